Context: an optimization exercise on an open-source flow, tuned for small area. The choices shown serve that exercise and are no tape-out recipe.
RTL that was checked went through simulation tests only; none was proved equivalent to the original.
Runs are listed by start time; runs that overlapped did not see each other's results, and the first one shown may already differ from the original design.
Not every run is shown, and edits may drop behaviour that the tests do not exercise.
The RTL of runs 4, 5, 8 and 9 was laid out without a check of its function.
The clock cells of runs 12 to 25 come from the design's own scripts or RTL, not from TritonCTS.
The flow treats the clock pin as an ideal source. Dropping or thinning the clock tree relies on that and would not hold on a real chip.
Power is estimated from default activity; no workload was simulated.

`config.mk`:
```
export PLATFORM = sky130hd
export DESIGN_NAME = controller
export DESIGN_NICKNAME = controller
export VERILOG_FILES = /design/flow/design.v
export SDC_FILE = /design/flow/constraint.sdc
export NUM_CORES = 4
export LEC_CHECK = 0
export CAP_MARGIN = 20
export CORE_MARGIN = 2
export CORE_UTILIZATION = 40
export SLEW_MARGIN = 20
```
`constraint.sdc`:
```
create_clock -name core_clock -period 10.0 [get_ports {clk}]
set_input_delay 2.0000 -clock core_clock [delete_from_list [all_inputs] [get_ports {clk}]]
set_output_delay 2.0000 -clock core_clock [all_outputs]
set_load 0.01 [all_outputs]
```
`design.v`:
```
`timescale 1ns / 1ps
module recieve(
input rxd,
input clk,
input ce,
input rst,
output [7:0] word,
output reg word_on_line);
reg [7:0] recieved_data_1;
reg [7:0] recieved_data;
reg [3:0] counter;
reg recieve_ready;
reg [7:0] recieved_data_1_n;
reg [7:0] recieved_data_n;
reg [3:0] counter_n;
reg word_on_line_n;
reg recieve_ready_n;
always @*
begin
    recieved_data_1_n = recieved_data_1;
    recieved_data_n = recieved_data;
    counter_n = counter;
    word_on_line_n = word_on_line;
    recieve_ready_n = recieve_ready;
    if (rst)
        begin
            recieved_data_n = 0;
            counter_n = 0;
            recieve_ready_n = 1;
            recieved_data_1_n = 0;
            word_on_line_n = 0;
        end
    else if (counter_n == 8 && rxd == 1 && recieve_ready_n == 0)  
        begin
            recieved_data_n = recieved_data_1_n;
            counter_n = 0;
            recieve_ready_n = 1;
            word_on_line_n = 1;
        end
    else if (rxd == 0 && counter_n == 0 && recieve_ready_n == 1)  
        begin
            recieve_ready_n = 0;
            word_on_line_n = 0;
        end
    else if (recieve_ready_n == 0 && counter_n < 8)  
        begin
            recieved_data_1_n = recieved_data_1_n >> 1;
            recieved_data_1_n[7] = rxd;
            counter_n = counter_n + 1;
            word_on_line_n = 0;
        end
    else
        word_on_line_n = 0;
end
always @(posedge clk)
    if (ce)
        begin
            recieved_data_1 <= recieved_data_1_n;
            recieved_data <= recieved_data_n;
            counter <= counter_n;
            word_on_line <= word_on_line_n;
            recieve_ready <= recieve_ready_n;
        end
assign word = recieved_data;
endmodule
`timescale 1ns / 1ps
module transmit(
input [7:0] word,
input clk,
input ce,
input rst,
input connection_status,
output reg transmit_ready,
output reg txd);
reg [7:0] transmissive_data;
reg [9:0] counter;
reg [7:0] transmissive_data_n;
reg [9:0] counter_n;
reg transmit_ready_n;
reg txd_n;
always @*
begin
    transmissive_data_n = transmissive_data;
    counter_n = counter;
    transmit_ready_n = transmit_ready;
    txd_n = txd;
    if (rst)
        begin
            txd_n = 1;
            counter_n = 0;
            transmissive_data_n = 0;
            transmit_ready_n = 1;
        end
    else if (connection_status)
        begin
            if (transmit_ready_n)
                begin
                    transmissive_data_n = word;
                    transmit_ready_n = 0;
                end
            else if (counter_n >= 10 && counter_n < 23)
                begin
                    txd_n = 1;
                    counter_n = counter_n + 1;
                end
            else if (counter_n == 23)
                begin
                    counter_n = 0;
                    transmit_ready_n = 1;
                    transmissive_data_n = 0;
                end
            else
                begin
                    if (counter_n == 0)
                        txd_n = 1;
                    else if (counter_n == 1)
                        txd_n = 0;
                    else
                        begin
                            txd_n = transmissive_data_n[0];
                            transmissive_data_n = transmissive_data_n >> 1;
                        end
                    counter_n = counter_n + 1;
                end
        end
    else
        begin
            txd_n = 1;
            counter_n = 0;
            transmit_ready_n = 1;
        end
end
always @(posedge clk)
    if (ce)
        begin
            transmissive_data <= transmissive_data_n;
            counter <= counter_n;
            transmit_ready <= transmit_ready_n;
            txd <= txd_n;
        end
endmodule
`timescale 1ns / 1ps
module echo_mode(
input clk,
input ce,
input rst,
input SW,
input rxd,
output txd,
output [7:0] word
);
reg connection_status;
reg [9:0] counter;
reg connection_status_n;
reg [9:0] counter_n;
wire word_on_line;
wire transmit_ready;
recieve uut3 (
    .rxd(rxd),
    .clk(clk),
    .ce(ce),
    .rst(rst),
    .word(word),
    .word_on_line(word_on_line)
);
transmit uut2 (
    .word(word),
    .clk(clk),
    .ce(ce),
    .rst(rst),
    .connection_status(connection_status),
    .txd(txd),
    .transmit_ready(transmit_ready)
);
always @*
begin
    connection_status_n = connection_status;
    counter_n = counter;
    if (rst)
        begin
            connection_status_n = 0;
            counter_n = 0;
        end
    else if (!SW)
        begin
            if (word_on_line)              
                begin
                    connection_status_n = 1;
                    counter_n = 0;
                end
            else if (transmit_ready && counter_n > 1)
                connection_status_n = 0;
            counter_n = counter_n + 1;
        end
end
always @(posedge clk)
    if (ce)
        begin
            connection_status <= connection_status_n;
            counter <= counter_n;
        end
endmodule
`timescale 1ns / 1ps
module message_mode(
input clk,
input ce,
input rst,
input SW,
output txd,
output [7:0] word
);
reg [95:0] str;
reg [32:0] counter;
reg connection_status;
reg [7:0] char;
reg [95:0] str_n;
reg [32:0] counter_n;
reg connection_status_n;
reg [7:0] char_n;
wire transmit_ready;
transmit uut1 (
    .word(word),
    .clk(clk),
    .ce(ce),
    .rst(rst),
    .connection_status(connection_status),
    .txd(txd),
    .transmit_ready(transmit_ready)
);
always @*
begin
    str_n = str;
    counter_n = counter;
    connection_status_n = connection_status;
    char_n = char;
    if (rst)
        begin
            str_n = "hello world!";
            connection_status_n = 0;
            counter_n = 0;
            char_n = 0;
        end
    if (SW)
        begin
            if (counter_n > 12 && transmit_ready && counter_n < 15000)
                begin
                    connection_status_n = 0;
                    counter_n = counter_n + 1;
                end
            else if (counter_n >= 15000)
                begin
                    counter_n = 0;
                    connection_status_n = 0;
                    str_n = "hello world!";
                end
            else if (transmit_ready && counter_n < 13)
                begin
                    connection_status_n = 1;
                    char_n = str_n[95:88];
                    str_n = str_n << 8;
                    counter_n = counter_n + 1;
                end
        end
end
always @(posedge clk)
    if (ce)
        begin
            str <= str_n;
            counter <= counter_n;
            connection_status <= connection_status_n;
            char <= char_n;
        end
assign word = char;
endmodule
`timescale 1ns / 1ps
module controller(
input clk,
input SW,
input rst,
input rxd,
output reg txd,
output [7:0] LD
);
reg [31:0] counter;
wire freq_tick = (counter == 99);
wire txd_1;
wire txd_2;
echo_mode echo(
    .clk(clk),
    .ce(freq_tick),
    .rst(rst),
    .SW(SW),
    .rxd(rxd),
    .word(LD),
    .txd(txd_1)
);
message_mode uut (
    .clk(clk),
    .ce(freq_tick),
    .rst(rst),
    .SW(SW),
    .txd(txd_2),
    .word()
);
always @(posedge clk)
begin
    if (rst)
        counter <= 99;
    else if (counter == 0)
        counter <= 99;
    else
        counter <= counter - 1;
end
always @(posedge clk)
begin
    if (rst)
        txd <= 1'b1;
    else if (SW)
        txd <= txd_2;
    else
        txd <= txd_1;
end
endmodule
```
`run.sh`:
```
#!/bin/bash
# synth_recipe.tcl (not shown) runs the flow's synth.tcl, then flattens the netlist and writes it again
# the make line also repeats each setting of config.mk as NAME=value (left out here)
make -C /OpenROAD-flow-scripts/flow DESIGN_CONFIG=/design/flow/config.mk WORK_HOME=/design/flow/orfs CLKGATE_MAP_FILE= SYNTH_SCRIPT=/design/flow/synth_recipe.tcl finish
```
==> results.py, run 1 <==
metrics = {
    "logic_synthesis": {
        "ys_top_cells_by_count": "211 x edfxtp_1, 157 x nor2_1, 81 x nand2_1",
        "syn_inst": 1015,
        "synth_top_area_share_pct": 55.6,
        "synth_edf_count": 211,
        "ys_seq_area_share_pct": 61.4,
        "ys_top_cells_by_area": "edfxtp_1 56%, dfxtp_1 5.8%, nor2_1 5.2%",
        "synthesis.nets": 1035,
        "yosysMostFrequentCell": "edfxtp_1",
        "synth_area_sq_um": 11400,
        "ys_ff_latch": 244,
        "synth_top_area_cell": "edfxtp_1",
        "ys_warn_count": 5,
        "postSynth.asyncResetShare_pct": 0,
        "synthDistinctLibCells": 64,
        "syn-mean-instance-area_sq_um": 11.2,
        "ys.flop_type": "edfxtp_1",
    },
    "setup_path": {
        "timing.rr.end": "uut.str[22]",
        "crit_type": "primary input to flip-flop",
        "crit_top_cell": "a21oi_1",
        "timing.rr.start": "counter[17]",
        "worstRegToRegCells": 6,
        "regToRegSetupSlack_ns": 5.48,
        "worst-endpoint-required_ns": 10.24,
        "cp-start-kind": "primary input",
        "path_cells": "buf_4 -> nor2b_1 -> inv_1 -> ha_1 -> nor2_1 -> nor4b_1 -> nand3_2 -> a21oi_1 -> a21oi_1",
        "crit_arrival_ns": 4.78,
        "critical_path_buf_inv_count": 2,
        "crit_family": "simple AND/OR/NAND/NOR gates",
        "worstSetupEndpoint": "uut.str[25]",
        "cp_slowest_stage_delay_ns": 0.80,
        "startpoint": "rst",
        "cp.depth": 9,
        "cp-end-kind": "flip-flop",
        "crit_slowest_cell": "nand3_2",
        "path_max_fanout": 56,
    },
    "routing": {
        "vias_per_cell": 5.40,
        "drt-initial-drc-count": 622,
        "route.met3.wl_microns": 838,
        "drt_pass1_iterations": 6,
        "ant_nets": 0,
        "routedWlPerCell_microns": 15.6,
        "totalWireLength_mm": 21.9,
        "top_layer": "met4",
        "route.met2.wl_mm": 9.71,
        "drc": 0,
        "vias": 7596,
        "wl_met1_mm": 10.9,
    },
    "sta": {
        "setup_viol": 0,
        "rsz0062_at_grt": "no",
        "fmax_mhz": 220,
        "slew_violations": 0,
        "period_minus_slack_ns": 4.54,
        "hold_viol_final": 0,
        "finClkSkew_ns": 0.0196,
        "whs_ns": 0.431,
        "tns_ns": 0,
        "tightest_slew_ns": 1.06,
        "period_share_pct": 45.4,
        "slew_headroom_pct": 29.5,
    },
    "pwr": {
        "p_leak_nw": 4.31,
        "internal_power_mw": 1.92,
        "power_frac_clock_pct": 36.3,
        "sw_frac_of_total_pct": 25.5,
        "ir_worst_vdd_mv": 0.145,
        "power.density_nw_per_um2": 203,
        "p_comb_share_pct": 11.1,
        "p_seq_share_pct": 52.6,
        "p_switching_mw": 0.657,
    },
    "clocking": {
        "htreeDepth": 1,
        "cts_tree": "built",
        "post_cts_buffers": 0,
        "clk_latency_ns": 0.54,
        "clkTransAtPathRegs_ns": 0.06,
        "clock_path_buffers": 3,
        "cts.sinks": 244,
        "cts_made_buffers": 27,
        "cts.repair.resized": 0,
        "root_buffer": "clkbuf_16",
        "hold_buffers": 0,
    },
    "floorplan": {
        "die_h_microns": 173,
        "coreArea_sq_um": 27900,
        "ioPinCount": 13,
        "dieWidth_microns": 173,
        "dieArea_sq_um": 29900,
        "initial_utilization_pct": 40.8,
        "rows": 61,
    },
    "worst_hold_path": {
        "hp-class": "flip-flop to flip-flop",
        "hp-start": "counter[0]",
    },
    "placed_design": {
        "port_buffers": 12,
        "hpwl_mm": 12.7,
        "gp_congestion": 0.775,
        "place_area_sq_um": 11800,
    },
    "global_route": {
        "grt_max_degree": 73,
        "grt_pass1_vias": 7390,
        "grt_pass1_wl_mm": 37.1,
        "grt_overflow": 0,
        "grt_antenna_before_repair": 0,
        "grt_use_total_pct": 14.5,
    },
    "finish": {
        "n_antenna_cell": 0,
        "drive_gt1_share_pct": 5.84,
        "postLayoutCellArea_sq_um": 12700,
        "syn_to_final_growth_pct": 11.1,
        "nets": 1028,
    },
    "outcome": {
        "status": "finished clean",
    },
    "job": {
        "max_cap_violations": 0,
    },
}
through the flow:
step           util (%)  worst slack (ns)  instances  power (mW)
2_1_floorplan         -              4.68       1015        1.58
3_3_place_gp       42.4              5.00       1357        1.66
3_5_place_dp       42.4              4.92       1357        1.66
4_1_cts            45.4              5.39       1406        2.61
5_1_grt            45.4              5.12       1406        2.70
6_report           45.4              5.46       1406        2.58
routing by layer:
| metal | up-vias | track usage, % |
|---|---|---|
| li1 | 3739 | - |
| met1 | 3708 | 21.2 |
| met2 | 116 | 22.3 |
| met3 | 33 | 2.33 |
| met4 | 0 | 3.99 |
| met5 | - | 0 |
cell families after synthesis:
logic type | synth area share (%)
flip-flops | 61.4
buffers and inverters | 2.52
multiplexers | 0.0878
AO/OA/AOI/OAI | 11.0
AND/OR/NAND/NOR | 19.5
adder cells (fa/ha/maj) | 1.76
XOR/XNOR | 3.84
sequential cells by signal, indices dropped and copies added, names as in the netlist:
name	cells
echo.uut3.recieved_data	8
uut.uut1.transmissive_data	8
txd	1
echo.uut2.counter	10
echo.uut3.recieved_data_1	8
echo.counter	10
uut.connection_status	1
counter	32
uut.counter	33
echo.uut3.recieve_ready	1
uut.uut1.txd	1
uut.uut1.counter	10
echo.uut2.transmissive_data	8
uut.uut1.transmit_ready	1
echo.uut2.txd	1
echo.connection_status	1
echo.uut2.transmit_ready	1
uut.char	8
echo.uut3.counter	4
uut.str	96
echo.uut3.word_on_line	1
final cells by class:
cell class / count / area [sq um]
clock buffer: 34 / 702
fill: 2603 / 15300
sequential: 244 / 7000
tap: 378 / 473
inverter: 21 / 83.8
timing repair buffer: 18 / 163
multi-input combinational: 696 / 4130
clock inverter: 15 / 120
layout by cell type, fill, tap and decap left out, types with 7 or more instances in the layout:
cell,count
edfxtp_1,211
nor2_1,157
nand2_1,81
a22oi_1,55
a21oi_1,37
dfxtp_1,33
nor2b_1,32
xnor2_1,30
o22ai_1,30
and2_1,27
clkbuf_16,27
nand3_1,26
and3_1,25
nor3_1,24
inv_1,20
xor2_1,20
ha_1,16
o21ai_0,15
or4_1,11
nor4_1,11
clkdlybuf4s50_1,11
nand4_1,10
a22o_1,8
nand3b_1,8
or3_1,7
clkinv_1,7
clkbuf_1,7
buf_4,7
worst reg2reg max path, delay by kind of cell (launching register included):
family / cells / cell delay, ns
flip-flops: 1 / 0.34
AND/OR/NAND/NOR: 4 / 2.20
buffers and inverters: 2 / 1.52
how the worst min path moves through the flow:
stage | cells after the start | to
2_1_floorplan | 1 | counter[0]
3_3_place_gp | 1 | counter[0]
3_5_place_dp | 1 | counter[0]
4_1_cts | 1 | counter[0]
5_1_grt | 1 | counter[0]
6_report | 1 | counter[0]
power by group through the flow:
stage	logic, mW	registers [mW]	clock network, mW
finish	0.285	1.36	0.936
global route	0.324	1.37	1.00
CTS	0.290	1.36	0.965
detailed placement	0.289	1.37	0
global placement	0.283	1.37	0
floorplan	0.222	1.36	0
==> inputs of run 2 (changes only) <==
==> design.v (replaced) <==
`timescale 1ns / 1ps
module recieve(
input rxd,
input clk,
input ce,
input rst,
output reg [7:0] word,
output word_on_line);
reg [7:0] shift;
reg [3:0] state;
assign word_on_line = (state == 4'd9);
always @(posedge clk)
    if (ce)
        begin
            if (rst)
                state <= 4'd15;
            else if (state[3] == 1'b0)
                state <= state + 4'd1;
            else if (state == 4'd8)
                state <= rxd ? 4'd9 : 4'd8;
            else
                state <= rxd ? 4'd15 : 4'd0;
        end
always @(posedge clk)
    if (ce && state[3] == 1'b0)
        shift <= {rxd, shift[7:1]};
always @(posedge clk)
    if (ce)
        begin
            if (rst)
                word <= 8'd0;
            else if (state == 4'd8 && rxd)
                word <= shift;
        end
endmodule
`timescale 1ns / 1ps
module transmit(
input clk,
input ce,
input rst,
input connection_status,
output transmit_ready,
output start_bit,
output data_bit,
output [2:0] bit_index
);
reg [4:0] state;
assign transmit_ready = (state == 5'd4);
assign start_bit = (state == 5'd7);
assign data_bit = (state[4:3] == 2'b01);
assign bit_index = state[2:0];
always @(posedge clk)
    if (ce)
        begin
            if (rst || !connection_status || state == 5'd28)
                state <= 5'd4;
            else
                state <= state + 5'd1;
        end
endmodule
`timescale 1ns / 1ps
module echo_mode(
input clk,
input ce,
input rst,
input SW,
input rxd,
output txd,
output [7:0] word
);
reg connection_status;
reg [9:0] counter;       
reg [7:0] data;
wire word_on_line;
wire transmit_ready;
wire start_bit;
wire data_bit;
wire [2:0] bit_index;
recieve rx (
    .rxd(rxd),
    .clk(clk),
    .ce(ce),
    .rst(rst),
    .word(word),
    .word_on_line(word_on_line)
);
transmit tx (
    .clk(clk),
    .ce(ce),
    .rst(rst),
    .connection_status(connection_status),
    .transmit_ready(transmit_ready),
    .start_bit(start_bit),
    .data_bit(data_bit),
    .bit_index(bit_index)
);
assign txd = !(start_bit || (data_bit && !data[bit_index]));
always @(posedge clk)
    if (ce && transmit_ready && connection_status)
        data <= word;
always @(posedge clk)
    if (ce)
        begin
            if (rst)
                connection_status <= 1'b0;
            else if (!SW)
                begin
                    if (word_on_line)
                        connection_status <= 1'b1;
                    else if (transmit_ready && counter[9:1] != 9'd0)
                        connection_status <= 1'b0;
                end
        end
always @(posedge clk)
    if (ce && !rst && !SW)
        counter <= word_on_line ? 10'd1 : counter + 10'd1;
endmodule
`timescale 1ns / 1ps
module message_mode(
input clk,
input ce,
input rst,
input SW,
output txd
);
reg [13:0] counter;
reg adv;
wire transmit_ready;
wire start_bit;
wire data_bit;
wire [2:0] bit_index;
wire connection_status = (counter != 14'd0) && (counter <= 14'd13);
transmit tx (
    .clk(clk),
    .ce(ce),
    .rst(rst),
    .connection_status(connection_status),
    .transmit_ready(transmit_ready),
    .start_bit(start_bit),
    .data_bit(data_bit),
    .bit_index(bit_index)
);
reg [7:0] ch;
always @*
    case (counter[3:0] - {3'd0, adv})
        4'd1:  ch = "h";
        4'd2:  ch = "e";
        4'd3:  ch = "l";
        4'd4:  ch = "l";
        4'd5:  ch = "o";
        4'd6:  ch = " ";
        4'd7:  ch = "w";
        4'd8:  ch = "o";
        4'd9:  ch = "r";
        4'd10: ch = "l";
        4'd11: ch = "d";
        4'd12: ch = "!";
        default: ch = 8'd0;
    endcase
assign txd = !(start_bit || (data_bit && !ch[bit_index]));
always @(posedge clk)
    if (ce && transmit_ready && connection_status)
        adv <= SW;
always @(posedge clk)
    if (ce)
        begin
            if (rst)
                counter <= (SW && transmit_ready) ? 14'd1 : 14'd0;
            else if (SW)
                begin
                    if (counter == 14'd15000)
                        counter <= 14'd0;
                    else if (transmit_ready)
                        counter <= counter + 14'd1;
                end
        end
endmodule
`timescale 1ns / 1ps
module controller(
input clk,
input SW,
input rst,
input rxd,
output reg txd,
output [7:0] LD
);
reg [6:0] div;
wire tick = div[6] & div[5] & div[1] & div[0];    
wire txd_1;
wire txd_2;
always @(posedge clk)
    if (rst || tick)
        div <= rst ? 7'd99 : 7'd0;
    else
        div <= div + 7'd1;
echo_mode echo(
    .clk(clk),
    .ce(tick),
    .rst(rst),
    .SW(SW),
    .rxd(rxd),
    .word(LD),
    .txd(txd_1)
);
message_mode msg(
    .clk(clk),
    .ce(tick),
    .rst(rst),
    .SW(SW),
    .txd(txd_2)
);
always @(posedge clk)
    if (rst)
        txd <= 1'b1;
    else
        txd <= SW ? txd_2 : txd_1;
endmodule
==> run 2 against run 1 <==
Clock-buffer cell count decreased by 25. Die area shrank 64%. First-iteration DRC count decreased by 74%. Largest power group unchanged. Synthesized cell count fell by 63%. Routed wire length is 67% lower. Utilization shrank 0.11 points. Highest routed layer unchanged. Non-clock buffer count decreased by 5.
==> results.py, run 2 <==
metrics = {
    "floorplan": {
        "ioPinCount": 13,
        "dieArea_sq_um": 10700,
        "dieWidth_microns": 103,
        "rows": 36,
        "initial_utilization_pct": 40.9,
        "die_h_microns": 103,
        "coreArea_sq_um": 9680,
    },
    "sta": {
        "fmax_mhz": 231,
        "worst_slack_ns": 5.67,
        "slew_headroom_pct": 45.4,
        "period_share_pct": 43.3,
        "tightest_slew_ns": 0.816,
        "rsz0062_at_grt": "no",
        "slew_violations": 0,
        "hold_viol_final": 0,
        "finClkSkew_ns": 0.0142,
        "whs_ns": 0.415,
        "tns_ns": 0,
        "setup_viol": 0,
        "period_minus_slack_ns": 4.33,
    },
    "logic_synthesis": {
        "ys.flop_type": "edfxtp_1",
        "syn-mean-instance-area_sq_um": 10.5,
        "ys_seq_area_share_pct": 52.6,
        "postSynth.asyncResetShare_pct": 0,
        "synth_edf_count": 64,
        "synth_area_sq_um": 3960,
        "ys_top_cells_by_area": "edfxtp_1 49%, ha_1 4.4%, xor2_1 4.2%",
        "ys_top_cells_by_count": "64 x edfxtp_1, 44 x nor2_1, 29 x nand2_1",
        "syn_inst": 378,
        "yosysMostFrequentCell": "edfxtp_1",
        "ys_ff_latch": 72,
        "ys_warn_count": 5,
        "synth_top_area_cell": "edfxtp_1",
        "synth_top_area_share_pct": 48.6,
        "synthDistinctLibCells": 48,
        "synthesis.nets": 396,
    },
    "setup_path": {
        "path_max_fanout": 19,
        "crit_family": "buffers and inverters",
        "cp_slowest_stage_delay_ns": 0.91,
        "crit_arrival_ns": 4.30,
        "crit_slowest_cell": "clkdlybuf4s50_1",
        "cp-end-kind": "flip-flop",
        "worst-endpoint-required_ns": 9.97,
        "path_cells": "clkdlybuf4s50_1 -> inv_1 -> o41ai_4 -> nor2b_1 -> nor2_2",
        "critical_path_buf_inv_count": 2,
        "crit_type": "primary input to flip-flop",
        "cp-start-kind": "primary input",
    },
    "job": {
        "max_cap_violations": 0,
    },
    "pwr": {
        "power.density_nw_per_um2": 166,
        "p_leak_nw": 1.50,
        "internal_power_mw": 0.519,
        "power_frac_clock_pct": 33.7,
        "sw_frac_of_total_pct": 28.4,
        "p_comb_share_pct": 13.5,
        "p_seq_share_pct": 52.8,
        "p_switching_mw": 0.206,
        "ir_worst_vdd_mv": 0.109,
    },
    "clocking": {
        "cts_tree": "built",
        "clkTransAtPathRegs_ns": 0.08,
        "clk_latency_ns": 0.35,
        "cts.sinks": 72,
        "hold_buffers": 0,
        "cts_made_buffers": 9,
        "post_cts_buffers": 0,
        "cts.repair.resized": 0,
        "clock_path_buffers": 2,
        "root_buffer": "clkbuf_8",
        "htreeDepth": 3,
    },
    "routing": {
        "routedWlPerCell_microns": 13.8,
        "drt-initial-drc-count": 162,
        "drc": 0,
        "vias_per_cell": 5.27,
        "totalWireLength_mm": 7.22,
        "ant_nets": 0,
        "vias": 2749,
        "drt_pass1_iterations": 4,
    },
    "global_route": {
        "grt_use_total_pct": 14.3,
        "grt_antenna_before_repair": 0,
        "grt_pass1_wl_mm": 11.9,
        "grt_pass1_vias": 2507,
        "grt_max_degree": 24,
        "grt_overflow": 0,
    },
    "placed_design": {
        "gp_congestion": 0.797,
        "port_buffers": 12,
        "hpwl_mm": 4.93,
        "post-place-ws_ns": 5.02,
    },
    "finish": {
        "final_util_pct": 45.2,
        "multi_input_area_sq_um": 1740,
        "nets": 402,
        "fillers": 908,
        "regMostFlops": "msg.counter",
        "n_antenna_cell": 0,
        "regArea_sq_um": 2080,
        "drive_gt1_share_pct": 6.94,
        "largest_reg_flops": 14,
        "reg.largest.list": "msg.counter (14), echo.counter (10)",
        "syn_to_final_growth_pct": 10.7,
        "most-common-layout-cells": "64 x edfxtp_1, 43 x nor2_1, 29 x nand2_1",
        "final_common_cell": "edfxtp_1",
    },
    "worst_hold_path": {
        "hp-class": "flip-flop to flip-flop",
    },
    "outcome": {
        "status": "finished clean",
    },
}
==> run 2: per-layer routing <==
layer / vias to the layer above / wire length (microns) / track usage [%]
met5: - / 0 / 0
met4: 0 / 73 / 3.64
met3: 6 / 226 / 3.36
met2: 35 / 3400 / 22.7
met1: 1313 / 3520 / 19.9
li1: 1395 / - / -
==> run 2: stage by stage <==
step / cells / cell area [sq um] / power, mW
global placement: 506 / 4170 / 0.485
detailed placement: 506 / 4170 / 0.488
floorplan: 378 / 3960 / 0.458
CTS: 522 / 4380 / 0.733
finish: 522 / 4380 / 0.725
global route: 522 / 4380 / 0.760
==> run 2: path summary, 6_finish.rpt <==
| check | slack (ns) | cells after the start | from | end |
|---|---|---|---|---|
| hold / removal | 0.42 | 1 | div[0] | div[0] |
| hold reg to reg | 0.42 | 1 | div[0] | div[0] |
| setup / recovery | 5.67 | 5 | rst | msg.counter[5] |
| setup reg to reg | 6.74 | 5 | msg.counter[3] | msg.counter[5] |
==> run 2: cell type report <==
| cell class | instances | share of cell area (%) |
|---|---|---|
| sequential | 72 | 47.5 |
| clock buffer | 9 | 2.83 |
| multi-input combinational | 272 | 39.6 |
| inverter | 16 | 1.37 |
| tap | 133 | 3.80 |
| timing repair buffer | 13 | 2.91 |
| clock inverter | 7 | 1.97 |
==> run 2: logic make-up after synthesis <==
| family | share of synthesized area (%) |
|---|---|
| and+or+nand+nor | 20.2 |
| muxes | 1.14 |
| adders and majority gates | 4.43 |
| AOI/OAI and AO/OA | 11.8 |
| buffers and inverters | 3.60 |
| DFF | 52.6 |
| xor gates and xnor gates | 6.20 |
==> run 2: power groups by stage <==
stage	logic, mW	clock network [mW]	registers, mW
finish	0.0979	0.244	0.383
global route	0.111	0.261	0.387
CTS	0.0984	0.251	0.383
detailed placement	0.0980	0	0.390
global placement	0.0957	0	0.389
floorplan	0.0772	0	0.381
==> inputs of run 3 (changes only) <==
--- a/config.mk
+++ b/config.mk
@@ -5,6 +5,7 @@
 export SDC_FILE = /design/flow/constraint.sdc
 export NUM_CORES = 4
 export LEC_CHECK = 0
+export ABC_AREA = 1
 export CAP_MARGIN = 20
 export CORE_MARGIN = 2
 export CORE_UTILIZATION = 40
==> run 3 against run 2 <==
Clock skew rose by 0.0025 ns. Register-to-register slack improved by 0.68 ns. Power rose by 3.6%. Hold slack improved by 0.019 ns. Design area fell by 0.91%. Sequential cell count did not move. Maximum frequency rose by 8.3%. Clock power rose by 14%. Combinational power fell by 2%. Global-route usage rose by 0.34 points. Critical path depth fell by 1. Critical path type unchanged.
==> results.py, run 3 <==
metrics = {
    "placed_design": {
        "place_area_sq_um": 4100,
        "gp_congestion": 0.847,
        "hpwl_mm": 5.10,
        "port_buffers": 12,
    },
    "global_route": {
        "grt_pass1_wl_mm": 12.0,
        "grt_use_total_pct": 14.7,
        "grt_pass1_vias": 2586,
        "grt_max_degree": 18,
        "grt_overflow": 0,
        "grt_antenna_before_repair": 0,
    },
    "pwr": {
        "ir_worst_vdd_mv": 0.0882,
        "p_leak_nw": 1.79,
        "power.density_nw_per_um2": 173,
        "total_power_mw": 0.751,
    },
    "floorplan": {
        "dieWidth_microns": 102,
        "ioPinCount": 13,
        "rows": 35,
        "initial_utilization_pct": 41.4,
        "die_h_microns": 102,
        "dieArea_sq_um": 10400,
        "coreArea_sq_um": 9280,
    },
    "finish": {
        "fillers": 922,
        "nets": 456,
        "multi_input_area_sq_um": 1500,
        "syn_to_final_growth_pct": 12.9,
        "drive_gt1_share_pct": 7.67,
        "reg.largest.list": "msg.counter (14), echo.counter (10)",
        "n_antenna_cell": 0,
        "postLayoutCellArea_sq_um": 4340,
        "largest_reg_flops": 14,
        "most-common-layout-cells": "85 x nand2_1, 64 x edfxtp_1, 61 x inv_1",
        "final_common_cell": "nand2_1",
        "regMostFlops": "msg.counter",
        "regArea_sq_um": 2080,
        "final_util_pct": 46.8,
    },
    "sta": {
        "slew_violations": 0,
        "setup_viol": 0,
        "hold_viol_final": 0,
        "period_minus_slack_ns": 3.99,
        "rsz0062_at_grt": "no",
        "period_share_pct": 39.9,
        "tns_ns": 0,
        "tightest_slew_ns": 0.860,
        "slew_headroom_pct": 42.5,
        "fmax_mhz": 250,
        "finClkSkew_ns": 0.0167,
    },
    "clocking": {
        "cts_made_buffers": 9,
        "post_cts_buffers": 0,
        "hold_buffers": 0,
        "htreeDepth": 3,
        "clk_latency_ns": 0.34,
        "clock_path_buffers": 2,
        "cts.sinks": 72,
        "cts_tree": "built",
        "root_buffer": "clkbuf_8",
        "cts.repair.resized": 0,
        "clkTransAtPathRegs_ns": 0.09,
    },
    "logic_synthesis": {
        "synth_area_sq_um": 3850,
        "ys_top_cells_by_count": "85 x nand2_1, 64 x edfxtp_1, 61 x inv_1",
        "ys_ff_latch": 72,
        "synth_top_area_share_pct": 50.0,
        "syn_inst": 422,
        "yosysMostFrequentCell": "nand2_1",
        "ys_warn_count": 5,
        "synthDistinctLibCells": 35,
        "ys.flop_type": "edfxtp_1",
        "ys_top_cells_by_area": "edfxtp_1 50%, nand2_1 8.3%, inv_1 6.0%",
        "ys_seq_area_share_pct": 54.1,
        "synth_top_area_cell": "edfxtp_1",
        "syn-mean-instance-area_sq_um": 9.11,
        "postSynth.asyncResetShare_pct": 0,
        "synth_edf_count": 64,
        "synthesis.nets": 440,
    },
    "routing": {
        "ant_nets": 0,
        "vias": 2773,
        "drt_pass1_iterations": 5,
        "routedWlPerCell_microns": 12.0,
        "drt-initial-drc-count": 140,
        "totalWireLength_mm": 6.87,
        "drc": 0,
        "vias_per_cell": 4.85,
    },
    "setup_path": {
        "crit_family": "buffers and inverters",
        "path_cells": "clkdlybuf4s50_1 -> inv_1 -> nand2_1 -> nor2_1",
        "regToRegSetupSlack_ns": 7.42,
        "path_max_fanout": 16,
        "crit_arrival_ns": 3.96,
        "worst-endpoint-required_ns": 9.96,
        "crit_slowest_cell": "clkdlybuf4s50_1",
        "cp-end-kind": "flip-flop",
        "cp-start-kind": "primary input",
        "critical_path_buf_inv_count": 2,
        "worstRegToRegCells": 8,
        "crit_type": "primary input to flip-flop",
        "cp.depth": 4,
        "cp_slowest_stage_delay_ns": 0.72,
    },
    "job": {
        "max_cap_violations": 0,
    },
    "worst_hold_path": {
        "holdPathStages": 0,
        "hp-class": "flip-flop to flip-flop",
    },
    "outcome": {
        "status": "finished clean",
    },
}
## run 3: cell types whose count changed after synthesis, sizes merged, moves of 6 or more
cell,before,now
xor2,19,5
nand2,29,90
xnor2,9,3
and3,7,1
nand3,20,32
nor2b,18,0
buf,8,2
nor2,44,63
inv,15,62
## run 3: logic make-up (layout without fill, tap and decap cells)
logic type,Yosys count,in the layout,synth area share [%]
adders and majority gates,14,14,4.55
xor gates and xnor gates,8,8,1.82
AOI/OAI and AO/OA,43,43,6.51
and+or+nand+nor,216,216,26.2
DFF,72,72,54.1
buffers and inverters,69,90,6.80
## run 3: power breakdown
part           leakage [nW]  internal, mW  total, mW  switching (mW)
logic                  1.02        0.0331     0.0964          0.0632
clock network         0.116         0.166      0.278           0.112
registers             0.654         0.357      0.377          0.0198
## run 3: worst paths after layout
check / from / end
worst max-delay path: rst / echo.counter[2]
worst min-delay path: echo.rx.word[1] / echo.data[1]
worst max register to register: msg.counter[1] / msg.counter[7]
worst min register to register: echo.rx.word[1] / echo.data[1]
## run 3: area by class of cell
class | instances | share of cell area [%]
Timing Repair Buffer | 12 | 2.77
Clock buffer | 9 | 2.85
Multi-Input combinational cell | 281 | 34.6
Clock inverter | 7 | 2.74
Sequential cell | 72 | 48.0
Tap cell | 129 | 3.72
Inverter | 62 | 5.36
## run 3: routing by layer
metal	GRT usage [%]	routed length [microns]
met5	0	0
met4	4.00	60
met3	3.49	221
met2	22.2	3050
met1	21.2	3540
## run 3: through the flow
step / instances / worst slack [ns] / hold slack [ns]
6_report: 572 / 6.01 / 0.434
5_1_grt: 572 / 5.78 / 0.451
4_1_cts: 572 / 5.97 / 0.437
3_5_place_dp: 556 / 5.60 / 0.418
3_3_place_gp: 556 / 5.66 / 0.414
2_1_floorplan: 422 / 6.59 / 0.397
==> inputs of run 4 (changes only) <==
--- a/design.v
+++ b/design.v
@@ -69,7 +69,7 @@
 output [7:0] word
 );
 reg connection_status;
-reg [9:0] counter;       
+reg [9:0] counter;
 reg [7:0] data;
 wire word_on_line;
 wire transmit_ready;
@@ -113,7 +113,7 @@
         end
 always @(posedge clk)
     if (ce && !rst && !SW)
-        counter <= word_on_line ? 10'd1 : counter + 10'd1;
+        counter <= word_on_line ? 10'd1 : {counter[8:0], counter[9] ^ counter[6] ^ (counter[8:0] == 9'd0)};
 endmodule
 `timescale 1ns / 1ps
 module message_mode(
@@ -123,13 +123,16 @@
 input SW,
 output txd
 );
-reg [13:0] counter;
+reg [9:0] hi;
+reg [3:0] lo;
 reg adv;
 wire transmit_ready;
 wire start_bit;
 wire data_bit;
 wire [2:0] bit_index;
-wire connection_status = (counter != 14'd0) && (counter <= 14'd13);
+wire at_end = (hi == 10'b1111010000) && (lo == 4'd8);      
+wire connection_status = (hi == 10'd0) && (lo != 4'd0) && (lo <= 4'd13);
+wire step = SW && (transmit_ready || at_end);
 transmit tx (
     .clk(clk),
     .ce(ce),
@@ -142,7 +145,7 @@
 );
 reg [7:0] ch;
 always @*
-    case (counter[3:0] - {3'd0, adv})
+    case (lo - {3'd0, adv})
         4'd1:  ch = "h";
         4'd2:  ch = "e";
         4'd3:  ch = "l";
@@ -165,14 +168,17 @@
     if (ce)
         begin
             if (rst)
-                counter <= (SW && transmit_ready) ? 14'd1 : 14'd0;
-            else if (SW)
-                begin
-                    if (counter == 14'd15000)
-                        counter <= 14'd0;
-                    else if (transmit_ready)
-                        counter <= counter + 14'd1;
-                end
+                lo <= (SW && transmit_ready) ? 4'd1 : 4'd0;
+            else if (step)
+                lo <= at_end ? 4'd0 : lo + 4'd1;
+        end
+always @(posedge clk)
+    if (ce)
+        begin
+            if (rst)
+                hi <= 10'd0;
+            else if (step && (lo == 4'd15 || at_end))
+                hi <= at_end ? 10'd0 : {hi[8:0], ~(hi[9] ^ hi[6])};
         end
 endmodule
 `timescale 1ns / 1ps
@@ -185,14 +191,14 @@
 output [7:0] LD
 );
 reg [6:0] div;
-wire tick = div[6] & div[5] & div[1] & div[0];    
+wire tick = (div == 7'b1110001);
 wire txd_1;
 wire txd_2;
 always @(posedge clk)
-    if (rst || tick)
-        div <= rst ? 7'd99 : 7'd0;
+    if (rst)
+        div <= 7'b1110001;
     else
-        div <= div + 7'd1;
+        div <= {div[5:0], div[6] ^ div[5] ^ tick};
 echo_mode echo(
     .clk(clk),
     .ce(tick),
==> run 4 against run 3 <==
Design area fell by 8.2%. Sequential cell count did not move. Setup slack got worse by 0.35 ns. Maximum frequency fell by 8.0%. Clock-buffer cell count rose by 1. Routed wire length fell by 11%. Clock skew fell by 0.0087 ns. Combinational power fell by about 60%. Global-route usage fell by 1.3 points. Critical endpoint is now msg.hi[8]. Sequential share of layout area rose by 4.3 points. Die area fell by 7.0%. First-iteration DRC count fell by 34%. Largest power group unchanged.
==> results.py, run 4 <==
metrics = {
    "routing": {
        "drt_pass1_iterations": 4,
        "vias": 2436,
        "vias_per_cell": 4.86,
        "routedWlPerCell_microns": 12.3,
        "ant_nets": 0,
        "drt-initial-drc-count": 92,
        "totalWireLength_mm": 6.14,
        "drc": 0,
    },
    "setup_path": {
        "worst-endpoint-required_ns": 9.98,
        "cp-end-kind": "flip-flop",
        "worstRegToRegCells": 6,
        "crit_arrival_ns": 4.32,
        "timing.rr.end": "msg.hi[8]",
        "timing.rr.start": "msg.lo[1]",
        "regToRegSetupSlack_ns": 7.17,
        "cp-start-kind": "primary input",
        "path_max_fanout": 21,
        "crit_type": "primary input to flip-flop",
    },
    "finish": {
        "final_common_cell": "inv_1",
        "most-common-layout-cells": "70 x inv_1, 64 x edfxtp_1, 60 x nand2_1",
        "n_antenna_cell": 0,
        "drive_gt1_share_pct": 8.14,
        "syn_to_final_growth_pct": 11.8,
        "reg.largest.list": "echo.counter (10), msg.hi (10)",
        "nets": 405,
        "final_util_pct": 45.9,
    },
    "logic_synthesis": {
        "synth_top_area_share_pct": 53.9,
        "synth_area_sq_um": 3570,
        "postSynth.asyncResetShare_pct": 0,
        "syn-mean-instance-area_sq_um": 9.61,
        "synth_edf_count": 64,
        "ys_top_cells_by_count": "70 x inv_1, 64 x edfxtp_1, 60 x nand2_1",
        "yosysMostFrequentCell": "inv_1",
        "synthesis.nets": 388,
        "syn_inst": 371,
        "synthDistinctLibCells": 36,
        "ys_top_cells_by_area": "edfxtp_1 54%, inv_1 7.4%, nand2_1 6.3%",
        "ys.flop_type": "edfxtp_1",
        "synth_top_area_cell": "edfxtp_1",
        "ys_warn_count": 5,
        "ys_seq_area_share_pct": 58.4,
        "ys_ff_latch": 72,
    },
    "sta": {
        "period_share_pct": 43.4,
        "tightest_slew_ns": 0.759,
        "hold_viol_final": 0,
        "slew_violations": 0,
        "setup_viol": 0,
        "finClkSkew_ns": 0.00798,
        "period_minus_slack_ns": 4.34,
        "fmax_mhz": 230,
        "rsz0062_at_grt": "no",
        "tns_ns": 0,
        "slew_headroom_pct": 49.2,
    },
    "pwr": {
        "power.density_nw_per_um2": 151,
        "p_leak_nw": 1.70,
        "ir_worst_vdd_mv": 0.0888,
    },
    "global_route": {
        "grt_pass1_vias": 2298,
        "grt_overflow": 0,
        "grt_use_total_pct": 13.4,
        "grt_max_degree": 22,
        "grt_antenna_before_repair": 0,
        "grt_pass1_wl_mm": 10.2,
    },
    "floorplan": {
        "dieArea_sq_um": 9690,
        "rows": 34,
        "initial_utilization_pct": 41.1,
        "coreArea_sq_um": 8680,
        "die_h_microns": 98.4,
        "ioPinCount": 13,
        "dieWidth_microns": 98.4,
    },
    "clocking": {
        "cts_made_buffers": 9,
        "cts.sinks": 72,
        "clkTransAtPathRegs_ns": 0.07,
        "cts.repair.resized": 0,
        "clock_path_buffers": 2,
        "htreeDepth": 3,
        "post_cts_buffers": 0,
        "cts_tree": "built",
        "root_buffer": "clkbuf_8",
        "clk_latency_ns": 0.34,
        "hold_buffers": 0,
    },
    "worst_hold_path": {
        "hp-class": "flip-flop to flip-flop",
        "holdPathStages": 2,
        "hold_path_end": "div[3]",
        "hp-start": "div[2]",
    },
    "placed_design": {
        "hpwl_mm": 4.45,
        "gp_congestion": 0.829,
        "port_buffers": 12,
    },
    "outcome": {
        "status": "finished clean",
    },
    "job": {
        "max_cap_violations": 0,
    },
}
-- run 4: cell types whose count changed after synthesis, sizes merged, moves of 2 or more --
cell   before  now
a21oi      17   11
inv        62   72
nand2      90   65
nand3      32   25
nand4      11    5
nor2       63   52
nor3       10    4
nor3b       5    1
o21a        2    0
or2         0    4
-- run 4: logic make-up (layout without fill, tap and decap cells) --
logic type | Yosys count | in the layout | share of synthesized area [%]
XOR/XNOR | 8 | 8 | 1.96
AND/OR/NAND/NOR | 163 | 163 | 20.4
buffers and inverters | 80 | 102 | 8.81
AO/OA/AOI/OAI | 35 | 35 | 5.93
flip-flops | 72 | 72 | 58.4
adder cells (fa/ha/maj) | 13 | 13 | 4.56
-- run 4: final cells by class --
| class | instances | area (sq um) |
|---|---|---|
| Sequential cell | 72 | 2080 |
| Inverter | 72 | 270 |
| Timing Repair Buffer | 14 | 135 |
| Clock inverter | 6 | 60.1 |
| Tap cell | 108 | 135 |
| Fill cell | 823 | 4690 |
| Clock buffer | 10 | 128 |
| Multi-Input combinational cell | 219 | 1170 |
-- run 4: layer usage --
metal,track usage (%),share of wire [%],vias up
met4,7.17,2.0,0
met3,3.62,2.4,10
met1,16.4,45,1146
li1,-,-,1244
met5,0,0,-
met2,21.7,50,36
-- run 4: how the worst max path moves through the flow --
stage	startpoint	to	slack, ns	cells after the start
global placement	rst	msg.hi[5]	5.31	5
finish	rst	msg.hi[8]	5.66	5
detailed placement	rst	msg.hi[0]	5.25	5
global route	rst	msg.hi[8]	5.33	5
floorplan	rst	echo.counter[0]	6.64	2
CTS	rst	msg.hi[8]	5.62	5
-- run 4: power by group --
part           internal (mW)  leakage (nW)  switching (mW)  total (mW)
clock network          0.114        0.0920           0.106       0.220
logic                 0.0144         0.964          0.0247      0.0390
registers              0.336         0.648         0.00633       0.342
-- run 4: metrics by stage --
step | hold slack, ns | std cells | power [mW] | area, sq um | setup slack (ns)
3_3_place_gp | 0.414 | 485 | 0.387 | 3790 | 5.31
2_1_floorplan | 0.400 | 371 | 0.375 | 3570 | 6.64
5_1_grt | 0.447 | 501 | 0.629 | 3990 | 5.33
6_report | 0.429 | 501 | 0.601 | 3990 | 5.66
4_1_cts | 0.433 | 501 | 0.609 | 3990 | 5.62
3_5_place_dp | 0.422 | 485 | 0.388 | 3800 | 5.25
-- run 4: critical path, cell delays in order --
cell             delay [ns]
clkdlybuf4s50_1        0.96
inv_1                  0.35
o41ai_4                0.23
o21ai_1                0.14
nor2_1                 0.62
==> inputs of run 5 (changes only) <==
==> flow/run.sh (new file) <==
#!/bin/bash
# Standard ORFS layout (standard.sh, standard synthesis unchanged) with
# clock tree synthesis told not to add dummy loads and small port buffers.
set -euo pipefail
export CTS_ARGS="-sink_clustering_enable -repair_clock_nets -dont_use_dummy_load"
export BUFFER_PORTS_ARGS="-buffer_cell sky130_fd_sc_hd__buf_1"
bash standard.sh > standard.log 2>&1
==> standard.sh (new file) <==
#!/bin/bash
# synth_recipe.tcl (not shown) runs the flow's synth.tcl, then flattens the netlist and writes it again
# the make line also repeats each setting of config.mk as NAME=value (left out here)
make -C /OpenROAD-flow-scripts/flow DESIGN_CONFIG=/design/flow/config.mk WORK_HOME=/design/flow/orfs CLKGATE_MAP_FILE= SYNTH_SCRIPT=/design/flow/synth_recipe.tcl "${@:-finish}"
removed: run.sh
==> run 5 against run 4 <==
Still clean on timing, DRC and antenna. Combinational power is 4% lower. Global-route usage increased by 0.43 points. Routed wire length rose by 1.2%. Via count down 1.9%. Setup slack gained 0.76 ns. Sequential share of layout area rose by 1.8 points. Sequential power about the same. Die area unchanged. Utilization decreased by 1.5 points. Design area down 3.3%. Critical path type unchanged.
==> results.py, run 5 <==
metrics = {
    "global_route": {
        "grt_overflow": 0,
        "grt.busiest_layer": "met2",
        "grtUsageMet1_pct": 17.3,
        "use_met2_pct": 23.7,
        "grt_pass1_vias": 2370,
        "grt_pass1_wl_mm": 10.8,
        "grt_use_total_pct": 13.8,
        "grt_antenna_before_repair": 0,
        "grt_max_degree": 22,
        "grtUsageMet3_pct": 3.05,
    },
    "clocking": {
        "clk_latency_ns": 0.34,
        "cts.repair.resized": 0,
        "root_buffer": "clkbuf_8",
        "clkTransAtPathRegs_ns": 0.06,
        "htreeDepth": 3,
        "cts_tree": "built",
        "clock_path_buffers": 2,
        "cts.sinks": 72,
        "cts_made_buffers": 9,
        "hold_buffers": 0,
        "post_cts_buffers": 0,
    },
    "floorplan": {
        "initial_utilization_pct": 41.1,
        "die_h_microns": 98.4,
        "dieArea_sq_um": 9690,
        "ioPinCount": 13,
        "coreArea_sq_um": 8680,
        "dieWidth_microns": 98.4,
        "rows": 34,
    },
    "setup_path": {
        "cp-end-kind": "flip-flop",
        "timing.rr.end": "msg.hi[7]",
        "regToRegSetupSlack_ns": 7.09,
        "cp-start-kind": "primary input",
        "crit_type": "primary input to flip-flop",
        "timing.rr.start": "msg.lo[1]",
        "crit_arrival_ns": 3.54,
        "worst-endpoint-required_ns": 9.96,
        "worstRegToRegCells": 6,
        "path_max_fanout": 21,
    },
    "sta": {
        "period_share_pct": 35.9,
        "period_minus_slack_ns": 3.59,
        "rsz0062_at_grt": "no",
        "setup_viol": 0,
        "whs_ns": 0.414,
        "tightest_slew_ns": 0.799,
        "hold_viol_final": 0,
        "tns_ns": 0,
        "slew_headroom_pct": 46.5,
        "worst_slack_ns": 6.41,
        "slew_violations": 0,
        "finClkSkew_ns": 0.0140,
        "fmax_mhz": 279,
    },
    "finish": {
        "drive_gt1_share_pct": 6.98,
        "nets": 406,
        "reg.largest.list": "echo.counter (10), msg.hi (10)",
        "final_common_cell": "inv_1",
        "multi_input_area_sq_um": 1170,
        "regArea_sq_um": 2080,
        "syn_to_final_growth_pct": 8.07,
        "most-common-layout-cells": "70 x inv_1, 64 x edfxtp_1, 60 x nand2_1",
        "fillers": 849,
        "n_antenna_cell": 0,
    },
    "worst_hold_path": {
        "holdPathStages": 2,
        "hp-class": "flip-flop to flip-flop",
        "hold_path_end": "div[1]",
        "hp-start": "div[0]",
    },
    "pwr": {
        "ir_worst_vdd_mv": 0.0633,
        "power.density_nw_per_um2": 143,
        "p_leak_nw": 1.65,
        "total_power_mw": 0.552,
    },
    "job": {
        "max_cap_violations": 0,
    },
    "routing": {
        "ant_nets": 0,
        "drc": 0,
        "vias_per_cell": 4.83,
        "drt_pass1_iterations": 6,
        "drt-initial-drc-count": 114,
        "routedWlPerCell_microns": 12.5,
        "vias": 2390,
        "totalWireLength_mm": 6.21,
    },
    "logic_synthesis": {
        "ys_top_cells_by_count": "70 x inv_1, 64 x edfxtp_1, 60 x nand2_1",
        "synth_area_sq_um": 3570,
        "synthesis.nets": 388,
        "synth_top_area_cell": "edfxtp_1",
        "synthDistinctLibCells": 36,
        "ys_warn_count": 5,
        "ys_ff_latch": 72,
        "ys_top_cells_by_area": "edfxtp_1 54%, inv_1 7.4%, nand2_1 6.3%",
        "ys_seq_area_share_pct": 58.4,
        "syn-mean-instance-area_sq_um": 9.61,
        "synth_top_area_share_pct": 53.9,
        "postSynth.asyncResetShare_pct": 0,
        "syn_inst": 371,
        "ys.flop_type": "edfxtp_1",
        "yosysMostFrequentCell": "inv_1",
        "synth_edf_count": 64,
    },
    "outcome": {
        "status": "finished clean",
    },
    "placed_design": {
        "port_buffers": 12,
        "hpwl_mm": 4.59,
        "gp_congestion": 0.892,
        "post-place-ws_ns": 6.03,
    },
}
[run 5: layout make-up]
class	count	share of cell area [%]
Inverter	72	7.01
Tap cell	108	3.51
Sequential cell	72	54.0
Multi-Input combinational cell	219	30.5
Clock buffer	9	3.21
Timing Repair Buffer	15	1.75
[run 5: worst max-delay path, stage by stage]
cell and delay (ns):
buf_1 0.08, buf_4 0.24, inv_1 0.20, o41ai_4 0.19
o21ai_1 0.17, nor2_1 0.66
[run 5: cell families after synthesis]
family	after synthesis	synth area share [%]
adder cells (fa/ha/maj)	13	4.56
flip-flops	72	58.4
XOR/XNOR	8	1.96
AND/OR/NAND/NOR	163	20.4
buffers and inverters	80	8.81
AO/OA/AOI/OAI	35	5.93
[run 5: stage by stage]
stage / instances / instance area, sq um / util [%]
2_1_floorplan: 371 / 3570 / -
3_3_place_gp: 486 / 3720 / 42.9
3_5_place_dp: 486 / 3720 / 42.9
4_1_cts: 495 / 3850 / 44.3
5_1_grt: 495 / 3850 / 44.4
6_report: 495 / 3850 / 44.4
[run 5: power breakdown]
part / total [mW] / internal [mW] / switching (mW)
sequential: 0.342 / 0.336 / 0.00618
clock: 0.173 / 0.0803 / 0.0925
combinational: 0.0373 / 0.0124 / 0.0249
total: 0.552 / 0.429 / 0.124
[run 5: worst max path at each step]
stage | from | to | slack (ns) | depth (start not counted)
3_5_place_dp | rst | msg.hi[0] | 6.03 | 6
4_1_cts | rst | msg.hi[4] | 6.37 | 6
3_3_place_gp | rst | msg.hi[0] | 6.13 | 6
5_1_grt | rst | msg.hi[7] | 6.21 | 6
6_report | rst | msg.hi[7] | 6.41 | 6
2_1_floorplan | rst | echo.counter[0] | 6.64 | 2
[run 5: layer usage]
layer / share of wire, % / vias up
li1: - / 1239
met1: 45 / 1106
met2: 51 / 38
met3: 2.9 / 7
met4: 1.2 / 0
met5: 0 / -
==> inputs of run 6 (changes only) <==
--- a/design.v
+++ b/design.v
@@ -40,19 +40,21 @@
 input rst,
 input connection_status,
 output transmit_ready,
+output last_step,
 output start_bit,
 output data_bit,
 output [2:0] bit_index
 );
 reg [4:0] state;
 assign transmit_ready = (state == 5'd4);
+assign last_step = (state == 5'd28);
 assign start_bit = (state == 5'd7);
 assign data_bit = (state[4:3] == 2'b01);
 assign bit_index = state[2:0];
 always @(posedge clk)
     if (ce)
         begin
-            if (rst || !connection_status || state == 5'd28)
+            if (rst || !connection_status || last_step)
                 state <= 5'd4;
             else
                 state <= state + 5'd1;
@@ -90,6 +92,7 @@
     .rst(rst),
     .connection_status(connection_status),
     .transmit_ready(transmit_ready),
+    .last_step(),
     .start_bit(start_bit),
     .data_bit(data_bit),
     .bit_index(bit_index)
@@ -129,6 +132,7 @@
 wire transmit_ready;
 wire start_bit;
 wire data_bit;
+wire last_step;
 wire [2:0] bit_index;
 wire at_end = (hi == 10'b1111010000) && (lo == 4'd8);      
 wire connection_status = (hi == 10'd0) && (lo != 4'd0) && (lo <= 4'd13);
@@ -139,38 +143,77 @@
     .rst(rst),
     .connection_status(connection_status),
     .transmit_ready(transmit_ready),
+    .last_step(last_step),
     .start_bit(start_bit),
     .data_bit(data_bit),
     .bit_index(bit_index)
 );
-reg [7:0] ch;
+reg rom;
 always @*
-    case (lo - {3'd0, adv})
-        4'd1:  ch = "h";
-        4'd2:  ch = "e";
-        4'd3:  ch = "l";
-        4'd4:  ch = "l";
-        4'd5:  ch = "o";
-        4'd6:  ch = " ";
-        4'd7:  ch = "w";
-        4'd8:  ch = "o";
-        4'd9:  ch = "r";
-        4'd10: ch = "l";
-        4'd11: ch = "d";
-        4'd12: ch = "!";
-        default: ch = 8'd0;
+    case ({lo, bit_index})
+        7'b0001011: rom = 1'b1;
+        7'b0001101: rom = 1'b1;
+        7'b0001110: rom = 1'b1;
+        7'b0010000: rom = 1'b1;
+        7'b0010010: rom = 1'b1;
+        7'b0010101: rom = 1'b1;
+        7'b0010110: rom = 1'b1;
+        7'b0011010: rom = 1'b1;
+        7'b0011011: rom = 1'b1;
+        7'b0011101: rom = 1'b1;
+        7'b0011110: rom = 1'b1;
+        7'b0100010: rom = 1'b1;
+        7'b0100011: rom = 1'b1;
+        7'b0100101: rom = 1'b1;
+        7'b0100110: rom = 1'b1;
+        7'b0101000: rom = 1'b1;
+        7'b0101001: rom = 1'b1;
+        7'b0101010: rom = 1'b1;
+        7'b0101011: rom = 1'b1;
+        7'b0101101: rom = 1'b1;
+        7'b0101110: rom = 1'b1;
+        7'b0110101: rom = 1'b1;
+        7'b0111000: rom = 1'b1;
+        7'b0111001: rom = 1'b1;
+        7'b0111010: rom = 1'b1;
+        7'b0111100: rom = 1'b1;
+        7'b0111101: rom = 1'b1;
+        7'b0111110: rom = 1'b1;
+        7'b1000000: rom = 1'b1;
+        7'b1000001: rom = 1'b1;
+        7'b1000010: rom = 1'b1;
+        7'b1000011: rom = 1'b1;
+        7'b1000101: rom = 1'b1;
+        7'b1000110: rom = 1'b1;
+        7'b1001001: rom = 1'b1;
+        7'b1001100: rom = 1'b1;
+        7'b1001101: rom = 1'b1;
+        7'b1001110: rom = 1'b1;
+        7'b1010010: rom = 1'b1;
+        7'b1010011: rom = 1'b1;
+        7'b1010101: rom = 1'b1;
+        7'b1010110: rom = 1'b1;
+        7'b1011010: rom = 1'b1;
+        7'b1011101: rom = 1'b1;
+        7'b1011110: rom = 1'b1;
+        7'b1100000: rom = 1'b1;
+        7'b1100101: rom = 1'b1;
+        default: rom = 1'b0;
     endcase
-assign txd = !(start_bit || (data_bit && !ch[bit_index]));
+assign txd = !(start_bit || (data_bit && !rom));
 always @(posedge clk)
     if (ce && transmit_ready && connection_status)
         adv <= SW;
+wire load_defer = transmit_ready && connection_status && (lo != 4'd13);
 always @(posedge clk)
     if (ce)
         begin
             if (rst)
                 lo <= (SW && transmit_ready) ? 4'd1 : 4'd0;
-            else if (step)
-                lo <= at_end ? 4'd0 : lo + 4'd1;
+            else if (SW && at_end)
+                lo <= 4'd0;
+            else if ((SW && transmit_ready && !load_defer) || (last_step && adv))
+                lo <= lo + 4'd1;
         end
 always @(posedge clk)
     if (ce)
==> run.sh (new file) <==
#!/bin/bash
# synth_recipe.tcl (not shown) runs the flow's synth.tcl, then flattens the netlist and writes it again
# the make line also repeats each setting of config.mk as NAME=value (left out here)
make -C /OpenROAD-flow-scripts/flow DESIGN_CONFIG=/design/flow/config.mk WORK_HOME=/design/flow/orfs CLKGATE_MAP_FILE= SYNTH_SCRIPT=/design/flow/synth_recipe.tcl finish
removed: flow/run.sh
removed: standard.sh
==> run 6 against run 5 <==
Still clean on timing, DRC and antenna. Design area increased by 1.8%. Global-route usage decreased by 0.32 points. Synthesized cell count decreased by 3.0%. Clock-buffer cell count increased by 2. Sequential power about the same. Cell count decreased by 0.81%. Routed wire length decreased by 4.7%. Power increased by 11%. Clock skew decreased by 0.0070 ns. Largest power group unchanged. Highest routed layer unchanged.
==> results.py, run 6 <==
metrics = {
    "logic_synthesis": {
        "synthesis.nets": 376,
        "syn-mean-instance-area_sq_um": 9.70,
        "synth_edf_count": 64,
        "synth_area_sq_um": 3490,
        "ys_top_cells_by_area": "edfxtp_1 55%, nand2_1 6.6%, inv_1 5.9%",
        "synth_top_area_share_pct": 55.0,
        "ys.flop_type": "edfxtp_1",
        "synthDistinctLibCells": 35,
        "ys_top_cells_by_count": "64 x edfxtp_1, 61 x nand2_1, 55 x inv_1",
        "yosysMostFrequentCell": "edfxtp_1",
        "postSynth.asyncResetShare_pct": 0,
        "syn_inst": 360,
        "synth_top_area_cell": "edfxtp_1",
        "ys_warn_count": 5,
        "ys_seq_area_share_pct": 59.6,
        "ys_ff_latch": 72,
    },
    "clocking": {
        "htreeDepth": 3,
        "hold_buffers": 0,
        "cts.repair.resized": 0,
        "root_buffer": "clkbuf_8",
        "cts_tree": "built",
        "cts.sinks": 72,
        "clk_latency_ns": 0.34,
        "clkTransAtPathRegs_ns": 0.08,
        "post_cts_buffers": 0,
        "cts_made_buffers": 9,
        "clock_path_buffers": 2,
    },
    "setup_path": {
        "crit_type": "primary input to flip-flop",
        "path_max_fanout": 20,
        "cp-start-kind": "primary input",
        "cp-end-kind": "flip-flop",
        "worst-endpoint-required_ns": 9.97,
        "regToRegSetupSlack_ns": 7.38,
        "timing.rr.start": "msg.lo[0]",
        "worstRegToRegCells": 8,
        "crit_arrival_ns": 4.30,
        "worstSetupEndpoint": "msg.hi[1]",
        "startpoint": "rst",
        "timing.rr.end": "msg.hi[1]",
    },
    "placed_design": {
        "post-place-ws_ns": 5.22,
        "hpwl_mm": 4.31,
        "gp_congestion": 0.782,
        "place_area_sq_um": 3720,
        "port_buffers": 12,
    },
    "pwr": {
        "ir_worst_vdd_mv": 0.0689,
        "p_leak_nw": 1.65,
        "power.density_nw_per_um2": 156,
    },
    "finish": {
        "n_antenna_cell": 0,
        "syn_to_final_growth_pct": 12.2,
        "fillers": 839,
        "postLayoutCellArea_sq_um": 3920,
        "reg.largest.list": "echo.counter (10), msg.hi (10)",
        "final_common_cell": "edfxtp_1",
        "most-common-layout-cells": "64 x edfxtp_1, 61 x nand2_1, 55 x inv_1",
        "drive_gt1_share_pct": 11.0,
        "nets": 394,
    },
    "global_route": {
        "grt_pass1_wl_mm": 10.3,
        "grt_max_degree": 21,
        "grt_antenna_before_repair": 0,
        "grt_use_total_pct": 13.5,
        "grt_pass1_vias": 2194,
        "grt_overflow": 0,
    },
    "floorplan": {
        "initial_utilization_pct": 40.7,
        "dieWidth_microns": 97.5,
        "die_h_microns": 97.5,
        "rows": 34,
        "ioPinCount": 13,
        "dieArea_sq_um": 9500,
        "coreArea_sq_um": 8590,
    },
    "sta": {
        "slew_headroom_pct": 40.4,
        "tightest_slew_ns": 0.893,
        "period_share_pct": 43.3,
        "setup_viol": 0,
        "finClkSkew_ns": 0.00699,
        "slew_violations": 0,
        "period_minus_slack_ns": 4.33,
        "tns_ns": 0,
        "worst_slack_ns": 5.67,
        "hold_viol_final": 0,
        "fmax_mhz": 231,
        "rsz0062_at_grt": "no",
    },
    "worst_hold_path": {
        "hp-class": "flip-flop to flip-flop",
    },
    "routing": {
        "vias": 2325,
        "drc": 0,
        "totalWireLength_mm": 5.92,
        "drt_pass1_iterations": 4,
        "routedWlPerCell_microns": 12.1,
        "vias_per_cell": 4.74,
        "ant_nets": 0,
        "drt-initial-drc-count": 92,
    },
    "job": {
        "max_cap_violations": 0,
    },
    "outcome": {
        "status": "finished clean",
    },
}
==> run 6: how the worst min path moves through the flow <==
| stage | from | to | slack [ns] | cells after the start |
|---|---|---|---|---|
| 3_5_place_dp | div[0] | div[1] | 0.42 | 2 |
| 4_1_cts | div[0] | div[1] | 0.43 | 2 |
| 6_report | div[0] | div[1] | 0.43 | 2 |
| 3_3_place_gp | div[0] | div[1] | 0.41 | 2 |
| 2_1_floorplan | div[3] | div[4] | 0.40 | 2 |
| 5_1_grt | div[0] | div[1] | 0.44 | 2 |
==> run 6: kinds of logic after synthesis <==
kind of cell / share of synthesized area (%)
simple gates: 20.7
buf+inv: 8.38
flops: 59.6
compound gates: 5.27
fa+ha+maj: 4.30
xor+xnor: 1.76
==> run 6: metal layers <==
layer | vias up | global-route usage [%] | wire [microns]
li1 | 1204 | - | -
met1 | 1069 | 18.9 | 3070
met2 | 43 | 20.0 | 2560
met3 | 9 | 2.37 | 175
met4 | 0 | 7.37 | 111
met5 | - | 0 | 0
==> run 6: power by group <==
group / switching, mW / internal, mW
registers: 0.00678 / 0.336
logic: 0.0251 / 0.0143
clock network: 0.107 / 0.122
total: 0.139 / 0.473
==> run 6: area by class of cell <==
class	count	area (sq um)	area share, %
Clock buffer	11	141	3.61
Sequential cell	72	2080	53.1
Clock inverter	5	56.3	1.44
Tap cell	108	135	3.45
Multi-Input combinational cell	214	1120	28.5
Timing Repair Buffer	14	135	3.45
Inverter	67	253	6.45
==> run 6: critical path, stage by stage <==
cell	delay, ns
clkdlybuf4s50_1	0.94
inv_2	0.22
nand2_2	0.30
nand2_1	0.12
a21oi_1	0.71
==> run 6: metrics by stage <==
step,utilization (%),power [mW],std cells,hold slack [ns]
6_report,45.6,0.611,491,0.427
5_1_grt,45.6,0.637,491,0.443
4_1_cts,45.6,0.617,491,0.426
3_5_place_dp,43.3,0.390,475,0.418
3_3_place_gp,43.3,0.389,475,0.408
2_1_floorplan,-,0.377,360,0.400
==> inputs of run 7 (changes only) <==
==> flow/run.sh (new file) <==
#!/bin/bash
# Standard ORFS layout (standard.sh, standard synthesis unchanged) with
# clock tree synthesis told not to add dummy loads and small port buffers.
set -euo pipefail
export CTS_ARGS="-sink_clustering_enable -repair_clock_nets -dont_use_dummy_load"
export BUFFER_PORTS_ARGS="-buffer_cell sky130_fd_sc_hd__buf_1"
bash standard.sh > standard.log 2>&1
==> standard.sh (new file) <==
#!/bin/bash
# synth_recipe.tcl (not shown) runs the flow's synth.tcl, then flattens the netlist and writes it again
# the make line also repeats each setting of config.mk as NAME=value (left out here)
make -C /OpenROAD-flow-scripts/flow DESIGN_CONFIG=/design/flow/config.mk WORK_HOME=/design/flow/orfs CLKGATE_MAP_FILE= SYNTH_SCRIPT=/design/flow/synth_recipe.tcl "${@:-finish}"
removed: run.sh
==> run 7 against run 6 <==
Maximum frequency rose by 3.6%. First-iteration DRC count rose by 13%. Highest routed layer unchanged. Design area fell by 3.8%. Area after synthesis did not move. Critical endpoint is now msg.hi[3]. Critical path type unchanged. Utilization fell by 1.7 points. Sequential share of layout area rose by 2.1 points. Largest cell class unchanged. Combinational power fell by 6.3%.
==> results.py, run 7 <==
metrics = {
    "setup_path": {
        "critical_path_buf_inv_count": 2,
        "regToRegSetupSlack_ns": 7.32,
        "path_max_fanout": 20,
        "worstSetupEndpoint": "msg.hi[3]",
        "cp_slowest_stage_delay_ns": 0.75,
        "cp.depth": 5,
        "timing.rr.end": "msg.hi[3]",
        "cp-start-kind": "primary input",
        "cp-end-kind": "flip-flop",
        "path_cells": "buf_1 -> inv_2 -> nand2_2 -> nand2_1 -> a21oi_1",
        "crit_family": "buffers and inverters",
        "timing.rr.start": "msg.lo[0]",
        "crit_slowest_cell": "a21oi_1",
        "worst-endpoint-required_ns": 9.94,
        "crit_arrival_ns": 4.12,
        "crit_type": "primary input to flip-flop",
        "worstRegToRegCells": 8,
        "startpoint": "rst",
    },
    "placed_design": {
        "hpwl_mm": 4.26,
        "dp.cells": 475,
        "port_buffers": 12,
        "gp_congestion": 0.811,
    },
    "routing": {
        "routedWlPerCell_microns": 12.2,
        "drt_pass1_iterations": 4,
        "totalWireLength_mm": 5.90,
        "vias": 2267,
        "drt-initial-drc-count": 104,
        "vias_per_cell": 4.68,
        "drc": 0,
        "ant_nets": 0,
    },
    "clocking": {
        "clock_path_buffers": 2,
        "cts_tree": "built",
        "post_cts_buffers": 0,
        "cts.repair.resized": 0,
        "hold_buffers": 0,
        "root_buffer": "clkbuf_8",
        "clk_latency_ns": 0.34,
        "cts.sinks": 72,
        "cts_made_buffers": 9,
        "htreeDepth": 3,
        "clkTransAtPathRegs_ns": 0.07,
    },
    "global_route": {
        "grt_antenna_before_repair": 0,
        "grt_use_total_pct": 13.4,
        "grt_pass1_vias": 2115,
        "grt_overflow": 0,
        "grt_max_degree": 21,
        "grt_pass1_wl_mm": 10.1,
    },
    "logic_synthesis": {
        "synthesis.nets": 376,
        "syn_inst": 360,
        "synth_top_area_share_pct": 55.0,
        "syn-mean-instance-area_sq_um": 9.70,
        "synth_top_area_cell": "edfxtp_1",
        "synth_area_sq_um": 3490,
        "ys_top_cells_by_area": "edfxtp_1 55%, nand2_1 6.6%, inv_1 5.9%",
        "ys.flop_type": "edfxtp_1",
        "yosysMostFrequentCell": "edfxtp_1",
        "postSynth.asyncResetShare_pct": 0,
        "synthDistinctLibCells": 35,
        "ys_ff_latch": 72,
        "synth_edf_count": 64,
        "ys_top_cells_by_count": "64 x edfxtp_1, 61 x nand2_1, 55 x inv_1",
        "ys_seq_area_share_pct": 59.6,
        "ys_warn_count": 5,
    },
    "sta": {
        "finClkSkew_ns": 0.0309,
        "fmax_mhz": 239,
        "setup_viol": 0,
        "tightest_slew_ns": 0.953,
        "period_minus_slack_ns": 4.18,
        "hold_viol_final": 0,
        "rsz0062_at_grt": "no",
        "slew_headroom_pct": 36.5,
        "period_share_pct": 41.8,
        "tns_ns": 0,
        "slew_violations": 0,
    },
    "finish": {
        "n_antenna_cell": 0,
        "reg.largest.list": "echo.counter (10), msg.hi (10)",
        "nets": 394,
        "drive_gt1_share_pct": 9.57,
        "fillers": 826,
        "fin_cells": 484,
        "regArea_sq_um": 2080,
        "most-common-layout-cells": "64 x edfxtp_1, 61 x nand2_1, 55 x inv_1",
        "multi_input_area_sq_um": 1120,
        "final_common_cell": "edfxtp_1",
        "syn_to_final_growth_pct": 7.99,
    },
    "job": {
        "max_cap_violations": 0,
    },
    "floorplan": {
        "dieWidth_microns": 97.5,
        "dieArea_sq_um": 9500,
        "die_h_microns": 97.5,
        "coreArea_sq_um": 8590,
        "ioPinCount": 13,
        "rows": 34,
        "initial_utilization_pct": 40.7,
    },
    "pwr": {
        "ir_worst_vdd_mv": 0.0573,
        "power.density_nw_per_um2": 146,
        "p_leak_nw": 1.58,
        "total_power_mw": 0.551,
    },
    "worst_hold_path": {
        "holdPathStages": 2,
        "hp-class": "flip-flop to flip-flop",
        "hp-start": "div[0]",
    },
    "outcome": {
        "status": "finished clean",
    },
}
[run 7: cell counts after synthesis]
Identical to the previous run, type by type.
[run 7: power breakdown]
part | switching, mW | internal, mW | leakage (nW)
clock | 0.0905 | 0.0801 | 0.0647
sequential | 0.00672 | 0.337 | 0.648
combinational | 0.0249 | 0.0120 | 0.865
[run 7: worst register-to-register path, cell delays in order (launching register included)]
cell	delay, ns
edfxtp_1	0.51
inv_2	0.22
ha_1	0.20
nand3_1	0.08
nor2_1	0.10
nand2_1	0.09
nand2_2	0.24
nand2_1	0.11
a21oi_1	0.75
[run 7: how the worst min path moves through the flow]
stage,end
2_1_floorplan,div[4]
3_3_place_gp,div[1]
3_5_place_dp,div[1]
4_1_cts,div[1]
5_1_grt,div[1]
6_report,div[1]
[run 7: per-stage QoR]
step	area, sq um	utilization, %	setup slack (ns)	hold slack (ns)
final	3770	43.9	5.82	0.423
after global routing	3770	43.9	5.57	0.447
after CTS	3770	43.9	5.81	0.422
after detailed placement	3650	42.5	5.47	0.412
after global placement	3650	42.5	5.58	0.408
after floorplan	3490	-	6.76	0.400
[run 7: layout make-up]
type,count,share of cell area (%)
repair buffers,14,1.59
clock buffers,9,3.28
inverters,67,6.70
multi-input cells,214,29.7
flip-flops and latches,72,55.2
well taps,108,3.58
[run 7: logic make-up (layout without fill, tap and decap cells)]
kind of cell,Yosys count,in the layout,share of synthesized area (%)
DFF,72,72,59.6
AOI/OAI and AO/OA,31,31,5.27
and+or+nand+nor,164,164,20.7
adders and majority gates,12,12,4.30
xor gates and xnor gates,7,7,1.76
buffers and inverters,74,90,8.38
[run 7: metal layers]
metal  part of all wire [%]  vias up  global-route usage [%]
met3                    3.0        6                    3.96
met2                     43       27                    19.2
met5                      0        -                       0
met1                     52     1041                    19.5
li1                       -     1193                       -
met4                    1.5        0                    4.91
==> inputs of run 8 (changes only) <==
--- a/design.v
+++ b/design.v
@@ -135,7 +135,7 @@
 wire last_step;
 wire [2:0] bit_index;
 wire at_end = (hi == 10'b1111010000) && (lo == 4'd8);      
-wire connection_status = (hi == 10'd0) && (lo != 4'd0) && (lo <= 4'd13);
+wire connection_status = (hi == 10'd0) && (lo != 4'd0) && !(lo[3] && lo[2] && lo[1]);    
 wire step = SW && (transmit_ready || at_end);
 transmit tx (
     .clk(clk),
==> flow/run.sh (replaced) <==
#!/bin/bash
# The standard layout (standard.sh) with three changes:
#  - synthesis is the standard flow's script unchanged except that ABC maps the logic with
#    flow/abc_area.script (area-oriented mapping, no buffering or upsizing);
#  - clock tree synthesis adds no dummy loads;
#  - port buffers are buf_1 cells.
# Each tool's output is in the ORFS logs under orfs/logs; make's is in standard.log.
set -euo pipefail
here=$(pwd)
{
  echo 'proc abc {args} {'
  echo '  set i [lsearch -exact $args -script]'
  echo '  if { $i >= 0 } { lset args [expr {$i + 1}] '"$here"'/flow/abc_area.script }'
  echo '  set j [lsearch -exact $args -D]'
  echo '  if { $j >= 0 } { set args [lreplace $args $j [expr {$j + 1}]] }'
  echo '  yosys abc {*}$args'
  echo '}'
  cat synth_recipe.tcl
} > my_synth.tcl
sed "s#SYNTH_SCRIPT=[^ ]*#SYNTH_SCRIPT=$here/my_synth.tcl#" standard.sh > my_standard.sh
grep -q "SYNTH_SCRIPT=$here/my_synth.tcl" my_standard.sh
export CTS_ARGS="-sink_clustering_enable -repair_clock_nets -dont_use_dummy_load"
export BUFFER_PORTS_ARGS="-buffer_cell sky130_fd_sc_hd__buf_1"
bash my_standard.sh > standard.log 2>&1
==> flow/abc_area.script (new file) <==
strash; &get -n; &fraig -x; &dch -f; &nf -R 1000; &put; strash; &get -n; &dch -f; &nf -R 1000; &put; topo
==> run 8 against run 7 <==
Still clean on timing, DRC and antenna. Design area decreased by 6.5%. Via count decreased by 16%. Cell count decreased by 22%. Global-route usage increased by 0.061 points. Maximum frequency increased by 14%. Routed wire length decreased by 9.3%. Clock skew decreased by 0.0033 ns. Critical endpoint is now msg.hi[8]. Largest power group unchanged.
==> results.py, run 8 <==
metrics = {
    "logic_synthesis": {
        "synth_area_sq_um": 3220,
        "syn-mean-instance-area_sq_um": 12.7,
        "ys_seq_area_share_pct": 64.7,
        "synth_top_area_share_pct": 59.7,
        "ys_top_cells_by_area": "edfxtp_1 60%, dfxtp_1 5.0%, ha_1 4.7%",
        "synth_top_area_cell": "edfxtp_1",
        "synthesis.nets": 269,
        "postSynth.asyncResetShare_pct": 0,
        "syn_inst": 253,
        "ys.flop_type": "edfxtp_1",
        "synth_edf_count": 64,
        "synthDistinctLibCells": 34,
        "ys_top_cells_by_count": "64 x edfxtp_1, 29 x nor2_1, 17 x and2_0",
        "ys_ff_latch": 72,
        "ys_warn_count": 5,
        "yosysMostFrequentCell": "edfxtp_1",
    },
    "global_route": {
        "grt_overflow": 0,
        "grtUsageMet3_pct": 4.57,
        "use_met2_pct": 20.1,
        "grt_use_total_pct": 13.5,
        "grt_pass1_wl_mm": 8.91,
        "grt_max_degree": 30,
        "grtUsageMet1_pct": 17.9,
        "grt_antenna_before_repair": 0,
        "grt.busiest_layer": "met2",
        "grt_pass1_vias": 1882,
    },
    "worst_hold_path": {
        "hold_path_end": "echo.rx.shift[6]",
        "hp-start": "echo.rx.shift[7]",
        "holdPathStages": 0,
        "hp-class": "flip-flop to flip-flop",
    },
    "clocking": {
        "clock_path_buffers": 2,
        "htreeDepth": 3,
        "clk_latency_ns": 0.35,
        "clkTransAtPathRegs_ns": 0.08,
        "cts.sinks": 72,
        "cts.repair.resized": 0,
        "root_buffer": "clkbuf_8",
        "post_cts_buffers": 0,
        "hold_buffers": 0,
        "cts_made_buffers": 9,
        "cts_tree": "built",
    },
    "routing": {
        "totalWireLength_mm": 5.35,
        "ant_nets": 0,
        "drt-initial-drc-count": 70,
        "drt_pass1_iterations": 6,
        "vias_per_cell": 5.06,
        "drc": 0,
        "routedWlPerCell_microns": 14.2,
        "vias": 1912,
    },
    "sta": {
        "period_minus_slack_ns": 3.66,
        "tightest_slew_ns": 0.807,
        "hold_viol_final": 0,
        "setup_viol": 0,
        "rsz0062_at_grt": "no",
        "fmax_mhz": 273,
        "slew_violations": 0,
        "period_share_pct": 36.6,
        "finClkSkew_ns": 0.0276,
        "slew_headroom_pct": 46.0,
        "tns_ns": 0,
    },
    "finish": {
        "fin_cells": 378,
        "nets": 294,
        "syn_to_final_growth_pct": 9.68,
        "final_common_cell": "edfxtp_1",
        "n_antenna_cell": 0,
        "reg.largest.list": "echo.counter (10), msg.hi (10)",
        "final_util_pct": 45.4,
        "most-common-layout-cells": "64 x edfxtp_1, 29 x nor2_1, 17 x and2_0",
        "drive_gt1_share_pct": 4.71,
        "postLayoutCellArea_sq_um": 3530,
    },
    "placed_design": {
        "dp.cells": 369,
        "gp_congestion": 0.734,
        "place_area_sq_um": 3400,
        "port_buffers": 12,
        "hpwl_mm": 3.62,
    },
    "floorplan": {
        "dieArea_sq_um": 8780,
        "rows": 32,
        "coreArea_sq_um": 7770,
        "ioPinCount": 13,
        "dieWidth_microns": 93.7,
        "die_h_microns": 93.7,
        "initial_utilization_pct": 41.4,
    },
    "pwr": {
        "total_power_mw": 0.548,
        "power.density_nw_per_um2": 155,
        "ir_worst_vdd_mv": 0.102,
        "p_leak_nw": 1.14,
    },
    "setup_path": {
        "crit_arrival_ns": 3.61,
        "worst-endpoint-required_ns": 9.95,
        "timing.rr.end": "msg.hi[8]",
        "timing.rr.start": "msg.hi[1]",
        "regToRegSetupSlack_ns": 6.97,
        "crit_type": "primary input to flip-flop",
        "cp-start-kind": "primary input",
        "path_max_fanout": 29,
        "cp-end-kind": "flip-flop",
        "worstRegToRegCells": 6,
    },
    "outcome": {
        "status": "finished clean",
    },
    "job": {
        "max_cap_violations": 0,
    },
}
-- run 8: cell types whose count changed after synthesis, moves of 9 or more --
cell,before,now
and2_0,0,17
nand2_1,61,10
inv_2,9,0
nor2_1,54,29
nor2b_1,0,14
clkinv_1,2,13
nand3_1,21,9
inv_1,55,0
-- run 8: final cells by class --
cell class / count / area [sq um]
Inverter: 13 / 48.8
Tap cell: 102 / 128
Multi-Input combinational cell: 168 / 1090
Timing Repair Buffer: 14 / 60.1
Fill cell: 728 / 4240
Sequential cell: 72 / 2080
Clock buffer: 9 / 124
-- run 8: critical path: stages --
cell and delay [ns]:
buf_1 0.07, buf_4 0.29, nor2_1 0.19, nor2_1 0.34
a41oi_1 0.08, nor2_1 0.64
-- run 8: how the worst max path moves through the flow --
stage	start	to	slack (ns)	cells after the start
6_report	rst	msg.hi[8]	6.34	6
5_1_grt	rst	msg.hi[8]	6.17	6
4_1_cts	rst	msg.hi[8]	6.34	6
3_5_place_dp	rst	msg.hi[1]	6.00	6
3_3_place_gp	rst	msg.hi[1]	6.08	6
2_1_floorplan	rst	msg.hi[0]	6.76	4
-- run 8: metrics by stage --
| stage | setup WS [ns] | hold WS, ns |
|---|---|---|
| 3_5_place_dp | 6.00 | 0.429 |
| 3_3_place_gp | 6.08 | 0.424 |
| 5_1_grt | 6.17 | 0.445 |
| 6_report | 6.34 | 0.431 |
| 2_1_floorplan | 6.76 | 0.415 |
| 4_1_cts | 6.34 | 0.440 |
-- run 8: cell families (layout without fill, tap and decap cells) --
family	count (synthesis)	after routing	synth area share, %
AOI/OAI and AO/OA	30	30	5.72
xor gates and xnor gates	12	12	3.27
adders and majority gates	12	12	4.67
buffers and inverters	13	36	1.52
DFF	72	72	64.7
muxes	4	4	2.06
and+or+nand+nor	110	110	18.0
-- run 8: report_power, final --
group	switching, mW	internal, mW
logic	0.0192	0.0121
clock network	0.0927	0.0802
registers	0.00753	0.337
total	0.120	0.429
-- run 8: routing by layer --
layer / wire length, microns / share of wire, %
met5: 0 / 0
met4: 113 / 2.1
met3: 214 / 4.0
met2: 2410 / 45
met1: 2610 / 49
==> inputs of run 9 (changes only) <==
--- a/flow/run.sh
+++ b/flow/run.sh
@@ -19,6 +19,6 @@
 } > my_synth.tcl
 sed "s#SYNTH_SCRIPT=[^ ]*#SYNTH_SCRIPT=$here/my_synth.tcl#" standard.sh > my_standard.sh
 grep -q "SYNTH_SCRIPT=$here/my_synth.tcl" my_standard.sh
-export CTS_ARGS="-sink_clustering_enable -repair_clock_nets -dont_use_dummy_load"
+export CTS_ARGS="-sink_clustering_enable -repair_clock_nets -dont_use_dummy_load -sink_clustering_size 25 -sink_clustering_max_diameter 80 -buf_list sky130_fd_sc_hd__clkbuf_8"
 export BUFFER_PORTS_ARGS="-buffer_cell sky130_fd_sc_hd__buf_1"
 bash my_standard.sh > standard.log 2>&1
==> run 9 against run 8 <==
Hold slack stayed put. Design area did not move. Clock skew stayed put. Cell count did not move.
==> results.py, run 9 <==
metrics = {
    "global_route": {
        "grt_overflow": 0,
        "grt_pass1_wl_mm": 8.91,
        "grt_use_total_pct": 13.5,
        "grt_max_degree": 30,
        "grt_antenna_before_repair": 0,
        "grt_pass1_vias": 1882,
    },
    "logic_synthesis": {
        "synthMuxAreaShare_pct": 2.06,
        "synth-simple-area-share_pct": 18.0,
        "synth_edf_count": 64,
        "ys_top_cells_by_area": "edfxtp_1 60%, dfxtp_1 5.0%, ha_1 4.7%",
        "synth_top_area_share_pct": 59.7,
        "synthAdderAreaFrac_pct": 4.67,
        "ys.flop_type": "edfxtp_1",
        "synth_compound_area_share_pct": 5.72,
        "synth_area_sq_um": 3220,
        "postSynth.asyncResetShare_pct": 0,
        "yosysMostFrequentCell": "edfxtp_1",
        "ys_warn_count": 5,
        "synthesis.nets": 269,
        "synth_top_area_cell": "edfxtp_1",
        "ys_top_cells_by_count": "64 x edfxtp_1, 29 x nor2_1, 17 x and2_0",
        "syn_inst": 253,
        "synth_top_family_by_area": "simple AND/OR/NAND/NOR gates",
        "ys_seq_area_share_pct": 64.7,
        "synthXorXnorAreaFrac_pct": 3.27,
        "syn-mean-instance-area_sq_um": 12.7,
        "ys_ff_latch": 72,
        "synthDistinctLibCells": 34,
    },
    "routing": {
        "drt_pass1_iterations": 6,
        "vias": 1912,
        "totalWireLength_mm": 5.35,
        "routedWlPerCell_microns": 14.2,
        "vias_per_cell": 5.06,
        "drt-initial-drc-count": 70,
        "ant_nets": 0,
        "drc": 0,
    },
    "clocking": {
        "root_buffer": "clkbuf_8",
        "clock_path_buffers": 2,
        "post_cts_buffers": 0,
        "hold_buffers": 0,
        "htreeDepth": 3,
        "cts.repair.resized": 0,
        "cts.sinks": 72,
        "clkTransAtPathRegs_ns": 0.08,
        "cts_made_buffers": 9,
        "cts_tree": "built",
        "clk_latency_ns": 0.35,
    },
    "sta": {
        "finClkSkew_ns": 0.0276,
        "rsz0062_at_grt": "no",
        "whs_ns": 0.431,
        "period_minus_slack_ns": 3.66,
        "hold_viol_final": 0,
        "tns_ns": 0,
        "worst_slack_ns": 6.34,
        "slew_headroom_pct": 46.0,
        "fmax_mhz": 273,
        "slew_violations": 0,
        "setup_viol": 0,
        "tightest_slew_ns": 0.807,
        "period_share_pct": 36.6,
    },
    "finish": {
        "fillers": 728,
        "drive_gt1_share_pct": 4.71,
        "reg.largest.list": "echo.counter (10), msg.hi (10)",
        "final_util_pct": 45.4,
        "fin_cells": 378,
        "final_common_cell": "edfxtp_1",
        "postLayoutCellArea_sq_um": 3530,
        "most-common-layout-cells": "64 x edfxtp_1, 29 x nor2_1, 17 x and2_0",
        "nets": 294,
        "syn_to_final_growth_pct": 9.68,
        "n_antenna_cell": 0,
    },
    "pwr": {
        "sw_frac_of_total_pct": 21.8,
        "power_frac_clock_pct": 31.5,
        "total_power_mw": 0.548,
        "ir_worst_vdd_mv": 0.102,
        "p_comb_share_pct": 5.7,
        "power.density_nw_per_um2": 155,
        "internal_power_mw": 0.429,
        "p_seq_share_pct": 62.8,
        "p_leak_nw": 1.14,
        "p_switching_mw": 0.120,
    },
    "floorplan": {
        "ioPinCount": 13,
        "coreArea_sq_um": 7770,
        "rows": 32,
        "dieWidth_microns": 93.7,
        "initial_utilization_pct": 41.4,
        "dieArea_sq_um": 8780,
        "die_h_microns": 93.7,
    },
    "setup_path": {
        "crit_type": "primary input to flip-flop",
        "cp-end-kind": "flip-flop",
        "cp-start-kind": "primary input",
        "worst-endpoint-required_ns": 9.95,
        "crit_arrival_ns": 3.61,
        "path_max_fanout": 29,
        "worstRegToRegCells": 6,
    },
    "worst_hold_path": {
        "holdPathStages": 0,
        "hp-class": "flip-flop to flip-flop",
    },
    "placed_design": {
        "place_area_sq_um": 3400,
        "dp.cells": 369,
        "hpwl_mm": 3.62,
        "port_buffers": 12,
        "gp_congestion": 0.734,
        "post-place-ws_ns": 6.00,
    },
    "job": {
        "max_cap_violations": 0,
    },
    "outcome": {
        "status": "finished clean",
    },
}
## run 9: cell counts after synthesis
No cell type changed its count.
## run 9: cell type report
class                           instances  area [sq um]  share of cell area (%)
Timing Repair Buffer                   14          60.1                    1.70
Clock buffer                            9           124                    3.51
Sequential cell                        72          2080                    59.0
Multi-Input combinational cell        168          1090                    30.8
Tap cell                              102           128                    3.62
Inverter                               13          48.8                    1.38
## run 9: power by group through the flow
stage	clock network, mW	registers [mW]	logic (mW)
2_1_floorplan	0	0.349	0.0218
3_3_place_gp	0	0.351	0.0312
3_5_place_dp	0	0.351	0.0316
4_1_cts	0.180	0.344	0.0319
5_1_grt	0.192	0.346	0.0357
6_report	0.173	0.344	0.0313
## run 9: final timing paths
kind / from / end / slack, ns
max: rst / msg.hi[8] / 6.34
min: echo.rx.shift[7] / echo.rx.shift[6] / 0.43
max reg2reg: msg.hi[1] / msg.hi[8] / 6.97
min reg2reg: echo.rx.shift[7] / echo.rx.shift[6] / 0.43
## run 9: cells by family (layout without fill, tap and decap cells)
| logic type | Yosys count | in the layout |
|---|---|---|
| AO/OA/AOI/OAI | 30 | 30 |
| XOR/XNOR | 12 | 12 |
| adder cells (fa/ha/maj) | 12 | 12 |
| buffers and inverters | 13 | 36 |
| flip-flops | 72 | 72 |
| multiplexers | 4 | 4 |
| AND/OR/NAND/NOR | 110 | 110 |
## run 9: worst max-delay path: stages
cell and delay (ns):
buf_1 0.07, buf_4 0.29, nor2_1 0.19, nor2_1 0.34
a41oi_1 0.08, nor2_1 0.64
## run 9: layer usage
metal,vias up,wire [microns],GRT usage [%]
met5,-,0,0
met4,0,113,6.16
met3,10,214,4.57
met2,29,2410,20.1
met1,907,2610,17.9
li1,966,-,-
==> inputs of run 10 (changes only) <==
--- a/design.v
+++ b/design.v
@@ -126,81 +126,99 @@
 input SW,
 output txd
 );
+reg p;
 reg [9:0] hi;
 reg [3:0] lo;
 reg adv;
-wire transmit_ready;
-wire start_bit;
-wire data_bit;
-wire last_step;
-wire [2:0] bit_index;
-wire at_end = (hi == 10'b1111010000) && (lo == 4'd8);      
-wire connection_status = (hi == 10'd0) && (lo != 4'd0) && !(lo[3] && lo[2] && lo[1]);    
+wire at_end = !p && (hi == 10'b0011001001) && (lo == 4'd8);    
+wire connection_status = p && (lo != 4'd0) && !(lo[3] && lo[2] && lo[1]);    
+wire transmit_ready = !p || ready_st;
 wire step = SW && (transmit_ready || at_end);
-transmit tx (
-    .clk(clk),
-    .ce(ce),
-    .rst(rst),
-    .connection_status(connection_status),
-    .transmit_ready(transmit_ready),
-    .last_step(last_step),
-    .start_bit(start_bit),
-    .data_bit(data_bit),
-    .bit_index(bit_index)
-);
+wire carry = step && (lo == 4'd15);        
+reg ready_st;
+always @*
+    case ({hi[8], hi[6], hi[2:0]})
+        5'b00101: ready_st = 1'b1;
+        default: ready_st = 1'b0;
+    endcase
+reg start_bit;
+always @*
+    case ({hi[8], hi[6], hi[2:0]})
+        5'b11100: start_bit = 1'b1;
+        default: start_bit = 1'b0;
+    endcase
+reg data_bit;
+always @*
+    case ({hi[8], hi[6], hi[2:0]})
+        5'b11000: data_bit = 1'b1;
+        5'b10001: data_bit = 1'b1;
+        5'b11010: data_bit = 1'b1;
+        5'b01101: data_bit = 1'b1;
+        5'b10011: data_bit = 1'b1;
+        5'b10111: data_bit = 1'b1;
+        5'b00110: data_bit = 1'b1;
+        5'b01100: data_bit = 1'b1;
+        default: data_bit = 1'b0;
+    endcase
+reg last_step;
+always @*
+    case ({hi[8], hi[6], hi[2:0]})
+        5'b00001: last_step = 1'b1;
+        default: last_step = 1'b0;
+    endcase
 reg rom;
 always @*
-    case ({lo, bit_index})
-        7'b0001011: rom = 1'b1;
+    case ({lo, hi[2:0]})
         7'b0001101: rom = 1'b1;
         7'b0001110: rom = 1'b1;
+        7'b0001111: rom = 1'b1;
         7'b0010000: rom = 1'b1;
         7'b0010010: rom = 1'b1;
-        7'b0010101: rom = 1'b1;
         7'b0010110: rom = 1'b1;
+        7'b0010111: rom = 1'b1;
         7'b0011010: rom = 1'b1;
-        7'b0011011: rom = 1'b1;
         7'b0011101: rom = 1'b1;
         7'b0011110: rom = 1'b1;
+        7'b0011111: rom = 1'b1;
         7'b0100010: rom = 1'b1;
-        7'b0100011: rom = 1'b1;
         7'b0100101: rom = 1'b1;
         7'b0100110: rom = 1'b1;
+        7'b0100111: rom = 1'b1;
         7'b0101000: rom = 1'b1;
         7'b0101001: rom = 1'b1;
         7'b0101010: rom = 1'b1;
-        7'b0101011: rom = 1'b1;
         7'b0101101: rom = 1'b1;
         7'b0101110: rom = 1'b1;
-        7'b0110101: rom = 1'b1;
+        7'b0101111: rom = 1'b1;
+        7'b0110111: rom = 1'b1;
         7'b0111000: rom = 1'b1;
         7'b0111001: rom = 1'b1;
         7'b0111010: rom = 1'b1;
-        7'b0111100: rom = 1'b1;
-        7'b0111101: rom = 1'b1;
+        7'b0111011: rom = 1'b1;
         7'b0111110: rom = 1'b1;
+        7'b0111111: rom = 1'b1;
         7'b1000000: rom = 1'b1;
         7'b1000001: rom = 1'b1;
         7'b1000010: rom = 1'b1;
-        7'b1000011: rom = 1'b1;
         7'b1000101: rom = 1'b1;
         7'b1000110: rom = 1'b1;
+        7'b1000111: rom = 1'b1;
         7'b1001001: rom = 1'b1;
-        7'b1001100: rom = 1'b1;
-        7'b1001101: rom = 1'b1;
+        7'b1001011: rom = 1'b1;
         7'b1001110: rom = 1'b1;
+        7'b1001111: rom = 1'b1;
         7'b1010010: rom = 1'b1;
-        7'b1010011: rom = 1'b1;
         7'b1010101: rom = 1'b1;
         7'b1010110: rom = 1'b1;
+        7'b1010111: rom = 1'b1;
         7'b1011010: rom = 1'b1;
-        7'b1011101: rom = 1'b1;
         7'b1011110: rom = 1'b1;
+        7'b1011111: rom = 1'b1;
         7'b1100000: rom = 1'b1;
-        7'b1100101: rom = 1'b1;
+        7'b1100111: rom = 1'b1;
         default: rom = 1'b0;
     endcase
-assign txd = !(start_bit || (data_bit && !rom));
+assign txd = !(p && (start_bit || (data_bit && !rom)));
 always @(posedge clk)
     if (ce && transmit_ready && connection_status)
         adv <= SW;
@@ -212,16 +230,24 @@
                 lo <= (SW && transmit_ready) ? 4'd1 : 4'd0;
             else if (SW && at_end)
                 lo <= 4'd0;
-            else if ((SW && transmit_ready && !load_defer) || (last_step && adv))
+            else if ((SW && transmit_ready && !load_defer) || (connection_status && last_step && adv))
                 lo <= lo + 4'd1;
         end
 always @(posedge clk)
     if (ce)
         begin
-            if (rst)
-                hi <= 10'd0;
-            else if (step && (lo == 4'd15 || at_end))
-                hi <= at_end ? 10'd0 : {hi[8:0], ~(hi[9] ^ hi[6])};
+            if (rst || (SW && at_end))
+                begin
+                    p <= 1'b1;
+                    hi <= 10'b0000111101;
+                end
+            else if (carry)
+                begin
+                    p <= 1'b0;
+                    hi <= {hi[8:0], ~(hi[9] ^ hi[6])};
+                end
+            else if (p)
+                hi <= (!connection_status || last_step) ? 10'b0000111101 : {hi[8:0], ~(hi[9] ^ hi[6])};
         end
 endmodule
 `timescale 1ns / 1ps
--- a/flow/run.sh
+++ b/flow/run.sh
@@ -19,6 +19,6 @@
 } > my_synth.tcl
 sed "s#SYNTH_SCRIPT=[^ ]*#SYNTH_SCRIPT=$here/my_synth.tcl#" standard.sh > my_standard.sh
 grep -q "SYNTH_SCRIPT=$here/my_synth.tcl" my_standard.sh
-export CTS_ARGS="-sink_clustering_enable -repair_clock_nets -dont_use_dummy_load -sink_clustering_size 25 -sink_clustering_max_diameter 80 -buf_list sky130_fd_sc_hd__clkbuf_8"
+export CTS_ARGS="-sink_clustering_enable -repair_clock_nets -dont_use_dummy_load"
 export BUFFER_PORTS_ARGS="-buffer_cell sky130_fd_sc_hd__buf_1"
 bash my_standard.sh > standard.log 2>&1
==> run 10 against run 9 <==
Power fell by 3.1%. Sequential power fell by 3%. Clock-buffer cell count did not move. Routed wire length rose by 4.4%. Clock power fell by 3%. Still clean on timing, DRC and antenna.
==> results.py, run 10 <==
metrics = {
    "logic_synthesis": {
        "ys.flop_type": "edfxtp_1",
        "yosysMostFrequentCell": "edfxtp_1",
        "synth_compound_area_share_pct": 9.34,
        "synthDistinctLibCells": 38,
        "synth_area_sq_um": 3100,
        "ys_warn_count": 5,
        "synth_top_area_cell": "edfxtp_1",
        "synthesis.nets": 262,
        "postSynth.asyncResetShare_pct": 0,
        "ys_top_cells_by_count": "60 x edfxtp_1, 18 x nor2_1, 17 x nand2_1",
        "ys_seq_area_share_pct": 64.0,
        "synth_top_family_by_area": "simple AND/OR/NAND/NOR gates",
        "synth_top_area_share_pct": 58.2,
        "synthAdderAreaFrac_pct": 3.23,
        "ys_ff_latch": 69,
        "ys_top_cells_by_area": "edfxtp_1 58%, dfxtp_1 5.8%, ha_1 3.2%",
        "synthXorXnorAreaFrac_pct": 2.55,
        "synth_edf_count": 60,
        "syn-mean-instance-area_sq_um": 12.4,
        "syn_inst": 250,
        "synth-simple-area-share_pct": 17.3,
        "synthMuxAreaShare_pct": 2.10,
    },
    "clocking": {
        "htreeDepth": 3,
        "cts.sinks": 69,
        "cts.repair.resized": 0,
        "clkTransAtPathRegs_ns": 0.07,
        "post_cts_buffers": 0,
        "cts_tree": "built",
        "cts_made_buffers": 9,
        "clock_path_buffers": 2,
        "root_buffer": "clkbuf_8",
        "hold_buffers": 0,
        "clk_latency_ns": 0.33,
    },
    "global_route": {
        "grt_pass1_vias": 1953,
        "grt_overflow": 0,
        "grt_pass1_wl_mm": 9.48,
        "grt_max_degree": 28,
        "grt_use_total_pct": 14.4,
        "grt_antenna_before_repair": 0,
    },
    "setup_path": {
        "path_cells": "buf_1 -> and4b_1 -> a31oi_1 -> clkinv_1 -> nor2_1 -> nand2_1 -> nand2_1 -> o21ai_0 -> a22oi_1 -> mux2i_1",
        "crit_arrival_ns": 4.13,
        "path_max_fanout": 9,
        "crit_top_cell": "nand2_1",
        "cp-start-kind": "primary input",
        "crit_family": "simple AND/OR/NAND/NOR gates",
        "worst-endpoint-required_ns": 10.18,
        "crit_type": "primary input to flip-flop",
        "cp_slowest_stage_delay_ns": 0.43,
        "critical_path_buf_inv_count": 2,
        "crit_slowest_cell": "a31oi_1",
        "cp-end-kind": "flip-flop",
    },
    "finish": {
        "most-common-layout-cells": "60 x edfxtp_1, 18 x nor2_1, 17 x nand2_1",
        "nets": 287,
        "final_common_cell": "edfxtp_1",
        "multi_input_area_sq_um": 1070,
        "syn_to_final_growth_pct": 10.3,
        "reg.largest.list": "echo.counter (10), msg.hi (10)",
        "n_antenna_cell": 0,
        "drive_gt1_share_pct": 5.13,
        "regArea_sq_um": 1980,
        "fillers": 709,
    },
    "sta": {
        "setup_viol": 0,
        "hold_viol_final": 0,
        "finClkSkew_ns": 0.0294,
        "slew_headroom_pct": 53.4,
        "tightest_slew_ns": 0.696,
        "slew_violations": 0,
        "rsz0062_at_grt": "no",
        "tns_ns": 0,
        "period_share_pct": 39.5,
        "period_minus_slack_ns": 3.95,
        "fmax_mhz": 253,
    },
    "floorplan": {
        "coreArea_sq_um": 7610,
        "rows": 32,
        "initial_utilization_pct": 40.7,
        "ioPinCount": 13,
        "dieWidth_microns": 92.0,
        "die_h_microns": 92.0,
        "dieArea_sq_um": 8460,
    },
    "routing": {
        "drt-initial-drc-count": 143,
        "vias": 1991,
        "totalWireLength_mm": 5.59,
        "vias_per_cell": 5.31,
        "drc": 0,
        "drt_pass1_iterations": 4,
        "routedWlPerCell_microns": 14.9,
        "ant_nets": 0,
    },
    "worst_hold_path": {
        "hp-class": "flip-flop to flip-flop",
    },
    "placed_design": {
        "port_buffers": 12,
        "hpwl_mm": 3.85,
        "gp_congestion": 0.777,
    },
    "pwr": {
        "total_power_mw": 0.531,
        "power.density_nw_per_um2": 156,
        "p_leak_nw": 1.09,
        "ir_worst_vdd_mv": 0.0902,
    },
    "job": {
        "max_cap_violations": 0,
    },
    "outcome": {
        "status": "finished clean",
    },
}
[run 10: changes by cell type in the layout (fill, tap and decap cells not counted), sizes merged, moves of 3 or more]
cell    before  now
and2        17   14
o21ai       10   13
a21oi        6   16
edfxtp      64   60
nor2        29   18
ha          12    8
nand2       10   17
[run 10: metrics by stage]
| stage | cell area, sq um | hold slack, ns | setup slack (ns) | utilization (%) | instances |
|---|---|---|---|---|---|
| 6_report | 3410 | 0.443 | 6.05 | 44.9 | 375 |
| 2_1_floorplan | 3100 | 0.415 | 6.38 | - | 250 |
| 3_3_place_gp | 3280 | 0.426 | 5.95 | 43.2 | 366 |
| 5_1_grt | 3410 | 0.463 | 5.73 | 44.9 | 375 |
| 4_1_cts | 3410 | 0.446 | 6.15 | 44.8 | 375 |
| 3_5_place_dp | 3280 | 0.429 | 5.82 | 43.2 | 366 |
[run 10: routing by layer]
| metal | vias up | track usage, % | routed length [microns] |
|---|---|---|---|
| met1 | 956 | 21.4 | 2880 |
| met4 | 0 | 4.10 | 76 |
| met3 | 6 | 4.03 | 224 |
| met2 | 49 | 20.7 | 2410 |
| met5 | - | 0 | 0 |
| li1 | 980 | - | - |
[run 10: final timing paths]
check	start	end	slack, ns	cells past startpoint
setup / recovery	SW	msg.data_bit	6.05	10
setup reg to reg	msg.lo[0]	msg.data_bit	6.98	11
hold reg to reg	div[1]	div[2]	0.44	1
hold / removal	div[1]	div[2]	0.44	1
[run 10: cells by family after synthesis]
| group | Yosys count |
|---|---|
| adders and majority gates | 8 |
| and+or+nand+nor | 100 |
| AOI/OAI and AO/OA | 48 |
| xor gates and xnor gates | 9 |
| muxes | 4 |
| DFF | 69 |
| buffers and inverters | 12 |
[run 10: final cells by class]
cell class              instances  share of cell area [%]
well taps                     102                    3.74
repair buffers                 14                    1.76
inverters                      12                    1.32
clock buffers                   9                    3.63
multi-input cells             169                    31.5
flip-flops and latches         69                    58.1
[run 10: where the power goes]
group	leakage, nW	total, mW	internal (mW)	switching [mW]
clock network	0.0647	0.167	0.0801	0.0864
logic	0.404	0.0329	0.0124	0.0205
registers	0.617	0.332	0.323	0.00881
==> inputs of run 11 (changes only) <==
--- a/design.v
+++ b/design.v
@@ -130,92 +130,64 @@
 reg [9:0] hi;
 reg [3:0] lo;
 reg adv;
-wire at_end = !p && (hi == 10'b0011001001) && (lo == 4'd8);    
+wire at_end = !p && (hi == 10'b1000010111) && (lo == 4'd8);    
 wire connection_status = p && (lo != 4'd0) && !(lo[3] && lo[2] && lo[1]);    
-wire transmit_ready = !p || ready_st;
+wire transmit_ready = !p || (hi[4:0] == 5'd4);
+wire last_step = (hi[4:0] == 5'd28);        
+wire start_bit = (hi[4:0] == 5'd7);
+wire data_bit = (hi[4:3] == 2'b01);
 wire step = SW && (transmit_ready || at_end);
 wire carry = step && (lo == 4'd15);        
-reg ready_st;
-always @*
-    case ({hi[8], hi[6], hi[2:0]})
-        5'b00101: ready_st = 1'b1;
-        default: ready_st = 1'b0;
-    endcase
-reg start_bit;
-always @*
-    case ({hi[8], hi[6], hi[2:0]})
-        5'b11100: start_bit = 1'b1;
-        default: start_bit = 1'b0;
-    endcase
-reg data_bit;
-always @*
-    case ({hi[8], hi[6], hi[2:0]})
-        5'b11000: data_bit = 1'b1;
-        5'b10001: data_bit = 1'b1;
-        5'b11010: data_bit = 1'b1;
-        5'b01101: data_bit = 1'b1;
-        5'b10011: data_bit = 1'b1;
-        5'b10111: data_bit = 1'b1;
-        5'b00110: data_bit = 1'b1;
-        5'b01100: data_bit = 1'b1;
-        default: data_bit = 1'b0;
-    endcase
-reg last_step;
-always @*
-    case ({hi[8], hi[6], hi[2:0]})
-        5'b00001: last_step = 1'b1;
-        default: last_step = 1'b0;
-    endcase
 reg rom;
 always @*
     case ({lo, hi[2:0]})
+        7'b0001011: rom = 1'b1;
         7'b0001101: rom = 1'b1;
         7'b0001110: rom = 1'b1;
-        7'b0001111: rom = 1'b1;
         7'b0010000: rom = 1'b1;
         7'b0010010: rom = 1'b1;
+        7'b0010101: rom = 1'b1;
         7'b0010110: rom = 1'b1;
-        7'b0010111: rom = 1'b1;
         7'b0011010: rom = 1'b1;
+        7'b0011011: rom = 1'b1;
         7'b0011101: rom = 1'b1;
         7'b0011110: rom = 1'b1;
-        7'b0011111: rom = 1'b1;
         7'b0100010: rom = 1'b1;
+        7'b0100011: rom = 1'b1;
         7'b0100101: rom = 1'b1;
         7'b0100110: rom = 1'b1;
-        7'b0100111: rom = 1'b1;
         7'b0101000: rom = 1'b1;
         7'b0101001: rom = 1'b1;
         7'b0101010: rom = 1'b1;
+        7'b0101011: rom = 1'b1;
         7'b0101101: rom = 1'b1;
         7'b0101110: rom = 1'b1;
-        7'b0101111: rom = 1'b1;
-        7'b0110111: rom = 1'b1;
+        7'b0110101: rom = 1'b1;
         7'b0111000: rom = 1'b1;
         7'b0111001: rom = 1'b1;
         7'b0111010: rom = 1'b1;
-        7'b0111011: rom = 1'b1;
+        7'b0111100: rom = 1'b1;
+        7'b0111101: rom = 1'b1;
         7'b0111110: rom = 1'b1;
-        7'b0111111: rom = 1'b1;
         7'b1000000: rom = 1'b1;
         7'b1000001: rom = 1'b1;
         7'b1000010: rom = 1'b1;
+        7'b1000011: rom = 1'b1;
         7'b1000101: rom = 1'b1;
         7'b1000110: rom = 1'b1;
-        7'b1000111: rom = 1'b1;
         7'b1001001: rom = 1'b1;
-        7'b1001011: rom = 1'b1;
+        7'b1001100: rom = 1'b1;
+        7'b1001101: rom = 1'b1;
         7'b1001110: rom = 1'b1;
-        7'b1001111: rom = 1'b1;
         7'b1010010: rom = 1'b1;
+        7'b1010011: rom = 1'b1;
         7'b1010101: rom = 1'b1;
         7'b1010110: rom = 1'b1;
-        7'b1010111: rom = 1'b1;
         7'b1011010: rom = 1'b1;
+        7'b1011101: rom = 1'b1;
         7'b1011110: rom = 1'b1;
-        7'b1011111: rom = 1'b1;
         7'b1100000: rom = 1'b1;
-        7'b1100111: rom = 1'b1;
+        7'b1100101: rom = 1'b1;
         default: rom = 1'b0;
     endcase
 assign txd = !(p && (start_bit || (data_bit && !rom)));
@@ -239,7 +211,7 @@
             if (rst || (SW && at_end))
                 begin
                     p <= 1'b1;
-                    hi <= 10'b0000111101;
+                    hi <= 10'd4;
                 end
             else if (carry)
                 begin
@@ -247,7 +219,12 @@
                     hi <= {hi[8:0], ~(hi[9] ^ hi[6])};
                 end
             else if (p)
-                hi <= (!connection_status || last_step) ? 10'b0000111101 : {hi[8:0], ~(hi[9] ^ hi[6])};
+                begin
+                    if (!connection_status || last_step)
+                        hi[4:0] <= 5'd4;
+                    else
+                        hi[4:0] <= hi[4:0] + 5'd1;
+                end
         end
 endmodule
 `timescale 1ns / 1ps
--- a/flow/run.sh
+++ b/flow/run.sh
@@ -1,7 +1,8 @@
 #!/bin/bash
 # The standard layout (standard.sh) with three changes:
 #  - synthesis is the standard flow's script unchanged except that ABC maps the logic with
-#    flow/abc_area.script (area-oriented mapping, no buffering or upsizing);
+#    flow/abc_area.script (area-oriented mapping, no buffering or upsizing)
+#    and no half/full adder cells are extracted before it (ABC maps them);
 #  - clock tree synthesis adds no dummy loads;
 #  - port buffers are buf_1 cells.
 # Each tool's output is in the ORFS logs under orfs/logs; make's is in standard.log.
@@ -15,6 +16,7 @@
   echo '  if { $j >= 0 } { set args [lreplace $args $j [expr {$j + 1}]] }'
   echo '  yosys abc {*}$args'
   echo '}'
+  echo 'proc extract_fa {args} {}'
   cat synth_recipe.tcl
 } > my_synth.tcl
 sed "s#SYNTH_SCRIPT=[^ ]*#SYNTH_SCRIPT=$here/my_synth.tcl#" standard.sh > my_standard.sh
==> run 11 against run 10 <==
Still clean on timing, DRC and antenna. Non-clock buffer count up 1. Power down 0.61%. Sequential cell count down 1. Combinational power about the same. Critical path depth down 4. Clock power about the same. Die area down 4.1%. Utilization up 0.62 points. Setup slack better by 0.17 ns. Critical path type unchanged.
==> results.py, run 11 <==
metrics = {
    "clocking": {
        "cts.sinks": 68,
        "htreeDepth": 3,
        "cts.repair.resized": 0,
        "cts_tree": "built",
        "clk_latency_ns": 0.33,
        "root_buffer": "clkbuf_8",
        "hold_buffers": 0,
        "cts_made_buffers": 9,
        "post_cts_buffers": 0,
        "clock_path_buffers": 2,
        "clkTransAtPathRegs_ns": 0.07,
    },
    "setup_path": {
        "crit_type": "primary input to flip-flop",
        "path_max_fanout": 7,
        "cp_slowest_stage_delay_ns": 0.62,
        "crit_slowest_cell": "nor3_1",
        "path_cells": "buf_1 -> nand2_1 -> nor3_1 -> nor2_1 -> nor2_1 -> a21o_1",
        "crit_family": "simple AND/OR/NAND/NOR gates",
        "crit_arrival_ns": 3.79,
        "crit_top_cell": "nor2_1",
        "critical_path_buf_inv_count": 1,
        "cp-end-kind": "flip-flop",
        "worst-endpoint-required_ns": 10.01,
        "cp-start-kind": "primary input",
    },
    "sta": {
        "slew_headroom_pct": 52.2,
        "period_share_pct": 37.8,
        "hold_viol_final": 0,
        "whs_ns": 0.434,
        "tightest_slew_ns": 0.712,
        "tns_ns": 0,
        "period_minus_slack_ns": 3.78,
        "slew_violations": 0,
        "setup_viol": 0,
        "rsz0062_at_grt": "no",
        "finClkSkew_ns": 0.0282,
        "fmax_mhz": 265,
        "worst_slack_ns": 6.22,
    },
    "logic_synthesis": {
        "ys_seq_area_share_pct": 66.2,
        "ys.flop_type": "edfxtp_1",
        "postSynth.asyncResetShare_pct": 0,
        "ys_top_cells_by_count": "60 x edfxtp_1, 28 x nor2b_1, 21 x nor2_1",
        "syn-mean-instance-area_sq_um": 12.5,
        "synth_edf_count": 60,
        "yosysMostFrequentCell": "edfxtp_1",
        "synthDistinctLibCells": 38,
        "ys_top_cells_by_area": "edfxtp_1 61%, nor2b_1 5.9%, dfxtp_1 5.4%",
        "syn_inst": 237,
        "ys_ff_latch": 68,
        "synth_area_sq_um": 2960,
        "ys_warn_count": 5,
        "synthesis.nets": 241,
        "synth_top_area_cell": "edfxtp_1",
        "synth_top_area_share_pct": 60.8,
    },
    "routing": {
        "totalWireLength_mm": 5.30,
        "ant_nets": 0,
        "drt-initial-drc-count": 92,
        "routedWlPerCell_microns": 14.7,
        "vias_per_cell": 5.20,
        "vias": 1873,
        "drc": 0,
        "drt_pass1_iterations": 4,
    },
    "finish": {
        "reg.largest.list": "echo.counter (10), msg.hi (10)",
        "final_common_cell": "edfxtp_1",
        "fin_cells": 360,
        "most-common-layout-cells": "60 x edfxtp_1, 28 x nor2b_1, 21 x nor2_1",
        "syn_to_final_growth_pct": 10.8,
        "n_antenna_cell": 0,
        "drive_gt1_share_pct": 5.75,
        "nets": 267,
    },
    "global_route": {
        "grt_use_total_pct": 14.2,
        "grt_max_degree": 28,
        "grt_pass1_vias": 1908,
        "grt_pass1_wl_mm": 9.14,
        "grt_antenna_before_repair": 0,
        "grt_overflow": 0,
    },
    "placed_design": {
        "post-place-ws_ns": 5.86,
        "hpwl_mm": 3.60,
        "gp_congestion": 0.877,
        "dp.cells": 351,
        "port_buffers": 12,
    },
    "worst_hold_path": {
        "hp-class": "flip-flop to flip-flop",
    },
    "floorplan": {
        "rows": 31,
        "dieWidth_microns": 90.0,
        "ioPinCount": 13,
        "die_h_microns": 90.0,
        "dieArea_sq_um": 8110,
        "initial_utilization_pct": 41.1,
        "coreArea_sq_um": 7210,
    },
    "pwr": {
        "p_leak_nw": 1.05,
        "p_seq_share_pct": 62.2,
        "p_switching_mw": 0.116,
        "p_comb_share_pct": 6.2,
        "total_power_mw": 0.528,
        "sw_frac_of_total_pct": 22.0,
        "internal_power_mw": 0.412,
        "ir_worst_vdd_mv": 0.0574,
        "power.density_nw_per_um2": 161,
        "power_frac_clock_pct": 31.7,
    },
    "job": {
        "max_cap_violations": 0,
    },
    "outcome": {
        "status": "finished clean",
    },
}
==> run 11: cell types whose count changed after synthesis, moves of 3 or more <==
cell	previous run	this run
nand2_1	17	14
clkinv_1	12	5
ha_1	8	0
or3_1	5	2
nand3b_1	0	3
and2_0	14	1
nor2b_1	14	28
xnor2_1	3	6
and3_1	2	5
nor2_1	18	21
xor2_1	6	2
==> run 11: final timing paths <==
kind	start	end	slack (ns)	depth (start not counted)
max	SW	msg.hi[2]	6.22	6
min	echo.rx.shift[2]	echo.rx.shift[1]	0.43	0
max reg2reg	msg.hi[0]	msg.hi[2]	7.08	8
min reg2reg	echo.rx.shift[2]	echo.rx.shift[1]	0.43	0
==> run 11: kinds of logic (layout without fill, tap and decap cells) <==
| group | after synthesis | in the layout | share of synthesized area [%] |
|---|---|---|---|
| AND/OR/NAND/NOR | 106 | 106 | 19.2 |
| flip-flops | 68 | 68 | 66.2 |
| AO/OA/AOI/OAI | 47 | 47 | 9.67 |
| XOR/XNOR | 8 | 8 | 2.37 |
| buffers and inverters | 5 | 29 | 0.634 |
| multiplexers | 3 | 3 | 1.86 |
==> run 11: area by class of cell <==
| cell class | instances | area, sq um |
|---|---|---|
| fillers | 673 | 3930 |
| flip-flops and latches | 68 | 1960 |
| multi-input cells | 164 | 986 |
| clock buffers | 9 | 124 |
| well taps | 99 | 124 |
| repair buffers | 15 | 67.6 |
| inverters | 5 | 18.8 |
==> run 11: stage by stage <==
step	utilization [%]	area, sq um
2_1_floorplan	-	2960
3_3_place_gp	43.7	3150
5_1_grt	45.5	3280
6_report	45.5	3280
3_5_place_dp	43.7	3150
4_1_cts	45.4	3280
==> run 11: routing by layer <==
metal / vias up / share of wire (%) / GRT usage (%)
li1: 947 / - / -
met1: 882 / 51 / 20.2
met2: 32 / 44 / 20.0
met3: 12 / 2.7 / 3.94
met4: 0 / 2.3 / 6.92
met5: - / 0 / 0
==> run 11: power by group through the flow <==
| stage | logic [mW] | registers [mW] | clock network (mW) |
|---|---|---|---|
| after floorplan | 0.0227 | 0.332 | 0 |
| after global placement | 0.0322 | 0.334 | 0 |
| after detailed placement | 0.0327 | 0.334 | 0 |
| after CTS | 0.0330 | 0.328 | 0.172 |
| after global routing | 0.0376 | 0.330 | 0.185 |
| final | 0.0326 | 0.328 | 0.167 |
==> inputs of run 12 (changes only) <==
--- a/flow/run.sh
+++ b/flow/run.sh
@@ -3,7 +3,9 @@
 #  - synthesis is the standard flow's script unchanged except that ABC maps the logic with
 #    flow/abc_area.script (area-oriented mapping, no buffering or upsizing)
 #    and no half/full adder cells are extracted before it (ABC maps them);
-#  - clock tree synthesis adds no dummy loads;
+#  - the clock tree is built by flow/pre_cts.tcl (a root buffer and five
+#    leaf buffers at the centres of k-means clusters of the flip-flops) in
+#    place of clock_tree_synthesis;
 #  - port buffers are buf_1 cells.
 # Each tool's output is in the ORFS logs under orfs/logs; make's is in standard.log.
 set -euo pipefail
@@ -22,5 +24,6 @@
 sed "s#SYNTH_SCRIPT=[^ ]*#SYNTH_SCRIPT=$here/my_synth.tcl#" standard.sh > my_standard.sh
 grep -q "SYNTH_SCRIPT=$here/my_synth.tcl" my_standard.sh
 export CTS_ARGS="-sink_clustering_enable -repair_clock_nets -dont_use_dummy_load"
+export PRE_CTS_TCL="$here/flow/pre_cts.tcl"
 export BUFFER_PORTS_ARGS="-buffer_cell sky130_fd_sc_hd__buf_1"
 bash my_standard.sh > standard.log 2>&1
==> flow/pre_cts.tcl (new file) <==
# Clock tree built by hand in place of clock_tree_synthesis: the clock port
# drives one root buffer, which drives NLEAF leaf buffers, each placed at the
# centroid of a k-means cluster of the clock's sinks (flip-flop clock pins).
proc my_clock_tree { nleaf bufname rootname } {
  set block [ord::get_db_block]
  set clknet [$block findNet clk]
  set sinks {}
  foreach it [$clknet getITerms] {
    set inst [$it getInst]
    set bb [$inst getBBox]
    lappend sinks [list $it [expr {([$bb xMin] + [$bb xMax]) / 2}] [expr {([$bb yMin] + [$bb yMax]) / 2}]]
  }
  set n [llength $sinks]
  # k-means, seeded by sorting on x then taking evenly spaced sinks
  set sorted [lsort -integer -index 1 $sinks]
  set cents {}
  for {set k 0} {$k < $nleaf} {incr k} {
    set s [lindex $sorted [expr {int(($k + 0.5) * $n / $nleaf)}]]
    lappend cents [list [lindex $s 1] [lindex $s 2]]
  }
  for {set iter 0} {$iter < 30} {incr iter} {
    set assign {}
    foreach s $sinks {
      set best 0; set bd 1e30
      for {set k 0} {$k < $nleaf} {incr k} {
        lassign [lindex $cents $k] cx cy
        set d [expr {abs([lindex $s 1] - $cx) + abs([lindex $s 2] - $cy)}]
        if {$d < $bd} { set bd $d; set best $k }
      }
      lappend assign $best
    }
    set newc {}
    for {set k 0} {$k < $nleaf} {incr k} {
      set sx 0; set sy 0; set c 0
      foreach s $sinks a $assign { if {$a == $k} { set sx [expr {$sx + [lindex $s 1]}]; set sy [expr {$sy + [lindex $s 2]}]; incr c } }
      if {$c > 0} { lappend newc [list [expr {$sx / $c}] [expr {$sy / $c}]] } else { lappend newc [lindex $cents $k] }
    }
    set cents $newc
  }
  set master [[ord::get_db] findMaster $bufname]
  for {set k 0} {$k < $nleaf} {incr k} {
    set buf [odb::dbInst_create $block $master clkleaf_$k]
    lassign [lindex $cents $k] cx cy
    $buf setLocation [expr {int($cx)}] [expr {int($cy)}]
    $buf setPlacementStatus PLACED
    set net [odb::dbNet_create $block clk_leaf_$k]
    $net setSigType CLOCK
    [$buf findITerm A] connect $clknet
    [$buf findITerm X] connect $net
    foreach s $sinks a $assign {
      if {$a == $k} { set it [lindex $s 0]; $it disconnect; $it connect $net }
    }
  }
  # root buffer between the port and the leaves
  set rmaster [[ord::get_db] findMaster $rootname]
  set root [odb::dbInst_create $block $rmaster clkroot]
  set sx 0; set sy 0
  foreach c $cents { set sx [expr {$sx + [lindex $c 0]}]; set sy [expr {$sy + [lindex $c 1]}] }
  $root setLocation [expr {int($sx / $nleaf)}] [expr {int($sy / $nleaf)}]
  $root setPlacementStatus PLACED
  set rnet [odb::dbNet_create $block clk_root]
  $rnet setSigType CLOCK
  for {set k 0} {$k < $nleaf} {incr k} {
    set it [[$block findInst clkleaf_$k] findITerm A]
    $it disconnect
    $it connect $rnet
  }
  [$root findITerm A] connect $clknet
  [$root findITerm X] connect $rnet
  $clknet setSigType CLOCK
}

proc clock_tree_synthesis { args } {
  my_clock_tree 5 sky130_fd_sc_hd__clkbuf_8 sky130_fd_sc_hd__clkbuf_4
  set_propagated_clock [all_clocks]
}
==> run 12 against run 11 <==
Power fell by 7.2%. Sequential share of layout area increased by 0.88 points. Setup slack better by 0.038 ns. Design area decreased by 1.4%. Critical endpoint unchanged. Critical path depth is the same. Largest power group unchanged. Clock skew grew 0.0093 ns. Hold slack better by 0.013 ns. Register-to-register slack hardly changed. Clock power fell by 23%. Sequential cell count did not move. Combinational power about the same. Largest cell class unchanged.
==> results.py, run 12 <==
metrics = {
    "clocking": {
        "cts.repair.resized": 0,
        "clk_latency_ns": 0.40,
        "hold_buffers": 0,
        "clkTransAtPathRegs_ns": 0.12,
        "post_cts_buffers": 0,
    },
    "logic_synthesis": {
        "ys.flop_type": "edfxtp_1",
        "synthesis.nets": 241,
        "synth_area_sq_um": 2960,
        "ys_ff_latch": 68,
        "synthDistinctLibCells": 38,
        "synth_top_area_cell": "edfxtp_1",
        "ys_warn_count": 5,
        "ys_top_cells_by_area": "edfxtp_1 61%, nor2b_1 5.9%, dfxtp_1 5.4%",
        "ys_seq_area_share_pct": 66.2,
        "postSynth.asyncResetShare_pct": 0,
        "syn_inst": 237,
        "synth_edf_count": 60,
        "yosysMostFrequentCell": "edfxtp_1",
        "ys_top_cells_by_count": "60 x edfxtp_1, 28 x nor2b_1, 21 x nor2_1",
        "syn-mean-instance-area_sq_um": 12.5,
        "synth_top_area_share_pct": 60.8,
    },
    "sta": {
        "period_minus_slack_ns": 3.74,
        "tns_ns": 0,
        "slew_headroom_pct": 51.5,
        "hold_viol_final": 0,
        "tightest_slew_ns": 0.721,
        "period_share_pct": 37.4,
        "finClkSkew_ns": 0.0376,
        "fmax_mhz": 267,
        "rsz0062_at_grt": "no",
        "setup_viol": 0,
        "slew_violations": 0,
    },
    "floorplan": {
        "die_h_microns": 90.0,
        "rows": 31,
        "ioPinCount": 13,
        "initial_utilization_pct": 41.1,
        "dieArea_sq_um": 8110,
        "coreArea_sq_um": 7210,
        "dieWidth_microns": 90.0,
    },
    "routing": {
        "drt-initial-drc-count": 129,
        "vias": 1879,
        "ant_nets": 0,
        "totalWireLength_mm": 5.28,
        "routedWlPerCell_microns": 14.8,
        "drc": 0,
        "drt_pass1_iterations": 4,
        "vias_per_cell": 5.26,
    },
    "placed_design": {
        "gp_congestion": 0.877,
        "hpwl_mm": 3.60,
        "dp.cells": 351,
        "port_buffers": 12,
        "place_area_sq_um": 3150,
    },
    "global_route": {
        "grt_use_total_pct": 12.9,
        "grt_pass1_vias": 1885,
        "grt_overflow": 0,
        "grt_antenna_before_repair": 0,
        "grt_pass1_wl_mm": 9.03,
        "grt_max_degree": 28,
    },
    "finish": {
        "reg.largest.list": "echo.counter (10), msg.hi (10)",
        "nets": 264,
        "fin_cells": 357,
        "n_antenna_cell": 0,
        "postLayoutCellArea_sq_um": 3230,
        "most-common-layout-cells": "60 x edfxtp_1, 28 x nor2b_1, 21 x nor2_1",
        "syn_to_final_growth_pct": 9.21,
        "final_util_pct": 44.8,
        "final_common_cell": "edfxtp_1",
        "drive_gt1_share_pct": 4.65,
    },
    "pwr": {
        "ir_worst_vdd_mv": 0.0495,
        "total_power_mw": 0.490,
        "p_switching_mw": 0.109,
        "p_leak_nw": 1.03,
        "power_frac_clock_pct": 26.4,
        "p_seq_share_pct": 66.9,
        "p_comb_share_pct": 6.7,
        "power.density_nw_per_um2": 151,
        "sw_frac_of_total_pct": 22.2,
        "internal_power_mw": 0.381,
    },
    "setup_path": {
        "cp-end-kind": "flip-flop",
        "cp-start-kind": "primary input",
        "crit_type": "primary input to flip-flop",
        "worst-endpoint-required_ns": 10.07,
        "crit_arrival_ns": 3.81,
        "path_max_fanout": 7,
    },
    "worst_hold_path": {
        "hp-class": "flip-flop to flip-flop",
    },
    "outcome": {
        "status": "finished clean",
    },
    "job": {
        "max_cap_violations": 0,
    },
}
[run 12: cell counts after synthesis]
Identical to the previous run, type by type.
[run 12: per-stage QoR]
stage,worst slack [ns],hold WS (ns)
floorplan,6.35,0.415
global placement,5.99,0.425
detailed placement,5.86,0.432
CTS,6.28,0.447
global route,6.12,0.470
finish,6.26,0.447
[run 12: final cells by class]
cell class | count | area [sq um]
Fill cell | 675 | 3980
Multi-Input combinational cell | 164 | 986
Timing Repair Buffer | 15 | 67.6
Buffer | 6 | 76.3
Sequential cell | 68 | 1960
Inverter | 5 | 18.8
Tap cell | 99 | 124
[run 12: worst paths after layout]
kind / start / to / slack, ns / cells after the start
max: SW / msg.hi[2] / 6.26 / 6
min: echo.rx.word[3] / echo.data[3] / 0.45 / 0
max reg2reg: msg.hi[0] / msg.hi[2] / 7.07 / 8
min reg2reg: echo.rx.word[3] / echo.data[3] / 0.45 / 0
[run 12: worst max-delay path: stages]
cell and delay (ns):
buf_1 0.24, nand2_1 0.15, nor3_1 0.63, nor2_1 0.08
nor2_1 0.46, a21o_1 0.25
[run 12: power groups by stage]
stage | Sequential [mW] | Combinational, mW | Clock (mW)
after floorplan | 0.332 | 0.0227 | 0
after global placement | 0.334 | 0.0322 | 0
after detailed placement | 0.334 | 0.0327 | 0
after CTS | 0.328 | 0.0329 | 0.135
after global routing | 0.330 | 0.0375 | 0.145
final | 0.328 | 0.0327 | 0.129
[run 12: cell families (layout without fill, tap and decap cells)]
group	after synthesis	in the layout	share of synthesized area, %
and+or+nand+nor	106	106	19.2
DFF	68	68	66.2
AOI/OAI and AO/OA	47	47	9.67
xor gates and xnor gates	8	8	2.37
buffers and inverters	5	26	0.634
muxes	3	3	1.86
[run 12: layer usage]
metal  vias up  global-route usage [%]  share of wire (%)
met4         0                    2.56                2.0
met5         -                       0                  0
met2        36                    20.4                 45
met1       893                    19.3                 49
li1        942                       -                  -
met3         8                    1.76                3.8
==> inputs of run 13 (changes only) <==
--- a/flow/pre_cts.tcl
+++ b/flow/pre_cts.tcl
@@ -71,6 +71,6 @@
 }
 
 proc clock_tree_synthesis { args } {
-  my_clock_tree 5 sky130_fd_sc_hd__clkbuf_8 sky130_fd_sc_hd__clkbuf_4
+  my_clock_tree 6 sky130_fd_sc_hd__clkbuf_8 sky130_fd_sc_hd__clkbuf_4
   set_propagated_clock [all_clocks]
 }
==> run 13 against run 12 <==
Global-route usage about the same. Utilization up 0.19 points. Maximum frequency increased by 1.7%. Sequential cell count unchanged. Design area increased by 0.43%. Cell count is 0.28% higher.
==> results.py, run 13 <==
metrics = {
    "worst_hold_path": {
        "hp-class": "flip-flop to flip-flop",
        "hold_path_end": "div[4]",
        "hp-start": "div[3]",
        "holdPathStages": 1,
    },
    "setup_path": {
        "path_max_fanout": 7,
        "regToRegSetupSlack_ns": 7.08,
        "crit_slowest_cell": "nor3_1",
        "cp-start-kind": "primary input",
        "path_cells": "buf_1 -> nand2_1 -> nor3_1 -> nor2_1 -> nor2_1 -> a21o_1",
        "crit_type": "primary input to flip-flop",
        "cp-end-kind": "flip-flop",
        "timing.rr.start": "msg.hi[0]",
        "worst-endpoint-required_ns": 10.12,
        "cp_slowest_stage_delay_ns": 0.62,
        "crit_arrival_ns": 3.80,
        "crit_top_cell": "nor2_1",
        "timing.rr.end": "msg.hi[2]",
        "worstRegToRegCells": 8,
    },
    "floorplan": {
        "dieArea_sq_um": 8110,
        "rows": 31,
        "ioPinCount": 13,
        "die_h_microns": 90.0,
        "initial_utilization_pct": 41.1,
        "coreArea_sq_um": 7210,
        "dieWidth_microns": 90.0,
    },
    "clocking": {
        "cts.repair.resized": 0,
        "clkTransAtPathRegs_ns": 0.10,
        "hold_buffers": 0,
        "post_cts_buffers": 0,
        "clk_latency_ns": 0.41,
    },
    "sta": {
        "slew_violations": 0,
        "worst_slack_ns": 6.32,
        "period_share_pct": 36.8,
        "tns_ns": 0,
        "hold_viol_final": 0,
        "whs_ns": 0.448,
        "slew_headroom_pct": 52.7,
        "period_minus_slack_ns": 3.68,
        "tightest_slew_ns": 0.704,
        "fmax_mhz": 272,
        "setup_viol": 0,
        "finClkSkew_ns": 0.0334,
        "rsz0062_at_grt": "no",
    },
    "job": {
        "max_cap_violations": 0,
    },
    "finish": {
        "drive_gt1_share_pct": 5.02,
        "syn_to_final_growth_pct": 9.67,
        "reg.largest.list": "echo.counter (10), msg.hi (10)",
        "nets": 265,
        "n_antenna_cell": 0,
        "most-common-layout-cells": "60 x edfxtp_1, 28 x nor2b_1, 21 x nor2_1",
        "fillers": 673,
        "final_common_cell": "edfxtp_1",
    },
    "routing": {
        "totalWireLength_mm": 5.30,
        "drt_pass1_iterations": 4,
        "ant_nets": 0,
        "drt-initial-drc-count": 54,
        "routedWlPerCell_microns": 14.8,
        "vias": 1862,
        "drc": 0,
        "vias_per_cell": 5.20,
    },
    "logic_synthesis": {
        "postSynth.asyncResetShare_pct": 0,
        "syn-mean-instance-area_sq_um": 12.5,
        "synthDistinctLibCells": 38,
        "ys_top_cells_by_count": "60 x edfxtp_1, 28 x nor2b_1, 21 x nor2_1",
        "synth_top_area_share_pct": 60.8,
        "synthesis.nets": 241,
        "syn_inst": 237,
        "yosysMostFrequentCell": "edfxtp_1",
        "ys_ff_latch": 68,
        "synth_edf_count": 60,
        "synth_area_sq_um": 2960,
        "ys_warn_count": 5,
        "synth_top_area_cell": "edfxtp_1",
        "ys_top_cells_by_area": "edfxtp_1 61%, nor2b_1 5.9%, dfxtp_1 5.4%",
        "ys_seq_area_share_pct": 66.2,
        "ys.flop_type": "edfxtp_1",
    },
    "global_route": {
        "grt_max_degree": 28,
        "grt_pass1_vias": 1887,
        "grt_overflow": 0,
        "grt_pass1_wl_mm": 9.00,
        "grt_antenna_before_repair": 0,
        "grt_use_total_pct": 12.9,
    },
    "pwr": {
        "power.density_nw_per_um2": 155,
        "ir_worst_vdd_mv": 0.0705,
        "p_leak_nw": 1.03,
    },
    "outcome": {
        "status": "finished clean",
    },
    "placed_design": {
        "hpwl_mm": 3.60,
        "port_buffers": 12,
        "gp_congestion": 0.877,
        "post-place-ws_ns": 5.86,
    },
}
run 13: cell count changes in the layout (fill, tap and decap cells not counted):
cell	previous run	this run
clkbuf_8	5	6
run 13: cell type report:
class | count | area [sq um] | share of cell area (%)
buffer | 7 | 90.1 | 2.77
tap | 99 | 124 | 3.81
sequential | 68 | 1960 | 60.4
timing repair buffer | 15 | 67.6 | 2.08
multi-input combinational | 164 | 986 | 30.4
inverter | 5 | 18.8 | 0.578
run 13: logic make-up (layout without fill, tap and decap cells):
kind of cell    count (synthesis)  count (layout)  synth area share, %
buf+inv                         5              27                0.634
xor+xnor                        8               8                 2.37
flops                          68              68                 66.2
compound gates                 47              47                 9.67
simple gates                  106             106                 19.2
mux                             3               3                 1.86
run 13: worst max path at each step:
| stage | start | end | slack [ns] | cells past startpoint |
|---|---|---|---|---|
| 2_1_floorplan | SW | msg.hi[0] | 6.35 | 5 |
| 3_3_place_gp | SW | msg.hi[1] | 5.99 | 6 |
| 3_5_place_dp | SW | msg.hi[2] | 5.86 | 6 |
| 4_1_cts | SW | msg.hi[2] | 6.33 | 6 |
| 5_1_grt | SW | msg.hi[4] | 6.16 | 6 |
| 6_report | SW | msg.hi[2] | 6.32 | 6 |
run 13: stage by stage:
stage / instances / power [mW] / utilization, % / cell area, sq um
2_1_floorplan: 237 / 0.355 / - / 2960
3_3_place_gp: 351 / 0.366 / 43.7 / 3150
3_5_place_dp: 351 / 0.367 / 43.7 / 3150
4_1_cts: 358 / 0.507 / 45.0 / 3240
5_1_grt: 358 / 0.522 / 45.0 / 3250
6_report: 358 / 0.502 / 45.0 / 3250
run 13: per-layer routing:
layer / up-vias / share of wire [%] / track usage [%]
met5: - / 0 / 0
met4: 0 / 2.6 / 2.95
met2: 29 / 44 / 20.0
met3: 13 / 3.5 / 1.68
li1: 947 / - / -
met1: 873 / 50 / 19.5
run 13: critical path: cells and delay by family:
family | cells | cell delay (ns)
buffers and inverters | 1 | 0.25
AOI/OAI and AO/OA | 1 | 0.25
and+or+nand+nor | 4 | 1.30
run 13: report_power, final:
group,internal [mW],switching [mW]
clock,0.0580,0.0838
combinational,0.0128,0.0198
sequential,0.319,0.00921
==> inputs of run 14 (changes only) <==
--- a/flow/pre_cts.tcl
+++ b/flow/pre_cts.tcl
@@ -71,6 +71,6 @@
 }
 
 proc clock_tree_synthesis { args } {
-  my_clock_tree 6 sky130_fd_sc_hd__clkbuf_8 sky130_fd_sc_hd__clkbuf_4
+  my_clock_tree 5 sky130_fd_sc_hd__clkbuf_8 sky130_fd_sc_hd__clkbuf_8
   set_propagated_clock [all_clocks]
 }
==> run 14 against run 13 <==
Critical path depth unchanged. Area after synthesis unchanged. Design area decreased by 0.23%. Clock power is 6% lower. Die area stayed put.
==> results.py, run 14 <==
metrics = {
    "routing": {
        "ant_nets": 0,
        "vias": 1888,
        "drt_pass1_iterations": 4,
        "drt-initial-drc-count": 123,
        "drc": 0,
        "routedWlPerCell_microns": 14.8,
        "vias_per_cell": 5.29,
        "totalWireLength_mm": 5.27,
    },
    "logic_synthesis": {
        "synth_top_area_cell": "edfxtp_1",
        "synthDistinctLibCells": 38,
        "ys_seq_area_share_pct": 66.2,
        "ys_top_cells_by_count": "60 x edfxtp_1, 28 x nor2b_1, 21 x nor2_1",
        "ys_ff_latch": 68,
        "synth_edf_count": 60,
        "synthMuxAreaShare_pct": 1.86,
        "ys.flop_type": "edfxtp_1",
        "yosysMostFrequentCell": "edfxtp_1",
        "synth-simple-area-share_pct": 19.2,
        "synth_top_family_by_area": "simple AND/OR/NAND/NOR gates",
        "synth_top_area_share_pct": 60.8,
        "synthXorXnorAreaFrac_pct": 2.37,
        "synth_compound_area_share_pct": 9.67,
        "ys_top_cells_by_area": "edfxtp_1 61%, nor2b_1 5.9%, dfxtp_1 5.4%",
        "synth_area_sq_um": 2960,
        "synthAdderAreaFrac_pct": 0,
        "syn-mean-instance-area_sq_um": 12.5,
        "ys_warn_count": 5,
        "syn_inst": 237,
        "synthesis.nets": 241,
        "postSynth.asyncResetShare_pct": 0,
    },
    "floorplan": {
        "rows": 31,
        "ioPinCount": 13,
        "dieWidth_microns": 90.0,
        "dieArea_sq_um": 8110,
        "initial_utilization_pct": 41.1,
        "die_h_microns": 90.0,
        "coreArea_sq_um": 7210,
    },
    "sta": {
        "worst_slack_ns": 6.21,
        "finClkSkew_ns": 0.0375,
        "tightest_slew_ns": 0.723,
        "tns_ns": 0,
        "setup_viol": 0,
        "rsz0062_at_grt": "no",
        "slew_violations": 0,
        "fmax_mhz": 264,
        "period_share_pct": 37.9,
        "hold_viol_final": 0,
        "whs_ns": 0.447,
        "period_minus_slack_ns": 3.79,
        "slew_headroom_pct": 51.4,
    },
    "global_route": {
        "grt_pass1_wl_mm": 9.03,
        "grt_overflow": 0,
        "grt_max_degree": 28,
        "grt_pass1_vias": 1886,
        "grt_antenna_before_repair": 0,
        "grt_use_total_pct": 12.9,
    },
    "placed_design": {
        "post-place-ws_ns": 5.86,
        "port_buffers": 12,
        "hpwl_mm": 3.60,
        "gp_congestion": 0.877,
        "place_area_sq_um": 3150,
    },
    "finish": {
        "nets": 264,
        "final_common_cell": "edfxtp_1",
        "reg.largest.list": "echo.counter (10), msg.hi (10)",
        "syn_to_final_growth_pct": 9.42,
        "n_antenna_cell": 0,
        "postLayoutCellArea_sq_um": 3240,
        "final_util_pct": 44.9,
        "most-common-layout-cells": "60 x edfxtp_1, 28 x nor2b_1, 21 x nor2_1",
        "drive_gt1_share_pct": 4.65,
    },
    "setup_path": {
        "crit_arrival_ns": 3.80,
        "cp-end-kind": "flip-flop",
        "cp-start-kind": "primary input",
        "path_max_fanout": 7,
        "regToRegSetupSlack_ns": 7.07,
        "crit_type": "primary input to flip-flop",
        "worst-endpoint-required_ns": 10.01,
    },
    "clocking": {
        "clk_latency_ns": 0.34,
        "clkTransAtPathRegs_ns": 0.12,
        "hold_buffers": 0,
        "post_cts_buffers": 0,
        "cts.repair.resized": 0,
    },
    "outcome": {
        "status": "finished clean",
    },
    "pwr": {
        "ir_worst_vdd_mv": 0.0514,
        "p_leak_nw": 1.03,
        "power.density_nw_per_um2": 153,
    },
    "job": {
        "max_cap_violations": 0,
    },
    "worst_hold_path": {
        "hp-class": "flip-flop to flip-flop",
    },
}
==> run 14: cells by family after synthesis <==
family	count (synthesis)
AND/OR/NAND/NOR	106
buffers and inverters	5
flip-flops	68
XOR/XNOR	8
multiplexers	3
AO/OA/AOI/OAI	47
==> run 14: worst paths after layout <==
kind	from	endpoint	depth (start not counted)
max	SW	msg.hi[2]	6
min	echo.rx.word[3]	echo.data[3]	0
max reg2reg	msg.hi[0]	msg.hi[2]	8
min reg2reg	echo.rx.word[3]	echo.data[3]	0
==> run 14: power breakdown <==
part | switching (mW) | internal (mW)
Clock | 0.0797 | 0.0543
Sequential | 0.00923 | 0.319
Combinational | 0.0198 | 0.0128
==> run 14: stage by stage <==
| stage | instances | total power, mW |
|---|---|---|
| finish | 357 | 0.494 |
| CTS | 357 | 0.501 |
| global route | 357 | 0.517 |
| detailed placement | 351 | 0.367 |
| global placement | 351 | 0.366 |
| floorplan | 237 | 0.355 |
==> run 14: layout make-up <==
cell class | instances | area, sq um
inverter | 5 | 18.8
timing repair buffer | 15 | 67.6
buffer | 6 | 82.6
tap | 99 | 124
sequential | 68 | 1960
multi-input combinational | 164 | 986
fill | 673 | 3970
==> run 14: metal layers <==
| metal | track usage, % | vias up | part of all wire, % | wire (microns) |
|---|---|---|---|---|
| met2 | 20.4 | 45 | 45 | 2370 |
| li1 | - | 941 | - | - |
| met4 | 2.56 | 0 | 2.2 | 116 |
| met1 | 19.3 | 891 | 49 | 2560 |
| met5 | 0 | - | 0 | 0 |
| met3 | 1.76 | 11 | 4.2 | 222 |
==> run 14: worst max-delay path: stages <==
cell,delay (ns)
buf_1,0.24
nand2_1,0.15
nor3_1,0.63
nor2_1,0.08
nor2_1,0.45
a21o_1,0.25
==> inputs of run 15 (changes only) <==
--- a/flow/run.sh
+++ b/flow/run.sh
@@ -3,7 +3,7 @@
 #  - synthesis is the standard flow's script unchanged except that ABC maps the logic with
 #    flow/abc_area.script (area-oriented mapping, no buffering or upsizing)
 #    and no half/full adder cells are extracted before it (ABC maps them);
-#  - the clock tree is built by flow/pre_cts.tcl (a root buffer and five
+#  - the clock tree is built by flow/pre_cts.tcl (a root buffer and six
 #    leaf buffers at the centres of k-means clusters of the flip-flops) in
 #    place of clock_tree_synthesis;
 #  - port buffers are buf_1 cells.
--- a/flow/pre_cts.tcl
+++ b/flow/pre_cts.tcl
@@ -71,6 +71,6 @@
 }
 
 proc clock_tree_synthesis { args } {
-  my_clock_tree 5 sky130_fd_sc_hd__clkbuf_8 sky130_fd_sc_hd__clkbuf_8
+  my_clock_tree 6 sky130_fd_sc_hd__clkbuf_8 sky130_fd_sc_hd__clkbuf_4
   set_propagated_clock [all_clocks]
 }
==> run 15 against run 14 <==
First-iteration DRC count down 56%. Cell count up 0.28%. Design area up 0.23%. Register-to-register slack about the same. Clock skew down 0.0042 ns. Critical path depth did not move. Utilization is 0.10 points higher. Critical path type unchanged. Largest cell class unchanged. Largest power group unchanged.
==> results.py, run 15 <==
metrics = {
    "logic_synthesis": {
        "ys.flop_type": "edfxtp_1",
        "synth_top_area_cell": "edfxtp_1",
        "synthDistinctLibCells": 38,
        "synth_area_sq_um": 2960,
        "synth_edf_count": 60,
        "synthMuxAreaShare_pct": 1.86,
        "postSynth.asyncResetShare_pct": 0,
        "synth_top_area_share_pct": 60.8,
        "ys_ff_latch": 68,
        "ys_top_cells_by_area": "edfxtp_1 61%, nor2b_1 5.9%, dfxtp_1 5.4%",
        "ys_seq_area_share_pct": 66.2,
        "synthXorXnorAreaFrac_pct": 2.37,
        "synth_compound_area_share_pct": 9.67,
        "synthesis.nets": 241,
        "synth_top_family_by_area": "simple AND/OR/NAND/NOR gates",
        "synth-simple-area-share_pct": 19.2,
        "yosysMostFrequentCell": "edfxtp_1",
        "ys_warn_count": 5,
        "ys_top_cells_by_count": "60 x edfxtp_1, 28 x nor2b_1, 21 x nor2_1",
        "syn_inst": 237,
        "syn-mean-instance-area_sq_um": 12.5,
        "synthAdderAreaFrac_pct": 0,
    },
    "global_route": {
        "grt_antenna_before_repair": 0,
        "grt_max_degree": 28,
        "grt_pass1_wl_mm": 9.00,
        "grt_pass1_vias": 1887,
        "grt_overflow": 0,
        "grt_use_total_pct": 12.9,
    },
    "floorplan": {
        "coreArea_sq_um": 7210,
        "rows": 31,
        "dieArea_sq_um": 8110,
        "ioPinCount": 13,
        "die_h_microns": 90.0,
        "initial_utilization_pct": 41.1,
        "dieWidth_microns": 90.0,
    },
    "sta": {
        "tns_ns": 0,
        "finClkSkew_ns": 0.0334,
        "worst_slack_ns": 6.32,
        "tightest_slew_ns": 0.704,
        "slew_headroom_pct": 52.7,
        "rsz0062_at_grt": "no",
        "setup_viol": 0,
        "slew_violations": 0,
        "period_share_pct": 36.8,
        "hold_viol_final": 0,
        "fmax_mhz": 272,
        "period_minus_slack_ns": 3.68,
    },
    "outcome": {
        "status": "finished clean",
    },
    "routing": {
        "drt_pass1_iterations": 4,
        "drt-initial-drc-count": 54,
        "ant_nets": 0,
        "vias_per_cell": 5.20,
        "vias": 1862,
        "totalWireLength_mm": 5.30,
        "drc": 0,
        "routedWlPerCell_microns": 14.8,
    },
    "clocking": {
        "cts.repair.resized": 0,
        "hold_buffers": 0,
        "clkTransAtPathRegs_ns": 0.10,
        "post_cts_buffers": 0,
        "clk_latency_ns": 0.41,
    },
    "setup_path": {
        "timing.rr.start": "msg.hi[0]",
        "cp-start-kind": "primary input",
        "crit_type": "primary input to flip-flop",
        "regToRegSetupSlack_ns": 7.08,
        "worst-endpoint-required_ns": 10.12,
        "path_max_fanout": 7,
        "startpoint": "SW",
        "cp-end-kind": "flip-flop",
        "crit_arrival_ns": 3.80,
    },
    "job": {
        "max_cap_violations": 0,
    },
    "finish": {
        "most-common-layout-cells": "60 x edfxtp_1, 28 x nor2b_1, 21 x nor2_1",
        "nets": 265,
        "final_common_cell": "edfxtp_1",
        "fin_cells": 358,
        "drive_gt1_share_pct": 5.02,
        "syn_to_final_growth_pct": 9.67,
        "n_antenna_cell": 0,
        "fillers": 673,
        "final_util_pct": 45.0,
        "reg.largest.list": "echo.counter (10), msg.hi (10)",
    },
    "worst_hold_path": {
        "hp-start": "div[3]",
        "hp-class": "flip-flop to flip-flop",
    },
    "placed_design": {
        "port_buffers": 12,
        "hpwl_mm": 3.60,
        "post-place-ws_ns": 5.86,
        "dp.cells": 351,
        "gp_congestion": 0.877,
    },
    "pwr": {
        "power.density_nw_per_um2": 155,
        "p_leak_nw": 1.03,
        "ir_worst_vdd_mv": 0.0705,
    },
}
==> run 15: cell types whose count changed in the layout (fill, tap and decap cells not counted) <==
cell,change
clkbuf_4,+1
==> run 15: final cells by class <==
class                           instances  area [sq um]  share of cell area (%)
Tap cell                               99           124                    3.81
Buffer                                  7          90.1                    2.77
Sequential cell                        68          1960                    60.4
Multi-Input combinational cell        164           986                    30.4
Timing Repair Buffer                   15          67.6                    2.08
Inverter                                5          18.8                   0.578
==> run 15: final timing paths <==
| check | end | cells past startpoint |
|---|---|---|
| setup reg to reg | msg.hi[2] | 8 |
| hold / removal | div[4] | 1 |
| setup / recovery | msg.hi[2] | 6 |
| hold reg to reg | div[4] | 1 |
==> run 15: power by group <==
part           internal [mW]  leakage (nW)  switching (mW)
Clock                 0.0580        0.0477          0.0838
Sequential             0.319         0.613         0.00921
Combinational         0.0128         0.373          0.0198
Total                  0.390          1.03           0.113
==> run 15: per-layer routing <==
metal,track usage [%],up-vias,routed length (microns)
li1,-,947,-
met2,20.0,29,2330
met5,0,-,0
met1,19.5,873,2650
met4,2.95,0,136
met3,1.68,13,183
==> run 15: logic make-up (layout without fill, tap and decap cells) <==
logic type             count (synthesis)  in the layout
AND/OR/NAND/NOR                      106            106
XOR/XNOR                               8              8
buffers and inverters                  5             27
flip-flops                            68             68
multiplexers                           3              3
AO/OA/AOI/OAI                         47             47
==> run 15: worst max-delay path, stage by stage <==
cell,delay (ns)
buf_1,0.25
nand2_1,0.15
nor3_1,0.62
nor2_1,0.09
nor2_1,0.44
a21o_1,0.25
==> run 15: metrics by stage <==
step	total power, mW	hold slack (ns)	instance area, sq um
3_5_place_dp	0.367	0.432	3150
6_report	0.502	0.448	3250
3_3_place_gp	0.366	0.425	3150
4_1_cts	0.507	0.454	3240
2_1_floorplan	0.355	0.415	2960
5_1_grt	0.522	0.469	3250
==> inputs of run 16 (changes only) <==
--- a/config.mk
+++ b/config.mk
@@ -8,5 +8,5 @@
 export ABC_AREA = 1
 export CAP_MARGIN = 20
 export CORE_MARGIN = 2
-export CORE_UTILIZATION = 40
+export CORE_UTILIZATION = 65
 export SLEW_MARGIN = 20
==> run 16 against run 15 <==
Still clean. Sequential cell count stayed put. Hold slack worse by 0.025 ns. Sequential share of layout area is 1.3 points higher. Clock power fell by 6%. Sequential power hardly changed. Setup slack got worse by 0.027 ns. Critical path type unchanged. Highest routed layer unchanged.
==> results.py, run 16 <==
metrics = {
    "outcome": {
        "status": "finished clean",
    },
    "sta": {
        "rsz0062_at_grt": "no",
        "tns_ns": 0,
        "hold_viol_final": 0,
        "fmax_mhz": 270,
        "setup_viol": 0,
        "period_share_pct": 37.1,
        "slew_violations": 0,
        "period_minus_slack_ns": 3.71,
        "finClkSkew_ns": 0.0201,
        "tightest_slew_ns": 0.723,
        "slew_headroom_pct": 51.4,
    },
    "placed_design": {
        "dp.cells": 303,
        "port_buffers": 12,
        "hpwl_mm": 3.47,
        "gp_congestion": 0.821,
        "place_area_sq_um": 3090,
    },
    "logic_synthesis": {
        "synth_top_area_cell": "edfxtp_1",
        "postSynth.asyncResetShare_pct": 0,
        "synth_top_area_share_pct": 60.8,
        "synth_area_sq_um": 2960,
        "ys_warn_count": 5,
        "ys_ff_latch": 68,
        "ys_top_cells_by_count": "60 x edfxtp_1, 28 x nor2b_1, 21 x nor2_1",
        "syn-mean-instance-area_sq_um": 12.5,
        "ys_top_cells_by_area": "edfxtp_1 61%, nor2b_1 5.9%, dfxtp_1 5.4%",
        "ys_seq_area_share_pct": 66.2,
        "yosysMostFrequentCell": "edfxtp_1",
        "synth_edf_count": 60,
        "syn_inst": 237,
        "ys.flop_type": "edfxtp_1",
        "synthDistinctLibCells": 38,
        "synthesis.nets": 241,
    },
    "global_route": {
        "grt_max_degree": 28,
        "grt_pass1_wl_mm": 8.15,
        "grt_antenna_before_repair": 0,
        "grt_pass1_vias": 1724,
        "grt_use_total_pct": 19.3,
        "grt_overflow": 0,
    },
    "worst_hold_path": {
        "hp-class": "flip-flop to flip-flop",
    },
    "routing": {
        "drt_pass1_iterations": 4,
        "totalWireLength_mm": 4.83,
        "ant_nets": 0,
        "drt-initial-drc-count": 141,
        "drc": 0,
        "vias_per_cell": 6.09,
        "routedWlPerCell_microns": 15.6,
        "vias": 1889,
    },
    "floorplan": {
        "ioPinCount": 13,
        "rows": 24,
        "coreArea_sq_um": 4380,
        "dieWidth_microns": 71.5,
        "dieArea_sq_um": 5110,
        "initial_utilization_pct": 67.6,
        "die_h_microns": 71.5,
    },
    "finish": {
        "drive_gt1_share_pct": 4.65,
        "nets": 264,
        "fillers": 303,
        "postLayoutCellArea_sq_um": 3180,
        "reg.largest.list": "echo.counter (10), msg.hi (10)",
        "fin_cells": 310,
        "syn_to_final_growth_pct": 7.44,
        "n_antenna_cell": 0,
        "final_common_cell": "edfxtp_1",
        "most-common-layout-cells": "60 x edfxtp_1, 28 x nor2b_1, 21 x nor2_1",
    },
    "setup_path": {
        "crit_type": "primary input to flip-flop",
        "cp-start-kind": "primary input",
        "worst-endpoint-required_ns": 10.08,
        "path_max_fanout": 7,
        "crit_arrival_ns": 3.79,
        "cp-end-kind": "flip-flop",
    },
    "pwr": {
        "ir_worst_vdd_mv": 0.111,
        "power_frac_clock_pct": 27.1,
        "p_leak_nw": 1.03,
        "p_seq_share_pct": 66.4,
        "sw_frac_of_total_pct": 21.1,
        "power.density_nw_per_um2": 155,
        "p_comb_share_pct": 6.5,
        "p_switching_mw": 0.104,
        "internal_power_mw": 0.389,
    },
    "clocking": {
        "clkTransAtPathRegs_ns": 0.08,
        "cts.repair.resized": 0,
        "hold_buffers": 0,
        "post_cts_buffers": 0,
        "clk_latency_ns": 0.38,
    },
    "job": {
        "max_cap_violations": 0,
    },
}
## run 16: cell counts after synthesis
Identical to the previous run, type by type.
## run 16: through the flow
step | power, mW | hold WS (ns) | worst slack (ns) | util, %
6_report | 0.494 | 0.423 | 6.29 | 72.6
5_1_grt | 0.514 | 0.431 | 6.08 | 72.6
4_1_cts | 0.497 | 0.423 | 6.07 | 72.5
3_5_place_dp | 0.366 | 0.426 | 5.66 | 70.4
3_3_place_gp | 0.364 | 0.423 | 5.78 | 70.4
2_1_floorplan | 0.355 | 0.415 | 6.35 | -
## run 16: critical path, cell delays in order
cell and delay (ns):
buf_1 0.23, nand2_1 0.15, nor3_1 0.63, nor2_1 0.08, nor2_1 0.44, a21o_1 0.25
## run 16: path summary, 6_finish.rpt
check                         from                to  slack (ns)  depth (start not counted)
hold reg to reg   echo.rx.shift[2]  echo.rx.shift[1]        0.42                          0
setup reg to reg         msg.hi[4]         msg.hi[3]        6.93                          8
setup / recovery                SW         msg.hi[3]        6.29                          6
hold / removal    echo.rx.shift[2]  echo.rx.shift[1]        0.42                          0
## run 16: area by class of cell
class                      count  area, sq um  share of cell area (%)
multi-input combinational    164          986                    31.0
buffer                         7         90.1                    2.83
sequential                    68         1960                    61.7
tap                           52         65.1                    2.04
inverter                       5         18.8                   0.590
timing repair buffer          14         60.1                    1.89
## run 16: cell families (layout without fill, tap and decap cells)
kind of cell    after synthesis  in the layout  synth area share [%]
simple gates                106            106                  19.2
flops                        68             68                  66.2
xor+xnor                      8              8                  2.37
mux                           3              3                  1.86
buf+inv                       5             26                 0.634
compound gates               47             47                  9.67
## run 16: layer usage
layer | track usage (%) | wire length, microns
met5 | 0 | 0
met4 | 2.10 | 57
met3 | 1.83 | 178
met2 | 29.8 | 2220
met1 | 31.5 | 2380
## run 16: power by group through the flow
stage | registers [mW] | logic [mW] | clock network [mW]
floorplan | 0.332 | 0.0227 | 0
global placement | 0.333 | 0.0308 | 0
detailed placement | 0.334 | 0.0322 | 0
CTS | 0.328 | 0.0323 | 0.137
global route | 0.329 | 0.0366 | 0.148
finish | 0.328 | 0.0321 | 0.134
==> inputs of run 17 (changes only) <==
--- a/config.mk
+++ b/config.mk
@@ -6,7 +6,7 @@
 export NUM_CORES = 4
 export LEC_CHECK = 0
 export ABC_AREA = 1
-export CAP_MARGIN = 20
+export CAP_MARGIN = 0
 export CORE_MARGIN = 2
 export CORE_UTILIZATION = 65
-export SLEW_MARGIN = 20
+export SLEW_MARGIN = 0
==> run 17 against run 16 <==
Utilization fell by 0.11 points. Critical path depth stayed put. Maximum frequency shrank 5.9%. Clock power hardly changed. Cell count unchanged. Sequential share of layout area up 0.097 points. Critical path type unchanged. Sequential cell count unchanged. Routed wire length decreased by 0.77%. First-iteration DRC count decreased by 15%. Via count unchanged. Register-to-register slack got worse by 0.29 ns. Sequential power about the same.
==> results.py, run 17 <==
metrics = {
    "outcome": {
        "status": "finished clean",
    },
    "placed_design": {
        "hpwl_mm": 3.47,
        "gp_congestion": 0.821,
        "port_buffers": 12,
        "dp.cells": 303,
        "place_area_sq_um": 3090,
    },
    "sta": {
        "whs_ns": 0.423,
        "finClkSkew_ns": 0.0199,
        "setup_viol": 0,
        "period_minus_slack_ns": 3.94,
        "fmax_mhz": 254,
        "tightest_slew_ns": 1.10,
        "slew_headroom_pct": 25.8,
        "hold_viol_final": 0,
        "slew_violations": 0,
        "period_share_pct": 39.4,
        "tns_ns": 0,
        "rsz0062_at_grt": "no",
    },
    "routing": {
        "totalWireLength_mm": 4.80,
        "ant_nets": 0,
        "routedWlPerCell_microns": 15.5,
        "vias": 1889,
        "vias_per_cell": 6.09,
        "drt_pass1_iterations": 4,
        "drt-initial-drc-count": 120,
        "drc": 0,
    },
    "setup_path": {
        "worstRegToRegCells": 8,
        "crit_type": "primary input to flip-flop",
        "regToRegSetupSlack_ns": 6.64,
        "crit_arrival_ns": 4.02,
        "cp-end-kind": "flip-flop",
        "cp-start-kind": "primary input",
        "worst-endpoint-required_ns": 10.08,
        "path_max_fanout": 11,
        "path_cells": "buf_1 -> nand3_1 -> o21ai_0 -> nor2_1 -> nor2_1 -> a21o_1",
        "timing.rr.end": "msg.hi[3]",
        "cp_slowest_stage_delay_ns": 0.87,
        "timing.rr.start": "msg.hi[4]",
        "crit_slowest_cell": "o21ai_0",
        "crit_top_cell": "nor2_1",
    },
    "finish": {
        "syn_to_final_growth_pct": 7.27,
        "fillers": 301,
        "fin_cells": 310,
        "drive_gt1_share_pct": 4.26,
        "n_antenna_cell": 0,
        "nets": 264,
        "reg.largest.list": "echo.counter (10), msg.hi (10)",
        "postLayoutCellArea_sq_um": 3180,
        "final_common_cell": "edfxtp_1",
        "most-common-layout-cells": "60 x edfxtp_1, 28 x nor2b_1, 21 x nor2_1",
    },
    "logic_synthesis": {
        "synthDistinctLibCells": 38,
        "synth_top_area_cell": "edfxtp_1",
        "synth_top_area_share_pct": 60.8,
        "ys_top_cells_by_count": "60 x edfxtp_1, 28 x nor2b_1, 21 x nor2_1",
        "syn_inst": 237,
        "ys_seq_area_share_pct": 66.2,
        "synth_area_sq_um": 2960,
        "syn-mean-instance-area_sq_um": 12.5,
        "ys_warn_count": 5,
        "ys_ff_latch": 68,
        "synthesis.nets": 241,
        "ys.flop_type": "edfxtp_1",
        "synth_edf_count": 60,
        "yosysMostFrequentCell": "edfxtp_1",
        "postSynth.asyncResetShare_pct": 0,
        "ys_top_cells_by_area": "edfxtp_1 61%, nor2b_1 5.9%, dfxtp_1 5.4%",
    },
    "floorplan": {
        "ioPinCount": 13,
        "dieWidth_microns": 71.5,
        "coreArea_sq_um": 4380,
        "dieArea_sq_um": 5110,
        "initial_utilization_pct": 67.6,
        "rows": 24,
        "die_h_microns": 71.5,
    },
    "pwr": {
        "p_leak_nw": 1.03,
        "power.density_nw_per_um2": 155,
        "ir_worst_vdd_mv": 0.111,
    },
    "worst_hold_path": {
        "holdPathStages": 0,
        "hp-class": "flip-flop to flip-flop",
        "hold_path_end": "echo.rx.shift[1]",
        "hp-start": "echo.rx.shift[2]",
    },
    "global_route": {
        "grt_pass1_wl_mm": 8.15,
        "grt_use_total_pct": 19.3,
        "grt_overflow": 0,
        "grt_pass1_vias": 1724,
        "grt_max_degree": 28,
        "grt_antenna_before_repair": 0,
    },
    "clocking": {
        "hold_buffers": 0,
        "cts.repair.resized": 0,
        "clk_latency_ns": 0.38,
        "post_cts_buffers": 0,
        "clkTransAtPathRegs_ns": 0.08,
    },
    "job": {
        "max_cap_violations": 0,
    },
}
## run 17: cell count changes in the layout (fill, tap and decap cells not counted)
| cell | before | now |
|---|---|---|
| nor3b_1 | 1 | 2 |
| nor3b_2 | 1 | 0 |
| o21ai_0 | 11 | 12 |
| o21ai_1 | 1 | 0 |
## run 17: through the flow
stage | power [mW] | util, % | setup slack [ns]
finish | 0.494 | 72.5 | 6.06
global route | 0.514 | 72.5 | 5.75
CTS | 0.497 | 72.5 | 6.07
detailed placement | 0.366 | 70.4 | 5.66
global placement | 0.364 | 70.4 | 5.78
floorplan | 0.355 | - | 6.35
## run 17: worst max path at each step
stage          startpoint        end  slack, ns  cells after the start
3_3_place_gp           SW  msg.hi[0]       5.78                      6
5_1_grt                SW  msg.hi[3]       5.75                      6
2_1_floorplan          SW  msg.hi[0]       6.35                      5
3_5_place_dp           SW  msg.hi[4]       5.66                      6
6_report               SW  msg.hi[3]       6.06                      6
4_1_cts                SW  msg.hi[4]       6.07                      6
## run 17: worst max-delay path: cells and delay by family
family / cells / cell delay, ns
buffers and inverters: 1 / 0.23
AO/OA/AOI/OAI: 2 / 1.12
AND/OR/NAND/NOR: 3 / 0.67
## run 17: metal layers
| layer | share of wire (%) | global-route usage [%] |
|---|---|---|
| met1 | 50 | 31.5 |
| met2 | 45 | 29.8 |
| met5 | 0 | 0 |
| met3 | 4.0 | 1.83 |
| met4 | 1.2 | 2.10 |
## run 17: area by class of cell
type                            count  area [sq um]  area share, %
Tap cell                           52          65.1           2.05
Buffer                              7          90.1           2.84
Sequential cell                    68          1960           61.8
Multi-Input combinational cell    164           981           30.9
Inverter                            5          18.8          0.591
Timing Repair Buffer               14          60.1           1.89
## run 17: kinds of logic (layout without fill, tap and decap cells)
| group | count (synthesis) | after routing | synth area share, % |
|---|---|---|---|
| flip-flops | 68 | 68 | 66.2 |
| buffers and inverters | 5 | 26 | 0.634 |
| AO/OA/AOI/OAI | 47 | 47 | 9.67 |
| AND/OR/NAND/NOR | 106 | 106 | 19.2 |
| XOR/XNOR | 8 | 8 | 2.37 |
| multiplexers | 3 | 3 | 1.86 |
## run 17: where the power goes
part	switching, mW	internal, mW	total, mW
registers	0.00911	0.319	0.328
clock network	0.0757	0.0579	0.134
logic	0.0195	0.0126	0.0321
total	0.104	0.389	0.494
==> inputs of run 18 (changes only) <==
--- a/design.v
+++ b/design.v
@@ -130,14 +130,14 @@
 reg [9:0] hi;
 reg [3:0] lo;
 reg adv;
-wire at_end = !p && (hi == 10'b1000010111) && (lo == 4'd8);    
-wire connection_status = p && (lo != 4'd0) && !(lo[3] && lo[2] && lo[1]);    
+wire at_end = !p && (hi == 10'b1000010111) && (lo == 4'd4);    
+wire connection_status = p && (lo != 4'd0) && (lo != 4'd12) && (lo != 4'd8);    
 wire transmit_ready = !p || (hi[4:0] == 5'd4);
 wire last_step = (hi[4:0] == 5'd28);        
 wire start_bit = (hi[4:0] == 5'd7);
 wire data_bit = (hi[4:3] == 2'b01);
 wire step = SW && (transmit_ready || at_end);
-wire carry = step && (lo == 4'd15);        
+wire carry = step && (lo == 4'd8);         
 reg rom;
 always @*
     case ({lo, hi[2:0]})
@@ -152,49 +152,69 @@
         7'b0011011: rom = 1'b1;
         7'b0011101: rom = 1'b1;
         7'b0011110: rom = 1'b1;
+        7'b0100000: rom = 1'b1;
+        7'b0100001: rom = 1'b1;
         7'b0100010: rom = 1'b1;
         7'b0100011: rom = 1'b1;
         7'b0100101: rom = 1'b1;
         7'b0100110: rom = 1'b1;
-        7'b0101000: rom = 1'b1;
-        7'b0101001: rom = 1'b1;
         7'b0101010: rom = 1'b1;
         7'b0101011: rom = 1'b1;
         7'b0101101: rom = 1'b1;
         7'b0101110: rom = 1'b1;
+        7'b0110000: rom = 1'b1;
+        7'b0110001: rom = 1'b1;
+        7'b0110010: rom = 1'b1;
+        7'b0110011: rom = 1'b1;
         7'b0110101: rom = 1'b1;
-        7'b0111000: rom = 1'b1;
-        7'b0111001: rom = 1'b1;
+        7'b0110110: rom = 1'b1;
         7'b0111010: rom = 1'b1;
-        7'b0111100: rom = 1'b1;
         7'b0111101: rom = 1'b1;
         7'b0111110: rom = 1'b1;
-        7'b1000000: rom = 1'b1;
-        7'b1000001: rom = 1'b1;
-        7'b1000010: rom = 1'b1;
-        7'b1000011: rom = 1'b1;
-        7'b1000101: rom = 1'b1;
-        7'b1000110: rom = 1'b1;
         7'b1001001: rom = 1'b1;
         7'b1001100: rom = 1'b1;
         7'b1001101: rom = 1'b1;
         7'b1001110: rom = 1'b1;
+        7'b1010000: rom = 1'b1;
+        7'b1010001: rom = 1'b1;
         7'b1010010: rom = 1'b1;
-        7'b1010011: rom = 1'b1;
+        7'b1010100: rom = 1'b1;
         7'b1010101: rom = 1'b1;
         7'b1010110: rom = 1'b1;
         7'b1011010: rom = 1'b1;
+        7'b1011011: rom = 1'b1;
         7'b1011101: rom = 1'b1;
         7'b1011110: rom = 1'b1;
-        7'b1100000: rom = 1'b1;
-        7'b1100101: rom = 1'b1;
+        7'b1101101: rom = 1'b1;
+        7'b1111000: rom = 1'b1;
+        7'b1111101: rom = 1'b1;
         default: rom = 1'b0;
     endcase
 assign txd = !(p && (start_bit || (data_bit && !rom)));
 always @(posedge clk)
     if (ce && transmit_ready && connection_status)
         adv <= SW;
-wire load_defer = transmit_ready && connection_status && (lo != 4'd13);
+reg [3:0] lo_next;
+always @*
+    case (lo)
+        4'd0: lo_next = 4'd1;
+        4'd1: lo_next = 4'd2;
+        4'd2: lo_next = 4'd5;
+        4'd3: lo_next = 4'd7;
+        4'd4: lo_next = 4'd9;
+        4'd5: lo_next = 4'd11;
+        4'd6: lo_next = 4'd13;
+        4'd7: lo_next = 4'd15;
+        4'd8: lo_next = 4'd0;
+        4'd9: lo_next = 4'd3;
+        4'd10: lo_next = 4'd4;
+        4'd11: lo_next = 4'd6;
+        4'd12: lo_next = 4'd8;
+        4'd13: lo_next = 4'd10;
+        4'd14: lo_next = 4'd12;
+        4'd15: lo_next = 4'd14;
+    endcase
+wire load_defer = transmit_ready && connection_status && (lo != 4'd14);    
 always @(posedge clk)
     if (ce)
         begin
@@ -203,7 +223,7 @@
             else if (SW && at_end)
                 lo <= 4'd0;
             else if ((SW && transmit_ready && !load_defer) || (connection_status && last_step && adv))
-                lo <= lo + 4'd1;
+                lo <= lo_next;
         end
 always @(posedge clk)
     if (ce)
--- a/config.mk
+++ b/config.mk
@@ -6,7 +6,7 @@
 export NUM_CORES = 4
 export LEC_CHECK = 0
 export ABC_AREA = 1
-export CAP_MARGIN = 0
+export CAP_MARGIN = 20
 export CORE_MARGIN = 2
 export CORE_UTILIZATION = 65
-export SLEW_MARGIN = 0
+export SLEW_MARGIN = 20
==> run 18 against run 17 <==
Clock power is essentially flat. Critical path depth is the same. Via count grew 1.9%. Maximum frequency grew 0.26%. Clock skew grew 0.0062 ns. Setup slack gained 0.010 ns. Combinational power shrank 6%. Hold slack gained 0.029 ns. Area after synthesis shrank 1.2%. Die area shrank 1.2%. Global-route usage grew 0.46 points. Critical endpoint is now msg.hi[0]. Largest cell class unchanged.
==> results.py, run 18 <==
metrics = {
    "logic_synthesis": {
        "synth_area_sq_um": 2930,
        "synth_top_area_share_pct": 61.6,
        "syn-mean-instance-area_sq_um": 12.9,
        "ys_top_cells_by_count": "60 x edfxtp_1, 26 x nor2b_1, 24 x nor2_1",
        "synth_top_area_cell": "edfxtp_1",
        "synthDistinctLibCells": 39,
        "ys_top_cells_by_area": "edfxtp_1 62%, nor2b_1 5.6%, dfxtp_1 5.5%",
        "synth_edf_count": 60,
        "ys.flop_type": "edfxtp_1",
        "postSynth.asyncResetShare_pct": 0,
        "syn_inst": 226,
        "ys_warn_count": 5,
        "ys_seq_area_share_pct": 67.1,
        "yosysMostFrequentCell": "edfxtp_1",
        "ys_ff_latch": 68,
        "synthesis.nets": 230,
    },
    "global_route": {
        "grt_overflow": 0,
        "grt_pass1_wl_mm": 8.20,
        "grt_use_total_pct": 19.8,
        "grt_pass1_vias": 1755,
        "grt_antenna_before_repair": 0,
        "grt_max_degree": 30,
    },
    "setup_path": {
        "path_max_fanout": 10,
        "cp-start-kind": "primary input",
        "crit_arrival_ns": 3.98,
        "worst-endpoint-required_ns": 10.05,
        "cp-end-kind": "flip-flop",
        "crit_type": "primary input to flip-flop",
    },
    "finish": {
        "n_antenna_cell": 0,
        "reg.largest.list": "echo.counter (10), msg.hi (10)",
        "drive_gt1_share_pct": 4.45,
        "nets": 253,
        "syn_to_final_growth_pct": 7.36,
        "postLayoutCellArea_sq_um": 3140,
        "most-common-layout-cells": "60 x edfxtp_1, 26 x nor2b_1, 24 x nor2_1",
        "final_common_cell": "edfxtp_1",
    },
    "routing": {
        "wl_met1_mm": 2.05,
        "vias_per_cell": 6.43,
        "drt-initial-drc-count": 182,
        "top_layer": "met4",
        "totalWireLength_mm": 4.91,
        "vias": 1924,
        "routedWlPerCell_microns": 16.4,
        "route.met2.wl_mm": 2.44,
        "drc": 0,
        "ant_nets": 0,
        "drt_pass1_iterations": 5,
        "route.met3.wl_microns": 308,
    },
    "clocking": {
        "clkTransAtPathRegs_ns": 0.08,
        "clk_latency_ns": 0.38,
        "cts.repair.resized": 0,
        "hold_buffers": 0,
        "post_cts_buffers": 0,
    },
    "floorplan": {
        "rows": 24,
        "initial_utilization_pct": 67.2,
        "die_h_microns": 71.1,
        "ioPinCount": 13,
        "coreArea_sq_um": 4350,
        "dieWidth_microns": 71.1,
        "dieArea_sq_um": 5050,
    },
    "pwr": {
        "p_comb_share_pct": 6.2,
        "total_power_mw": 0.491,
        "power.density_nw_per_um2": 156,
        "ir_worst_vdd_mv": 0.0994,
        "p_switching_mw": 0.102,
        "power_frac_clock_pct": 27.0,
        "sw_frac_of_total_pct": 20.8,
        "internal_power_mw": 0.388,
        "p_seq_share_pct": 66.8,
        "p_leak_nw": 1.02,
    },
    "placed_design": {
        "post-place-ws_ns": 5.75,
        "place_area_sq_um": 3050,
        "port_buffers": 12,
        "hpwl_mm": 3.56,
        "gp_congestion": 0.891,
    },
    "sta": {
        "finClkSkew_ns": 0.0261,
        "hold_viol_final": 0,
        "setup_viol": 0,
        "slew_headroom_pct": 33.4,
        "rsz0062_at_grt": "no",
        "period_share_pct": 39.3,
        "fmax_mhz": 254,
        "tns_ns": 0,
        "slew_violations": 0,
        "tightest_slew_ns": 0.997,
        "period_minus_slack_ns": 3.93,
        "whs_ns": 0.451,
        "worst_slack_ns": 6.07,
    },
    "outcome": {
        "status": "finished clean",
    },
    "job": {
        "max_cap_violations": 0,
    },
    "worst_hold_path": {
        "hp-class": "flip-flop to flip-flop",
    },
}
-- run 18: through the flow --
| stage | util [%] | cells |
|---|---|---|
| final | 72.1 | 299 |
| after global routing | 72.1 | 299 |
| after CTS | 72.1 | 299 |
| after detailed placement | 70.1 | 292 |
| after global placement | 70.1 | 292 |
| after floorplan | - | 226 |
-- run 18: cell families after synthesis --
kind of cell | count (synthesis) | synth area share [%]
muxes | 3 | 1.88
xor gates and xnor gates | 6 | 1.80
AOI/OAI and AO/OA | 45 | 9.88
and+or+nand+nor | 99 | 18.7
DFF | 68 | 67.1
buffers and inverters | 5 | 0.642
-- run 18: layer usage --
| layer | track usage, % | vias up |
|---|---|---|
| met5 | 0 | - |
| met4 | 3.98 | 0 |
| met3 | 1.85 | 15 |
| met2 | 33.2 | 92 |
| met1 | 28.9 | 914 |
| li1 | - | 903 |
-- run 18: final timing paths --
kind / from / end / slack [ns] / depth (start not counted)
min: echo.rx.shift[7] / echo.rx.shift[6] / 0.45 / 0
max: SW / msg.hi[0] / 6.07 / 6
max reg2reg: msg.hi[1] / msg.hi[0] / 6.81 / 7
min reg2reg: echo.rx.shift[7] / echo.rx.shift[6] / 0.45 / 0
-- run 18: worst max-delay path: stages --
cell	delay, ns
buf_1	0.24
nor4bb_1	0.31
and3_1	0.19
a41oi_1	0.34
a21oi_1	0.63
a21o_1	0.27
-- run 18: area by class of cell --
type,instances,area (sq um)
fillers,300,1210
flip-flops and latches,68,1960
plain buffers,7,90.1
repair buffers,14,60.1
inverters,5,18.8
well taps,52,65.1
multi-input cells,153,945
-- run 18: power by group through the flow --
stage                     combinational (mW)  sequential (mW)  clock (mW)
after floorplan                       0.0209            0.331           0
after global placement                0.0286            0.333           0
after detailed placement              0.0302            0.334           0
after CTS                             0.0302            0.327       0.137
after global routing                  0.0339            0.329       0.145
final                                 0.0303            0.328       0.133
==> inputs of run 19 (changes only) <==
--- a/design.v
+++ b/design.v
@@ -8,18 +8,18 @@
 output word_on_line);
 reg [7:0] shift;
 reg [3:0] state;
-assign word_on_line = (state == 4'd9);
-always @(posedge clk)
-    if (ce)
-        begin
-            if (rst)
-                state <= 4'd15;
+assign word_on_line = (state == 4'd15);
+always @(posedge clk)
+    if (ce)
+        begin
+            if (rst)
+                state <= 4'd11;
             else if (state[3] == 1'b0)
                 state <= state + 4'd1;
             else if (state == 4'd8)
-                state <= rxd ? 4'd9 : 4'd8;
+                state <= rxd ? 4'd15 : 4'd8;
             else
-                state <= rxd ? 4'd15 : 4'd0;
+                state <= rxd ? 4'd11 : 4'd0;
         end
 always @(posedge clk)
     if (ce && state[3] == 1'b0)
==> run 19 against run 18 <==
Clock skew grew 0.00080 ns. Utilization is essentially flat. Combinational power shrank 4%. Cell count grew 1.0%. Largest power group unchanged. Hold slack is essentially flat. Sequential cell count is the same. Maximum frequency grew 11%. Die area shrank 0.65%. Largest cell class unchanged. Clock power is essentially flat.
==> results.py, run 19 <==
metrics = {
    "logic_synthesis": {
        "yosysMostFrequentCell": "edfxtp_1",
        "ys_top_cells_by_area": "edfxtp_1 62%, dfxtp_1 5.5%, nor2_1 3.6%",
        "synth_area_sq_um": 2910,
        "synthesis.nets": 233,
        "synth_top_area_cell": "edfxtp_1",
        "synth_top_area_share_pct": 62.0,
        "ys_top_cells_by_count": "60 x edfxtp_1, 28 x nor2_1, 15 x a21oi_1, 15 x and2_0, 14 x nor2b_1",
        "postSynth.asyncResetShare_pct": 0,
        "ys.flop_type": "edfxtp_1",
        "ys_seq_area_share_pct": 67.5,
        "syn-mean-instance-area_sq_um": 12.7,
        "syn_inst": 229,
        "ys_warn_count": 5,
        "synthDistinctLibCells": 38,
        "synth_edf_count": 60,
        "ys_ff_latch": 68,
    },
    "sta": {
        "hold_viol_final": 0,
        "finClkSkew_ns": 0.0269,
        "slew_headroom_pct": 54.5,
        "slew_violations": 0,
        "whs_ns": 0.452,
        "period_minus_slack_ns": 3.54,
        "tns_ns": 0,
        "setup_viol": 0,
        "fmax_mhz": 282,
        "tightest_slew_ns": 0.680,
        "rsz0062_at_grt": "no",
        "period_share_pct": 35.4,
    },
    "routing": {
        "routedWlPerCell_microns": 16.7,
        "drc": 0,
        "totalWireLength_mm": 5.04,
        "drt_pass1_iterations": 4,
        "vias": 1895,
        "vias_per_cell": 6.27,
        "drt-initial-drc-count": 141,
        "ant_nets": 0,
    },
    "setup_path": {
        "worst-endpoint-required_ns": 10.12,
        "crit_type": "primary input to flip-flop",
        "path_cells": "buf_1 -> nor4bb_1 -> a31oi_1 -> clkinv_1 -> nor3_1 -> nor2_1",
        "cp-start-kind": "primary input",
        "crit_arrival_ns": 3.66,
        "cp_slowest_stage_delay_ns": 0.54,
        "path_max_fanout": 9,
        "worstRegToRegCells": 7,
        "cp-end-kind": "flip-flop",
        "crit_slowest_cell": "a31oi_1",
    },
    "worst_hold_path": {
        "hp-class": "flip-flop to flip-flop",
        "holdPathStages": 0,
    },
    "clocking": {
        "post_cts_buffers": 0,
        "cts.repair.resized": 0,
        "clk_latency_ns": 0.40,
        "hold_buffers": 0,
        "clkTransAtPathRegs_ns": 0.07,
    },
    "placed_design": {
        "port_buffers": 12,
        "hpwl_mm": 3.61,
        "gp_congestion": 0.956,
    },
    "finish": {
        "drive_gt1_share_pct": 4.40,
        "reg.largest.list": "echo.counter (10), msg.hi (10)",
        "nets": 256,
        "syn_to_final_growth_pct": 7.32,
        "n_antenna_cell": 0,
        "most-common-layout-cells": "60 x edfxtp_1, 28 x nor2_1, 15 x a21oi_1, 15 x and2_0, 14 x nor2b_1",
        "final_common_cell": "edfxtp_1",
        "final_util_pct": 72.1,
    },
    "floorplan": {
        "initial_utilization_pct": 67.2,
        "dieArea_sq_um": 5020,
        "rows": 24,
        "dieWidth_microns": 70.9,
        "coreArea_sq_um": 4320,
        "die_h_microns": 70.9,
        "ioPinCount": 13,
    },
    "pwr": {
        "p_seq_share_pct": 66.4,
        "sw_frac_of_total_pct": 21.2,
        "power.density_nw_per_um2": 158,
        "p_comb_share_pct": 5.9,
        "internal_power_mw": 0.387,
        "p_switching_mw": 0.104,
        "ir_worst_vdd_mv": 0.124,
        "power_frac_clock_pct": 27.7,
        "p_leak_nw": 0.985,
    },
    "job": {
        "max_cap_violations": 0,
    },
    "global_route": {
        "grt_pass1_wl_mm": 8.46,
        "grt_use_total_pct": 20.8,
        "grt_overflow": 0,
        "grt_pass1_vias": 1830,
        "grt_max_degree": 30,
        "grt_antenna_before_repair": 0,
    },
    "outcome": {
        "status": "finished clean",
    },
}
==> run 19: critical path: cells and delay by family <==
family / cells / cell delay (ns)
AOI/OAI and AO/OA: 1 / 0.54
and+or+nand+nor: 3 / 0.58
buffers and inverters: 2 / 0.54
==> run 19: worst paths after layout <==
kind	start	endpoint	slack, ns
worst max-delay path	SW	msg.hi[3]	6.46
worst min-delay path	echo.rx.word[3]	echo.data[3]	0.45
worst max register to register	msg.hi[1]	msg.hi[0]	7.39
worst min register to register	echo.rx.word[3]	echo.data[3]	0.45
==> run 19: power by group through the flow <==
stage	Combinational (mW)	Sequential, mW	Clock, mW
2_1_floorplan	0.0198	0.330	0
3_3_place_gp	0.0275	0.331	0
3_5_place_dp	0.0290	0.332	0
4_1_cts	0.0292	0.326	0.140
5_1_grt	0.0331	0.327	0.152
6_report	0.0291	0.326	0.136
==> run 19: area by class of cell <==
class	count	area (sq um)
buffer	7	90.1
fill	288	1210
inverter	4	15.0
multi-input combinational	157	928
sequential	68	1960
tap	52	65.1
timing repair buffer	14	57.6
==> run 19: cells by family (layout without fill, tap and decap cells) <==
kind of cell           count (synthesis)  after routing  synth area share (%)
flip-flops                            68             68                  67.5
buffers and inverters                  4             25                 0.517
AO/OA/AOI/OAI                         41             41                  8.61
AND/OR/NAND/NOR                      107            107                  19.6
XOR/XNOR                               6              6                  1.81
multiplexers                           3              3                  1.89
==> run 19: metrics by stage <==
| step | cells | setup WS [ns] | area [sq um] | total power [mW] |
|---|---|---|---|---|
| after floorplan | 229 | 6.63 | 2910 | 0.350 |
| final | 302 | 6.46 | 3120 | 0.491 |
| after detailed placement | 295 | 6.14 | 3030 | 0.361 |
| after CTS | 302 | 6.57 | 3120 | 0.495 |
| after global placement | 294 | 6.27 | 3020 | 0.359 |
| after global routing | 302 | 6.27 | 3120 | 0.512 |
==> run 19: routing by layer <==
metal	track usage [%]	vias to the layer above	part of all wire (%)
met3	3.70	8	6.5
met4	4.82	0	1.5
met5	0	-	0
met1	29.0	916	44
met2	34.7	67	48
li1	-	904	-
==> inputs of run 20 (changes only) <==
--- a/design.v
+++ b/design.v
@@ -126,11 +126,11 @@
 input SW,
 output txd
 );
-reg p;
 reg [9:0] hi;
+wire p = (hi[9:5] == 5'd0);                 
 reg [3:0] lo;
 reg adv;
-wire at_end = !p && (hi == 10'b1000010111) && (lo == 4'd4);    
+wire at_end = (hi == 10'b1000001101) && (lo == 4'd4);    
 wire connection_status = p && (lo != 4'd0) && (lo != 4'd12) && (lo != 4'd8);    
 wire transmit_ready = !p || (hi[4:0] == 5'd4);
 wire last_step = (hi[4:0] == 5'd28);        
@@ -229,22 +229,19 @@
     if (ce)
         begin
             if (rst || (SW && at_end))
-                begin
-                    p <= 1'b1;
-                    hi <= 10'd4;
-                end
+                hi[4:0] <= 5'd4;
             else if (carry)
-                begin
-                    p <= 1'b0;
-                    hi <= {hi[8:0], ~(hi[9] ^ hi[6])};
-                end
+                hi[4:0] <= hi[4:0] + 5'd1;
             else if (p)
-                begin
-                    if (!connection_status || last_step)
-                        hi[4:0] <= 5'd4;
-                    else
-                        hi[4:0] <= hi[4:0] + 5'd1;
-                end
+                hi[4:0] <= (!connection_status || last_step) ? 5'd4 : hi[4:0] + 5'd1;
+        end
+always @(posedge clk)
+    if (ce)
+        begin
+            if (rst || (SW && at_end))
+                hi[9:5] <= 5'd0;
+            else if (carry && (p || hi[4:0] == 5'd31))
+                hi[9:5] <= {hi[8:5], ~(hi[9] ^ hi[7])};
         end
 endmodule
 `timescale 1ns / 1ps
==> run 20 against run 19 <==
Register-to-register slack worse by 0.32 ns. Power down 1.7%. Hold slack got worse by 0.0054 ns. Clock skew grew 0.013 ns. Utilization shrank 0.20 points. Sequential share of layout area down 0.36 points. Routed wire length shrank 1.2%. Sequential cell count down 1. Largest cell class unchanged. Synthesized cell count is 1.7% lower. Combinational power is 7.9% lower.
==> results.py, run 20 <==
metrics = {
    "setup_path": {
        "crit_family": "compound AO/OA/AOI/OAI gates",
        "startpoint": "SW",
        "cp_slowest_stage_delay_ns": 0.69,
        "timing.rr.start": "msg.lo[2]",
        "worstRegToRegCells": 6,
        "worstSetupEndpoint": "msg.hi[5]",
        "cp.depth": 6,
        "critical_path_buf_inv_count": 1,
        "path_max_fanout": 11,
        "path_cells": "buf_1 -> nand3_1 -> nor4_1 -> a41oi_1 -> and2_0 -> a311oi_1",
        "timing.rr.end": "msg.hi[5]",
        "cp-start-kind": "primary input",
        "crit_type": "primary input to flip-flop",
        "crit_arrival_ns": 3.99,
        "crit_slowest_cell": "a311oi_1",
        "regToRegSetupSlack_ns": 7.07,
        "cp-end-kind": "flip-flop",
        "worst-endpoint-required_ns": 9.99,
    },
    "floorplan": {
        "coreArea_sq_um": 4290,
        "initial_utilization_pct": 66.9,
        "die_h_microns": 70.5,
        "ioPinCount": 13,
        "dieArea_sq_um": 4970,
        "dieWidth_microns": 70.5,
        "rows": 24,
    },
    "logic_synthesis": {
        "ys_top_cells_by_count": "59 x edfxtp_1, 25 x nor2_1, 18 x and2_0",
        "synth_top_area_cell": "edfxtp_1",
        "postSynth.asyncResetShare_pct": 0,
        "ys_seq_area_share_pct": 67.2,
        "synth_area_sq_um": 2870,
        "synth_edf_count": 59,
        "synth_top_area_share_pct": 61.7,
        "synthDistinctLibCells": 38,
        "syn-mean-instance-area_sq_um": 12.8,
        "syn_inst": 225,
        "ys_warn_count": 5,
        "ys_ff_latch": 67,
        "synthesis.nets": 229,
        "yosysMostFrequentCell": "edfxtp_1",
        "ys_top_cells_by_area": "edfxtp_1 62%, dfxtp_1 5.6%, and2_0 3.9%",
        "ys.flop_type": "edfxtp_1",
    },
    "sta": {
        "fmax_mhz": 250,
        "setup_viol": 0,
        "tns_ns": 0,
        "hold_viol_final": 0,
        "slew_violations": 0,
        "rsz0062_at_grt": "no",
        "tightest_slew_ns": 0.820,
        "period_minus_slack_ns": 4.01,
        "slew_headroom_pct": 45.0,
        "period_share_pct": 40.1,
        "finClkSkew_ns": 0.0404,
    },
    "clocking": {
        "hold_buffers": 0,
        "clk_latency_ns": 0.40,
        "clkTransAtPathRegs_ns": 0.08,
        "cts.repair.resized": 0,
        "post_cts_buffers": 0,
    },
    "global_route": {
        "grt_antenna_before_repair": 0,
        "grt_max_degree": 30,
        "grt_pass1_vias": 1806,
        "grt_use_total_pct": 20.2,
        "grt_pass1_wl_mm": 8.20,
        "grt_overflow": 0,
    },
    "outcome": {
        "status": "finished clean",
    },
    "worst_hold_path": {
        "hp-class": "flip-flop to flip-flop",
    },
    "routing": {
        "vias": 1917,
        "vias_per_cell": 6.43,
        "routedWlPerCell_microns": 16.7,
        "totalWireLength_mm": 4.98,
        "drc": 0,
        "drt_pass1_iterations": 5,
        "ant_nets": 0,
        "drt-initial-drc-count": 146,
    },
    "pwr": {
        "p_leak_nw": 0.956,
        "power.density_nw_per_um2": 156,
        "total_power_mw": 0.483,
        "ir_worst_vdd_mv": 0.0988,
    },
    "placed_design": {
        "hpwl_mm": 3.49,
        "gp_congestion": 0.877,
        "port_buffers": 12,
    },
    "finish": {
        "nets": 252,
        "most-common-layout-cells": "59 x edfxtp_1, 25 x nor2_1, 18 x and2_0",
        "final_common_cell": "edfxtp_1",
        "syn_to_final_growth_pct": 7.49,
        "reg.largest.list": "echo.counter (10), msg.hi (10)",
        "n_antenna_cell": 0,
        "drive_gt1_share_pct": 4.47,
    },
    "job": {
        "max_cap_violations": 0,
    },
}
-- run 20: cell types whose count changed after synthesis, sizes merged, moves of 3 or more --
cell	change
a21oi	-5
a22oi	-3
nor2	-3
and2	+3
-- run 20: cell families after synthesis --
group                     count (synthesis)  synth area share (%)
AOI/OAI and AO/OA                        36                  7.84
xor gates and xnor gates                  6                  1.83
buffers and inverters                     3                 0.392
DFF                                      67                  67.2
muxes                                     3                  1.92
and+or+nand+nor                         110                  20.8
-- run 20: worst min-delay path by stage --
| stage | start | to | slack, ns | depth (start not counted) |
|---|---|---|---|---|
| 2_1_floorplan | div[4] | div[5] | 0.41 | 1 |
| 3_3_place_gp | div[3] | div[4] | 0.43 | 1 |
| 3_5_place_dp | echo.rx.shift[4] | echo.rx.shift[3] | 0.43 | 0 |
| 4_1_cts | echo.rx.shift[1] | echo.rx.shift[0] | 0.45 | 0 |
| 5_1_grt | echo.rx.shift[1] | echo.rx.shift[0] | 0.46 | 0 |
| 6_report | echo.rx.shift[1] | echo.rx.shift[0] | 0.45 | 0 |
-- run 20: layout make-up --
| type | count | area [sq um] |
|---|---|---|
| sequential | 67 | 1930 |
| fill | 284 | 1210 |
| multi-input combinational | 155 | 930 |
| buffer | 7 | 90.1 |
| tap | 52 | 65.1 |
| timing repair buffer | 14 | 60.1 |
| inverter | 3 | 11.3 |
-- run 20: metal layers --
| metal | GRT usage [%] | vias to the layer above | part of all wire (%) |
|---|---|---|---|
| li1 | - | 891 | - |
| met1 | 26.9 | 924 | 41 |
| met2 | 35.4 | 90 | 49 |
| met3 | 2.45 | 12 | 7.6 |
| met4 | 5.13 | 0 | 2.0 |
| met5 | 0 | - | 0 |
-- run 20: power by group --
part	total [mW]	switching, mW	leakage (nW)	internal (mW)
Clock	0.135	0.0777	0.0477	0.0577
Combinational	0.0268	0.0165	0.306	0.0103
Sequential	0.321	0.00791	0.603	0.313
Total	0.483	0.102	0.956	0.381
-- run 20: metrics by stage --
stage / cells / hold WS (ns) / instance area (sq um) / setup WS [ns] / utilization (%)
after global routing: 298 / 0.465 / 3090 / 5.80 / 71.9
after global placement: 291 / 0.429 / 3000 / 5.87 / 69.8
final: 298 / 0.446 / 3090 / 5.99 / 71.9
after floorplan: 225 / 0.415 / 2870 / 6.28 / -
after detailed placement: 291 / 0.430 / 3000 / 5.63 / 69.8
after CTS: 298 / 0.450 / 3090 / 6.00 / 71.9
==> inputs of run 21 (changes only) <==
--- a/design.v
+++ b/design.v
@@ -38,25 +38,26 @@
 input clk,
 input ce,
 input rst,
-input connection_status,
+input connect,       
+input drop,          
 output transmit_ready,
-output last_step,
 output start_bit,
 output data_bit,
 output [2:0] bit_index
 );
 reg [4:0] state;
 assign transmit_ready = (state == 5'd4);
-assign last_step = (state == 5'd28);
 assign start_bit = (state == 5'd7);
 assign data_bit = (state[4:3] == 2'b01);
 assign bit_index = state[2:0];
 always @(posedge clk)
     if (ce)
         begin
-            if (rst || !connection_status || last_step)
+            if (rst || (transmit_ready && drop))
+                state <= 5'd3;
+            else if (state == 5'd28)
                 state <= 5'd4;
-            else
+            else if (state != 5'd3 || connect)
                 state <= state + 5'd1;
         end
 endmodule
@@ -70,7 +71,6 @@
 output txd,
 output [7:0] word
 );
-reg connection_status;
 reg [9:0] counter;
 reg [7:0] data;
 wire word_on_line;
@@ -90,30 +90,17 @@
     .clk(clk),
     .ce(ce),
     .rst(rst),
-    .connection_status(connection_status),
+    .connect(!SW && word_on_line),
+    .drop(!SW && !word_on_line && counter[9:1] != 9'd0),
     .transmit_ready(transmit_ready),
-    .last_step(),
     .start_bit(start_bit),
     .data_bit(data_bit),
     .bit_index(bit_index)
 );
 assign txd = !(start_bit || (data_bit && !data[bit_index]));
 always @(posedge clk)
-    if (ce && transmit_ready && connection_status)
+    if (ce && transmit_ready)
         data <= word;
-always @(posedge clk)
-    if (ce)
-        begin
-            if (rst)
-                connection_status <= 1'b0;
-            else if (!SW)
-                begin
-                    if (word_on_line)
-                        connection_status <= 1'b1;
-                    else if (transmit_ready && counter[9:1] != 9'd0)
-                        connection_status <= 1'b0;
-                end
-        end
 always @(posedge clk)
     if (ce && !rst && !SW)
         counter <= word_on_line ? 10'd1 : {counter[8:0], counter[9] ^ counter[6] ^ (counter[8:0] == 9'd0)};
==> run 21 against run 20 <==
First-iteration DRC count increased by 34%. Critical endpoint unchanged. Still clean. Sequential share of layout area decreased by 0.57 points. Hold slack got worse by 0.0045 ns. Clock power about the same. Power decreased by 1.4%.
==> results.py, run 21 <==
metrics = {
    "outcome": {
        "status": "finished clean",
    },
    "setup_path": {
        "timing.rr.end": "msg.hi[5]",
        "crit_arrival_ns": 3.61,
        "cp-end-kind": "flip-flop",
        "worst-endpoint-required_ns": 10.00,
        "crit_slowest_cell": "a211oi_1",
        "cp_slowest_stage_delay_ns": 0.65,
        "crit_family": "compound AO/OA/AOI/OAI gates",
        "critical_path_buf_inv_count": 1,
        "path_cells": "buf_1 -> a21boi_0 -> nand3_1 -> and2_0 -> a211oi_1",
        "worstRegToRegCells": 7,
        "cp-start-kind": "primary input",
        "path_max_fanout": 8,
        "regToRegSetupSlack_ns": 7.03,
        "crit_type": "primary input to flip-flop",
        "timing.rr.start": "msg.hi[4]",
    },
    "finish": {
        "nets": 257,
        "final_common_cell": "edfxtp_1",
        "syn_to_final_growth_pct": 7.54,
        "multi_input_area_sq_um": 940,
        "regArea_sq_um": 1900,
        "most-common-layout-cells": "58 x edfxtp_1, 24 x nor2_1, 17 x and2_0",
        "n_antenna_cell": 0,
        "drive_gt1_share_pct": 4.38,
        "final_util_pct": 71.4,
        "reg.largest.list": "echo.counter (10), msg.hi (10)",
        "fillers": 306,
    },
    "clocking": {
        "clkTransAtPathRegs_ns": 0.07,
        "cts.repair.resized": 0,
        "post_cts_buffers": 0,
        "hold_buffers": 0,
        "clk_latency_ns": 0.38,
    },
    "placed_design": {
        "post-place-ws_ns": 6.02,
        "port_buffers": 12,
        "gp_congestion": 0.915,
        "hpwl_mm": 3.56,
    },
    "routing": {
        "drt_pass1_iterations": 5,
        "routedWlPerCell_microns": 16.3,
        "vias_per_cell": 6.16,
        "drc": 0,
        "ant_nets": 0,
        "totalWireLength_mm": 4.93,
        "vias": 1866,
        "drt-initial-drc-count": 196,
    },
    "logic_synthesis": {
        "ys_seq_area_share_pct": 66.7,
        "synthesis.nets": 234,
        "ys_warn_count": 5,
        "synth_top_area_cell": "edfxtp_1",
        "synth_top_area_share_pct": 61.1,
        "ys.flop_type": "edfxtp_1",
        "syn_inst": 230,
        "ys_top_cells_by_area": "edfxtp_1 61%, dfxtp_1 5.6%, and2_0 3.7%",
        "synth_area_sq_um": 2850,
        "synthDistinctLibCells": 37,
        "ys_top_cells_by_count": "58 x edfxtp_1, 24 x nor2_1, 17 x and2_0",
        "yosysMostFrequentCell": "edfxtp_1",
        "syn-mean-instance-area_sq_um": 12.4,
        "postSynth.asyncResetShare_pct": 0,
        "ys_ff_latch": 66,
        "synth_edf_count": 58,
    },
    "global_route": {
        "grt_pass1_vias": 1807,
        "grt_use_total_pct": 20.5,
        "grt_pass1_wl_mm": 8.36,
        "grt_max_degree": 29,
        "grt_overflow": 0,
        "grt_antenna_before_repair": 0,
    },
    "sta": {
        "tightest_slew_ns": 0.760,
        "finClkSkew_ns": 0.0169,
        "whs_ns": 0.442,
        "worst_slack_ns": 6.39,
        "rsz0062_at_grt": "no",
        "tns_ns": 0,
        "period_minus_slack_ns": 3.61,
        "hold_viol_final": 0,
        "fmax_mhz": 277,
        "period_share_pct": 36.1,
        "slew_violations": 0,
        "slew_headroom_pct": 49.1,
        "setup_viol": 0,
    },
    "pwr": {
        "p_leak_nw": 0.955,
        "ir_worst_vdd_mv": 0.109,
        "power.density_nw_per_um2": 155,
    },
    "worst_hold_path": {
        "hp-class": "flip-flop to flip-flop",
        "hp-start": "echo.rx.word[1]",
        "holdPathStages": 0,
        "hold_path_end": "echo.data[1]",
    },
    "floorplan": {
        "initial_utilization_pct": 66.4,
        "ioPinCount": 13,
        "dieWidth_microns": 70.3,
        "die_h_microns": 70.3,
        "coreArea_sq_um": 4290,
        "rows": 24,
        "dieArea_sq_um": 4940,
    },
    "job": {
        "max_cap_violations": 0,
    },
}
run 21: cell types whose count changed in the layout (fill, tap and decap cells not counted), sizes merged, moves of 2 or more:
cell and delta:
xnor2 -2, o211ai +2, o21bai -2, nand4 -3
nand2b +2, a21oi +3, a211oi +2, a31oi +2
nand3 -2, nand2 +5, nor3 +4, nand4b -2
run 21: routing by layer:
layer | global-route usage, % | routed length (microns) | up-vias
li1 | - | - | 904
met1 | 28.0 | 2080 | 874
met2 | 35.2 | 2420 | 72
met3 | 2.45 | 290 | 16
met4 | 5.34 | 134 | 0
met5 | 0 | 0 | -
run 21: area by class of cell:
cell class	count	area share (%)
sequential	66	62.0
inverter	3	0.367
buffer	7	2.94
timing repair buffer	14	1.96
tap	52	2.12
multi-input combinational	161	30.6
run 21: cells by family after synthesis:
| kind of cell | synth area share (%) |
|---|---|
| flip-flops | 66.7 |
| buffers and inverters | 0.395 |
| multiplexers | 1.93 |
| AO/OA/AOI/OAI | 8.73 |
| AND/OR/NAND/NOR | 21.1 |
| XOR/XNOR | 1.23 |
run 21: worst max path at each step:
stage / slack (ns) / start / to / cells past startpoint
global placement: 6.16 / SW / msg.hi[6] / 5
finish: 6.39 / SW / msg.hi[5] / 5
detailed placement: 6.02 / SW / msg.hi[9] / 5
CTS: 6.41 / SW / msg.hi[5] / 5
floorplan: 6.57 / SW / msg.hi[5] / 4
global route: 6.28 / SW / msg.hi[7] / 5
run 21: report_power, final:
group	switching [mW]	total (mW)	internal (mW)
clock	0.0753	0.133	0.0579
sequential	0.00775	0.316	0.308
combinational	0.0167	0.0269	0.0101
run 21: per-stage QoR:
stage	cells	cell area [sq um]	power, mW
3_5_place_dp	296	2980	0.349
6_report	303	3070	0.476
4_1_cts	303	3070	0.479
5_1_grt	303	3070	0.495
3_3_place_gp	296	2980	0.346
2_1_floorplan	230	2850	0.338
==> inputs of run 22 (changes only) <==
--- a/design.v
+++ b/design.v
@@ -5,32 +5,35 @@
 input ce,
 input rst,
 output reg [7:0] word,
-output word_on_line);
-reg [7:0] shift;
-reg [3:0] state;
-assign word_on_line = (state == 4'd15);
+output reg word_on_line);
+reg [8:0] shift;
+wire idle = (shift == 9'd0);
+wire full = shift[0];            
 always @(posedge clk)
     if (ce)
         begin
             if (rst)
-                state <= 4'd11;
-            else if (state[3] == 1'b0)
-                state <= state + 4'd1;
-            else if (state == 4'd8)
-                state <= rxd ? 4'd15 : 4'd8;
-            else
-                state <= rxd ? 4'd11 : 4'd0;
-        end
-always @(posedge clk)
-    if (ce && state[3] == 1'b0)
-        shift <= {rxd, shift[7:1]};
+                shift <= 9'd0;
+            else if (idle)
+                begin
+                    if (!rxd)
+                        shift <= 9'b100000000;
+                end
+            else if (!full)
+                shift <= {rxd, shift[8:1]};
+            else if (rxd)
+                shift <= 9'd0;
+        end
+always @(posedge clk)
+    if (ce)
+        word_on_line <= !rst && full && rxd;
 always @(posedge clk)
     if (ce)
         begin
             if (rst)
                 word <= 8'd0;
-            else if (state == 4'd8 && rxd)
-                word <= shift;
+            else if (full && rxd)
+                word <= shift[8:1];
         end
 endmodule
 `timescale 1ns / 1ps
==> run 22 against run 21 <==
Largest cell class unchanged. Largest power group unchanged. Routed wire length increased by 4.3%. First-iteration DRC count decreased by 26%. Critical endpoint is now msg.hi[8]. Hold slack improved by 0.0021 ns. Synthesized cell count decreased by 0.87%. Area after synthesis decreased by 1.4%. Clock power about the same. Cell count decreased by 1.7%. Critical path type unchanged. Setup slack improved by 0.11 ns.
==> results.py, run 22 <==
metrics = {
    "placed_design": {
        "gp_congestion": 0.840,
        "port_buffers": 12,
        "dp.cells": 291,
        "post-place-ws_ns": 6.13,
        "hpwl_mm": 3.71,
        "place_area_sq_um": 2930,
    },
    "floorplan": {
        "rows": 23,
        "dieArea_sq_um": 4870,
        "ioPinCount": 13,
        "die_h_microns": 69.8,
        "coreArea_sq_um": 4090,
        "dieWidth_microns": 69.8,
        "initial_utilization_pct": 68.8,
    },
    "pwr": {
        "ir_worst_vdd_mv": 0.120,
        "p_leak_nw": 0.971,
        "power.density_nw_per_um2": 156,
        "total_power_mw": 0.471,
    },
    "sta": {
        "fmax_mhz": 286,
        "setup_viol": 0,
        "period_minus_slack_ns": 3.50,
        "slew_headroom_pct": 47.8,
        "finClkSkew_ns": 0.0153,
        "hold_viol_final": 0,
        "period_share_pct": 35.0,
        "slew_violations": 0,
        "tns_ns": 0,
        "worst_slack_ns": 6.50,
        "tightest_slew_ns": 0.778,
        "rsz0062_at_grt": "no",
    },
    "logic_synthesis": {
        "synthAdderAreaFrac_pct": 0,
        "synth-simple-area-share_pct": 22.4,
        "syn-mean-instance-area_sq_um": 12.3,
        "yosysMostFrequentCell": "edfxtp_1",
        "ys_ff_latch": 64,
        "synthMuxAreaShare_pct": 2.00,
        "synthXorXnorAreaFrac_pct": 1.56,
        "ys_top_cells_by_count": "56 x edfxtp_1, 30 x nor2b_1, 27 x nor2_1",
        "ys_seq_area_share_pct": 65.5,
        "synth_area_sq_um": 2810,
        "synth_top_family_by_area": "simple AND/OR/NAND/NOR gates",
        "synthDistinctLibCells": 38,
        "syn_inst": 228,
        "ys_warn_count": 5,
        "synth_top_area_share_pct": 59.8,
        "ys_top_cells_by_area": "edfxtp_1 60%, nor2b_1 6.7%, dfxtp_1 5.7%",
        "synth_top_area_cell": "edfxtp_1",
        "synthesis.nets": 232,
        "postSynth.asyncResetShare_pct": 0,
        "synth_compound_area_share_pct": 8.10,
        "ys.flop_type": "edfxtp_1",
        "synth_edf_count": 56,
    },
    "finish": {
        "n_antenna_cell": 0,
        "most-common-layout-cells": "56 x edfxtp_1, 30 x nor2b_1, 27 x nor2_1",
        "fin_cells": 298,
        "syn_to_final_growth_pct": 7.65,
        "nets": 254,
        "reg.largest.list": "echo.counter (10), msg.hi (10), echo.rx.shift (9)",
        "final_common_cell": "edfxtp_1",
        "drive_gt1_share_pct": 4.84,
        "postLayoutCellArea_sq_um": 3030,
    },
    "clocking": {
        "post_cts_buffers": 0,
        "cts.repair.resized": 0,
        "clk_latency_ns": 0.39,
        "hold_buffers": 0,
        "clkTransAtPathRegs_ns": 0.07,
    },
    "routing": {
        "drc": 0,
        "drt_pass1_iterations": 4,
        "drt-initial-drc-count": 146,
        "vias_per_cell": 6.38,
        "vias": 1902,
        "routedWlPerCell_microns": 17.2,
        "ant_nets": 0,
        "totalWireLength_mm": 5.14,
    },
    "global_route": {
        "grt_pass1_vias": 1857,
        "grt_antenna_before_repair": 0,
        "grt_use_total_pct": 21.7,
        "grt_pass1_wl_mm": 8.75,
        "grt_overflow": 0,
        "grt_max_degree": 31,
    },
    "setup_path": {
        "crit_type": "primary input to flip-flop",
        "path_max_fanout": 11,
        "crit_arrival_ns": 3.50,
        "worst-endpoint-required_ns": 10.01,
        "cp-start-kind": "primary input",
        "cp-end-kind": "flip-flop",
    },
    "outcome": {
        "status": "finished clean",
    },
    "job": {
        "max_cap_violations": 0,
    },
    "worst_hold_path": {
        "hp-class": "flip-flop to flip-flop",
    },
}
[run 22: cell type report]
class	count	area [sq um]
tap	50	62.6
timing repair buffer	13	52.6
inverter	3	11.3
buffer	7	90.1
fill	282	1060
sequential	64	1840
multi-input combinational	161	968
[run 22: report_power, final]
group	internal [mW]	switching [mW]	total, mW
clock network	0.0579	0.0752	0.133
registers	0.300	0.00859	0.309
logic	0.0113	0.0179	0.0293
total	0.369	0.102	0.471
[run 22: routing by layer]
| layer | share of wire [%] | track usage (%) | routed length [microns] | up-vias |
|---|---|---|---|---|
| met1 | 42 | 30.1 | 2180 | 940 |
| met2 | 50 | 37.7 | 2590 | 54 |
| met4 | 1.9 | 3.63 | 97 | 0 |
| li1 | - | - | - | 897 |
| met5 | 0 | 0 | 0 | - |
| met3 | 5.3 | 2.62 | 274 | 11 |
[run 22: per-stage QoR]
stage,hold slack [ns],util (%)
2_1_floorplan,0.415,-
3_3_place_gp,0.430,71.6
3_5_place_dp,0.438,71.6
4_1_cts,0.443,73.8
5_1_grt,0.467,74.1
6_report,0.444,74.1
[run 22: worst paths after layout]
path,from,endpoint,slack (ns),cells after the start
hold / removal,echo.rx.word[3],echo.data[3],0.44,0
setup reg to reg,msg.hi[4],msg.hi[8],7.07,6
setup / recovery,SW,msg.hi[8],6.50,4
hold reg to reg,echo.rx.word[3],echo.data[3],0.44,0
[run 22: critical path: stages]
cell      delay, ns
buf_1          0.25
a31oi_1        0.33
and2_0         0.25
a311oi_1       0.66
[run 22: logic make-up after synthesis]
| family | count (synthesis) |
|---|---|
| AOI/OAI and AO/OA | 34 |
| xor gates and xnor gates | 5 |
| buffers and inverters | 3 |
| muxes | 3 |
| and+or+nand+nor | 119 |
| DFF | 64 |
==> inputs of run 23 (changes only) <==
--- a/design.v
+++ b/design.v
@@ -28,13 +28,8 @@
     if (ce)
         word_on_line <= !rst && full && rxd;
 always @(posedge clk)
-    if (ce)
-        begin
-            if (rst)
-                word <= 8'd0;
-            else if (full && rxd)
-                word <= shift[8:1];
-        end
+    if (ce && (rst || (full && rxd)))
+        word <= shift[8:1];
 endmodule
 `timescale 1ns / 1ps
 module transmit(
==> run 23 against run 22 <==
Utilization down 0.77 points. Sequential power about the same. Sequential share of layout area grew 1.1 points. Global-route usage is 2.1 points lower. Maximum frequency shrank 7.3%. Via count decreased by 5.6%. Area after synthesis is 1.7% lower. Combinational power is 6% lower. Synthesized cell count is 3.1% lower. Die area shrank 1.6%. Critical path depth increased by 2. Largest cell class unchanged. Largest power group unchanged.
==> results.py, run 23 <==
metrics = {
    "routing": {
        "totalWireLength_mm": 4.75,
        "routedWlPerCell_microns": 16.3,
        "wl_met1_mm": 2.17,
        "ant_nets": 0,
        "vias_per_cell": 6.17,
        "drt_pass1_iterations": 4,
        "vias": 1795,
        "top_layer": "met4",
        "drt-initial-drc-count": 115,
        "route.met2.wl_mm": 2.28,
        "drc": 0,
        "route.met3.wl_microns": 266,
    },
    "pwr": {
        "p_comb_share_pct": 5.9,
        "p_switching_mw": 0.0988,
        "p_leak_nw": 0.937,
        "p_seq_share_pct": 66.0,
        "internal_power_mw": 0.368,
        "power_frac_clock_pct": 28.1,
        "ir_worst_vdd_mv": 0.120,
        "sw_frac_of_total_pct": 21.2,
        "power.density_nw_per_um2": 157,
    },
    "setup_path": {
        "worstRegToRegCells": 6,
        "crit_family": "compound AO/OA/AOI/OAI gates",
        "crit_arrival_ns": 3.77,
        "worst-endpoint-required_ns": 10.00,
        "path_max_fanout": 10,
        "startpoint": "SW",
        "regToRegSetupSlack_ns": 7.38,
        "timing.rr.start": "msg.hi[1]",
        "crit_slowest_cell": "a311oi_1",
        "cp.depth": 6,
        "timing.rr.end": "msg.hi[5]",
        "cp_slowest_stage_delay_ns": 0.66,
        "cp-start-kind": "primary input",
        "crit_type": "primary input to flip-flop",
        "critical_path_buf_inv_count": 1,
        "cp-end-kind": "flip-flop",
        "path_cells": "buf_1 -> nand2_1 -> nor3_1 -> a31oi_1 -> and2_0 -> a311oi_1",
        "worstSetupEndpoint": "msg.hi[5]",
    },
    "sta": {
        "fmax_mhz": 265,
        "setup_viol": 0,
        "slew_violations": 0,
        "period_minus_slack_ns": 3.77,
        "slew_headroom_pct": 46.1,
        "tns_ns": 0,
        "rsz0062_at_grt": "no",
        "tightest_slew_ns": 0.804,
        "finClkSkew_ns": 0.0259,
        "hold_viol_final": 0,
        "period_share_pct": 37.7,
    },
    "logic_synthesis": {
        "postSynth.asyncResetShare_pct": 0,
        "synth_area_sq_um": 2760,
        "synthesis.nets": 225,
        "syn-mean-instance-area_sq_um": 12.5,
        "ys.flop_type": "edfxtp_1",
        "synth_top_area_share_pct": 60.8,
        "synth_edf_count": 56,
        "synth_top_area_cell": "edfxtp_1",
        "synthDistinctLibCells": 38,
        "yosysMostFrequentCell": "edfxtp_1",
        "ys_top_cells_by_count": "56 x edfxtp_1, 27 x nor2_1, 21 x nor2b_1",
        "ys_seq_area_share_pct": 66.6,
        "ys_ff_latch": 64,
        "ys_warn_count": 5,
        "ys_top_cells_by_area": "edfxtp_1 61%, dfxtp_1 5.8%, nor2b_1 4.8%",
        "syn_inst": 221,
    },
    "floorplan": {
        "ioPinCount": 13,
        "coreArea_sq_um": 4060,
        "initial_utilization_pct": 68.1,
        "die_h_microns": 69.2,
        "dieWidth_microns": 69.2,
        "dieArea_sq_um": 4790,
        "rows": 23,
    },
    "global_route": {
        "grt_max_degree": 24,
        "grt_antenna_before_repair": 0,
        "grt_overflow": 0,
        "grt_pass1_vias": 1726,
        "grt_pass1_wl_mm": 7.83,
        "grt_use_total_pct": 19.6,
    },
    "finish": {
        "syn_to_final_growth_pct": 7.61,
        "fillers": 285,
        "multi_input_area_sq_um": 912,
        "drive_gt1_share_pct": 4.56,
        "regArea_sq_um": 1840,
        "most-common-layout-cells": "56 x edfxtp_1, 27 x nor2_1, 21 x nor2b_1",
        "n_antenna_cell": 0,
        "reg.largest.list": "echo.counter (10), msg.hi (10), echo.rx.shift (9)",
        "final_common_cell": "edfxtp_1",
        "nets": 247,
        "final_util_pct": 73.3,
    },
    "clocking": {
        "clkTransAtPathRegs_ns": 0.06,
        "post_cts_buffers": 0,
        "clk_latency_ns": 0.39,
        "cts.repair.resized": 0,
        "hold_buffers": 0,
    },
    "outcome": {
        "status": "finished clean",
    },
    "placed_design": {
        "port_buffers": 12,
        "hpwl_mm": 3.41,
        "gp_congestion": 0.841,
    },
    "job": {
        "max_cap_violations": 0,
    },
    "worst_hold_path": {
        "hp-class": "flip-flop to flip-flop",
    },
}
-- run 23: cell count changes after synthesis, moves of 2 or more --
cell and change:
nand2b_1 -2, nand2_1 -2, nor2b_1 -9, a211oi_1 -2
and2_0 +7, a21oi_1 -2, nand3_1 -2, nor3_1 +4
-- run 23: how the worst min path moves through the flow --
| stage | start | end | slack [ns] | cells after the start |
|---|---|---|---|---|
| after floorplan | div[4] | div[5] | 0.41 | 1 |
| after global placement | echo.rx.word[6] | echo.data[6] | 0.43 | 0 |
| after detailed placement | div[4] | div[5] | 0.44 | 1 |
| after CTS | echo.rx.word[7] | echo.data[7] | 0.46 | 0 |
| after global routing | echo.rx.word[6] | echo.data[6] | 0.47 | 0 |
| final | echo.rx.word[6] | echo.data[6] | 0.46 | 0 |
-- run 23: power groups by stage --
stage | Clock (mW) | Sequential, mW | Combinational (mW)
detailed placement | 0 | 0.314 | 0.0272
finish | 0.131 | 0.308 | 0.0274
floorplan | 0 | 0.312 | 0.0186
CTS | 0.134 | 0.308 | 0.0273
global route | 0.145 | 0.310 | 0.0307
global placement | 0 | 0.313 | 0.0255
-- run 23: metrics by stage --
step                      area, sq um  hold WS [ns]  cells  worst slack, ns  total power, mW
after floorplan                  2760         0.415    221             6.49            0.331
after CTS                        2970         0.457    291             6.30            0.469
after global placement           2880         0.433    284             6.05            0.339
after detailed placement         2880         0.437    284             5.94            0.341
final                            2970         0.456    291             6.23            0.467
after global routing             2970         0.469    291             6.04            0.486
-- run 23: kinds of logic after synthesis --
family / synth area share, %
AO/OA/AOI/OAI: 8.42
XOR/XNOR: 0.951
buffers and inverters: 0.543
flip-flops: 66.6
multiplexers: 1.99
AND/OR/NAND/NOR: 21.5
-- run 23: metal layers --
| layer | up-vias | track usage [%] |
|---|---|---|
| li1 | 878 | - |
| met1 | 863 | 26.8 |
| met2 | 48 | 34.0 |
| met3 | 6 | 3.05 |
| met4 | 0 | 3.49 |
| met5 | - | 0 |
-- run 23: area by class of cell --
type,instances,share of cell area [%]
Buffer,7,3.03
Sequential cell,64,61.9
Inverter,4,0.505
Tap cell,50,2.10
Timing Repair Buffer,13,1.77
Multi-Input combinational cell,153,30.7
-- run 23: worst reg2reg max path, delay by kind of cell (launching register included) --
kind,cells,cell delay (ns)
AND/OR/NAND/NOR,4,0.74
flip-flops,1,0.51
AO/OA/AOI/OAI,2,0.99
==> inputs of run 24 (changes only) <==
--- a/flow/run.sh
+++ b/flow/run.sh
@@ -3,7 +3,7 @@
 #  - synthesis is the standard flow's script unchanged except that ABC maps the logic with
 #    flow/abc_area.script (area-oriented mapping, no buffering or upsizing)
 #    and no half/full adder cells are extracted before it (ABC maps them);
-#  - the clock tree is built by flow/pre_cts.tcl (a root buffer and six
+#  - the clock tree is built by flow/pre_cts.tcl (a root buffer and four
 #    leaf buffers at the centres of k-means clusters of the flip-flops) in
 #    place of clock_tree_synthesis;
 #  - port buffers are buf_1 cells.
--- a/flow/pre_cts.tcl
+++ b/flow/pre_cts.tcl
@@ -71,6 +71,6 @@
 }
 
 proc clock_tree_synthesis { args } {
-  my_clock_tree 6 sky130_fd_sc_hd__clkbuf_8 sky130_fd_sc_hd__clkbuf_4
+  my_clock_tree 4 sky130_fd_sc_hd__clkbuf_8 sky130_fd_sc_hd__clkbuf_4
   set_propagated_clock [all_clocks]
 }
==> run 24 against run 23 <==
Design area decreased by 0.93%. Highest routed layer unchanged. Area after synthesis did not move. Critical path type unchanged. Clock power down 16%. Cell count shrank 0.69%. Synthesized cell count stayed put. Via count is 0.11% lower. Combinational power hardly changed. Critical path depth stayed put.
==> results.py, run 24 <==
metrics = {
    "pwr": {
        "p_leak_nw": 0.923,
        "total_power_mw": 0.446,
        "power.density_nw_per_um2": 151,
        "ir_worst_vdd_mv": 0.113,
    },
    "logic_synthesis": {
        "synth_top_area_share_pct": 60.8,
        "ys_warn_count": 5,
        "ys_top_cells_by_area": "edfxtp_1 61%, dfxtp_1 5.8%, nor2b_1 4.8%",
        "syn_inst": 221,
        "ys_seq_area_share_pct": 66.6,
        "synthDistinctLibCells": 38,
        "yosysMostFrequentCell": "edfxtp_1",
        "ys.flop_type": "edfxtp_1",
        "synth_area_sq_um": 2760,
        "ys_top_cells_by_count": "56 x edfxtp_1, 27 x nor2_1, 21 x nor2b_1",
        "synthesis.nets": 225,
        "ys_ff_latch": 64,
        "synth_top_area_cell": "edfxtp_1",
        "postSynth.asyncResetShare_pct": 0,
        "syn-mean-instance-area_sq_um": 12.5,
        "synth_edf_count": 56,
    },
    "setup_path": {
        "worstRegToRegCells": 6,
        "crit_family": "compound AO/OA/AOI/OAI gates",
        "cp_slowest_stage_delay_ns": 0.65,
        "crit_arrival_ns": 3.74,
        "cp.depth": 6,
        "worst-endpoint-required_ns": 9.97,
        "crit_type": "primary input to flip-flop",
        "cp-end-kind": "flip-flop",
        "crit_slowest_cell": "a311oi_1",
        "regToRegSetupSlack_ns": 7.41,
        "critical_path_buf_inv_count": 1,
        "cp-start-kind": "primary input",
        "path_max_fanout": 10,
        "path_cells": "buf_1 -> nand2_1 -> nor3_1 -> a31oi_1 -> and2_0 -> a311oi_1",
    },
    "routing": {
        "drt_pass1_iterations": 4,
        "totalWireLength_mm": 4.72,
        "ant_nets": 0,
        "vias": 1793,
        "drt-initial-drc-count": 111,
        "routedWlPerCell_microns": 16.3,
        "drc": 0,
        "vias_per_cell": 6.20,
    },
    "sta": {
        "slew_violations": 0,
        "slew_headroom_pct": 47.0,
        "tns_ns": 0,
        "whs_ns": 0.449,
        "period_minus_slack_ns": 3.77,
        "period_share_pct": 37.7,
        "finClkSkew_ns": 0.0226,
        "hold_viol_final": 0,
        "tightest_slew_ns": 0.791,
        "fmax_mhz": 265,
        "rsz0062_at_grt": "no",
        "worst_slack_ns": 6.23,
        "setup_viol": 0,
    },
    "finish": {
        "n_antenna_cell": 0,
        "syn_to_final_growth_pct": 6.61,
        "reg.largest.list": "echo.counter (10), msg.hi (10), echo.rx.shift (9)",
        "fin_cells": 289,
        "most-common-layout-cells": "56 x edfxtp_1, 27 x nor2_1, 21 x nor2b_1",
        "postLayoutCellArea_sq_um": 2950,
        "drive_gt1_share_pct": 3.77,
        "final_common_cell": "edfxtp_1",
        "nets": 245,
        "final_util_pct": 72.6,
    },
    "outcome": {
        "status": "finished clean",
    },
    "floorplan": {
        "rows": 23,
        "ioPinCount": 13,
        "dieArea_sq_um": 4790,
        "dieWidth_microns": 69.2,
        "coreArea_sq_um": 4060,
        "initial_utilization_pct": 68.1,
        "die_h_microns": 69.2,
    },
    "global_route": {
        "grtUsageMet3_pct": 2.33,
        "grt_use_total_pct": 19.5,
        "grt_pass1_wl_mm": 7.80,
        "grt_antenna_before_repair": 0,
        "grt_max_degree": 24,
        "grt.busiest_layer": "met2",
        "use_met2_pct": 33.5,
        "grt_overflow": 0,
        "grt_pass1_vias": 1720,
        "grtUsageMet1_pct": 27.2,
    },
    "job": {
        "max_cap_violations": 0,
    },
    "placed_design": {
        "hpwl_mm": 3.41,
        "gp_congestion": 0.841,
        "dp.cells": 284,
        "port_buffers": 12,
        "place_area_sq_um": 2880,
        "post-place-ws_ns": 5.94,
    },
    "clocking": {
        "post_cts_buffers": 0,
        "clk_latency_ns": 0.37,
        "cts.repair.resized": 0,
        "hold_buffers": 0,
        "clkTransAtPathRegs_ns": 0.11,
    },
    "worst_hold_path": {
        "hp-class": "flip-flop to flip-flop",
        "holdPathStages": 0,
    },
}
[run 24: cell counts after synthesis]
No cell type changed its count.
[run 24: metal layers]
layer | share of wire [%] | up-vias
met4 | 2.3 | 0
li1 | - | 879
met1 | 45 | 844
met2 | 47 | 56
met3 | 5.3 | 14
met5 | 0 | -
[run 24: cell type report]
| cell class | count | area, sq um |
|---|---|---|
| repair buffers | 13 | 52.6 |
| plain buffers | 5 | 62.6 |
| fillers | 286 | 1110 |
| inverters | 4 | 15.0 |
| flip-flops and latches | 64 | 1840 |
| well taps | 50 | 62.6 |
| multi-input cells | 153 | 912 |
[run 24: report_power, final]
part,internal (mW),switching (mW),leakage [nW]
registers,0.300,0.00851,0.578
logic,0.0105,0.0168,0.311
clock network,0.0409,0.0695,0.0334
total,0.351,0.0948,0.923
[run 24: cells by family after synthesis]
group / Yosys count / share of synthesized area [%]
AND/OR/NAND/NOR: 113 / 21.5
flip-flops: 64 / 66.6
AO/OA/AOI/OAI: 34 / 8.42
buffers and inverters: 4 / 0.543
XOR/XNOR: 3 / 0.951
multiplexers: 3 / 1.99
[run 24: path summary, 6_finish.rpt]
check                    end              from
max                msg.hi[7]                SW
min          echo.rx.word[0]  echo.rx.shift[1]
max reg2reg        msg.hi[7]         msg.hi[1]
min reg2reg  echo.rx.word[0]  echo.rx.shift[1]
[run 24: worst register-to-register path, cell delays in order (launching register included)]
cell and delay (ns):
edfxtp_1 0.52, nor2_1 0.25, nand3_1 0.13, a21boi_0 0.32, nand3_1 0.15, and2_0 0.20
a311oi_1 0.65
==> inputs of run 25 (changes only) <==
--- a/flow/run.sh
+++ b/flow/run.sh
@@ -3,7 +3,7 @@
 #  - synthesis is the standard flow's script unchanged except that ABC maps the logic with
 #    flow/abc_area.script (area-oriented mapping, no buffering or upsizing)
 #    and no half/full adder cells are extracted before it (ABC maps them);
-#  - the clock tree is built by flow/pre_cts.tcl (a root buffer and four
+#  - the clock tree is built by flow/pre_cts.tcl (a root buffer and five
 #    leaf buffers at the centres of k-means clusters of the flip-flops) in
 #    place of clock_tree_synthesis;
 #  - port buffers are buf_1 cells.
--- a/flow/pre_cts.tcl
+++ b/flow/pre_cts.tcl
@@ -71,6 +71,6 @@
 }
 
 proc clock_tree_synthesis { args } {
-  my_clock_tree 4 sky130_fd_sc_hd__clkbuf_8 sky130_fd_sc_hd__clkbuf_4
+  my_clock_tree 5 sky130_fd_sc_hd__clkbuf_8 sky130_fd_sc_hd__clkbuf_4
   set_propagated_clock [all_clocks]
 }
==> run 25 against run 24 <==
Largest cell class unchanged. Global-route usage is 0.16 points higher. Critical path depth did not move. Critical endpoint is now msg.hi[5]. Via count fell by 0.89%.
==> results.py, run 25 <==
metrics = {
    "logic_synthesis": {
        "ys_ff_latch": 64,
        "synthesis.nets": 225,
        "synth_top_area_cell": "edfxtp_1",
        "synth_top_family_by_area": "simple AND/OR/NAND/NOR gates",
        "synth-simple-area-share_pct": 21.5,
        "syn_inst": 221,
        "syn-mean-instance-area_sq_um": 12.5,
        "synth_top_area_share_pct": 60.8,
        "synthMuxAreaShare_pct": 1.99,
        "ys.flop_type": "edfxtp_1",
        "synthAdderAreaFrac_pct": 0,
        "ys_seq_area_share_pct": 66.6,
        "synthXorXnorAreaFrac_pct": 0.951,
        "synth_area_sq_um": 2760,
        "synthDistinctLibCells": 38,
        "ys_top_cells_by_area": "edfxtp_1 61%, dfxtp_1 5.8%, nor2b_1 4.8%",
        "postSynth.asyncResetShare_pct": 0,
        "yosysMostFrequentCell": "edfxtp_1",
        "synth_compound_area_share_pct": 8.42,
        "ys_warn_count": 5,
        "synth_edf_count": 56,
        "ys_top_cells_by_count": "56 x edfxtp_1, 27 x nor2_1, 21 x nor2b_1",
    },
    "global_route": {
        "grt_antenna_before_repair": 0,
        "grt_pass1_vias": 1713,
        "grt_use_total_pct": 19.7,
        "grt_overflow": 0,
        "grt_max_degree": 24,
        "grt_pass1_wl_mm": 7.85,
    },
    "floorplan": {
        "dieArea_sq_um": 4790,
        "ioPinCount": 13,
        "coreArea_sq_um": 4060,
        "rows": 23,
        "initial_utilization_pct": 68.1,
        "die_h_microns": 69.2,
        "dieWidth_microns": 69.2,
    },
    "setup_path": {
        "worst-endpoint-required_ns": 9.98,
        "crit_arrival_ns": 3.76,
        "cp-end-kind": "flip-flop",
        "path_max_fanout": 10,
        "timing.rr.end": "msg.hi[5]",
        "worstRegToRegCells": 6,
        "worstSetupEndpoint": "msg.hi[5]",
        "regToRegSetupSlack_ns": 7.41,
        "cp-start-kind": "primary input",
        "timing.rr.start": "msg.hi[1]",
        "startpoint": "SW",
        "crit_type": "primary input to flip-flop",
    },
    "finish": {
        "most-common-layout-cells": "56 x edfxtp_1, 27 x nor2_1, 21 x nor2b_1",
        "final_common_cell": "edfxtp_1",
        "drive_gt1_share_pct": 4.17,
        "final_util_pct": 73.0,
        "nets": 246,
        "reg.largest.list": "echo.counter (10), msg.hi (10), echo.rx.shift (9)",
        "syn_to_final_growth_pct": 7.11,
        "n_antenna_cell": 0,
    },
    "placed_design": {
        "port_buffers": 12,
        "gp_congestion": 0.841,
        "hpwl_mm": 3.41,
    },
    "routing": {
        "vias": 1777,
        "drc": 0,
        "route.met3.wl_microns": 290,
        "vias_per_cell": 6.13,
        "routedWlPerCell_microns": 16.4,
        "route.met2.wl_mm": 2.28,
        "ant_nets": 0,
        "drt-initial-drc-count": 95,
        "top_layer": "met4",
        "totalWireLength_mm": 4.77,
        "drt_pass1_iterations": 4,
        "wl_met1_mm": 2.11,
    },
    "sta": {
        "period_share_pct": 37.8,
        "tightest_slew_ns": 0.792,
        "tns_ns": 0,
        "fmax_mhz": 264,
        "period_minus_slack_ns": 3.78,
        "rsz0062_at_grt": "no",
        "setup_viol": 0,
        "finClkSkew_ns": 0.0307,
        "hold_viol_final": 0,
        "slew_headroom_pct": 46.9,
        "slew_violations": 0,
    },
    "worst_hold_path": {
        "hp-class": "flip-flop to flip-flop",
    },
    "clocking": {
        "hold_buffers": 0,
        "clk_latency_ns": 0.38,
        "cts.repair.resized": 0,
        "post_cts_buffers": 0,
        "clkTransAtPathRegs_ns": 0.09,
    },
    "pwr": {
        "ir_worst_vdd_mv": 0.115,
        "p_leak_nw": 0.930,
        "total_power_mw": 0.457,
        "power.density_nw_per_um2": 154,
    },
    "outcome": {
        "status": "finished clean",
    },
    "job": {
        "max_cap_violations": 0,
    },
}
[run 25: cell counts after synthesis]
No cell type changed its count.
[run 25: report_power, final]
group          total, mW  internal, mW  switching (mW)
combinational     0.0274        0.0105          0.0169
sequential         0.308         0.300         0.00845
clock              0.121        0.0494          0.0718
total              0.457         0.360          0.0972
[run 25: area by class of cell]
class | instances | area (sq um)
Sequential cell | 64 | 1840
Fill cell | 284 | 1100
Multi-Input combinational cell | 153 | 912
Buffer | 6 | 76.3
Tap cell | 50 | 62.6
Timing Repair Buffer | 13 | 52.6
Inverter | 4 | 15.0
[run 25: logic make-up (layout without fill, tap and decap cells)]
logic type,after synthesis,after routing
AOI/OAI and AO/OA,34,34
and+or+nand+nor,113,113
muxes,3,3
xor gates and xnor gates,3,3
DFF,64,64
buffers and inverters,4,23
[run 25: critical path, cell delays in order]
cell	delay (ns)
buf_1	0.32
nand2_1	0.10
nor3_1	0.14
a31oi_1	0.27
and2_0	0.27
a311oi_1	0.66
[run 25: worst min-delay path by stage]
stage	start	to	slack, ns	cells past startpoint
after CTS	echo.rx.word[6]	echo.data[6]	0.47	0
after floorplan	div[4]	div[5]	0.41	1
after global placement	echo.rx.word[6]	echo.data[6]	0.43	0
after detailed placement	div[4]	div[5]	0.44	1
final	echo.rx.word[6]	echo.data[6]	0.46	0
after global routing	echo.rx.word[6]	echo.data[6]	0.48	0
[run 25: routing by layer]
layer  global-route usage [%]  vias up
li1                         -      878
met1                     26.8      830
met2                     33.8       59
met3                     3.05       10
met4                     4.58        0
met5                        0        -
[run 25: per-stage QoR]
stage          instance area, sq um  setup WS (ns)  hold slack, ns  cells
2_1_floorplan                  2760           6.49           0.415    221
3_3_place_gp                   2880           6.05           0.433    284
3_5_place_dp                   2880           5.94           0.437    284
4_1_cts                        2960           6.28           0.467    290
5_1_grt                        2960           6.03           0.477    290
6_report                       2960           6.22           0.461    290

## separate check: timing with driven ports
In the flow no input, the clock included, has a driving cell. The finished layouts below were timed again as built, in two steps.
Step 1, drivers: a clkbuf_16 drives clk and a buf_2 each remaining input, both assumed.
Step 2 times the ports against the registers' clock, not the clock port: input delays grow and output delays shrink by t, the midpoint of the rising clock arrivals with the driver on.
a / b / c = ideal / step 1 / step 2; a / b = the first two.
run	shift t [ns]	slack for setup (ns)	worst hold slack (ns)	worst data-port slew with drivers (ns)
run 1	0.574	5.462 / 5.465 / 4.891	0.431 / 0.431 / 0.431	0.05
run 2	0.370	5.674 / 5.682 / 5.312	0.415 / 0.415 / 0.415	0.03
run 3	0.366	6.006 / 6.011 / 5.645	0.434 / 0.434 / 0.434	0.03
run 4	0.366	5.657 / 5.652 / 5.286	0.429 / 0.429 / 0.429	0.03
run 5	0.358	6.414 / 6.419 / 6.061	0.414 / 0.414 / 0.414	0.03
run 6	0.364	5.670 / 5.669 / 5.305	0.427 / 0.427 / 0.427	0.03
run 7	0.357	5.822 / 5.820 / 5.464	0.423 / 0.423 / 0.423	0.03
run 8	0.365	6.339 / 6.345 / 5.980	0.431 / 0.431 / 0.431	0.03
run 9	0.365	6.339 / 6.345 / 5.980	0.431 / 0.431 / 0.431	0.03
run 10	0.346	6.048 / 6.055 / 5.709	0.443 / 0.443 / 0.443	0.03
run 11	0.347	6.219 / 6.219 / 5.872	0.434 / 0.434 / 0.434	0.03
run 12	0.410	6.257 / 6.255 / 5.845	0.447 / 0.447 / 0.447	0.03
run 13	0.422	6.319 / 6.313 / 5.891	0.448 / 0.448 / 0.448	0.03
run 14	0.352	6.206 / 6.205 / 5.853	0.447 / 0.447 / 0.447	0.03
run 15	0.422	6.319 / 6.313 / 5.891	0.448 / 0.448 / 0.448	0.03
run 16	0.399	6.291 / 6.292 / 5.892	0.423 / 0.423 / 0.423	0.03
run 17	0.400	6.060 / 6.061 / 5.661	0.423 / 0.423 / 0.423	0.03
run 18	0.392	6.071 / 6.070 / 5.678	0.451 / 0.451 / 0.451	0.03
run 19	0.409	6.458 / 6.464 / 6.055	0.452 / 0.452 / 0.452	0.03
run 20	0.404	5.994 / 5.997 / 5.593	0.446 / 0.446 / 0.446	0.03
run 21	0.397	6.388 / 6.385 / 5.989	0.442 / 0.442 / 0.442	0.03
run 22	0.406	6.503 / 6.496 / 6.090	0.444 / 0.444 / 0.444	0.03
run 23	0.401	6.228 / 6.230 / 5.829	0.456 / 0.456 / 0.456	0.03
run 24	0.379	6.232 / 6.234 / 5.855	0.449 / 0.449 / 0.449	0.03
run 25	0.390	6.219 / 6.224 / 5.835	0.461 / 0.461 / 0.461	0.03
After both steps every run listed still meets setup and hold. The setup slack of run 1, which loses most, moves by +0.003 ns with the drivers and by -0.571 ns with both steps.
